This design comes from an exercise in tuning for small area and few clock cycles on the open sky130 flow, not from production work.
At most, simulation tests tie the RTL to the original design; equivalence was not proved.
The runs stand in the order in which they began. Some may have run side by side, so a run need not build on the results above it, and the first need not be the original design.
The series may have gaps, and a smaller design here may also do less where the tests do not look.
Only the layout flow was run in runs 3, 6, 7 and 12; the RTL was not checked for function there.

**flow/run.sh**
```bash
#!/bin/bash
# synth_recipe.tcl (not shown) runs the flow's synth.tcl, then flattens the netlist and writes it again
# the make line also repeats each setting of config.mk as NAME=value (left out here)
make -C /OpenROAD-flow-scripts/flow DESIGN_CONFIG=/design/flow/config.mk WORK_HOME=/design/flow/orfs CLKGATE_MAP_FILE= SYNTH_SCRIPT=/design/flow/synth_recipe.tcl finish
```
**flow/config.mk**
```make
export PLATFORM = sky130hd
export DESIGN_NAME = ALU
export DESIGN_NICKNAME = ALU
export VERILOG_FILES = /design/flow/design.v
export SDC_FILE = /design/flow/constraint.sdc
export NUM_CORES = 4
export LEC_CHECK = 0
export CAP_MARGIN = 20
export CORE_MARGIN = 2
export CORE_UTILIZATION = 40
export SLEW_MARGIN = 20
```
**flow/constraint.sdc**
```tcl
create_clock -name core_clock -period 10.0 [get_ports {clk}]
set_input_delay 2.0000 -clock core_clock [delete_from_list [all_inputs] [get_ports {clk}]]
set_output_delay 2.0000 -clock core_clock [all_outputs]
set_load 0.01 [all_outputs]
```
**flow/design.v**
```verilog
module ALU(
    clk,
    rst_n,
    valid,
    ready,
    mode,
    in_A,
    in_B,
    out
);
    input         clk, rst_n;
    input         valid;
    input  [1:0]  mode;  
    output        ready;
    input  [31:0] in_A, in_B;
    output [63:0] out;
    parameter IDLE = 3'd0;
    parameter MUL  = 3'd1;
    parameter DIV  = 3'd2;
    parameter AND  = 3'd3;
    parameter AVG  = 3'd4;
    parameter OUT  = 3'd5;
    reg  [ 2:0] state, state_nxt;
    reg  [ 4:0] counter, counter_nxt;
    reg  [64:0] shreg, shreg_nxt;  
    reg  [31:0] alu_in, alu_in_nxt;
    reg  [32:0] alu_out;
    reg         ready_;
    assign ready = ready_;
    assign out = shreg[63:0];
    always @(*) begin
        case(state)
            IDLE: begin
                if (valid) 
                    case (mode)
                        0 : state_nxt = MUL;
                        1 : state_nxt = DIV;
                        2 : state_nxt = AND;
                        3 : state_nxt = AVG;
                    endcase
                else state_nxt = IDLE;
            end
            MUL : state_nxt = (counter != 31) ? MUL : OUT;
            DIV : state_nxt = (counter != 31) ? DIV : OUT;
            AND : state_nxt = OUT;
            AVG : state_nxt = OUT;
            OUT : state_nxt = IDLE;
            default : state_nxt = IDLE;
        endcase
    end
    always @(*) begin
        if ((state == MUL) || (state == DIV)) counter_nxt = counter + 1; 
        else                                  counter_nxt = 0;
    end
    always @(*) begin
        case(state)
            IDLE: begin
                if (valid) alu_in_nxt = in_B;
                else       alu_in_nxt = 0;
            end
            OUT : alu_in_nxt = 0;
            default: alu_in_nxt = alu_in;
        endcase
    end
    always @(*) begin
        case (state)
            MUL : begin
                if (shreg[0]) alu_out = shreg[63:32] + alu_in;
                else          alu_out = shreg[63:32];
            end
            DIV : alu_out = shreg[64:32] - {1'b0, alu_in};
            AND : alu_out = shreg[31:0] & alu_in;
            AVG : alu_out = (shreg[31:0] + alu_in) >> 1;
            default alu_out = 0;
        endcase
    end
    always @(*) begin
        case (state)
            IDLE: begin
                if (valid) begin
                    shreg_nxt = {33'b0, in_A};
                    if (state_nxt == DIV) shreg_nxt = shreg_nxt << 1;                 
                end
                else shreg_nxt = 0;
            end
            MUL : shreg_nxt = {1'b0, alu_out, shreg[31:1]};
            DIV : begin
                if (shreg[64:32] < {1'b0, alu_in}) shreg_nxt = shreg << 1;
                else                      shreg_nxt = {alu_out[31:0], shreg[31:0], 1'b1};
                if (counter == 31) shreg_nxt = {1'b0, shreg_nxt[64:33], shreg_nxt[31:0]};
            end
            AND : shreg_nxt = {32'b0, alu_out};
            AVG : shreg_nxt = {32'b0, alu_out};
            OUT : shreg_nxt = 0;
            default : shreg_nxt = 0;
        endcase
    end
    always @(posedge clk or negedge rst_n) begin
        if (!rst_n) begin
            state   <= IDLE;
            counter <= 0;
            shreg   <= 0;
            alu_in  <= 0;
            ready_  <= 0;
        end
        else begin
            state   <= state_nxt;
            counter <= counter_nxt;
            shreg   <= shreg_nxt;
            alu_in  <= alu_in_nxt;
            ready_  <= (state_nxt == OUT) ? 1 : 0;
        end
    end
endmodule
```
==> flow_summary_export.csv, run 1 <==
group,metric,value,unit
critical_path,worstPathCellList,"clkdlybuf4s50_1 > and2_4 > a21oi_1 > or3_1 > buf_4 > mux2_1 > a222oi_1 > nand2_1",
cts,cts_tree,"built",
critical_path,cp_slowest_stage_delay,0.66,ns
sta,hold_viol_final,0,
routing,drt-initial-drc-count,1371,
cts,clock_path_buffers,2,
job,max-cap-violations,0,
routing,firstDrtPassIters,7,
logic_synthesis,syn_area,0.0129,mm2
cells_and_area,layout-drive-gt1-share,6.19,%
sta,period_minus_slack,4.87,ns
critical_path,cp_slowest_cell,"or3_1",
global_routing,grt_pass1_vias,12300,
sta,fin_skew,0.0183,ns
routing,vias,13000,
logic_synthesis,synthFlopType,"dfrtp_1",
sta,fin_crit_sh,48.7,%
logic_synthesis,ys_warn_count,1,
global_routing,grt_max_degree,55,
cts,clk-insertion-delay-late,0.39,ns
global_routing,grt_antenna_before_repair,0,
cts,cts.sinks,106,
logic_synthesis,ys_types,105,
cts,htree_levels,3,
global_routing,grt_pass1_wl,77000,um
critical_path,worstSetupStartpointType,"primary input",
critical_path,worst_ep_required_time,10.24,ns
critical_path,r2r-start,"shreg[0]$_DFF_PN0_",
logic_synthesis,synth.avg_cell_area,8.01,um2
floorplan,start_util,40.8,%
critical_path,crit_start,"valid",
cts,cts_root_buf,"clkbuf_16",
sta,maxSlewViolCount,0,
routing,vias_per_cell,6.43,
sta,worst_pin_slew,1.09,ns
routing,drc,0,
cts,cts-resized-gates,0,
floorplan,die_w,184,um
logic_synthesis,synth_edf_count,0,
logic_synthesis,synth_top_area_share,20.6,%
floorplan,die_h,184,um
worst_hold_path,min_path_type,"flip-flop to flip-flop",
logic_synthesis,synthArstFlopShare,100,%
floorplan,die_area,0.0337,mm2
logic_synthesis,synth.most_common_cell,"a21oi_1",
routing,drt_wl_total,51500,um
cts,clk_pin_slew,0.08,ns
cells_and_area,fin_nets,1782,
routing,routedWlPerCell,25.5,um
cells_and_area,area_delta_synth_final,9.76,%
logic_synthesis,yosysTopAreaCell,"dfrtp_1",
cts,cts-hold-fix-buffers,0,
critical_path,reg2reg_depth,13,
critical_path,worstPathArrival,5.11,ns
placed_design,gp_congestion,0.969,
logic_synthesis,yosys_register_bits,106,
critical_path,cp_max_fo,54,
sta,rsz0062_at_grt,"no",
logic_synthesis,synthTopCellsByArea,"dfrtp_1 (21%), ha_1 (9.7%), a21oi_1 (5.6%)",
global_routing,grt_usage,30.2,%
critical_path,end_kind,"flip-flop",
outcome,status,"finished clean",
logic_synthesis,netlist_instances,1610,
floorplan,core,0.0316,mm2
worst_hold_path,hold_depth,1,
cells_and_area,antennaDiodeCount,0,
placed_design,place_hpwl,39800,um
sta,setup_violations,0,
floorplan,io_pins,134,
logic_synthesis,yosysSeqAreaShare,20.6,%
sta,setup_tns,0,ns
worst_hold_path,min_from,"counter[0]$_DFF_PN0_",
logic_synthesis,synth_commonest_cells,"a21oi_1 (145), nand2_1 (127), nor2_1 (127)",
sta,max_slew_margin,27.2,%
logic_synthesis,syn_nets,1782,
critical_path,path_class,"primary input to flip-flop",
sta,max_clock_freq,0.205,GHz
cts,cts_made_buffers,9,
global_routing,gr-total-overflow,0,
floorplan,rows,65,
placed_design,port_buffers,133,
routing,drtAntennaViolNets,0,
cts,cts_setup_buffers,0,
==> flip-flops by register name, summed over array words and instances (netlist names) <==
signal   cells
alu_in      32
state        3
shreg       65
ready_       1
counter      5
==> per-layer routing <==
metal  GRT usage, %  share of wire (%)  vias to the layer above
met5              0                  0                        -
li1               -                  -                     5954
met1           39.0                 42                     6337
met2           51.0                 47                      584
met4           12.0                4.4                        0
met3           3.84                6.3                       97
==> path summary, 6_finish.rpt <==
path | slack [ns] | end
setup / recovery | 5.13 | shreg[7]$_DFF_PN0_
hold / removal | 0.47 | counter[0]$_DFF_PN0_
setup reg to reg | 5.40 | shreg[60]$_DFF_PN0_
hold reg to reg | 0.47 | counter[0]$_DFF_PN0_
max in group asynchronous | 7.13 | shreg[4]$_DFF_PN0_
min in group asynchronous | 1.68 | alu_in[29]$_DFFE_PN0P_
==> worst max-delay path, delay by kind of cell <==
family,cells,cell delay (ns)
AO/OA/AOI/OAI,2,0.51
buffers and inverters,2,0.87
multiplexers,1,0.35
AND/OR/NAND/NOR,3,1.35
==> area by class of cell <==
| class | instances | area (um2) |
|---|---|---|
| clock inverters | 7 | 85.1 |
| multi-input cells | 1259 | 8920 |
| well taps | 402 | 503 |
| flip-flops and latches | 106 | 2650 |
| fillers | 3207 | 17500 |
| inverters | 85 | 319 |
| repair buffers | 149 | 1450 |
| clock buffers | 9 | 225 |
==> layout by cell type, fill, tap and decap left out, types with 21 or more instances in the layout <==
master | Yosys | layout
nor3_1 | 32 | 32
a211oi_1 | 23 | 23
clkdlybuf4s50_1 | 0 | 132
inv_1 | 75 | 75
nand3_1 | 30 | 30
mux2i_1 | 37 | 37
nand2_1 | 127 | 127
a21o_1 | 22 | 22
o21ai_0 | 75 | 75
o211ai_1 | 31 | 31
nor2_1 | 127 | 125
a21oi_1 | 145 | 145
o21ai_1 | 21 | 21
dfrtp_1 | 106 | 106
ha_1 | 100 | 100
a22o_1 | 35 | 35
xnor2_1 | 57 | 57
==> cell families (layout without fill, tap and decap cells) <==
family	Yosys count	count (layout)	share of synthesized area [%]
buf+inv	245	250	10.5
simple gates	448	448	16.9
compound gates	583	583	32.5
xor+xnor	67	67	4.61
fa+ha+maj	103	103	10.2
mux	58	58	4.71
flops	106	106	20.6
==> metrics by stage <==
stage,util [%],hold WS (ns),cells,setup slack [ns],area (um2)
3_3_place_gp,43.7,0.447,2001,4.40,13800
5_1_grt,44.7,0.496,2017,4.91,14200
2_1_floorplan,-,0.433,1610,5.91,12900
3_5_place_dp,43.7,0.464,2001,4.36,13800
6_report,44.7,0.468,2017,5.13,14200
4_1_cts,44.7,0.475,2017,4.76,14200
Testbench counts, summed over its fixed seeds: cycles 43,519.
Power of run 1 is not shown: the default activity estimate is doubtful for this run.
==> run 2: changes to the inputs <==
==> flow/design.v (replaced) <==
module ALU(
    clk,
    rst_n,
    valid,
    ready,
    mode,
    in_A,
    in_B,
    out
);
    input         clk, rst_n;
    input         valid;
    input  [1:0]  mode;  
    output        ready;
    input  [31:0] in_A, in_B;
    output [63:0] out;
    parameter K = 4;                 
    localparam NSTEP = 32 / K;
    localparam IDLE  = 3'd0;
    localparam MUL   = 3'd1;
    localparam DSRCH = 3'd2;         
    localparam DSTEP = 3'd3;         
    localparam AVG   = 3'd4;
    reg  [2:0]  state;
    reg  [4:0]  cnt;
    reg         ready_;
    reg  [31:0] X;    
    reg  [31:0] H;    
    reg  [31:0] L;    
    assign ready = ready_;
    assign out   = {H, L};
    wire is_mul = (state == MUL);
    wire is_div = (state == DSRCH) || (state == DSTEP);
    wire [K-1:0] m = is_mul ? L[K-1:0] : {{(K-1){1'b0}}, 1'b1};
    reg  [31+K:0] S;
    integer j;
    always @(*) begin
        S = {{K{1'b0}}, H} + {{K{1'b0}}, (X & {32{m[0]}}) ^ {32{is_div}}} + is_div;
        for (j = 1; j < K; j = j + 1)
            S = S + ({{K{1'b0}}, X & {32{m[j]}}} << j);
    end
    wire c1 = S[32];                                    
    wire c2 = (state == DSRCH) && !X[31] && (cnt != 5'd31) &&
              (H[31:1] >= X[30:0]);                     
    always @(posedge clk) begin
        case (state)
            IDLE: begin
                X <= in_B;
                H <= (mode[0]) ? in_A : 32'd0;
                L <= in_A & ((mode == 2'd0) ? 32'hffffffff : (mode == 2'd2) ? in_B : 32'd0);
            end
            MUL: begin
                H <= S[31+K:K];
                L <= {S[K-1:0], L[31:K]};
            end
            DSRCH, DSTEP: begin
                if (c2) X <= X << 1;
                else begin
                    X <= X >> 1;
                    if (c1) H <= S[31:0];
                    L <= {L[30:0], c1};
                end
            end
            default: begin  
                H <= 32'd0;
                L <= S[32:1];
            end
        endcase
    end
    always @(posedge clk or negedge rst_n) begin
        if (!rst_n) begin
            state  <= IDLE;
            cnt    <= 5'd0;
            ready_ <= 1'b0;
        end else begin
            ready_ <= 1'b0;
            case (state)
                IDLE: begin
                    cnt <= 5'd0;
                    if (valid && !ready_) begin
                        case (mode)
                            2'd0: state <= MUL;
                            2'd1: state <= DSRCH;
                            2'd2: ready_ <= 1'b1;
                            2'd3: state <= AVG;
                        endcase
                    end
                end
                MUL: begin
                    cnt <= cnt + 5'd1;
                    if (cnt == NSTEP - 1) begin
                        state  <= IDLE;
                        ready_ <= 1'b1;
                    end
                end
                DSRCH, DSTEP: begin
                    if (c2) cnt <= cnt + 5'd1;
                    else begin
                        cnt <= cnt - 5'd1;
                        state <= DSTEP;
                        if (cnt == 5'd0) begin
                            state  <= IDLE;
                            ready_ <= 1'b1;
                        end
                    end
                end
                default: begin
                    state  <= IDLE;
                    ready_ <= 1'b1;
                end
            endcase
        end
    end
endmodule
==> run 2 against run 1 <==
Still clean on timing, DRC and antenna. Global-route usage down 3.6 points. Sequential cell count is 1 lower. Wire length shrank 22%. Critical path depth grew 13. First-iteration DRC count down 19%. Sequential share of layout area is 4.1 points higher. Critical path type is now flip-flop to flip-flop. Via count down 20%.
==> flow_summary_export.csv, run 2 <==
group,metric,value,unit
outcome,status,"finished clean",
sta,period_minus_slack,7.54,ns
sta,rsz0062_at_grt,"no",
logic_synthesis,synthFlopType,"edfxtp_1",
floorplan,core,0.0286,mm2
critical_path,path_class,"flip-flop to flip-flop",
global_routing,gr-total-overflow,0,
cts,htree_levels,3,
routing,routedWlPerCell,23.0,um
cts,cts_made_buffers,9,
sta,fin_skew,0.0128,ns
worst_hold_path,min_path_type,"flip-flop to flip-flop",
critical_path,worstPathCellList,"buf_4 > nor2b_4 > nand2_1 > or2_2 > nand2_1 > xnor2_1 > fa_1 > fa_1 > inv_1 > fa_1 > inv_1 > ha_1 > a21oi_2 > o211ai_1 > a31oi_2 > a211oi_4 > o31ai_1 > and3_1 > nor2_1 > a21oi_4 > buf_4",
floorplan,rows,62,
logic_synthesis,yosysSeqAreaShare,26.8,%
sta,max_clock_freq,0.133,GHz
logic_synthesis,ys_types,73,
cells_and_area,fin_nets,1589,
cts,clk-insertion-delay-late,0.37,ns
global_routing,grt_pass1_wl,62100,um
cts,cts.sinks,105,
logic_synthesis,ys_warn_count,1,
routing,vias_per_cell,5.95,
sta,maxSlewViolCount,0,
routing,drt-initial-drc-count,1112,
floorplan,die_area,0.0304,mm2
cells_and_area,layout_commonest_cell,"inv_1",
logic_synthesis,synth_commonest_cells,"inv_1 (166), nand2_1 (105), edfxtp_1 (96)",
floorplan,start_util,40.5,%
routing,drtAntennaViolNets,0,
cells_and_area,fillCellCount,2720,
global_routing,grt_antenna_before_repair,1,
cells_and_area,layout_common_cells,"inv_1 (165), clkdlybuf4s50_1 (133), nand2_1 (104), edfxtp_1 (96), fa_1 (93)",
cts,cts-resized-gates,0,
critical_path,worst_ep_required_time,10.00,ns
sta,hold_viol_final,0,
critical_path,reg2reg_depth,21,
logic_synthesis,syn_area,0.0116,mm2
global_routing,grt_max_degree,60,
floorplan,die_h,174,um
floorplan,die_w,174,um
cells_and_area,antennaDiodeCount,0,
floorplan,io_pins,134,
logic_synthesis,synth.most_common_cell,"inv_1",
worst_hold_path,hold_depth,1,
logic_synthesis,synthArstFlopShare,8.57,%
cts,cts_setup_buffers,0,
critical_path,cp_slowest_stage_delay,0.78,ns
sta,worst_pin_slew,1.21,ns
sta,setup_violations,0,
logic_synthesis,synth_edf_count,96,
logic_synthesis,syn_nets,1500,
cells_and_area,area_delta_synth_final,17.4,%
cts,clock_path_buffers,2,
cells_and_area,layout-drive-gt1-share,4.56,%
logic_synthesis,yosys_register_bits,105,
logic_synthesis,synth.avg_cell_area,9.16,um2
logic_synthesis,synth_top_area_share,24.9,%
critical_path,worstSetupStartpointType,"flip-flop",
logic_synthesis,netlist_instances,1265,
placed_design,place_hpwl,30200,um
cts,cts-hold-fix-buffers,0,
critical_path,cp_slowest_cell,"or2_2",
job,max-cap-violations,0,
logic_synthesis,yosysTopAreaCell,"edfxtp_1",
cts,clk_pin_slew,0.09,ns
placed_design,port_buffers,133,
routing,vias,10400,
sta,fin_crit_sh,75.4,%
routing,drc,0,
placed_design,gp_congestion,0.925,
cts,cts_tree,"built",
global_routing,grt_pass1_vias,10200,
cts,cts_root_buf,"clkbuf_16",
sta,max_slew_margin,18.9,%
critical_path,crit_top_cell,"fa_1",
critical_path,worstPathArrival,7.55,ns
cells_and_area,reg_top3,"H (32), L (32), X (32)",
routing,drt_wl_total,40100,um
global_routing,grt_usage,26.6,%
sta,setup_tns,0,ns
logic_synthesis,synthTopCellsByArea,"edfxtp_1 (25%), fa_1 (16%), ha_1 (7.9%)",
critical_path,cp_max_fo,59,
cells_and_area,ff_latch_area,0.00311,mm2
critical_path,end_kind,"flip-flop",
routing,firstDrtPassIters,6,
cells_and_area,multi_input_area,0.00760,mm2
[run 2: cell types whose count changed after synthesis, moves of 31 or more]
cell,before,now
a21oi_1,145,57
a22o_1,35,1
and2_1,5,66
buf_4,69,0
dfrtp_1,106,9
edfxtp_1,0,96
fa_1,3,93
inv_1,75,166
mux2i_1,37,6
nor2_1,127,72
[run 2: cell type report]
cell class                 instances  share of cell area [%]
timing repair buffer             152                    10.9
inverter                         166                    4.58
clock inverter                     5                   0.331
multi-input combinational        920                    55.8
tap                              384                    3.53
clock buffer                      11                    1.94
sequential                       105                    22.9
[run 2: path summary, 6_finish.rpt]
| check | startpoint | to | slack (ns) |
|---|---|---|---|
| setup / recovery | state[1]$_DFFE_PN0P_ | H[13]$_DFFE_PP_ | 2.46 |
| hold / removal | cnt[0]$_DFFE_PN0N_ | cnt[0]$_DFFE_PN0N_ | 0.56 |
| setup reg to reg | state[1]$_DFFE_PN0P_ | H[13]$_DFFE_PP_ | 2.46 |
| hold reg to reg | cnt[0]$_DFFE_PN0N_ | cnt[0]$_DFFE_PN0N_ | 0.56 |
| max in group asynchronous | rst_n | state[2]$_DFFE_PN0P_ | 7.73 |
| min in group asynchronous | rst_n | ready_$_DFF_PN0_ | 1.93 |
[run 2: logic make-up (layout without fill, tap and decap cells)]
kind of cell,count (synthesis),after routing,share of synthesized area (%)
buffers and inverters,240,334,7.92
xor gates and xnor gates,54,54,4.08
DFF,105,105,26.8
muxes,8,8,0.712
and+or+nand+nor,348,348,14.7
AOI/OAI and AO/OA,344,344,21.9
adders and majority gates,166,166,23.9
[run 2: per-layer routing]
metal / up-vias / GRT usage, % / part of all wire [%]
li1: 4695 / - / -
met3: 75 / 4.33 / 7.9
met2: 470 / 42.3 / 46
met4: 2 / 8.86 / 3.1
met5: - / 0 / 0.032
met1: 5134 / 36.9 / 43
[run 2: critical path, delay by kind of cell, from the launching register on]
| kind | cells | cell delay [ns] |
|---|---|---|
| fa+ha+maj | 4 | 1.96 |
| flops | 1 | 0.37 |
| buf+inv | 4 | 1.14 |
| xor+xnor | 1 | 0.24 |
| simple gates | 6 | 1.92 |
| compound gates | 6 | 1.52 |
[run 2: per-stage QoR]
stage | hold WS [ns] | cell area (um2) | setup WS, ns | util (%) | instances
after floorplan | 0.504 | 11600 | 2.81 | - | 1265
after global placement | 0.532 | 13300 | 2.77 | 46.4 | 1726
after detailed placement | 0.544 | 13300 | 2.65 | 46.4 | 1726
after CTS | 0.563 | 13600 | 2.60 | 47.5 | 1742
after global routing | 0.586 | 13600 | 2.06 | 47.5 | 1743
final | 0.563 | 13600 | 2.46 | 47.5 | 1743
Testbench counts for the RTL of run 2, summed over its fixed seeds: cycles 9,501.
Power of run 2 is left out: the tool's default activity adds up to more than one toggle a clock period on the data nets, which glitch-free logic cannot reach.
==> run 3: changes to the inputs <==
--- a/flow/design.v
+++ b/flow/design.v
@@ -15,6 +15,8 @@
     input  [31:0] in_A, in_B;
     output [63:0] out;
-    parameter K = 4;                 
+    parameter K  = 4;                
+    parameter CW = 4;                
     localparam NSTEP = 32 / K;
+    localparam W = 32 + K;           
     localparam IDLE  = 3'd0;
     localparam MUL   = 3'd1;
@@ -33,14 +35,40 @@
     wire is_div = (state == DSRCH) || (state == DSTEP);
     wire [K-1:0] m = is_mul ? L[K-1:0] : {{(K-1){1'b0}}, 1'b1};
-    reg  [31+K:0] S;
+    reg [W-1:0] cs_s, cs_c, pp;
+    reg [W-1:0] t;
     integer j;
     always @(*) begin
-        S = {{K{1'b0}}, H} + {{K{1'b0}}, (X & {32{m[0]}}) ^ {32{is_div}}} + is_div;
-        for (j = 1; j < K; j = j + 1)
-            S = S + ({{K{1'b0}}, X & {32{m[j]}}} << j);
+        cs_s = {{K{1'b0}}, H};
+        pp   = {{K{1'b0}}, (X & {32{m[0]}}) ^ {32{is_div}}};
+        t    = {{(K-1){1'b0}}, X & {32{m[1]}}, is_div};
+        cs_c = ((cs_s & pp) | (cs_s & t) | (pp & t)) << 1;
+        cs_s = cs_s ^ pp ^ t;
+        for (j = 2; j < K; j = j + 1) begin
+            pp   = {{K{1'b0}}, X & {32{m[j]}}} << j;
+            t    = ((cs_s & cs_c) | (cs_s & pp) | (cs_c & pp)) << 1;
+            cs_s = cs_s ^ cs_c ^ pp;
+            cs_c = t;
+        end
     end
+    reg [W-1:0] G, P;
+    integer i, d;
+    always @(*) begin
+        G = cs_s & cs_c;
+        P = cs_s ^ cs_c;
+        for (d = 1; d < W; d = d * 2)
+            for (i = 2*d-1; i < W; i = i + 2*d) begin
+                G[i] = G[i] | (P[i] & G[i-d]);
+                P[i] = P[i] & P[i-d];
+            end
+        for (d = 64; d >= 1; d = d / 2)
+            for (i = 3*d-1; i < W; i = i + 2*d) begin
+                G[i] = G[i] | (P[i] & G[i-d]);
+                P[i] = P[i] & P[i-d];
+            end
+    end
+    wire [W-1:0] S = cs_s ^ cs_c ^ {G[W-2:0], 1'b0};
     wire c1 = S[32];                                    
     wire c2 = (state == DSRCH) && !X[31] && (cnt != 5'd31) &&
-              (H[31:1] >= X[30:0]);                     
+              (H[31:32-CW] >= X[30:31-CW]);
     always @(posedge clk) begin
         case (state)
@@ -59,6 +87,6 @@
                     X <= X >> 1;
                     if (c1) H <= S[31:0];
-                    L <= {L[30:0], c1};
                 end
+                L <= {L[30:0], c1 & !c2};
             end
             default: begin  
==> flow/flow/run.sh (new file) <==
#!/bin/bash
# Standard layout, with the port buffers made of the smallest buffer cell.
cp standard.sh standard_sh.log
cp config.mk config_mk.log
export BUFFER_PORTS_ARGS="-buffer_cell sky130_fd_sc_hd__buf_1"
bash standard.sh > standard_run.log 2>&1
==> flow/standard.sh (new file) <==
#!/bin/bash
# synth_recipe.tcl (not shown) runs the flow's synth.tcl, then flattens the netlist and writes it again
# the make line also repeats each setting of config.mk as NAME=value (left out here)
make -C /OpenROAD-flow-scripts/flow DESIGN_CONFIG=/design/flow/config.mk WORK_HOME=/design/flow/orfs CLKGATE_MAP_FILE= SYNTH_SCRIPT=/design/flow/synth_recipe.tcl "${@:-finish}"
removed: flow/run.sh
==> run 3 against run 2 <==
Still clean. Die area decreased by 13%. Sequential share of layout area increased by 2.3 points. Area after synthesis decreased by 14%. Via count decreased by 18%. Utilization decreased by 2.2 points. Fmax decreased by 3.8%. Wire length decreased by 19%. Critical path type unchanged. Largest cell class unchanged.
==> flow_summary_export.csv, run 3 <==
group,metric,value,unit
outcome,status,"finished clean",
cts,clk_pin_slew,0.07,ns
sta,rsz0062_at_grt,"no",
logic_synthesis,netlist_instances,1080,
critical_path,cp_slowest_stage_delay,1.10,ns
critical_path,cp_max_fo,90,
global_routing,grt_max_degree,91,
cts,cts_tree,"built",
placed_design,dpl-instance-area,0.0108,mm2
critical_path,r2r-start,"state[2]$_DFFE_PN0P_",
cells_and_area,final_area,0.0111,mm2
placed_design,place_hpwl,23700,um
global_routing,grt_pass1_wl,50300,um
sta,worst_pin_slew,1.08,ns
cts,clk-insertion-delay-late,0.37,ns
sta,hold_viol_final,0,
critical_path,worst_ep_required_time,10.06,ns
sta,fin_skew,0.0155,ns
cells_and_area,antennaDiodeCount,0,
critical_path,crit_start,"state[2]$_DFFE_PN0P_",
floorplan,die_area,0.0263,mm2
critical_path,cp_top_family,"adder cells",
logic_synthesis,yosys_register_bits,105,
sta,setup_tns,0,ns
global_routing,grt_pass1_vias,8548,
routing,firstDrtPassIters,6,
cells_and_area,area_delta_synth_final,10.9,%
global_routing,gr-total-overflow,0,
cells_and_area,reg_top3,"H (32), L (32), X (32)",
sta,setup_violations,0,
critical_path,end_kind,"flip-flop",
logic_synthesis,synth.most_common_cell,"nand2_1",
sta,max_clock_freq,0.127,GHz
cts,clock_path_buffers,2,
cts,htree_levels,3,
logic_synthesis,syn_area,0.0100,mm2
sta,fin_crit_sh,78.4,%
routing,drt_wl_total,32300,um
cts,cts_setup_buffers,0,
routing,drc,0,
critical_path,path_buf_inv,4,
job,max-cap-violations,0,
cells_and_area,layout-drive-gt1-share,3.99,%
routing,drt-initial-drc-count,937,
critical_path,worstPathCellList,"nand2b_1 > or2_1 > buf_4 > nand2_1 > xnor2_1 > fa_1 > fa_1 > inv_1 > fa_1 > ha_1 > a21o_1 > a21o_1 > a21oi_1 > o21ai_1 > a31oi_2 > o211ai_1 > and2_1 > fa_1 > inv_1 > o21ai_4 > buf_4",
floorplan,io_pins,134,
routing,vias,8519,
cts,cts_root_buf,"clkbuf_16",
worst_hold_path,min_from,"cnt[2]$_DFFE_PN0N_",
critical_path,crit_top_cell,"fa_1",
logic_synthesis,synthTopCellsByArea,"fa_1 (22%), edfxtp_1 (19%), nand2_1 (6.4%)",
sta,period_minus_slack,7.84,ns
placed_design,port_buffers,133,
critical_path,worstSetupStartpointType,"flip-flop",
cells_and_area,layout_common_cells,"nand2_1 (172), inv_1 (151), buf_1 (132), fa_1 (109), edfxtp_1 (64)",
worst_hold_path,min_path_type,"flip-flop to flip-flop",
routing,drtAntennaViolNets,0,
floorplan,start_util,40.9,%
cells_and_area,layout_commonest_cell,"nand2_1",
critical_path,worstPathArrival,7.90,ns
cells_and_area,fin_nets,1391,
routing,vias_per_cell,5.68,
cts,cts_made_buffers,9,
floorplan,core,0.0245,mm2
routing,routedWlPerCell,21.5,um
logic_synthesis,synth.avg_cell_area,9.27,um2
sta,max_slew_margin,28.3,%
logic_synthesis,synth_commonest_cells,"nand2_1 (172), inv_1 (151), fa_1 (109)",
logic_synthesis,syn_nets,1299,
logic_synthesis,synth_top_area_share,21.8,%
global_routing,grt_usage,25.1,%
critical_path,cp_slowest_cell,"dfrtp_4",
logic_synthesis,yosysSeqAreaShare,27.8,%
cts,cts.sinks,105,
sta,maxSlewViolCount,0,
floorplan,rows,57,
logic_synthesis,synthArstFlopShare,8.57,%
floorplan,die_w,162,um
logic_synthesis,ys_types,57,
logic_synthesis,synth_edf_count,64,
global_routing,grt_antenna_before_repair,0,
logic_synthesis,yosysTopAreaCell,"fa_1",
cts,cts-resized-gates,0,
placed_design,gp_congestion,0.835,
cts,cts-hold-fix-buffers,0,
logic_synthesis,ys_warn_count,1,
floorplan,die_h,162,um
logic_synthesis,synthFlopType,"edfxtp_1",
critical_path,path_class,"flip-flop to flip-flop",
run 3: path summary, 6_finish.rpt:
kind | end | slack (ns) | cells past startpoint
setup / recovery | H[5]$_DFFE_PP_ | 2.16 | 21
hold reg to reg | cnt[2]$_DFFE_PN0N_ | 0.61 | 1
min in group asynchronous | cnt[4]$_DFFE_PN0N_ | 1.58 | 1
setup reg to reg | H[5]$_DFFE_PP_ | 2.16 | 21
hold / removal | cnt[2]$_DFFE_PN0N_ | 0.61 | 1
max in group asynchronous | state[2]$_DFFE_PN0P_ | 8.02 | 1
run 3: cell type report:
class                           count  area (um2)
Multi-Input combinational cell    756        6430
Fill cell                        2415       13400
Clock inverter                      4        25.0
Timing Repair Buffer              147         606
Inverter                          153         576
Tap cell                          324         405
Clock buffer                       12         268
Sequential cell                   105        2790
run 3: routing by layer:
layer	global-route usage (%)	wire length (um)
met4	7.72	921
met2	39.6	14700
met1	35.2	14100
met3	4.42	2530
met5	0	0
run 3: stage by stage:
stage / hold slack, ns / utilization [%] / std cells / worst slack [ns]
after detailed placement: 0.588 / 44.2 / 1485 / 2.15
after CTS: 0.602 / 45.4 / 1501 / 2.12
after global placement: 0.588 / 44.2 / 1484 / 2.40
final: 0.606 / 45.4 / 1501 / 2.16
after global routing: 0.649 / 45.4 / 1501 / 1.58
after floorplan: 0.530 / - / 1080 / 3.04
run 3: logic make-up (layout without fill, tap and decap cells):
kind of cell | Yosys count | count (layout) | share of synthesized area, %
AO/OA/AOI/OAI | 237 | 237 | 17.3
buffers and inverters | 219 | 316 | 8.52
multiplexers | 1 | 1 | 0.112
adder cells (fa/ha/maj) | 150 | 150 | 26.9
flip-flops | 105 | 105 | 27.8
XOR/XNOR | 48 | 48 | 4.20
AND/OR/NAND/NOR | 320 | 320 | 15.1
run 3: worst reg2reg max path, stage by stage, from the launching register on:
cell and delay (ns):
dfrtp_4 1.10, nand2b_1 0.26, or2_1 0.73, buf_4 0.37, nand2_1 0.10, xnor2_1 0.20
fa_1 0.47, fa_1 0.49, inv_1 0.05, fa_1 0.43, ha_1 0.34, a21o_1 0.18
a21o_1 0.17, a21oi_1 0.15, o21ai_1 0.09, a31oi_2 0.37, o211ai_1 0.19, and2_1 0.19
fa_1 0.55, inv_1 0.10, o21ai_4 0.64, buf_4 0.37
Power of run 3 is left out for the same reason.
==> run 4: changes to the inputs <==
==> flow/design.v (replaced) <==
module ALU(
    clk,
    rst_n,
    valid,
    ready,
    mode,
    in_A,
    in_B,
    out
);
    input         clk, rst_n;
    input         valid;
    input  [1:0]  mode;  
    output        ready;
    input  [31:0] in_A, in_B;
    output [63:0] out;
    parameter K  = 8;                
    parameter CW = 4;                
    localparam NSTEP = 32 / K;
    localparam W = 32 + K;           
    localparam IDLE  = 2'd0;
    localparam MUL   = 2'd1;
    localparam DSRCH = 2'd2;         
    localparam DSTEP = 2'd3;         
    reg  [1:0]  state;
    reg  [4:0]  cnt;
    reg         ready_;
    reg  [31:0] X;
    reg  [31:0] H;
    reg  [31:0] L;
    assign ready = ready_;
    assign out   = {H, L};
    wire idle   = (state == IDLE);
    wire start  = idle && valid && !ready_;
    wire op_mul = idle ? (mode == 2'd0) : (state == MUL);
    wire op_div = idle ? (mode == 2'd1) : state[1];
    wire srch   = idle ? 1'b1 : (state == DSRCH);
    wire [31:0] Xi = idle ? in_B : X;
    wire [31:0] Hi = idle ? (in_A & {32{mode[0]}}) : H;
    wire [31:0] Li = idle ? (in_A & {32{mode == 2'd0}}) : L;
    wire [K-1:0] m = op_mul ? Li[K-1:0] : {{(K-1){1'b0}}, 1'b1};
    reg [W-1:0] cs_s, cs_c, pp;
    reg [W-1:0] t;
    integer j;
    always @(*) begin
        cs_s = {{K{1'b0}}, Hi};
        pp   = {{K{1'b0}}, (Xi & {32{m[0]}}) ^ {32{op_div}}};
        t    = {{(K-1){1'b0}}, Xi & {32{m[1]}}, op_div};
        cs_c = ((cs_s & pp) | (cs_s & t) | (pp & t)) << 1;
        cs_s = cs_s ^ pp ^ t;
        for (j = 2; j < K; j = j + 1) begin
            pp   = {{K{1'b0}}, Xi & {32{m[j]}}} << j;
            t    = ((cs_s & cs_c) | (cs_s & pp) | (cs_c & pp)) << 1;
            cs_s = cs_s ^ cs_c ^ pp;
            cs_c = t;
        end
    end
    reg [W-1:0] G, P;
    integer i, d;
    always @(*) begin
        G = cs_s & cs_c;
        P = cs_s ^ cs_c;
        for (d = 1; d < W; d = d * 2)
            for (i = 2*d-1; i < W; i = i + 2*d) begin
                G[i] = G[i] | (P[i] & G[i-d]);
                P[i] = P[i] & P[i-d];
            end
        for (d = 64; d >= 1; d = d / 2)
            for (i = 3*d-1; i < W; i = i + 2*d) begin
                G[i] = G[i] | (P[i] & G[i-d]);
                P[i] = P[i] & P[i-d];
            end
    end
    wire [W-1:0] S = cs_s ^ cs_c ^ {G[W-2:0], 1'b0};
    wire c1 = S[32];                                    
    wire c2 = srch && !Xi[31] && (cnt != 5'd31) &&
              (Hi[31:32-CW] >= Xi[30:31-CW]);
    always @(posedge clk) begin
        if (op_mul) begin
            X <= Xi;
            H <= S[31+K:K];
            L <= {S[K-1:0], Li[31:K]};
        end else if (op_div) begin
            if (c2) begin
                X <= Xi << 1;
                H <= Hi;
            end else begin
                X <= Xi >> 1;
                H <= c1 ? S[31:0] : Hi;
            end
            L <= {Li[30:0], c1 & !c2};
        end else begin  
            H <= 32'd0;
            L <= mode[0] ? S[32:1] : (in_A & in_B);
        end
    end
    always @(posedge clk or negedge rst_n) begin
        if (!rst_n) begin
            state  <= IDLE;
            cnt    <= 5'd0;
            ready_ <= 1'b0;
        end else begin
            ready_ <= 1'b0;
            case (state)
                IDLE: begin
                    if (start) begin
                        case (mode)
                            2'd0: begin
                                cnt   <= 5'd1;
                                state <= MUL;
                            end
                            2'd1: begin
                                if (c2) begin
                                    cnt   <= 5'd1;
                                    state <= DSRCH;
                                end else
                                    ready_ <= 1'b1;    
                            end
                            default: ready_ <= 1'b1;
                        endcase
                    end
                end
                MUL: begin
                    cnt <= cnt + 5'd1;
                    if (cnt == NSTEP - 1) begin
                        cnt    <= 5'd0;
                        state  <= IDLE;
                        ready_ <= 1'b1;
                    end
                end
                default: begin  
                    if (c2) cnt <= cnt + 5'd1;
                    else begin
                        cnt   <= cnt - 5'd1;
                        state <= DSTEP;
                        if (cnt == 5'd0) begin
                            cnt    <= 5'd0;
                            state  <= IDLE;
                            ready_ <= 1'b1;
                        end
                    end
                end
            endcase
        end
    end
endmodule
==> flow/run.sh (new file) <==
#!/bin/bash
# synth_recipe.tcl (not shown) runs the flow's synth.tcl, then flattens the netlist and writes it again
# the make line also repeats each setting of config.mk as NAME=value (left out here)
make -C /OpenROAD-flow-scripts/flow DESIGN_CONFIG=/design/flow/config.mk WORK_HOME=/design/flow/orfs CLKGATE_MAP_FILE= SYNTH_SCRIPT=/design/flow/synth_recipe.tcl finish
removed: flow/flow/run.sh
removed: flow/standard.sh
==> run 4 against run 3 <==
Still clean. Sequential cell count down 1. Critical path depth up 11. Non-clock buffer count up 121. Global-route usage up 3.1 points. Setup slack worse by 1.7 ns. Final cell count up 47%. Register-to-register slack worse by 0.75 ns. Utilization up 3.7 points. Design area up 51%. Worst hold slack worse by 0.10 ns. Wire length up 54%. Highest routed layer unchanged.
==> flow_summary_export.csv, run 4 <==
group,metric,value,unit
logic_synthesis,syn_area,0.0139,mm2
global_routing,grt_max_degree,77,
critical_path,path_class,"primary input to flip-flop",
floorplan,die_area,0.0361,mm2
sta,setup_violations,0,
routing,wl_met3,3880,um
sta,hold_viol_final,0,
placed_design,place_hpwl,39100,um
sta,fin_crit_sh,95.4,%
critical_path,cp_slowest_cell,"fa_1",
logic_synthesis,synth.most_common_cell,"nand2_1",
critical_path,worst_ep_required_time,10.26,ns
cts,clock_path_buffers,2,
sta,maxSlewViolCount,0,
sta,max_clock_freq,0.105,GHz
logic_synthesis,yosysTopAreaCell,"fa_1",
sta,setup_ws,0.458,ns
cells_and_area,layout-drive-gt1-share,11.4,%
logic_synthesis,ys_warn_count,1,
placed_design,port_buffers,133,
sta,max_slew_margin,39.3,%
logic_synthesis,synthTopCellsByArea,"fa_1 (34%), dfxtp_1 (9.2%), nand2_1 (7.7%)",
floorplan,core,0.0343,mm2
floorplan,die_h,190,um
sta,worst_pin_slew,0.910,ns
routing,vias_per_cell,5.77,
global_routing,grt_usage,28.2,%
cells_and_area,area_delta_synth_final,21.4,%
sta,fin_skew,0.0126,ns
critical_path,worstSetupStartpointType,"primary input",
routing,firstDrtPassIters,6,
critical_path,end_kind,"flip-flop",
logic_synthesis,yosys_register_bits,104,
cts,htree_levels,3,
logic_synthesis,ys_types,62,
worst_hold_path,min_path_type,"flip-flop to flip-flop",
global_routing,grt_pass1_wl,77200,um
cells_and_area,layout_commonest_cell,"nand2_1",
logic_synthesis,yosysSeqAreaShare,17.6,%
cts,clk_pin_slew,0.08,ns
routing,vias,12700,
routing,drc,0,
routing,drt_wl_total,49700,um
floorplan,start_util,40.4,%
global_routing,grt_pass1_vias,13200,
placed_design,placedCellCount,2185,
cells_and_area,ff_latch_area,0.00244,mm2
cells_and_area,antennaDiodeCount,0,
placed_design,gp_congestion,0.924,
cts,cts.sinks,104,
placed_design,pre_cts_ws,-0.218,ns
job,max-cap-violations,0,
critical_path,worstPathArrival,9.80,ns
outcome,status,"finished clean",
cells_and_area,fillCellCount,3294,
critical_path,crit_top_cell,"fa_1",
cells_and_area,multi_input_area,0.0106,mm2
sta,period_minus_slack,9.54,ns
floorplan,io_pins,134,
cts,cts_root_buf,"clkbuf_16",
logic_synthesis,synthArstFlopShare,7.69,%
cells_and_area,reg_top3,"H (32), L (32), X (32)",
sta,hold_slack,0.505,ns
cts,cts_tree,"built",
routing,met2_length,23100,um
floorplan,rows,68,
cts,cts_made_buffers,9,
cells_and_area,fin_nets,2088,
critical_path,cp_max_fo,28,
global_routing,gr-total-overflow,0,
cts,clk-insertion-delay-late,0.38,ns
routing,highest_layer,"met4",
cells_and_area,layout_common_cells,"nand2_1 (285), fa_1 (233), clkdlybuf4s50_1 (131), buf_4 (126), nor2_1 (121)",
sta,rsz0062_at_grt,"no",
sta,setup_tns,0,ns
logic_synthesis,synth_edf_count,32,
routing,routedWlPerCell,22.6,um
logic_synthesis,synth_top_area_share,33.7,%
floorplan,die_w,190,um
logic_synthesis,synth_commonest_cells,"nand2_1 (286), fa_1 (233), nor2_1 (125)",
logic_synthesis,netlist_instances,1566,
logic_synthesis,syn_nets,1912,
cts,cts-hold-fix-buffers,0,
routing,met1_length,20700,um
cells_and_area,layoutNonFillerInstCount,2202,
critical_path,cp_slowest_stage_delay,0.55,ns
logic_synthesis,synthFlopType,"dfxtp_1",
routing,drtAntennaViolNets,0,
routing,drt-initial-drc-count,1143,
global_routing,grt_antenna_before_repair,0,
logic_synthesis,synth.avg_cell_area,8.85,um2
run 4: cell types whose count changed after synthesis, sizes merged, moves of 42 or more:
cell   delta
fa      +124
nand2   +114
nor2     +98
nor3     +52
a21oi    +46
mux2i    +42
run 4: timing repair:
item,4_1_cts,5_1_grt
buffers inserted,0,1
resized for setup,0,10
setup endpoints to repair,0,38
run 4: worst paths after layout:
path,startpoint,to,slack [ns],cells past startpoint
max in group asynchronous,rst_n,state[1]$_DFFE_PN0P_,7.77,1
worst max-delay path,in_A[0],H[0]$_DFF_P_,0.46,32
worst min register to register,L[9]$_DFF_P_,L[10]$_DFF_P_,0.51,2
worst max register to register,state[0]$_DFFE_PN0P_,H[0]$_DFF_P_,1.41,31
min in group asynchronous,rst_n,ready_$_DFF_PN0_,1.92,1
worst min-delay path,L[9]$_DFF_P_,L[10]$_DFF_P_,0.51,2
run 4: final cells by class:
class / count / area share [%]
well taps: 455 / 3.39
multi-input cells: 1242 / 63.2
clock buffers: 9 / 1.34
repair buffers: 268 / 14.5
flip-flops and latches: 104 / 14.5
inverters: 117 / 2.61
clock inverters: 7 / 0.372
run 4: worst max-delay path, delay by kind of cell:
family	cells	cell delay (ns)
adder cells (fa/ha/maj)	9	4.12
buffers and inverters	8	1.56
AND/OR/NAND/NOR	8	0.92
XOR/XNOR	2	0.32
AO/OA/AOI/OAI	5	0.85
run 4: stage by stage:
stage                     utilization (%)  area [um2]
after floorplan                         -       13900
after global placement               48.0       16500
after detailed placement             48.0       16500
after CTS                            48.9       16800
after global routing                 49.0       16800
final                                49.0       16800
run 4: cells by family (layout without fill, tap and decap cells):
family / count (synthesis) / count (layout) / synth area share (%)
AOI/OAI and AO/OA: 298 / 298 / 13.9
xor gates and xnor gates: 48 / 48 / 3.03
adders and majority gates: 277 / 277 / 37.6
buffers and inverters: 220 / 401 / 6.32
DFF: 104 / 104 / 17.6
muxes: 44 / 44 / 3.36
and+or+nand+nor: 575 / 575 / 18.1
run 4: per-layer routing:
| metal | GRT usage, % | vias to the layer above |
|---|---|---|
| li1 | - | 5608 |
| met1 | 37.7 | 6421 |
| met2 | 45.5 | 583 |
| met3 | 4.45 | 100 |
| met4 | 12.0 | 0 |
| met5 | 0 | - |
Testbench counts for the RTL of run 4, summed over its fixed seeds: cycles 5,710.
Power of run 4 is left out for the same reason.
==> run 5: changes to the inputs <==
--- a/flow/design.v
+++ b/flow/design.v
@@ -15,8 +15,8 @@
     input  [31:0] in_A, in_B;
     output [63:0] out;
-    parameter K  = 8;                
-    parameter CW = 4;                
-    localparam NSTEP = 32 / K;
-    localparam W = 32 + K;           
+    localparam K  = 8;               
+    localparam CW = 4;               
+    localparam NSTEP = 4;
+    localparam W = 40;               
     localparam IDLE  = 2'd0;
     localparam MUL   = 2'd1;
@@ -40,25 +40,249 @@
     wire [31:0] Li = idle ? (in_A & {32{mode == 2'd0}}) : L;
     wire [K-1:0] m = op_mul ? Li[K-1:0] : {{(K-1){1'b0}}, 1'b1};
-    reg [W-1:0] cs_s, cs_c, pp;
-    reg [W-1:0] t;
-    integer j;
-    always @(*) begin
-        cs_s = {{K{1'b0}}, Hi};
-        pp   = {{K{1'b0}}, (Xi & {32{m[0]}}) ^ {32{op_div}}};
-        t    = {{(K-1){1'b0}}, Xi & {32{m[1]}}, op_div};
-        cs_c = ((cs_s & pp) | (cs_s & t) | (pp & t)) << 1;
-        cs_s = cs_s ^ pp ^ t;
-        for (j = 2; j < K; j = j + 1) begin
-            pp   = {{K{1'b0}}, Xi & {32{m[j]}}} << j;
-            t    = ((cs_s & cs_c) | (cs_s & pp) | (cs_c & pp)) << 1;
-            cs_s = cs_s ^ cs_c ^ pp;
-            cs_c = t;
-        end
-    end
+    wire [31:0] nHi = ~Hi;
+    wire        ncin = ~op_div;
+    wire [31:0] npp0 = ~((Xi & {32{m[0]}}) ^ {32{op_div}});
+    wire [31:0] npp1 = ~(Xi & {32{m[1]}});
+    wire [31:0] npp2 = ~(Xi & {32{m[2]}});
+    wire [31:0] npp3 = ~(Xi & {32{m[3]}});
+    wire [31:0] npp4 = ~(Xi & {32{m[4]}});
+    wire [31:0] npp5 = ~(Xi & {32{m[5]}});
+    wire [31:0] npp6 = ~(Xi & {32{m[6]}});
+    wire [31:0] npp7 = ~(Xi & {32{m[7]}});
+    wire fs0, fc0, fs1, fc1, fs2, fc2, fs3, fc3, fs4, fc4, fs5, fc5, fs6, fc6, fs7, fc7, fs8, fc8, fs9, fc9, fs10, fc10, fs11, fc11, fs12, fc12, fs13, fc13, fs14, fc14, fs15, fc15, fs16, fc16, fs17, fc17, fs18, fc18, fs19, fc19, fs20, fc20, fs21, fc21, fs22, fc22, fs23, fc23, fs24, fc24, fs25, fc25, fs26, fc26, fs27, fc27, fs28, fc28, fs29, fc29, fs30, fc30, fs31, fc31, fs32, fc32, fs33, fc33, fs34, fc34, fs35, fc35, fs36, fc36, fs37, fc37, fs38, fc38, fs39, fc39, fs40, fc40, fs41, fc41, fs42, fc42, fs43, fc43, fs44, fc44, fs45, fc45, fs46, fc46, fs47, fc47, fs48, fc48, fs49, fc49, fs50, fc50, fs51, fc51, fs52, fc52, fs53, fc53, fs54, fc54, fs55, fc55, fs56, fc56, fs57, fc57, fs58, fc58, fs59, fc59, fs60, fc60, fs61, fc61, fs62, fc62, fs63, fc63, fs64, fc64, fs65, fc65, fs66, fc66, fs67, fc67, fs68, fc68, fs69, fc69, fs70, fc70, fs71, fc71, fs72, fc72, fs73, fc73, fs74, fc74, fs75, fc75, fs76, fc76, fs77, fc77, fs78, fc78, fs79, fc79, fs80, fc80, fs81, fc81, fs82, fc82, fs83, fc83, fs84, fc84, fs85, fc85, fs86, fc86, fs87, fc87, fs88, fc88, fs89, fc89, fs90, fc90, fs91, fc91, fs92, fc92, fs93, fc93, fs94, fc94, fs95, fc95, fs96, fc96, fs97, fc97, fs98, fc98, fs99, fc99, fs100, fc100, fs101, fc101, fs102, fc102, fs103, fc103, fs104, fc104, fs105, fc105, fs106, fc106, fs107, fc107, fs108, fc108, fs109, fc109, fs110, fc110, fs111, fc111, fs112, fc112, fs113, fc113, fs114, fc114, fs115, fc115, fs116, fc116, fs117, fc117, fs118, fc118, fs119, fc119, fs120, fc120, fs121, fc121, fs122, fc122, fs123, fc123, fs124, fc124, fs125, fc125, fs126, fc126, fs127, fc127, fs128, fc128, fs129, fc129, fs130, fc130, fs131, fc131, fs132, fc132, fs133, fc133, fs134, fc134, fs135, fc135, fs136, fc136, fs137, fc137, fs138, fc138, fs139, fc139, fs140, fc140, fs141, fc141, fs142, fc142, fs143, fc143, fs144, fc144, fs145, fc145, fs146, fc146, fs147, fc147, fs148, fc148, fs149, fc149, fs150, fc150, fs151, fc151, fs152, fc152, fs153, fc153, fs154, fc154, fs155, fc155, fs156, fc156, fs157, fc157, fs158, fc158, fs159, fc159, fs160, fc160, fs161, fc161, fs162, fc162, fs163, fc163, fs164, fc164, fs165, fc165, fs166, fc166, fs167, fc167, fs168, fc168, fs169, fc169, fs170, fc170, fs171, fc171, fs172, fc172, fs173, fc173, fs174, fc174, fs175, fc175, fs176, fc176, fs177, fc177, fs178, fc178, fs179, fc179, fs180, fc180, fs181, fc181, fs182, fc182, fs183, fc183, fs184, fc184, fs185, fc185, fs186, fc186, fs187, fc187, fs188, fc188, fs189, fc189, fs190, fc190, fs191, fc191, fs192, fc192, fs193, fc193, fs194, fc194, fs195, fc195, fs196, fc196, fs197, fc197, fs198, fc198, fs199, fc199, fs200, fc200, fs201, fc201, fs202, fc202, fs203, fc203, fs204, fc204, fs205, fc205, fs206, fc206, fs207, fc207, fs208, fc208, fs209, fc209, fs210, fc210;
+    wire hs0, hc0, hs1, hc1, hs2, hc2, hs3, hc3, hs4, hc4, hs5, hc5, hs6, hc6;
+    assign hs0 = ~(nHi[5] ^ npp0[5]);
+    assign hc0 = nHi[5] | npp0[5];
+    ALU_fa u_fa0 (.a(nHi[6]), .b(npp0[6]), .c(npp1[5]), .s(fs0), .co(fc0));
+    assign hs1 = ~(npp2[4] ^ npp3[3]);
+    assign hc1 = npp2[4] | npp3[3];
+    ALU_fa u_fa1 (.a(nHi[7]), .b(npp0[7]), .c(npp1[6]), .s(fs1), .co(fc1));
+    ALU_fa u_fa2 (.a(npp2[5]), .b(npp3[4]), .c(npp4[3]), .s(fs2), .co(fc2));
+    assign hs2 = ~(npp5[2] ^ npp6[1]);
+    assign hc2 = npp5[2] | npp6[1];
+    ALU_fa u_fa3 (.a(nHi[8]), .b(npp0[8]), .c(npp1[7]), .s(fs3), .co(fc3));
+    ALU_fa u_fa4 (.a(npp2[6]), .b(npp3[5]), .c(npp4[4]), .s(fs4), .co(fc4));
+    ALU_fa u_fa5 (.a(npp5[3]), .b(npp6[2]), .c(npp7[1]), .s(fs5), .co(fc5));
+    ALU_fa u_fa6 (.a(nHi[9]), .b(npp0[9]), .c(npp1[8]), .s(fs6), .co(fc6));
+    ALU_fa u_fa7 (.a(npp2[7]), .b(npp3[6]), .c(npp4[5]), .s(fs7), .co(fc7));
+    ALU_fa u_fa8 (.a(npp5[4]), .b(npp6[3]), .c(npp7[2]), .s(fs8), .co(fc8));
+    ALU_fa u_fa9 (.a(nHi[10]), .b(npp0[10]), .c(npp1[9]), .s(fs9), .co(fc9));
+    ALU_fa u_fa10 (.a(npp2[8]), .b(npp3[7]), .c(npp4[6]), .s(fs10), .co(fc10));
+    ALU_fa u_fa11 (.a(npp5[5]), .b(npp6[4]), .c(npp7[3]), .s(fs11), .co(fc11));
+    ALU_fa u_fa12 (.a(nHi[11]), .b(npp0[11]), .c(npp1[10]), .s(fs12), .co(fc12));
+    ALU_fa u_fa13 (.a(npp2[9]), .b(npp3[8]), .c(npp4[7]), .s(fs13), .co(fc13));
+    ALU_fa u_fa14 (.a(npp5[6]), .b(npp6[5]), .c(npp7[4]), .s(fs14), .co(fc14));
+    ALU_fa u_fa15 (.a(nHi[12]), .b(npp0[12]), .c(npp1[11]), .s(fs15), .co(fc15));
+    ALU_fa u_fa16 (.a(npp2[10]), .b(npp3[9]), .c(npp4[8]), .s(fs16), .co(fc16));
+    ALU_fa u_fa17 (.a(npp5[7]), .b(npp6[6]), .c(npp7[5]), .s(fs17), .co(fc17));
+    ALU_fa u_fa18 (.a(nHi[13]), .b(npp0[13]), .c(npp1[12]), .s(fs18), .co(fc18));
+    ALU_fa u_fa19 (.a(npp2[11]), .b(npp3[10]), .c(npp4[9]), .s(fs19), .co(fc19));
+    ALU_fa u_fa20 (.a(npp5[8]), .b(npp6[7]), .c(npp7[6]), .s(fs20), .co(fc20));
+    ALU_fa u_fa21 (.a(nHi[14]), .b(npp0[14]), .c(npp1[13]), .s(fs21), .co(fc21));
+    ALU_fa u_fa22 (.a(npp2[12]), .b(npp3[11]), .c(npp4[10]), .s(fs22), .co(fc22));
+    ALU_fa u_fa23 (.a(npp5[9]), .b(npp6[8]), .c(npp7[7]), .s(fs23), .co(fc23));
+    ALU_fa u_fa24 (.a(nHi[15]), .b(npp0[15]), .c(npp1[14]), .s(fs24), .co(fc24));
+    ALU_fa u_fa25 (.a(npp2[13]), .b(npp3[12]), .c(npp4[11]), .s(fs25), .co(fc25));
+    ALU_fa u_fa26 (.a(npp5[10]), .b(npp6[9]), .c(npp7[8]), .s(fs26), .co(fc26));
+    ALU_fa u_fa27 (.a(nHi[16]), .b(npp0[16]), .c(npp1[15]), .s(fs27), .co(fc27));
+    ALU_fa u_fa28 (.a(npp2[14]), .b(npp3[13]), .c(npp4[12]), .s(fs28), .co(fc28));
+    ALU_fa u_fa29 (.a(npp5[11]), .b(npp6[10]), .c(npp7[9]), .s(fs29), .co(fc29));
+    ALU_fa u_fa30 (.a(nHi[17]), .b(npp0[17]), .c(npp1[16]), .s(fs30), .co(fc30));
+    ALU_fa u_fa31 (.a(npp2[15]), .b(npp3[14]), .c(npp4[13]), .s(fs31), .co(fc31));
+    ALU_fa u_fa32 (.a(npp5[12]), .b(npp6[11]), .c(npp7[10]), .s(fs32), .co(fc32));
+    ALU_fa u_fa33 (.a(nHi[18]), .b(npp0[18]), .c(npp1[17]), .s(fs33), .co(fc33));
+    ALU_fa u_fa34 (.a(npp2[16]), .b(npp3[15]), .c(npp4[14]), .s(fs34), .co(fc34));
+    ALU_fa u_fa35 (.a(npp5[13]), .b(npp6[12]), .c(npp7[11]), .s(fs35), .co(fc35));
+    ALU_fa u_fa36 (.a(nHi[19]), .b(npp0[19]), .c(npp1[18]), .s(fs36), .co(fc36));
+    ALU_fa u_fa37 (.a(npp2[17]), .b(npp3[16]), .c(npp4[15]), .s(fs37), .co(fc37));
+    ALU_fa u_fa38 (.a(npp5[14]), .b(npp6[13]), .c(npp7[12]), .s(fs38), .co(fc38));
+    ALU_fa u_fa39 (.a(nHi[20]), .b(npp0[20]), .c(npp1[19]), .s(fs39), .co(fc39));
+    ALU_fa u_fa40 (.a(npp2[18]), .b(npp3[17]), .c(npp4[16]), .s(fs40), .co(fc40));
+    ALU_fa u_fa41 (.a(npp5[15]), .b(npp6[14]), .c(npp7[13]), .s(fs41), .co(fc41));
+    ALU_fa u_fa42 (.a(nHi[21]), .b(npp0[21]), .c(npp1[20]), .s(fs42), .co(fc42));
+    ALU_fa u_fa43 (.a(npp2[19]), .b(npp3[18]), .c(npp4[17]), .s(fs43), .co(fc43));
+    ALU_fa u_fa44 (.a(npp5[16]), .b(npp6[15]), .c(npp7[14]), .s(fs44), .co(fc44));
+    ALU_fa u_fa45 (.a(nHi[22]), .b(npp0[22]), .c(npp1[21]), .s(fs45), .co(fc45));
+    ALU_fa u_fa46 (.a(npp2[20]), .b(npp3[19]), .c(npp4[18]), .s(fs46), .co(fc46));
+    ALU_fa u_fa47 (.a(npp5[17]), .b(npp6[16]), .c(npp7[15]), .s(fs47), .co(fc47));
+    ALU_fa u_fa48 (.a(nHi[23]), .b(npp0[23]), .c(npp1[22]), .s(fs48), .co(fc48));
+    ALU_fa u_fa49 (.a(npp2[21]), .b(npp3[20]), .c(npp4[19]), .s(fs49), .co(fc49));
+    ALU_fa u_fa50 (.a(npp5[18]), .b(npp6[17]), .c(npp7[16]), .s(fs50), .co(fc50));
+    ALU_fa u_fa51 (.a(nHi[24]), .b(npp0[24]), .c(npp1[23]), .s(fs51), .co(fc51));
+    ALU_fa u_fa52 (.a(npp2[22]), .b(npp3[21]), .c(npp4[20]), .s(fs52), .co(fc52));
+    ALU_fa u_fa53 (.a(npp5[19]), .b(npp6[18]), .c(npp7[17]), .s(fs53), .co(fc53));
+    ALU_fa u_fa54 (.a(nHi[25]), .b(npp0[25]), .c(npp1[24]), .s(fs54), .co(fc54));
+    ALU_fa u_fa55 (.a(npp2[23]), .b(npp3[22]), .c(npp4[21]), .s(fs55), .co(fc55));
+    ALU_fa u_fa56 (.a(npp5[20]), .b(npp6[19]), .c(npp7[18]), .s(fs56), .co(fc56));
+    ALU_fa u_fa57 (.a(nHi[26]), .b(npp0[26]), .c(npp1[25]), .s(fs57), .co(fc57));
+    ALU_fa u_fa58 (.a(npp2[24]), .b(npp3[23]), .c(npp4[22]), .s(fs58), .co(fc58));
+    ALU_fa u_fa59 (.a(npp5[21]), .b(npp6[20]), .c(npp7[19]), .s(fs59), .co(fc59));
+    ALU_fa u_fa60 (.a(nHi[27]), .b(npp0[27]), .c(npp1[26]), .s(fs60), .co(fc60));
+    ALU_fa u_fa61 (.a(npp2[25]), .b(npp3[24]), .c(npp4[23]), .s(fs61), .co(fc61));
+    ALU_fa u_fa62 (.a(npp5[22]), .b(npp6[21]), .c(npp7[20]), .s(fs62), .co(fc62));
+    ALU_fa u_fa63 (.a(nHi[28]), .b(npp0[28]), .c(npp1[27]), .s(fs63), .co(fc63));
+    ALU_fa u_fa64 (.a(npp2[26]), .b(npp3[25]), .c(npp4[24]), .s(fs64), .co(fc64));
+    ALU_fa u_fa65 (.a(npp5[23]), .b(npp6[22]), .c(npp7[21]), .s(fs65), .co(fc65));
+    ALU_fa u_fa66 (.a(nHi[29]), .b(npp0[29]), .c(npp1[28]), .s(fs66), .co(fc66));
+    ALU_fa u_fa67 (.a(npp2[27]), .b(npp3[26]), .c(npp4[25]), .s(fs67), .co(fc67));
+    ALU_fa u_fa68 (.a(npp5[24]), .b(npp6[23]), .c(npp7[22]), .s(fs68), .co(fc68));
+    ALU_fa u_fa69 (.a(nHi[30]), .b(npp0[30]), .c(npp1[29]), .s(fs69), .co(fc69));
+    ALU_fa u_fa70 (.a(npp2[28]), .b(npp3[27]), .c(npp4[26]), .s(fs70), .co(fc70));
+    ALU_fa u_fa71 (.a(npp5[25]), .b(npp6[24]), .c(npp7[23]), .s(fs71), .co(fc71));
+    ALU_fa u_fa72 (.a(nHi[31]), .b(npp0[31]), .c(npp1[30]), .s(fs72), .co(fc72));
+    ALU_fa u_fa73 (.a(npp2[29]), .b(npp3[28]), .c(npp4[27]), .s(fs73), .co(fc73));
+    ALU_fa u_fa74 (.a(npp5[26]), .b(npp6[25]), .c(npp7[24]), .s(fs74), .co(fc74));
+    ALU_fa u_fa75 (.a(npp1[31]), .b(npp2[30]), .c(npp3[29]), .s(fs75), .co(fc75));
+    ALU_fa u_fa76 (.a(npp4[28]), .b(npp5[27]), .c(npp6[26]), .s(fs76), .co(fc76));
+    ALU_fa u_fa77 (.a(npp2[31]), .b(npp3[30]), .c(npp4[29]), .s(fs77), .co(fc77));
+    assign hs3 = ~(nHi[3] ^ npp0[3]);
+    assign hc3 = nHi[3] | npp0[3];
+    ALU_fa u_fa78 (.a(nHi[4]), .b(npp0[4]), .c(npp1[3]), .s(fs78), .co(fc78));
+    assign hs4 = ~(npp2[2] ^ npp3[1]);
+    assign hc4 = npp2[2] | npp3[1];
+    ALU_fa u_fa79 (.a(hs0), .b(npp1[4]), .c(npp2[3]), .s(fs79), .co(fc79));
+    ALU_fa u_fa80 (.a(npp3[2]), .b(npp4[1]), .c(npp5[0]), .s(fs80), .co(fc80));
+    ALU_fa u_fa81 (.a(hc0), .b(fs0), .c(hs1), .s(fs81), .co(fc81));
+    ALU_fa u_fa82 (.a(npp4[2]), .b(npp5[1]), .c(npp6[0]), .s(fs82), .co(fc82));
+    ALU_fa u_fa83 (.a(fc0), .b(hc1), .c(fs1), .s(fs83), .co(fc83));
+    ALU_fa u_fa84 (.a(fs2), .b(hs2), .c(npp7[0]), .s(fs84), .co(fc84));
+    ALU_fa u_fa85 (.a(fc1), .b(fc2), .c(hc2), .s(fs85), .co(fc85));
+    ALU_fa u_fa86 (.a(fs3), .b(fs4), .c(fs5), .s(fs86), .co(fc86));
+    ALU_fa u_fa87 (.a(fc3), .b(fc4), .c(fc5), .s(fs87), .co(fc87));
+    ALU_fa u_fa88 (.a(fs6), .b(fs7), .c(fs8), .s(fs88), .co(fc88));
+    ALU_fa u_fa89 (.a(fc6), .b(fc7), .c(fc8), .s(fs89), .co(fc89));
+    ALU_fa u_fa90 (.a(fs9), .b(fs10), .c(fs11), .s(fs90), .co(fc90));
+    ALU_fa u_fa91 (.a(fc9), .b(fc10), .c(fc11), .s(fs91), .co(fc91));
+    ALU_fa u_fa92 (.a(fs12), .b(fs13), .c(fs14), .s(fs92), .co(fc92));
+    ALU_fa u_fa93 (.a(fc12), .b(fc13), .c(fc14), .s(fs93), .co(fc93));
+    ALU_fa u_fa94 (.a(fs15), .b(fs16), .c(fs17), .s(fs94), .co(fc94));
+    ALU_fa u_fa95 (.a(fc15), .b(fc16), .c(fc17), .s(fs95), .co(fc95));
+    ALU_fa u_fa96 (.a(fs18), .b(fs19), .c(fs20), .s(fs96), .co(fc96));
+    ALU_fa u_fa97 (.a(fc18), .b(fc19), .c(fc20), .s(fs97), .co(fc97));
+    ALU_fa u_fa98 (.a(fs21), .b(fs22), .c(fs23), .s(fs98), .co(fc98));
+    ALU_fa u_fa99 (.a(fc21), .b(fc22), .c(fc23), .s(fs99), .co(fc99));
+    ALU_fa u_fa100 (.a(fs24), .b(fs25), .c(fs26), .s(fs100), .co(fc100));
+    ALU_fa u_fa101 (.a(fc24), .b(fc25), .c(fc26), .s(fs101), .co(fc101));
+    ALU_fa u_fa102 (.a(fs27), .b(fs28), .c(fs29), .s(fs102), .co(fc102));
+    ALU_fa u_fa103 (.a(fc27), .b(fc28), .c(fc29), .s(fs103), .co(fc103));
+    ALU_fa u_fa104 (.a(fs30), .b(fs31), .c(fs32), .s(fs104), .co(fc104));
+    ALU_fa u_fa105 (.a(fc30), .b(fc31), .c(fc32), .s(fs105), .co(fc105));
+    ALU_fa u_fa106 (.a(fs33), .b(fs34), .c(fs35), .s(fs106), .co(fc106));
+    ALU_fa u_fa107 (.a(fc33), .b(fc34), .c(fc35), .s(fs107), .co(fc107));
+    ALU_fa u_fa108 (.a(fs36), .b(fs37), .c(fs38), .s(fs108), .co(fc108));
+    ALU_fa u_fa109 (.a(fc36), .b(fc37), .c(fc38), .s(fs109), .co(fc109));
+    ALU_fa u_fa110 (.a(fs39), .b(fs40), .c(fs41), .s(fs110), .co(fc110));
+    ALU_fa u_fa111 (.a(fc39), .b(fc40), .c(fc41), .s(fs111), .co(fc111));
+    ALU_fa u_fa112 (.a(fs42), .b(fs43), .c(fs44), .s(fs112), .co(fc112));
+    ALU_fa u_fa113 (.a(fc42), .b(fc43), .c(fc44), .s(fs113), .co(fc113));
+    ALU_fa u_fa114 (.a(fs45), .b(fs46), .c(fs47), .s(fs114), .co(fc114));
+    ALU_fa u_fa115 (.a(fc45), .b(fc46), .c(fc47), .s(fs115), .co(fc115));
+    ALU_fa u_fa116 (.a(fs48), .b(fs49), .c(fs50), .s(fs116), .co(fc116));
+    ALU_fa u_fa117 (.a(fc48), .b(fc49), .c(fc50), .s(fs117), .co(fc117));
+    ALU_fa u_fa118 (.a(fs51), .b(fs52), .c(fs53), .s(fs118), .co(fc118));
+    ALU_fa u_fa119 (.a(fc51), .b(fc52), .c(fc53), .s(fs119), .co(fc119));
+    ALU_fa u_fa120 (.a(fs54), .b(fs55), .c(fs56), .s(fs120), .co(fc120));
+    ALU_fa u_fa121 (.a(fc54), .b(fc55), .c(fc56), .s(fs121), .co(fc121));
+    ALU_fa u_fa122 (.a(fs57), .b(fs58), .c(fs59), .s(fs122), .co(fc122));
+    ALU_fa u_fa123 (.a(fc57), .b(fc58), .c(fc59), .s(fs123), .co(fc123));
+    ALU_fa u_fa124 (.a(fs60), .b(fs61), .c(fs62), .s(fs124), .co(fc124));
+    ALU_fa u_fa125 (.a(fc60), .b(fc61), .c(fc62), .s(fs125), .co(fc125));
+    ALU_fa u_fa126 (.a(fs63), .b(fs64), .c(fs65), .s(fs126), .co(fc126));
+    ALU_fa u_fa127 (.a(fc63), .b(fc64), .c(fc65), .s(fs127), .co(fc127));
+    ALU_fa u_fa128 (.a(fs66), .b(fs67), .c(fs68), .s(fs128), .co(fc128));
+    ALU_fa u_fa129 (.a(fc66), .b(fc67), .c(fc68), .s(fs129), .co(fc129));
+    ALU_fa u_fa130 (.a(fs69), .b(fs70), .c(fs71), .s(fs130), .co(fc130));
+    ALU_fa u_fa131 (.a(fc69), .b(fc70), .c(fc71), .s(fs131), .co(fc131));
+    ALU_fa u_fa132 (.a(fs72), .b(fs73), .c(fs74), .s(fs132), .co(fc132));
+    ALU_fa u_fa133 (.a(fc72), .b(fc73), .c(fc74), .s(fs133), .co(fc133));
+    ALU_fa u_fa134 (.a(fs75), .b(fs76), .c(npp7[25]), .s(fs134), .co(fc134));
+    ALU_fa u_fa135 (.a(fc75), .b(fc76), .c(fs77), .s(fs135), .co(fc135));
+    ALU_fa u_fa136 (.a(npp5[28]), .b(npp6[27]), .c(npp7[26]), .s(fs136), .co(fc136));
+    ALU_fa u_fa137 (.a(fc77), .b(npp3[31]), .c(npp4[30]), .s(fs137), .co(fc137));
+    ALU_fa u_fa138 (.a(npp5[29]), .b(npp6[28]), .c(npp7[27]), .s(fs138), .co(fc138));
+    ALU_fa u_fa139 (.a(npp4[31]), .b(npp5[30]), .c(npp6[29]), .s(fs139), .co(fc139));
+    assign hs5 = ~(nHi[2] ^ npp0[2]);
+    assign hc5 = nHi[2] | npp0[2];
+    ALU_fa u_fa140 (.a(hs3), .b(npp1[2]), .c(npp2[1]), .s(fs140), .co(fc140));
+    ALU_fa u_fa141 (.a(hc3), .b(fs78), .c(hs4), .s(fs141), .co(fc141));
+    ALU_fa u_fa142 (.a(fc78), .b(hc4), .c(fs79), .s(fs142), .co(fc142));
+    ALU_fa u_fa143 (.a(fc79), .b(fc80), .c(fs81), .s(fs143), .co(fc143));
+    ALU_fa u_fa144 (.a(fc81), .b(fc82), .c(fs83), .s(fs144), .co(fc144));
+    ALU_fa u_fa145 (.a(fc83), .b(fc84), .c(fs85), .s(fs145), .co(fc145));
+    ALU_fa u_fa146 (.a(fc85), .b(fc86), .c(fs87), .s(fs146), .co(fc146));
+    ALU_fa u_fa147 (.a(fc87), .b(fc88), .c(fs89), .s(fs147), .co(fc147));
+    ALU_fa u_fa148 (.a(fc89), .b(fc90), .c(fs91), .s(fs148), .co(fc148));
+    ALU_fa u_fa149 (.a(fc91), .b(fc92), .c(fs93), .s(fs149), .co(fc149));
+    ALU_fa u_fa150 (.a(fc93), .b(fc94), .c(fs95), .s(fs150), .co(fc150));
+    ALU_fa u_fa151 (.a(fc95), .b(fc96), .c(fs97), .s(fs151), .co(fc151));
+    ALU_fa u_fa152 (.a(fc97), .b(fc98), .c(fs99), .s(fs152), .co(fc152));
+    ALU_fa u_fa153 (.a(fc99), .b(fc100), .c(fs101), .s(fs153), .co(fc153));
+    ALU_fa u_fa154 (.a(fc101), .b(fc102), .c(fs103), .s(fs154), .co(fc154));
+    ALU_fa u_fa155 (.a(fc103), .b(fc104), .c(fs105), .s(fs155), .co(fc155));
+    ALU_fa u_fa156 (.a(fc105), .b(fc106), .c(fs107), .s(fs156), .co(fc156));
+    ALU_fa u_fa157 (.a(fc107), .b(fc108), .c(fs109), .s(fs157), .co(fc157));
+    ALU_fa u_fa158 (.a(fc109), .b(fc110), .c(fs111), .s(fs158), .co(fc158));
+    ALU_fa u_fa159 (.a(fc111), .b(fc112), .c(fs113), .s(fs159), .co(fc159));
+    ALU_fa u_fa160 (.a(fc113), .b(fc114), .c(fs115), .s(fs160), .co(fc160));
+    ALU_fa u_fa161 (.a(fc115), .b(fc116), .c(fs117), .s(fs161), .co(fc161));
+    ALU_fa u_fa162 (.a(fc117), .b(fc118), .c(fs119), .s(fs162), .co(fc162));
+    ALU_fa u_fa163 (.a(fc119), .b(fc120), .c(fs121), .s(fs163), .co(fc163));
+    ALU_fa u_fa164 (.a(fc121), .b(fc122), .c(fs123), .s(fs164), .co(fc164));
+    ALU_fa u_fa165 (.a(fc123), .b(fc124), .c(fs125), .s(fs165), .co(fc165));
+    ALU_fa u_fa166 (.a(fc125), .b(fc126), .c(fs127), .s(fs166), .co(fc166));
+    ALU_fa u_fa167 (.a(fc127), .b(fc128), .c(fs129), .s(fs167), .co(fc167));
+    ALU_fa u_fa168 (.a(fc129), .b(fc130), .c(fs131), .s(fs168), .co(fc168));
+    ALU_fa u_fa169 (.a(fc131), .b(fc132), .c(fs133), .s(fs169), .co(fc169));
+    ALU_fa u_fa170 (.a(fc133), .b(fc134), .c(fs135), .s(fs170), .co(fc170));
+    ALU_fa u_fa171 (.a(fc135), .b(fc136), .c(fs137), .s(fs171), .co(fc171));
+    ALU_fa u_fa172 (.a(fc137), .b(fc138), .c(fs139), .s(fs172), .co(fc172));
+    ALU_fa u_fa173 (.a(fc139), .b(npp5[31]), .c(npp6[30]), .s(fs173), .co(fc173));
+    assign hs6 = ~(nHi[0] ^ npp0[0]);
+    assign hc6 = nHi[0] | npp0[0];
+    ALU_fa u_fa174 (.a(nHi[1]), .b(npp0[1]), .c(npp1[0]), .s(fs174), .co(fc174));
+    ALU_fa u_fa175 (.a(hs5), .b(npp1[1]), .c(npp2[0]), .s(fs175), .co(fc175));
+    ALU_fa u_fa176 (.a(hc5), .b(fs140), .c(npp3[0]), .s(fs176), .co(fc176));
+    ALU_fa u_fa177 (.a(fc140), .b(fs141), .c(npp4[0]), .s(fs177), .co(fc177));
+    ALU_fa u_fa178 (.a(fc141), .b(fs142), .c(fs80), .s(fs178), .co(fc178));
+    ALU_fa u_fa179 (.a(fc142), .b(fs143), .c(fs82), .s(fs179), .co(fc179));
+    ALU_fa u_fa180 (.a(fc143), .b(fs144), .c(fs84), .s(fs180), .co(fc180));
+    ALU_fa u_fa181 (.a(fc144), .b(fs145), .c(fs86), .s(fs181), .co(fc181));
+    ALU_fa u_fa182 (.a(fc145), .b(fs146), .c(fs88), .s(fs182), .co(fc182));
+    ALU_fa u_fa183 (.a(fc146), .b(fs147), .c(fs90), .s(fs183), .co(fc183));
+    ALU_fa u_fa184 (.a(fc147), .b(fs148), .c(fs92), .s(fs184), .co(fc184));
+    ALU_fa u_fa185 (.a(fc148), .b(fs149), .c(fs94), .s(fs185), .co(fc185));
+    ALU_fa u_fa186 (.a(fc149), .b(fs150), .c(fs96), .s(fs186), .co(fc186));
+    ALU_fa u_fa187 (.a(fc150), .b(fs151), .c(fs98), .s(fs187), .co(fc187));
+    ALU_fa u_fa188 (.a(fc151), .b(fs152), .c(fs100), .s(fs188), .co(fc188));
+    ALU_fa u_fa189 (.a(fc152), .b(fs153), .c(fs102), .s(fs189), .co(fc189));
+    ALU_fa u_fa190 (.a(fc153), .b(fs154), .c(fs104), .s(fs190), .co(fc190));
+    ALU_fa u_fa191 (.a(fc154), .b(fs155), .c(fs106), .s(fs191), .co(fc191));
+    ALU_fa u_fa192 (.a(fc155), .b(fs156), .c(fs108), .s(fs192), .co(fc192));
+    ALU_fa u_fa193 (.a(fc156), .b(fs157), .c(fs110), .s(fs193), .co(fc193));
+    ALU_fa u_fa194 (.a(fc157), .b(fs158), .c(fs112), .s(fs194), .co(fc194));
+    ALU_fa u_fa195 (.a(fc158), .b(fs159), .c(fs114), .s(fs195), .co(fc195));
+    ALU_fa u_fa196 (.a(fc159), .b(fs160), .c(fs116), .s(fs196), .co(fc196));
+    ALU_fa u_fa197 (.a(fc160), .b(fs161), .c(fs118), .s(fs197), .co(fc197));
+    ALU_fa u_fa198 (.a(fc161), .b(fs162), .c(fs120), .s(fs198), .co(fc198));
+    ALU_fa u_fa199 (.a(fc162), .b(fs163), .c(fs122), .s(fs199), .co(fc199));
+    ALU_fa u_fa200 (.a(fc163), .b(fs164), .c(fs124), .s(fs200), .co(fc200));
+    ALU_fa u_fa201 (.a(fc164), .b(fs165), .c(fs126), .s(fs201), .co(fc201));
+    ALU_fa u_fa202 (.a(fc165), .b(fs166), .c(fs128), .s(fs202), .co(fc202));
+    ALU_fa u_fa203 (.a(fc166), .b(fs167), .c(fs130), .s(fs203), .co(fc203));
+    ALU_fa u_fa204 (.a(fc167), .b(fs168), .c(fs132), .s(fs204), .co(fc204));
+    ALU_fa u_fa205 (.a(fc168), .b(fs169), .c(fs134), .s(fs205), .co(fc205));
+    ALU_fa u_fa206 (.a(fc169), .b(fs170), .c(fs136), .s(fs206), .co(fc206));
+    ALU_fa u_fa207 (.a(fc170), .b(fs171), .c(fs138), .s(fs207), .co(fc207));
+    ALU_fa u_fa208 (.a(fc171), .b(fs172), .c(npp7[28]), .s(fs208), .co(fc208));
+    ALU_fa u_fa209 (.a(fc172), .b(fs173), .c(npp7[29]), .s(fs209), .co(fc209));
+    ALU_fa u_fa210 (.a(fc173), .b(npp6[31]), .c(npp7[30]), .s(fs210), .co(fc210));
+    wire [W-1:0] na = {1'b1, fc210, fc209, fc208, fc207, fc206, fc205, fc204, fc203, fc202, fc201, fc200, fc199, fc198, fc197, fc196, fc195, fc194, fc193, fc192, fc191, fc190, fc189, fc188, fc187, fc186, fc185, fc184, fc183, fc182, fc181, fc180, fc179, fc178, fc177, fc176, fc175, fc174, hc6, hs6};
+    wire [W-1:0] nb = {1'b1, npp7[31], fs210, fs209, fs208, fs207, fs206, fs205, fs204, fs203, fs202, fs201, fs200, fs199, fs198, fs197, fs196, fs195, fs194, fs193, fs192, fs191, fs190, fs189, fs188, fs187, fs186, fs185, fs184, fs183, fs182, fs181, fs180, fs179, fs178, fs177, fs176, fs175, fs174, ncin};
     reg [W-1:0] G, P;
     integer i, d;
     always @(*) begin
-        G = cs_s & cs_c;
-        P = cs_s ^ cs_c;
+        G = na & nb;
+        P = na ^ nb;
+        G[0] = G[0] | P[0];                              
         for (d = 1; d < W; d = d * 2)
             for (i = 2*d-1; i < W; i = i + 2*d) begin
@@ -72,5 +296,5 @@
             end
     end
-    wire [W-1:0] S = cs_s ^ cs_c ^ {G[W-2:0], 1'b0};
+    wire [W-1:0] S = ~(na ^ nb ^ {G[W-2:0], 1'b1});
     wire c1 = S[32];                                    
     wire c2 = srch && !Xi[31] && (cnt != 5'd31) &&
@@ -145,2 +369,8 @@
     end
 endmodule
+module ALU_fa(a, b, c, s, co);
+    input  a, b, c;
+    output s, co;
+    assign s  = a ^ b ^ c;
+    assign co = (a & b) | (a & c) | (b & c);
+endmodule
==> flow/flow/run.sh (new file) <==
#!/bin/bash
# The standard layout (standard.sh), with one change: the buffers that
# buffer_ports puts on every input and output port are the smallest buffer
# cell instead of the default choice. ORFS's global_place.tcl passes
# BUFFER_PORTS_ARGS to buffer_ports.
set -euo pipefail
export BUFFER_PORTS_ARGS="-buffer_cell sky130_fd_sc_hd__buf_1"
bash standard.sh > standard_run.log 2>&1
==> flow/standard.sh (new file) <==
#!/bin/bash
# synth_recipe.tcl (not shown) runs the flow's synth.tcl, then flattens the netlist and writes it again
# the make line also repeats each setting of config.mk as NAME=value (left out here)
make -C /OpenROAD-flow-scripts/flow DESIGN_CONFIG=/design/flow/config.mk WORK_HOME=/design/flow/orfs CLKGATE_MAP_FILE= SYNTH_SCRIPT=/design/flow/synth_recipe.tcl "${@:-finish}"
--- a/flow/config.mk
+++ b/flow/config.mk
@@ -9,3 +9,6 @@
 export CORE_MARGIN = 2
 export CORE_UTILIZATION = 40
+export CTS_BUF_LIST = sky130_fd_sc_hd__clkbuf_8
 export SLEW_MARGIN = 20
+export SYNTH_HIERARCHICAL = 1
+export SYNTH_MINIMUM_KEEP_SIZE = 0
removed: flow/run.sh
==> run 5 against run 4 <==
Non-clock buffer count fell by 98. Wire length fell by 2.0%. Fmax rose by 7.8%.
==> flow_summary_export.csv, run 5 <==
group,metric,value,unit
worst_hold_path,hold_path_end,"L[6]$_DFF_P_",
global_routing,gr-usage-met3,7.66,%
placed_design,gp_congestion,0.919,
critical_path,reg2reg_to,"H[25]$_DFF_P_",
placed_design,port_buffers,133,
critical_path,worst_ep_required_time,10.31,ns
floorplan,die_h,189,um
global_routing,grt_pass1_vias,12300,
floorplan,die_w,189,um
critical_path,path_buf_inv,3,
worst_hold_path,min_from,"L[5]$_DFF_P_",
critical_path,end_kind,"flip-flop",
global_routing,grt_antenna_before_repair,0,
cts,clk-insertion-delay-late,0.41,ns
logic_synthesis,synth.avg_cell_area,9.01,um2
logic_synthesis,ys_types,55,
floorplan,rows,67,
global_routing,grt_usage,27.7,%
logic_synthesis,yosysTopAreaCell,"fa_1",
floorplan,io_pins,134,
critical_path,reg2reg_depth,22,
outcome,status,"finished clean",
cts,cts-resized-gates,0,
logic_synthesis,netlist_instances,1518,
logic_synthesis,synth_top_area_share,33.8,%
critical_path,cp_max_fo,35,
job,max-cap-violations,0,
placed_design,place_hpwl,38300,um
logic_synthesis,synthArstFlopShare,7.69,%
sta,max_slew_margin,25.3,%
logic_synthesis,syn_nets,1869,
logic_synthesis,synthTopCellsByArea,"fa_1 (34%), nand2_1 (10%), dfxtp_1 (9.4%)",
routing,drtAntennaViolNets,0,
critical_path,worstPathCellList,"buf_1 > nor2_1 > o21ai_4 > buf_4 > nor2_1 > nand2_1 > fa_1 > fa_1 > fa_1 > fa_1 > ha_1 > nand4_1 > nor3_1 > nand4_1 > and3_1 > o21a_1 > o21bai_1 > fa_1 > a21oi_4 > buf_4 > mux2i_1 > a22o_1",
sta,worst_pin_slew,1.12,ns
critical_path,worstSetupStartpointType,"primary input",
floorplan,die_area,0.0357,mm2
logic_synthesis,synth_edf_count,32,
worst_hold_path,min_path_type,"flip-flop to flip-flop",
logic_synthesis,synth.most_common_cell,"nand2_1",
critical_path,cp_top_family,"adder cells",
logic_synthesis,synth_commonest_cells,"nand2_1 (381), fa_1 (231), nor2_1 (108)",
cts,cts.sinks,104,
cells_and_area,antennaDiodeCount,0,
critical_path,rrSetupSlack,1.59,ns
sta,setup_tns,0,ns
cts,clk_pin_slew,0.12,ns
cts,cts_made_buffers,9,
global_routing,met1_usage,37.4,%
global_routing,gr-total-overflow,0,
sta,max_clock_freq,0.113,GHz
cells_and_area,reg_top3,"H (32), L (32), X (32)",
critical_path,cp_slowest_cell,"o21ai_4",
logic_synthesis,yosysSeqAreaShare,17.8,%
critical_path,cp_slowest_stage_delay,0.82,ns
cts,clock_path_buffers,2,
cts,cts_tree,"built",
global_routing,grt_pass1_wl,74700,um
sta,fin_crit_sh,88.6,%
routing,vias_per_cell,5.89,
cells_and_area,fin_nets,1959,
sta,period_minus_slack,8.86,ns
cells_and_area,layout_commonest_cell,"nand2_1",
sta,hold_viol_final,0,
critical_path,path_class,"primary input to flip-flop",
sta,rsz0062_at_grt,"no",
sta,fin_skew,0.0157,ns
critical_path,crit_top_cell,"fa_1",
cts,cts_setup_buffers,0,
cts,cts_root_buf,"clkbuf_8",
logic_synthesis,yosys_register_bits,104,
routing,drt-initial-drc-count,1218,
critical_path,r2r-start,"state[0]$_DFFE_PN0P_",
cts,cts-hold-fix-buffers,0,
global_routing,grt_max_degree,65,
cells_and_area,layout-drive-gt1-share,5.58,%
critical_path,worstPathArrival,9.16,ns
routing,firstDrtPassIters,6,
logic_synthesis,syn_area,0.0137,mm2
logic_synthesis,ys_warn_count,7,
global_routing,top_usage_layer,"met2",
sta,maxSlewViolCount,0,
cts,htree_levels,3,
routing,drc,0,
critical_path,crit_start,"mode[1]",
floorplan,core,0.0336,mm2
logic_synthesis,synthFlopType,"dfxtp_1",
routing,routedWlPerCell,23.6,um
cells_and_area,area_delta_synth_final,9.22,%
routing,vias,12100,
global_routing,use_met2,42.6,%
floorplan,start_util,40.7,%
routing,drt_wl_total,48700,um
cells_and_area,layout_common_cells,"nand2_1 (380), fa_1 (231), buf_1 (132), nor2_1 (106), a21oi_1 (73)",
worst_hold_path,hold_depth,2,
sta,setup_violations,0,
-- run 5: worst max-delay path by stage --
stage	to	slack, ns	cells after the start
finish	H[25]$_DFF_P_	1.14	22
floorplan	H[26]$_DFF_P_	1.89	22
CTS	H[19]$_DFF_P_	1.22	22
detailed placement	H[25]$_DFF_P_	0.79	22
global route	H[17]$_DFF_P_	0.68	22
global placement	H[25]$_DFF_P_	0.92	22
-- run 5: logic make-up (layout without fill, tap and decap cells) --
kind of cell | after synthesis | count (layout) | share of synthesized area [%]
fa+ha+maj | 282 | 282 | 38.5
buf+inv | 156 | 251 | 4.43
flops | 104 | 104 | 17.8
mux | 47 | 47 | 3.52
simple gates | 605 | 605 | 18.5
xor+xnor | 53 | 53 | 3.39
compound gates | 271 | 271 | 13.9
-- run 5: layout make-up --
cell class                      count  area (um2)
Fill cell                        3329       18700
Multi-Input combinational cell   1258       10700
Clock buffer                       10         138
Inverter                           65         244
Sequential cell                   104        2440
Timing Repair Buffer              170         793
Clock inverter                      6        85.1
Tap cell                          448         561
-- run 5: per-stage QoR --
| step | cell area, um2 | hold WS, ns | setup slack [ns] | utilization (%) | cells |
|---|---|---|---|---|---|
| 2_1_floorplan | 13700 | 0.489 | 1.89 | - | 1518 |
| 3_3_place_gp | 14700 | 0.486 | 0.918 | 43.8 | 2045 |
| 3_5_place_dp | 14700 | 0.496 | 0.786 | 43.8 | 2045 |
| 4_1_cts | 14900 | 0.525 | 1.22 | 44.5 | 2061 |
| 5_1_grt | 14900 | 0.561 | 0.678 | 44.5 | 2061 |
| 6_report | 14900 | 0.526 | 1.14 | 44.5 | 2061 |
-- run 5: worst min-delay path, delay by kind of cell (launching register included) --
family           cells  cell delay, ns
flip-flops           1            0.38
AO/OA/AOI/OAI        1            0.06
AND/OR/NAND/NOR      1            0.06
-- run 5: modules after synthesis, one instance, submodules excluded --
module | flip-flops and latches | area (um2) | times used
ALU_fa | 0 | 20.0 | 211
ALU | 104 | 9460 | 1
-- run 5: per-layer routing --
| layer | vias up | routed length [um] |
|---|---|---|
| li1 | 5301 | - |
| met1 | 6052 | 20100 |
| met2 | 691 | 21700 |
| met3 | 98 | 5040 |
| met4 | 0 | 1810 |
| met5 | - | 0 |
Testbench counts for the RTL of run 5, summed over its fixed seeds: cycles 5,710.
Power of run 5 is left out for the same reason.
==> run 6: changes to the inputs <==
--- a/flow/design.v
+++ b/flow/design.v
@@ -19,9 +19,11 @@
     localparam NSTEP = 4;
     localparam W = 40;               
-    localparam IDLE  = 2'd0;
-    localparam MUL   = 2'd1;
-    localparam DSRCH = 2'd2;         
-    localparam DSTEP = 2'd3;         
-    reg  [1:0]  state;
+    localparam IDLE  = 3'd0;
+    localparam MUL   = 3'd1;
+    localparam DSRCH = 3'd2;         
+    localparam DSTEP = 3'd3;         
+    localparam LAND  = 3'd4;         
+    localparam LAVG  = 3'd5;         
+    reg  [2:0]  state;
     reg  [4:0]  cnt;
     reg         ready_;
@@ -29,13 +31,14 @@
     reg  [31:0] H;
     reg  [31:0] L;
+    reg  [31:0] X_nx, H_nx, L_nx;
     assign ready = ready_;
-    assign out   = {H, L};
+    assign out   = {H_nx, L_nx};
     wire idle   = (state == IDLE);
     wire start  = idle && valid && !ready_;
     wire op_mul = idle ? (mode == 2'd0) : (state == MUL);
-    wire op_div = idle ? (mode == 2'd1) : state[1];
-    wire srch   = idle ? 1'b1 : (state == DSRCH);
+    wire op_div = idle ? (mode == 2'd1) : (state == DSRCH) || (state == DSTEP);
+    wire srch   = idle ? (mode == 2'd1) : (state == DSRCH);
     wire [31:0] Xi = idle ? in_B : X;
-    wire [31:0] Hi = idle ? (in_A & {32{mode[0]}}) : H;
+    wire [31:0] Hi = idle ? (in_A & {32{mode != 2'd0}}) : H;
     wire [31:0] Li = idle ? (in_A & {32{mode == 2'd0}}) : L;
     wire [K-1:0] m = op_mul ? Li[K-1:0] : {{(K-1){1'b0}}, 1'b1};
@@ -300,23 +303,30 @@
     wire c2 = srch && !Xi[31] && (cnt != 5'd31) &&
               (Hi[31:32-CW] >= Xi[30:31-CW]);
-    always @(posedge clk) begin
+    wire load = idle && !op_mul && !c2;
+    always @(*) begin
         if (op_mul) begin
-            X <= Xi;
-            H <= S[31+K:K];
-            L <= {S[K-1:0], Li[31:K]};
-        end else if (op_div) begin
-            if (c2) begin
-                X <= Xi << 1;
-                H <= Hi;
+            X_nx = Xi;
+            H_nx = S[31+K:K];
+            L_nx = {S[K-1:0], Li[31:K]};
+        end else if (op_div || idle) begin
+            if (c2 || load) begin
+                X_nx = c2 ? Xi << 1 : Xi;
+                H_nx = Hi;
             end else begin
-                X <= Xi >> 1;
-                H <= c1 ? S[31:0] : Hi;
+                X_nx = Xi >> 1;
+                H_nx = c1 ? S[31:0] : Hi;
             end
-            L <= {Li[30:0], c1 & !c2};
+            L_nx = {Li[30:0], c1 & !c2 & !load};
         end else begin  
-            H <= 32'd0;
-            L <= mode[0] ? S[32:1] : (in_A & in_B);
+            X_nx = Xi;
+            H_nx = 32'd0;
+            L_nx = (state == LAVG) ? S[32:1] : (Hi & Xi);
         end
     end
+    always @(posedge clk) begin
+        X <= X_nx;
+        H <= H_nx;
+        L <= L_nx;
+    end
     always @(posedge clk or negedge rst_n) begin
         if (!rst_n) begin
@@ -331,6 +341,7 @@
                         case (mode)
                             2'd0: begin
-                                cnt   <= 5'd1;
-                                state <= MUL;
+                                cnt    <= 5'd1;
+                                state  <= MUL;
+                                ready_ <= (NSTEP == 2);
                             end
                             2'd1: begin
@@ -338,8 +349,17 @@
                                     cnt   <= 5'd1;
                                     state <= DSRCH;
-                                end else
-                                    ready_ <= 1'b1;    
+                                end else begin
+                                    state  <= DSTEP;
+                                    ready_ <= 1'b1;
+                                end
+                            end
+                            2'd2: begin
+                                state  <= LAND;
+                                ready_ <= 1'b1;
+                            end
+                            2'd3: begin
+                                state  <= LAVG;
+                                ready_ <= 1'b1;
                             end
-                            default: ready_ <= 1'b1;
                         endcase
                     end
@@ -347,22 +367,23 @@
                 MUL: begin
                     cnt <= cnt + 5'd1;
-                    if (cnt == NSTEP - 1) begin
-                        cnt    <= 5'd0;
-                        state  <= IDLE;
-                        ready_ <= 1'b1;
+                    if (cnt == NSTEP - 2) ready_ <= 1'b1;
+                    if (ready_) begin
+                        cnt   <= 5'd0;
+                        state <= IDLE;
                     end
                 end
-                default: begin  
+                DSRCH, DSTEP: begin
                     if (c2) cnt <= cnt + 5'd1;
                     else begin
                         cnt   <= cnt - 5'd1;
                         state <= DSTEP;
+                        if (cnt == 5'd1) ready_ <= 1'b1;
                         if (cnt == 5'd0) begin
-                            cnt    <= 5'd0;
-                            state  <= IDLE;
-                            ready_ <= 1'b1;
+                            cnt   <= 5'd0;
+                            state <= IDLE;
                         end
                     end
                 end
+                default: state <= IDLE;
             endcase
         end
--- a/flow/config.mk
+++ b/flow/config.mk
@@ -9,5 +9,4 @@
 export CORE_MARGIN = 2
 export CORE_UTILIZATION = 40
-export CTS_BUF_LIST = sky130_fd_sc_hd__clkbuf_8
 export SLEW_MARGIN = 20
 export SYNTH_HIERARCHICAL = 1
==> run 6 against run 5 <==
The layout now fails its checks (setup timing). Area after synthesis down 1.4%. Final cell count up 13%. Worst hold slack better by 0.038 ns. Sequential share of layout area down 4.3 points. Non-clock buffer count up 239.
==> flow_summary_export.csv, run 6 <==
group,metric,value,unit
logic_synthesis,syn_area,0.0135,mm2
cts,clock_path_buffers,2,
logic_synthesis,yosysTopAreaCell,"fa_1",
routing,drc,0,
floorplan,die_w,188,um
critical_path,cp_slowest_cell,"fa_1",
job,max-cap-violations,0,
sta,max_slew_margin,20.7,%
floorplan,die_area,0.0352,mm2
worst_hold_path,min_path_type,"flip-flop to flip-flop",
cells_and_area,utilization,53.6,%
logic_synthesis,synthFlopType,"dfxtp_1",
cts,cts_tree,"built",
placed_design,gp_congestion,0.936,
logic_synthesis,yosys_register_bits,105,
critical_path,cp_slowest_stage_delay,0.54,ns
cts,htree_levels,3,
outcome,status,"finished with violations",
critical_path,end_kind,"output pin",
logic_synthesis,synthArstFlopShare,8.57,%
cells_and_area,antennaDiodeCount,0,
cts,cts-hold-fix-buffers,0,
sta,period_minus_slack,10.26,ns
placed_design,place_hpwl,41000,um
routing,routedWlPerCell,22.8,um
logic_synthesis,yosysSeqAreaShare,15.9,%
cts,clk-insertion-delay-late,0.40,ns
placed_design,port_buffers,133,
floorplan,die_h,188,um
logic_synthesis,netlist_instances,1580,
routing,drt-initial-drc-count,1262,
routing,firstDrtPassIters,5,
logic_synthesis,ys_warn_count,7,
logic_synthesis,synth_top_area_share,34.3,%
routing,drt_wl_total,53300,um
critical_path,worstSetupStartpointType,"primary input",
global_routing,grt_max_degree,64,
logic_synthesis,syn_nets,1934,
logic_synthesis,synthTopCellsByArea,"fa_1 (34%), dfxtp_1 (14%), nand2_1 (11%)",
cells_and_area,area_delta_synth_final,32.5,%
floorplan,core,0.0334,mm2
cells_and_area,reg_top3,"H (32), L (32), X (32)",
sta,setup_ws,-0.260,ns
critical_path,path_class,"primary input to output pin",
cells_and_area,layout_common_cells,"nand2_1 (388), buf_4 (234), fa_1 (176), dfxtp_1 (96), nor2_1 (93)",
logic_synthesis,ys_types,56,
routing,vias_per_cell,5.73,
outcome,so_faults,"setup timing",
critical_path,worstPathArrival,8.26,ns
global_routing,grt_pass1_vias,13700,
routing,vias,13400,
sta,max_clock_freq,0.0975,GHz
routing,drtAntennaViolNets,0,
sta,maxSlewViolCount,0,
logic_synthesis,synth.most_common_cell,"nand2_1",
cells_and_area,layout-drive-gt1-share,28.7,%
sta,worst_pin_slew,1.18,ns
critical_path,worst_ep_required_time,8.00,ns
global_routing,grt_usage,30.4,%
cts,cts.sinks,105,
global_routing,gr-total-overflow,0,
cts,cts_made_buffers,9,
cts,clk_pin_slew,0.09,ns
logic_synthesis,synth_commonest_cells,"nand2_1 (407), fa_1 (231), nor2_1 (107)",
cells_and_area,fin_nets,2237,
sta,setup_violations,35,
critical_path,cp_max_fo,6,
cells_and_area,layout_commonest_cell,"nand2_1",
floorplan,start_util,40.4,%
sta,fin_skew,0.0192,ns
sta,fin_crit_sh,103,%
cts,cts_root_buf,"clkbuf_16",
logic_synthesis,synth_edf_count,0,
sta,rsz0062_at_grt,"yes",
global_routing,grt_pass1_wl,80700,um
floorplan,io_pins,134,
floorplan,rows,67,
global_routing,grt_antenna_before_repair,1,
sta,hold_viol_final,0,
logic_synthesis,synth.avg_cell_area,8.54,um2
[run 6: changes by cell type after synthesis, moves of 18 or more]
cell | before | now
o21ai_0 | 24 | 81
dfxtp_1 | 64 | 96
edfxtp_1 | 32 | 0
a22oi_1 | 34 | 64
a21oi_1 | 74 | 103
buf_2 | 11 | 40
nand2_1 | 381 | 407
a211oi_1 | 3 | 28
o221ai_1 | 26 | 1
and3_1 | 28 | 5
a31o_2 | 19 | 1
[run 6: layout make-up]
class / count / area [um2]
multi-input combinational: 1299 / 11500
inverter: 59 / 221
clock inverter: 7 / 72.6
timing repair buffer: 409 / 3100
fill: 3148 / 15500
clock buffer: 9 / 225
tap: 448 / 561
sequential: 105 / 2150
[run 6: cells by family (layout without fill, tap and decap cells)]
logic type | count (synthesis) | in the layout | synth area share [%]
adder cells (fa/ha/maj) | 285 | 285 | 39.3
AO/OA/AOI/OAI | 340 | 343 | 15.8
AND/OR/NAND/NOR | 580 | 580 | 17.2
XOR/XNOR | 50 | 50 | 3.25
buffers and inverters | 179 | 484 | 5.38
multiplexers | 41 | 41 | 3.18
flip-flops | 105 | 105 | 15.9
[run 6: per-layer routing]
| layer | part of all wire, % | global-route usage, % | vias to the layer above |
|---|---|---|---|
| met2 | 46 | 47.3 | 738 |
| met1 | 39 | 39.9 | 6610 |
| met5 | 0.017 | 0 | - |
| met4 | 5.3 | 15.8 | 2 |
| li1 | - | - | 5857 |
| met3 | 9.7 | 6.63 | 167 |
[run 6: worst max-delay path: cells and delay by family]
kind            cells  cell delay [ns]
buf+inv             9             1.21
simple gates        6             1.01
compound gates      8             1.42
fa+ha+maj           6             2.60
[run 6: repair_timing]
item	in CTS	in global routing
pin swaps	44	57
setup buffers	25	12
gates cloned	8	0
hold endpoints to repair	0	0
gates resized for setup	208	151
setup endpoints to repair	47	52
[run 6: path summary, 6_finish.rpt]
check	start	to	slack [ns]	cells after the start
max in group asynchronous	rst_n	state[0]$_DFFE_PN0P_	8.10	1
hold / removal	X[31]$_DFF_P_	X[31]$_DFF_P_	0.56	2
setup reg to reg	state[1]$_DFFE_PN0P_	H[18]$_DFF_P_	2.57	26
hold reg to reg	X[31]$_DFF_P_	X[31]$_DFF_P_	0.56	2
min in group asynchronous	rst_n	state[2]$_DFFE_PN0P_	1.55	1
setup / recovery	mode[0]	out[63]	-0.26	29
[run 6: per-module statistics from Yosys, one instance, submodules excluded]
module | flip-flops and latches | area [um2]
ALU | 105 | 9260
ALU_fa | 0 | 20.0
[run 6: metrics by stage]
step           instance area [um2]  hold WS (ns)  worst slack [ns]  TNS [ns]  instances
3_3_place_gp                 16100         0.538            -0.662    -17.64       2279
5_1_grt                      17900         0.606            -0.467    -14.11       2336
3_5_place_dp                 16100         0.544            -0.751    -20.64       2279
2_1_floorplan                13500         0.506            0.0139         0       1580
4_1_cts                      17400         0.565            -0.247     -5.31       2328
6_report                     17900         0.564            -0.260     -5.44       2336
Power of run 6 is left out for the same reason.
==> run 7: changes to the inputs <==
--- a/flow/design.v
+++ b/flow/design.v
@@ -36,12 +36,13 @@
     wire idle   = (state == IDLE);
     wire start  = idle && valid && !ready_;
-    wire op_mul = idle ? (mode == 2'd0) : (state == MUL);
-    wire op_div = idle ? (mode == 2'd1) : (state == DSRCH) || (state == DSTEP);
+    wire op_mul = idle || (state == MUL);
+    wire op_div = (state == DSRCH) || (state == DSTEP);
     wire srch   = idle ? (mode == 2'd1) : (state == DSRCH);
     wire [31:0] Xi = idle ? in_B : X;
-    wire [31:0] Hi = idle ? (in_A & {32{mode != 2'd0}}) : H;
-    wire [31:0] Li = idle ? (in_A & {32{mode == 2'd0}}) : L;
+    wire [31:0] Hi = idle ? in_A : H;            
+    wire [31:0] Ha = idle ? 32'd0 : H;           
+    wire [31:0] Li = idle ? in_A : L;
     wire [K-1:0] m = op_mul ? Li[K-1:0] : {{(K-1){1'b0}}, 1'b1};
-    wire [31:0] nHi = ~Hi;
+    wire [31:0] nHi = ~Ha;
     wire        ncin = ~op_div;
     wire [31:0] npp0 = ~((Xi & {32{m[0]}}) ^ {32{op_div}});
@@ -303,7 +304,7 @@
     wire c2 = srch && !Xi[31] && (cnt != 5'd31) &&
               (Hi[31:32-CW] >= Xi[30:31-CW]);
-    wire load = idle && !op_mul && !c2;
+    wire load = idle && !c2;
     always @(*) begin
-        if (op_mul) begin
+        if (idle ? (mode == 2'd0) : op_mul) begin
             X_nx = Xi;
             H_nx = S[31+K:K];
@@ -317,5 +318,5 @@
                 H_nx = c1 ? S[31:0] : Hi;
             end
-            L_nx = {Li[30:0], c1 & !c2 & !load};
+            L_nx = {Li[30:0] & {31{!idle}}, c1 & !c2 & !load};
         end else begin  
             X_nx = Xi;
==> run 7 against run 6 <==
First-iteration DRC count is 2.2% higher. Sequential cell count stayed put. Global-route usage is 0.67 points lower. Fmax is 1.3% higher. Synthesized cell count is 3.4% higher. The layout still fails its checks (setup timing). Highest routed layer unchanged. Non-clock buffer count is 150 lower.
==> flow_summary_export.csv, run 7 <==
group,metric,value,unit
outcome,status,"finished with violations",
outcome,so_faults,"setup timing",
sta,fin_crit_sh,101,%
sta,max_slew_margin,40.3,%
cells_and_area,reg_top3,"H (32), L (32), X (32)",
sta,hold_viol_final,0,
worst_hold_path,hold_depth,2,
cts,htree_levels,3,
logic_synthesis,synth.avg_cell_area,8.23,um2
cells_and_area,multi_input_area,0.0111,mm2
routing,drt_wl_total,52100,um
routing,firstDrtPassIters,5,
critical_path,worst-path-stages,26,
critical_path,reg2reg_depth,26,
global_routing,grt_antenna_before_repair,1,
logic_synthesis,ys_types,59,
placed_design,gp_congestion,0.986,
critical_path,path_buf_inv,8,
critical_path,cp_top_family,"adder cells",
floorplan,die_area,0.0351,mm2
critical_path,worstSetupStartpointType,"primary input",
logic_synthesis,yosys_register_bits,105,
sta,worst_pin_slew,0.896,ns
logic_synthesis,synth.most_common_cell,"nand2_1",
cts,cts-hold-fix-buffers,0,
logic_synthesis,synth_commonest_cells,"nand2_1 (474), fa_1 (231), a21oi_1 (112)",
placed_design,port_buffers,133,
floorplan,die_w,187,um
logic_synthesis,yosysTopAreaCell,"fa_1",
cells_and_area,ff_latch_area,0.00215,mm2
floorplan,rows,67,
sta,max_clock_freq,0.0987,GHz
placed_design,placedCellCount,2211,
logic_synthesis,syn_area,0.0134,mm2
cts,clock_path_buffers,2,
cts,clk_pin_slew,0.09,ns
worst_hold_path,min_path_type,"flip-flop to flip-flop",
critical_path,cp_slowest_stage_delay,0.49,ns
logic_synthesis,synth_edf_count,0,
logic_synthesis,synthArstFlopShare,8.57,%
floorplan,core,0.0333,mm2
critical_path,worstPathArrival,8.13,ns
cts,clk-insertion-delay-late,0.39,ns
cells_and_area,layout-drive-gt1-share,15.3,%
logic_synthesis,synthFlopType,"dfxtp_1",
cells_and_area,area_delta_synth_final,20.6,%
critical_path,path_class,"primary input to output pin",
cts,cts_made_buffers,9,
cts,cts_tree,"built",
cells_and_area,fin_nets,2152,
sta,fin_skew,0.0201,ns
routing,vias,13100,
job,max-cap-violations,0,
placed_design,pre_cts_ws,-0.507,ns
logic_synthesis,yosysSeqAreaShare,16.0,%
sta,period_minus_slack,10.13,ns
cts,cts_root_buf,"clkbuf_16",
sta,setup_violations,19,
sta,rsz0062_at_grt,"yes",
floorplan,io_pins,134,
logic_synthesis,syn_nets,1987,
logic_synthesis,netlist_instances,1633,
routing,drt-initial-drc-count,1290,
cts,cts.sinks,105,
critical_path,cp_slowest_cell,"fa_1",
cells_and_area,layoutNonFillerInstCount,2251,
routing,routedWlPerCell,23.1,um
critical_path,cp_max_fo,6,
sta,setup_ws,-0.127,ns
cells_and_area,fillCellCount,3239,
global_routing,grt_pass1_vias,13300,
cells_and_area,layout_common_cells,"nand2_1 (467), fa_1 (201), buf_1 (111), buf_4 (100), dfxtp_1 (96)",
routing,drc,0,
critical_path,worst_ep_required_time,8.00,ns
global_routing,grt_max_degree,73,
routing,drtAntennaViolNets,0,
critical_path,end_kind,"output pin",
logic_synthesis,ys_warn_count,7,
global_routing,gr-total-overflow,0,
global_routing,grt_pass1_wl,79400,um
floorplan,die_h,187,um
placed_design,place_hpwl,39800,um
cells_and_area,layout_commonest_cell,"nand2_1",
critical_path,crit_top_cell,"fa_2",
logic_synthesis,synth_top_area_share,34.4,%
sta,maxSlewViolCount,0,
cells_and_area,antennaDiodeCount,0,
floorplan,start_util,40.4,%
global_routing,grt_usage,29.7,%
routing,vias_per_cell,5.84,
logic_synthesis,synthTopCellsByArea,"fa_1 (34%), dfxtp_1 (14%), nand2_1 (13%)",
-- run 7: routing by layer --
| metal | vias up | track usage (%) | share of wire (%) |
|---|---|---|---|
| met2 | 725 | 47.4 | 46 |
| li1 | 5778 | - | - |
| met5 | - | 0 | 0.033 |
| met3 | 129 | 6.36 | 9.0 |
| met1 | 6505 | 38.8 | 41 |
| met4 | 2 | 13.6 | 4.5 |
-- run 7: logic make-up (layout without fill, tap and decap cells) --
| kind of cell | count (synthesis) | in the layout | share of synthesized area [%] |
|---|---|---|---|
| buffers and inverters | 195 | 364 | 5.45 |
| AND/OR/NAND/NOR | 656 | 657 | 19.7 |
| AO/OA/AOI/OAI | 356 | 356 | 16.9 |
| XOR/XNOR | 24 | 24 | 1.56 |
| adder cells (fa/ha/maj) | 285 | 285 | 39.4 |
| multiplexers | 12 | 12 | 0.940 |
| flip-flops | 105 | 105 | 16.0 |
-- run 7: final timing paths --
check / start / to / slack [ns]
setup / recovery: in_A[0] / out[45] / -0.13
hold / removal: X[31]$_DFF_P_ / L[31]$_DFF_P_ / 0.52
setup reg to reg: state[1]$_DFFE_PN0P_ / H[7]$_DFF_P_ / 2.59
hold reg to reg: X[31]$_DFF_P_ / L[31]$_DFF_P_ / 0.52
max in group asynchronous: rst_n / state[2]$_DFFE_PN0P_ / 8.01
min in group asynchronous: rst_n / ready_$_DFF_PN0_ / 1.58
-- run 7: area by class of cell --
type | count | share of cell area, %
tap | 448 | 3.46
sequential | 105 | 13.3
multi-input combinational | 1334 | 68.5
clock buffer | 13 | 1.61
clock inverter | 3 | 0.178
timing repair buffer | 259 | 10.9
inverter | 89 | 2.06
-- run 7: per-module statistics from Yosys (local to each module, per instance) --
module	cell area, um2	flops+latches	copies in the design	cells inside
ALU	9210	105	1	1422
ALU_fa	20.0	0	211	1
-- run 7: timing repair --
action,4_1_cts,5_1_grt
resized for setup,77,88
cloned,3,0
setup buffers,6,16
pin swaps,41,44
setup endpoints to repair,39,34
-- run 7: stage by stage --
step | hold slack (ns) | instance area [um2] | util, % | TNS, ns
after floorplan | 0.507 | 13400 | - | 0
after global placement | 0.507 | 15100 | 45.3 | -6.32
after detailed placement | 0.502 | 15100 | 45.3 | -12.00
after CTS | 0.522 | 15800 | 47.4 | 0
after global routing | 0.555 | 16200 | 48.7 | -5.71
final | 0.522 | 16200 | 48.7 | -1.08
-- run 7: worst reg2reg max path: cells and delay by family, from the launching register on --
family          cells  cell delay [ns]
compound gates      9             1.63
buf+inv             6             0.93
fa+ha+maj           6             2.70
flops               1             0.58
simple gates        5             1.42
Power of run 7 is left out for the same reason.
==> run 8: changes to the inputs <==
==> flow/design.v: back to that of run 5 <==
==> run 8 against run 7 <==
Now clean on timing, DRC and antenna. Design area fell by 7.1%. Clock skew fell by 0.0063 ns. Worst hold slack got worse by 0.0061 ns. Highest routed layer is now met4. First-iteration DRC count fell by 0.85%. Utilization fell by 3.9 points. Sequential share of layout area rose by 3.0 points. Clock-buffer cell count fell by 1. Critical path depth fell by 4. Synthesized cell count fell by 7.0%. Fmax rose by 13%. Sequential cell count fell by 1.
==> flow_summary_export.csv, run 8 <==
group,metric,value,unit
critical_path,reg2reg_depth,22,
cts,cts_root_buf,"clkbuf_16",
logic_synthesis,syn_area,0.0137,mm2
global_routing,grt_pass1_vias,12300,
logic_synthesis,syn_nets,1869,
logic_synthesis,synthArstFlopShare,7.69,%
cells_and_area,layout_commonest_cell,"nand2_1",
sta,worst_pin_slew,1.13,ns
logic_synthesis,yosysTopAreaCell,"fa_1",
floorplan,die_h,189,um
logic_synthesis,synth_top_area_share,33.8,%
placed_design,place_hpwl,38300,um
sta,hold_slack,0.516,ns
logic_synthesis,ys_types,55,
worst_hold_path,min_from,"L[4]$_DFF_P_",
routing,firstDrtPassIters,5,
cts,cts_tree,"built",
logic_synthesis,synth.most_common_cell,"nand2_1",
cts,clk-insertion-delay-late,0.38,ns
sta,maxSlewViolCount,0,
sta,max_slew_margin,24.6,%
placed_design,port_buffers,133,
critical_path,worstSetupStartpointType,"primary input",
cts,clock_path_buffers,2,
cells_and_area,fin_nets,1959,
global_routing,gr-total-overflow,0,
cells_and_area,layout-drive-gt1-share,5.58,%
sta,setup_tns,0,ns
critical_path,reg2reg_to,"H[19]$_DFF_P_",
cells_and_area,layout_common_cells,"nand2_1 (380), fa_1 (231), buf_1 (132), nor2_1 (106), a21oi_1 (73)",
sta,max_clock_freq,0.112,GHz
logic_synthesis,synth.avg_cell_area,9.01,um2
logic_synthesis,ys_warn_count,7,
worst_hold_path,min_path_type,"flip-flop to flip-flop",
worst_hold_path,hold_depth,2,
placed_design,gp_congestion,0.919,
routing,drc,0,
sta,fin_skew,0.0138,ns
global_routing,grt_pass1_wl,75000,um
cts,cts.sinks,104,
sta,setup_violations,0,
logic_synthesis,synthTopCellsByArea,"fa_1 (34%), nand2_1 (10%), dfxtp_1 (9.4%)",
cts,cts-resized-gates,0,
cells_and_area,reg_top3,"H (32), L (32), X (32)",
cts,htree_levels,3,
critical_path,rrSetupSlack,1.59,ns
global_routing,grt_usage,27.7,%
cells_and_area,area_delta_synth_final,9.96,%
worst_hold_path,hold_path_end,"L[5]$_DFF_P_",
routing,routedWlPerCell,23.6,um
routing,drt_wl_total,48700,um
logic_synthesis,synth_edf_count,32,
floorplan,die_area,0.0357,mm2
critical_path,cp_max_fo,35,
logic_synthesis,synth_commonest_cells,"nand2_1 (381), fa_1 (231), nor2_1 (108)",
routing,vias_per_cell,5.89,
cells_and_area,antennaDiodeCount,0,
global_routing,grt_max_degree,65,
sta,rsz0062_at_grt,"no",
logic_synthesis,yosysSeqAreaShare,17.8,%
cells_and_area,utilization,44.8,%
floorplan,core,0.0336,mm2
critical_path,worst_ep_required_time,10.27,ns
floorplan,io_pins,134,
sta,fin_crit_sh,89.5,%
routing,drt-initial-drc-count,1279,
cts,cts-hold-fix-buffers,0,
cts,cts_setup_buffers,0,
logic_synthesis,netlist_instances,1518,
routing,vias,12100,
critical_path,r2r-start,"state[0]$_DFFE_PN0P_",
global_routing,grt_antenna_before_repair,0,
logic_synthesis,synthFlopType,"dfxtp_1",
floorplan,rows,67,
cts,clk_pin_slew,0.08,ns
sta,period_minus_slack,8.95,ns
floorplan,start_util,40.7,%
floorplan,die_w,189,um
sta,hold_viol_final,0,
cts,cts_made_buffers,9,
job,max-cap-violations,0,
logic_synthesis,yosys_register_bits,104,
critical_path,path_class,"primary input to flip-flop",
routing,drtAntennaViolNets,0,
critical_path,worstPathArrival,9.22,ns
outcome,status,"finished clean",
critical_path,end_kind,"flip-flop",
[run 8: cell types whose count changed in the layout (fill, tap and decap cells not counted), moves of 32 or more]
| cell | before | now |
|---|---|---|
| a22oi_1 | 2 | 34 |
| buf_4 | 100 | 36 |
| dfxtp_1 | 96 | 64 |
| edfxtp_1 | 0 | 32 |
| nand2_1 | 467 | 380 |
| o22ai_1 | 52 | 4 |
[run 8: how the worst max path moves through the flow]
stage | endpoint | cells after the start | startpoint
after floorplan | H[26]$_DFF_P_ | 22 | mode[0]
after global placement | H[25]$_DFF_P_ | 22 | mode[1]
after detailed placement | H[25]$_DFF_P_ | 22 | mode[1]
after CTS | H[19]$_DFF_P_ | 22 | mode[1]
after global routing | H[17]$_DFF_P_ | 22 | mode[1]
final | H[19]$_DFF_P_ | 22 | mode[1]
[run 8: stage by stage]
stage | instance area [um2] | worst slack (ns) | cells
floorplan | 13700 | 1.89 | 1518
global placement | 14700 | 0.918 | 2045
detailed placement | 14700 | 0.786 | 2045
CTS | 15000 | 1.17 | 2061
global route | 15000 | 0.636 | 2061
finish | 15000 | 1.05 | 2061
[run 8: per-layer routing]
layer	GRT usage, %	part of all wire, %
met2	43.0	45
met4	8.71	3.2
met1	38.7	42
met5	0	0
met3	6.17	10
[run 8: worst max-delay path, cell delays in order]
cell	delay, ns
buf_1	0.28
nor2_1	0.14
o21ai_4	0.82
buf_4	0.39
nor2_1	0.19
nand2_1	0.13
fa_1	0.45
fa_1	0.46
fa_1	0.51
fa_1	0.52
ha_1	0.34
nand4_1	0.20
nor3_1	0.30
nand4_1	0.13
and3_1	0.30
o21a_1	0.25
o21bai_1	0.25
fa_1	0.52
a21oi_4	0.35
buf_4	0.31
nor2b_1	0.07
o32ai_1	0.28
[run 8: kinds of logic (layout without fill, tap and decap cells)]
| logic type | after synthesis | in the layout | share of synthesized area (%) |
|---|---|---|---|
| DFF | 104 | 104 | 17.8 |
| buffers and inverters | 156 | 251 | 4.43 |
| and+or+nand+nor | 605 | 605 | 18.5 |
| xor gates and xnor gates | 53 | 53 | 3.39 |
| AOI/OAI and AO/OA | 271 | 271 | 13.9 |
| muxes | 47 | 47 | 3.52 |
| adders and majority gates | 282 | 282 | 38.5 |
[run 8: per-module statistics from Yosys, one instance, submodules excluded]
module | times used | cell area [um2] | flip-flops and latches | cells inside
ALU | 1 | 9460 | 104 | 1307
ALU_fa | 211 | 20.0 | 0 | 1
[run 8: area by class of cell]
| cell class | count | area, um2 |
|---|---|---|
| multi-input combinational | 1258 | 10700 |
| timing repair buffer | 170 | 793 |
| tap | 448 | 561 |
| clock buffer | 12 | 246 |
| clock inverter | 4 | 77.6 |
| sequential | 104 | 2440 |
| fill | 3325 | 18600 |
| inverter | 65 | 244 |
Testbench counts for the RTL of run 8, summed over its fixed seeds: cycles 5,710.
Power of run 8 is left out for the same reason.
==> run 9: changes to the inputs <==
--- a/flow/design.v
+++ b/flow/design.v
@@ -19,9 +19,11 @@
     localparam NSTEP = 4;
     localparam W = 40;               
-    localparam IDLE  = 2'd0;
-    localparam MUL   = 2'd1;
-    localparam DSRCH = 2'd2;         
-    localparam DSTEP = 2'd3;         
-    reg  [1:0]  state;
+    localparam IDLE  = 3'd0;
+    localparam MUL   = 3'd1;
+    localparam DSRCH = 3'd2;         
+    localparam DSTEP = 3'd3;         
+    localparam LAND  = 3'd4;         
+    localparam LAVG  = 3'd5;         
+    reg  [2:0]  state;
     reg  [4:0]  cnt;
     reg         ready_;
@@ -29,25 +31,25 @@
     reg  [31:0] H;
     reg  [31:0] L;
+    reg  [31:0] X_nx, H_nx, L_nx;
     assign ready = ready_;
-    assign out   = {H, L};
+    assign out   = {H_nx, L_nx};
     wire idle   = (state == IDLE);
     wire start  = idle && valid && !ready_;
-    wire op_mul = idle ? (mode == 2'd0) : (state == MUL);
-    wire op_div = idle ? (mode == 2'd1) : state[1];
-    wire srch   = idle ? 1'b1 : (state == DSRCH);
+    wire op_mul = (state == MUL);
+    wire op_div = (state == DSRCH) || (state == DSTEP);
+    wire srch   = idle ? (mode == 2'd1) : (state == DSRCH);
     wire [31:0] Xi = idle ? in_B : X;
-    wire [31:0] Hi = idle ? (in_A & {32{mode[0]}}) : H;
-    wire [31:0] Li = idle ? (in_A & {32{mode == 2'd0}}) : L;
-    wire [K-1:0] m = op_mul ? Li[K-1:0] : {{(K-1){1'b0}}, 1'b1};
-    wire [31:0] nHi = ~Hi;
+    wire [31:0] Hi = idle ? in_A : H;
+    wire [K-1:0] m = op_mul ? L[K-1:0] : {{(K-1){1'b0}}, 1'b1};
+    wire [31:0] nHi = ~H;
     wire        ncin = ~op_div;
-    wire [31:0] npp0 = ~((Xi & {32{m[0]}}) ^ {32{op_div}});
-    wire [31:0] npp1 = ~(Xi & {32{m[1]}});
-    wire [31:0] npp2 = ~(Xi & {32{m[2]}});
-    wire [31:0] npp3 = ~(Xi & {32{m[3]}});
-    wire [31:0] npp4 = ~(Xi & {32{m[4]}});
-    wire [31:0] npp5 = ~(Xi & {32{m[5]}});
-    wire [31:0] npp6 = ~(Xi & {32{m[6]}});
-    wire [31:0] npp7 = ~(Xi & {32{m[7]}});
+    wire [31:0] npp0 = ~((X & {32{m[0]}}) ^ {32{op_div}});
+    wire [31:0] npp1 = ~(X & {32{m[1]}});
+    wire [31:0] npp2 = ~(X & {32{m[2]}});
+    wire [31:0] npp3 = ~(X & {32{m[3]}});
+    wire [31:0] npp4 = ~(X & {32{m[4]}});
+    wire [31:0] npp5 = ~(X & {32{m[5]}});
+    wire [31:0] npp6 = ~(X & {32{m[6]}});
+    wire [31:0] npp7 = ~(X & {32{m[7]}});
     wire fs0, fc0, fs1, fc1, fs2, fc2, fs3, fc3, fs4, fc4, fs5, fc5, fs6, fc6, fs7, fc7, fs8, fc8, fs9, fc9, fs10, fc10, fs11, fc11, fs12, fc12, fs13, fc13, fs14, fc14, fs15, fc15, fs16, fc16, fs17, fc17, fs18, fc18, fs19, fc19, fs20, fc20, fs21, fc21, fs22, fc22, fs23, fc23, fs24, fc24, fs25, fc25, fs26, fc26, fs27, fc27, fs28, fc28, fs29, fc29, fs30, fc30, fs31, fc31, fs32, fc32, fs33, fc33, fs34, fc34, fs35, fc35, fs36, fc36, fs37, fc37, fs38, fc38, fs39, fc39, fs40, fc40, fs41, fc41, fs42, fc42, fs43, fc43, fs44, fc44, fs45, fc45, fs46, fc46, fs47, fc47, fs48, fc48, fs49, fc49, fs50, fc50, fs51, fc51, fs52, fc52, fs53, fc53, fs54, fc54, fs55, fc55, fs56, fc56, fs57, fc57, fs58, fc58, fs59, fc59, fs60, fc60, fs61, fc61, fs62, fc62, fs63, fc63, fs64, fc64, fs65, fc65, fs66, fc66, fs67, fc67, fs68, fc68, fs69, fc69, fs70, fc70, fs71, fc71, fs72, fc72, fs73, fc73, fs74, fc74, fs75, fc75, fs76, fc76, fs77, fc77, fs78, fc78, fs79, fc79, fs80, fc80, fs81, fc81, fs82, fc82, fs83, fc83, fs84, fc84, fs85, fc85, fs86, fc86, fs87, fc87, fs88, fc88, fs89, fc89, fs90, fc90, fs91, fc91, fs92, fc92, fs93, fc93, fs94, fc94, fs95, fc95, fs96, fc96, fs97, fc97, fs98, fc98, fs99, fc99, fs100, fc100, fs101, fc101, fs102, fc102, fs103, fc103, fs104, fc104, fs105, fc105, fs106, fc106, fs107, fc107, fs108, fc108, fs109, fc109, fs110, fc110, fs111, fc111, fs112, fc112, fs113, fc113, fs114, fc114, fs115, fc115, fs116, fc116, fs117, fc117, fs118, fc118, fs119, fc119, fs120, fc120, fs121, fc121, fs122, fc122, fs123, fc123, fs124, fc124, fs125, fc125, fs126, fc126, fs127, fc127, fs128, fc128, fs129, fc129, fs130, fc130, fs131, fc131, fs132, fc132, fs133, fc133, fs134, fc134, fs135, fc135, fs136, fc136, fs137, fc137, fs138, fc138, fs139, fc139, fs140, fc140, fs141, fc141, fs142, fc142, fs143, fc143, fs144, fc144, fs145, fc145, fs146, fc146, fs147, fc147, fs148, fc148, fs149, fc149, fs150, fc150, fs151, fc151, fs152, fc152, fs153, fc153, fs154, fc154, fs155, fc155, fs156, fc156, fs157, fc157, fs158, fc158, fs159, fc159, fs160, fc160, fs161, fc161, fs162, fc162, fs163, fc163, fs164, fc164, fs165, fc165, fs166, fc166, fs167, fc167, fs168, fc168, fs169, fc169, fs170, fc170, fs171, fc171, fs172, fc172, fs173, fc173, fs174, fc174, fs175, fc175, fs176, fc176, fs177, fc177, fs178, fc178, fs179, fc179, fs180, fc180, fs181, fc181, fs182, fc182, fs183, fc183, fs184, fc184, fs185, fc185, fs186, fc186, fs187, fc187, fs188, fc188, fs189, fc189, fs190, fc190, fs191, fc191, fs192, fc192, fs193, fc193, fs194, fc194, fs195, fc195, fs196, fc196, fs197, fc197, fs198, fc198, fs199, fc199, fs200, fc200, fs201, fc201, fs202, fc202, fs203, fc203, fs204, fc204, fs205, fc205, fs206, fc206, fs207, fc207, fs208, fc208, fs209, fc209, fs210, fc210;
     wire hs0, hc0, hs1, hc1, hs2, hc2, hs3, hc3, hs4, hc4, hs5, hc5, hs6, hc6;
@@ -300,23 +302,33 @@
     wire c2 = srch && !Xi[31] && (cnt != 5'd31) &&
               (Hi[31:32-CW] >= Xi[30:31-CW]);
-    always @(posedge clk) begin
-        if (op_mul) begin
-            X <= Xi;
-            H <= S[31+K:K];
-            L <= {S[K-1:0], Li[31:K]};
+    always @(*) begin
+        if (idle) begin
+            X_nx = c2 ? in_B << 1 : in_B;
+            H_nx = in_A & {32{mode != 2'd0}};
+            L_nx = in_A & {32{mode == 2'd0}};
+        end else if (op_mul) begin
+            X_nx = X;
+            H_nx = S[31+K:K];
+            L_nx = {S[K-1:0], L[31:K]};
         end else if (op_div) begin
             if (c2) begin
-                X <= Xi << 1;
-                H <= Hi;
+                X_nx = X << 1;
+                H_nx = H;
             end else begin
-                X <= Xi >> 1;
-                H <= c1 ? S[31:0] : Hi;
+                X_nx = X >> 1;
+                H_nx = c1 ? S[31:0] : H;
             end
-            L <= {Li[30:0], c1 & !c2};
+            L_nx = {L[30:0], c1 & !c2};
         end else begin  
-            H <= 32'd0;
-            L <= mode[0] ? S[32:1] : (in_A & in_B);
+            X_nx = X;
+            H_nx = 32'd0;
+            L_nx = (state == LAVG) ? S[32:1] : (H & X);
         end
     end
+    always @(posedge clk) begin
+        X <= X_nx;
+        H <= H_nx;
+        L <= L_nx;
+    end
     always @(posedge clk or negedge rst_n) begin
         if (!rst_n) begin
@@ -330,16 +342,22 @@
                     if (start) begin
                         case (mode)
-                            2'd0: begin
-                                cnt   <= 5'd1;
-                                state <= MUL;
-                            end
+                            2'd0: state <= MUL;
                             2'd1: begin
                                 if (c2) begin
                                     cnt   <= 5'd1;
                                     state <= DSRCH;
-                                end else
-                                    ready_ <= 1'b1;    
+                                end else begin
+                                    state  <= DSTEP;
+                                    ready_ <= 1'b1;
+                                end
+                            end
+                            2'd2: begin
+                                state  <= LAND;
+                                ready_ <= 1'b1;
+                            end
+                            2'd3: begin
+                                state  <= LAVG;
+                                ready_ <= 1'b1;
                             end
-                            default: ready_ <= 1'b1;
                         endcase
                     end
@@ -347,22 +365,23 @@
                 MUL: begin
                     cnt <= cnt + 5'd1;
-                    if (cnt == NSTEP - 1) begin
-                        cnt    <= 5'd0;
-                        state  <= IDLE;
-                        ready_ <= 1'b1;
+                    if (cnt == NSTEP - 2) ready_ <= 1'b1;
+                    if (ready_) begin
+                        cnt   <= 5'd0;
+                        state <= IDLE;
                     end
                 end
-                default: begin  
+                DSRCH, DSTEP: begin
                     if (c2) cnt <= cnt + 5'd1;
                     else begin
                         cnt   <= cnt - 5'd1;
                         state <= DSTEP;
+                        if (cnt == 5'd1) ready_ <= 1'b1;
                         if (cnt == 5'd0) begin
-                            cnt    <= 5'd0;
-                            state  <= IDLE;
-                            ready_ <= 1'b1;
+                            cnt   <= 5'd0;
+                            state <= IDLE;
                         end
                     end
                 end
+                default: state <= IDLE;
             endcase
         end
==> run 9 against run 8 <==
Setup slack worse by 0.72 ns. Worst hold slack better by 0.055 ns. Utilization is 0.73 points lower. Final cell count is 6.6% lower. Wire length is 3.1% lower. Area after synthesis is 0.40% lower. Critical path depth is 2 lower. Die area is 0.40% lower. Still clean on timing, DRC and antenna.
==> flow_summary_export.csv, run 9 <==
group,metric,value,unit
outcome,status,"finished clean",
routing,routedWlPerCell,24.5,um
logic_synthesis,yosysSeqAreaShare,18.1,%
logic_synthesis,syn_nets,1765,
critical_path,worstPathArrival,7.67,ns
sta,fin_skew,0.0183,ns
critical_path,worstSetupStartpointType,"flip-flop",
critical_path,end_kind,"output pin",
cells_and_area,layout-drive-gt1-share,6.83,%
global_routing,grt_pass1_wl,72100,um
routing,vias_per_cell,5.90,
logic_synthesis,synthArstFlopShare,8.57,%
sta,maxSlewViolCount,0,
placed_design,placedCellCount,1907,
cells_and_area,ff_latch_area,0.00247,mm2
critical_path,crit_top_cell,"fa_1",
floorplan,die_w,189,um
sta,setup_tns,0,ns
global_routing,top_usage_layer,"met2",
logic_synthesis,synth_commonest_cells,"nand2_1 (331), fa_1 (231), clkbuf_1 (98)",
routing,firstDrtPassIters,6,
routing,drtAntennaViolNets,0,
cells_and_area,layoutNonFillerInstCount,1926,
floorplan,rows,67,
floorplan,io_pins,134,
routing,vias,11400,
cells_and_area,area_delta_synth_final,8.34,%
cells_and_area,layout_commonest_cell,"nand2_1",
logic_synthesis,yosys_register_bits,105,
global_routing,grt_max_degree,52,
critical_path,path_buf_inv,3,
sta,setup_violations,0,
logic_synthesis,synth_edf_count,32,
cells_and_area,reg_top3,"H (32), L (32), X (32)",
cts,cts_root_buf,"clkbuf_16",
logic_synthesis,synth_top_area_share,33.9,%
sta,fin_crit_sh,96.7,%
global_routing,use_met2,42.2,%
global_routing,grt_antenna_before_repair,0,
critical_path,cp_slowest_cell,"fa_1",
critical_path,cp_max_fo,19,
floorplan,start_util,40.6,%
cts,htree_levels,3,
global_routing,gr-usage-met3,5.16,%
worst_hold_path,min_path_type,"flip-flop to flip-flop",
global_routing,met1_usage,36.5,%
cells_and_area,fillCellCount,3311,
sta,rsz0062_at_grt,"no",
placed_design,gp_congestion,0.930,
logic_synthesis,netlist_instances,1412,
floorplan,die_area,0.0356,mm2
routing,drt-initial-drc-count,1165,
logic_synthesis,synthTopCellsByArea,"fa_1 (34%), dfxtp_1 (9.4%), nand2_1 (9.1%)",
sta,max_clock_freq,0.103,GHz
global_routing,grt_usage,27.1,%
critical_path,cp_slowest_stage_delay,0.57,ns
logic_synthesis,synth.most_common_cell,"nand2_1",
critical_path,worst_ep_required_time,8.00,ns
sta,hold_viol_final,0,
cts,cts_tree,"built",
logic_synthesis,synth.avg_cell_area,9.65,um2
sta,worst_pin_slew,1.06,ns
logic_synthesis,ys_types,62,
logic_synthesis,yosysTopAreaCell,"fa_1",
cells_and_area,multi_input_area,0.0104,mm2
cells_and_area,fin_nets,1826,
cells_and_area,antennaDiodeCount,0,
cts,cts.sinks,105,
cts,cts_made_buffers,9,
critical_path,path_class,"flip-flop to output pin",
placed_design,port_buffers,133,
global_routing,grt_pass1_vias,11900,
cells_and_area,layout_common_cells,"nand2_1 (330), fa_1 (231), buf_1 (133), inv_1 (77), dfxtp_1 (64)",
cts,clk_pin_slew,0.09,ns
cts,clock_path_buffers,2,
floorplan,core,0.0335,mm2
routing,drt_wl_total,47200,um
sta,period_minus_slack,9.67,ns
floorplan,die_h,189,um
placed_design,place_hpwl,35900,um
job,max-cap-violations,0,
logic_synthesis,synthFlopType,"dfxtp_1",
logic_synthesis,syn_area,0.0136,mm2
cts,clk-insertion-delay-late,0.39,ns
global_routing,gr-total-overflow,0,
routing,drc,0,
sta,max_slew_margin,29.1,%
logic_synthesis,ys_warn_count,7,
critical_path,cp_top_family,"adder cells",
critical_path,worstPathCellList,"nor2b_1 > and3_1 > buf_4 > nand2_1 > fa_1 > fa_1 > fa_1 > fa_1 > ha_1 > and4_1 > and3_1 > a31oi_4 > o31a_1 > o21ai_0 > fa_1 > a21oi_4 > buf_4 > nor2_1 > o31ai_1 > buf_1",
==> run 9: cell type report <==
class                           count  area share, %
Clock buffer                       11           1.58
Timing Repair Buffer              172           5.36
Tap cell                          448           3.80
Sequential cell                   105           16.7
Inverter                           77           1.96
Clock inverter                      5          0.271
Multi-Input combinational cell   1108           70.3
==> run 9: worst register-to-register path, delay by kind of cell, from the launching register on <==
kind | cells | cell delay, ns
adder cells (fa/ha/maj) | 6 | 2.85
AO/OA/AOI/OAI | 5 | 1.72
AND/OR/NAND/NOR | 6 | 1.44
buffers and inverters | 2 | 0.62
flip-flops | 1 | 0.44
==> run 9: Yosys stat by module (local to each module, per instance) <==
module,cells,copies in the design
ALU_fa,1,211
ALU,1201,1
==> run 9: worst paths after layout <==
| kind | endpoint | startpoint | cells past startpoint | slack [ns] |
|---|---|---|---|---|
| worst max-delay path | out[58] | state[0]$_DFFE_PN0P_ | 20 | 0.33 |
| worst min-delay path | ready_$_DFF_PN0_ | cnt[4]$_DFFE_PN0P_ | 1 | 0.57 |
| worst max register to register | H[26]$_DFF_P_ | state[0]$_DFFE_PN0P_ | 19 | 2.78 |
| worst min register to register | ready_$_DFF_PN0_ | cnt[4]$_DFFE_PN0P_ | 1 | 0.57 |
| max in group asynchronous | ready_$_DFF_PN0_ | rst_n | 1 | 8.04 |
| min in group asynchronous | cnt[4]$_DFFE_PN0P_ | rst_n | 1 | 1.58 |
==> run 9: kinds of logic after synthesis <==
kind of cell,synth area share [%]
fa+ha+maj,38.8
buf+inv,6.03
xor+xnor,3.41
flops,18.1
compound gates,12.8
mux,6.82
simple gates,14.0
==> run 9: what timing repair did <==
action | CTS | global route
buffers inserted | 3 | 0
hold buffers | 0 | 0
resized for setup | 0 | 8
endpoints found under the setup margin | 2 | 18
==> run 9: routing by layer <==
metal  up-vias  wire [um]
li1       4874          -
met1      5716      19100
met2       648      21500
met3       121       4310
met4         0       2330
met5         -          0
==> run 9: metrics by stage <==
step	setup slack, ns	hold WS (ns)	area, um2	utilization [%]
final	0.332	0.571	14800	44.0
after global routing	0.00630	0.598	14800	44.0
after CTS	0.251	0.576	14800	44.0
after detailed placement	0.391	0.554	14500	43.1
after global placement	0.523	0.556	14500	43.1
after floorplan	1.52	0.508	13600	-
Testbench counts for the RTL of run 9, summed over its fixed seeds: cycles 5,537.
Power of run 9 is left out for the same reason.
==> run 10: changes to the inputs <==
--- a/flow/config.mk
+++ b/flow/config.mk
@@ -6,8 +6,8 @@
 export NUM_CORES = 4
 export LEC_CHECK = 0
-export CAP_MARGIN = 20
+export CAP_MARGIN = 5
 export CORE_MARGIN = 2
-export CORE_UTILIZATION = 40
-export SLEW_MARGIN = 20
+export CORE_UTILIZATION = 55
+export SLEW_MARGIN = 5
 export SYNTH_HIERARCHICAL = 1
 export SYNTH_MINIMUM_KEEP_SIZE = 0
==> run 10 against run 9 <==
Global-route usage rose by 8.9 points. Clock-buffer cell count fell by 2. Utilization rose by 16 points. Synthesized cell count did not move. Critical path depth rose by 1. First-iteration DRC count rose by 4.4%. Register-to-register slack got worse by 0.09 ns. Final cell count fell by 6.6%. Design area fell by 0.75%.
==> flow_summary_export.csv, run 10 <==
group,metric,value,unit
critical_path,worst_ep_required_time,8.00,ns
cells_and_area,layout_commonest_cell,"nand2_1",
worst_hold_path,hold_depth,1,
sta,fin_skew,0.0175,ns
routing,vias_per_cell,6.32,
critical_path,worstSetupStartpointType,"flip-flop",
logic_synthesis,yosysSeqAreaShare,18.1,%
floorplan,rows,57,
routing,drt-initial-drc-count,1216,
sta,max_clock_freq,0.103,GHz
cells_and_area,fillCellCount,2144,
logic_synthesis,synthArstFlopShare,8.57,%
cts,cts-hold-fix-buffers,0,
floorplan,start_util,56.0,%
outcome,status,"finished clean",
critical_path,cp_max_fo,16,
critical_path,reg2reg_to,"H[6]$_DFF_P_",
sta,setup_violations,0,
logic_synthesis,yosys_register_bits,105,
logic_synthesis,yosysTopAreaCell,"fa_1",
cells_and_area,layout_common_cells,"nand2_1 (330), fa_1 (231), buf_1 (133), inv_1 (76), dfxtp_1 (64)",
sta,fin_crit_sh,97.5,%
cts,clock_path_buffers,2,
logic_synthesis,ys_warn_count,7,
logic_synthesis,synth.most_common_cell,"nand2_1",
global_routing,grt_pass1_wl,70200,um
cells_and_area,fin_nets,1823,
job,max-cap-violations,0,
logic_synthesis,synthFlopType,"dfxtp_1",
global_routing,grt_antenna_before_repair,1,
sta,maxSlewViolCount,0,
floorplan,io_pins,134,
cts,cts_root_buf,"clkbuf_16",
floorplan,core,0.0243,mm2
cts,cts.sinks,105,
cells_and_area,layout-drive-gt1-share,6.78,%
cts,cts_made_buffers,9,
placed_design,gp_congestion,0.935,
critical_path,r2r-start,"state[0]$_DFFE_PN0P_",
logic_synthesis,ys_types,62,
logic_synthesis,synth.avg_cell_area,9.65,um2
placed_design,place_hpwl,34700,um
cells_and_area,multi_input_area,0.0104,mm2
sta,worst_pin_slew,1.07,ns
sta,period_minus_slack,9.75,ns
routing,drtAntennaViolNets,0,
critical_path,path_class,"flip-flop to output pin",
worst_hold_path,min_from,"cnt[4]$_DFFE_PN0P_",
cells_and_area,ff_latch_area,0.00247,mm2
logic_synthesis,synth_top_area_share,33.9,%
sta,setup_tns,0,ns
critical_path,worstPathArrival,7.75,ns
global_routing,grt_pass1_vias,11600,
floorplan,die_area,0.0261,mm2
floorplan,die_w,161,um
cells_and_area,antennaDiodeCount,0,
logic_synthesis,synthTopCellsByArea,"fa_1 (34%), dfxtp_1 (9.4%), nand2_1 (9.1%)",
critical_path,rrSetupSlack,2.69,ns
logic_synthesis,synth_edf_count,32,
global_routing,gr-total-overflow,0,
sta,max_slew_margin,28.8,%
worst_hold_path,min_path_type,"flip-flop to flip-flop",
sta,hold_viol_final,0,
routing,routedWlPerCell,25.4,um
cts,clk-insertion-delay-late,0.38,ns
critical_path,end_kind,"output pin",
cells_and_area,area_delta_synth_final,7.52,%
critical_path,reg2reg_depth,20,
sta,rsz0062_at_grt,"no",
placed_design,port_buffers,133,
logic_synthesis,netlist_instances,1412,
routing,drt_wl_total,45700,um
cells_and_area,reg_top3,"H (32), L (32), X (32)",
logic_synthesis,syn_area,0.0136,mm2
logic_synthesis,synth_commonest_cells,"nand2_1 (331), fa_1 (231), clkbuf_1 (98)",
routing,firstDrtPassIters,6,
cts,htree_levels,3,
logic_synthesis,syn_nets,1765,
routing,drc,0,
cts,cts_tree,"built",
routing,vias,11400,
floorplan,die_h,161,um
cts,clk_pin_slew,0.10,ns
global_routing,grt_usage,36.1,%
worst_hold_path,hold_path_end,"ready_$_DFF_PN0_",
global_routing,grt_max_degree,58,
-- run 10: logic make-up (layout without fill, tap and decap cells) --
family	after synthesis	count (layout)	share of synthesized area (%)
and+or+nand+nor	460	460	14.0
xor gates and xnor gates	53	53	3.41
buffers and inverters	199	262	6.03
AOI/OAI and AO/OA	252	252	12.8
muxes	59	59	6.82
adders and majority gates	284	284	38.8
DFF	105	105	18.1
-- run 10: final cells by class --
type / instances / share of cell area [%]
tap: 324 / 2.77
multi-input combinational: 1108 / 70.8
clock inverter: 7 / 0.606
sequential: 105 / 16.8
inverter: 77 / 2.00
clock buffer: 9 / 1.54
timing repair buffer: 169 / 5.42
-- run 10: layer usage --
layer  GRT usage (%)  wire length, um  share of wire, %
met5               0                0                 0
met4            9.90             1270               2.8
met2            56.8            21400                47
met1            51.4            18800                41
met3            7.04             4240               9.3
-- run 10: critical path, stage by stage, from the launching register on --
cell,delay [ns]
dfrtp_1,0.58
nand2b_1,0.11
or3_1,0.63
buf_4,0.34
nand2_1,0.12
xnor2_1,0.15
fa_1,0.47
fa_1,0.46
fa_1,0.54
fa_1,0.43
ha_1,0.34
and4_1,0.18
a221o_1,0.35
a31oi_4,0.24
o31a_1,0.34
o21ai_0,0.20
fa_1,0.60
a21oi_4,0.32
buf_4,0.28
mux2i_1,0.09
o21ai_0,0.39
buf_1,0.20
-- run 10: worst max path at each step --
| stage | start | endpoint | slack, ns | depth (start not counted) |
|---|---|---|---|---|
| floorplan | state[0]$_DFFE_PN0P_ | out[33] | 1.52 | 22 |
| global placement | state[0]$_DFFE_PN0P_ | out[49] | 0.48 | 20 |
| detailed placement | state[0]$_DFFE_PN0P_ | out[49] | 0.35 | 20 |
| CTS | state[0]$_DFFE_PN0P_ | out[49] | 0.01 | 20 |
| global route | state[0]$_DFFE_PN0P_ | out[51] | 0.02 | 21 |
| finish | state[0]$_DFFE_PN0P_ | out[38] | 0.25 | 21 |
-- run 10: metrics by stage --
step	utilization (%)	hold WS, ns	worst slack [ns]	cell area (um2)	std cells
after floorplan	-	0.508	1.52	13600	1412
after global placement	58.8	0.573	0.476	14300	1780
after detailed placement	58.8	0.570	0.352	14300	1780
after CTS	60.1	0.589	0.0135	14600	1796
after global routing	60.3	0.631	0.0249	14700	1799
final	60.3	0.585	0.255	14700	1799
-- run 10: timing repair --
action,CTS,global route
setup endpoints to repair,7,33
buffers inserted,0,3
gates resized for setup,1,5
-- run 10: modules after synthesis (local to each module, per instance) --
module  cells  times used  cell area, um2  flops+latches
ALU      1201           1            9400            105
ALU_fa      1         211            20.0              0
Power of run 10 is left out for the same reason.
==> run 11: changes to the inputs <==
--- a/flow/design.v
+++ b/flow/design.v
@@ -39,114 +39,113 @@
     wire op_div = (state == DSRCH) || (state == DSTEP);
     wire srch   = idle ? (mode == 2'd1) : (state == DSRCH);
-    wire [31:0] Xi = idle ? in_B : X;
+    wire [31:0] Xi = idle ? in_B : ~X;
     wire [31:0] Hi = idle ? in_A : H;
     wire [K-1:0] m = op_mul ? L[K-1:0] : {{(K-1){1'b0}}, 1'b1};
-    wire [31:0] nHi = ~H;
-    wire        ncin = ~op_div;
-    wire [31:0] npp0 = ~((X & {32{m[0]}}) ^ {32{op_div}});
-    wire [31:0] npp1 = ~(X & {32{m[1]}});
-    wire [31:0] npp2 = ~(X & {32{m[2]}});
-    wire [31:0] npp3 = ~(X & {32{m[3]}});
-    wire [31:0] npp4 = ~(X & {32{m[4]}});
-    wire [31:0] npp5 = ~(X & {32{m[5]}});
-    wire [31:0] npp6 = ~(X & {32{m[6]}});
-    wire [31:0] npp7 = ~(X & {32{m[7]}});
+    wire        cin = op_div;
+    wire [31:0] pp0 = op_div ? X : ~(X | {32{~m[0]}});
+    wire [31:0] pp1 = ~(X | {32{~m[1]}});
+    wire [31:0] pp2 = ~(X | {32{~m[2]}});
+    wire [31:0] pp3 = ~(X | {32{~m[3]}});
+    wire [31:0] pp4 = ~(X | {32{~m[4]}});
+    wire [31:0] pp5 = ~(X | {32{~m[5]}});
+    wire [31:0] pp6 = ~(X | {32{~m[6]}});
+    wire [31:0] pp7 = ~(X | {32{~m[7]}});
     wire fs0, fc0, fs1, fc1, fs2, fc2, fs3, fc3, fs4, fc4, fs5, fc5, fs6, fc6, fs7, fc7, fs8, fc8, fs9, fc9, fs10, fc10, fs11, fc11, fs12, fc12, fs13, fc13, fs14, fc14, fs15, fc15, fs16, fc16, fs17, fc17, fs18, fc18, fs19, fc19, fs20, fc20, fs21, fc21, fs22, fc22, fs23, fc23, fs24, fc24, fs25, fc25, fs26, fc26, fs27, fc27, fs28, fc28, fs29, fc29, fs30, fc30, fs31, fc31, fs32, fc32, fs33, fc33, fs34, fc34, fs35, fc35, fs36, fc36, fs37, fc37, fs38, fc38, fs39, fc39, fs40, fc40, fs41, fc41, fs42, fc42, fs43, fc43, fs44, fc44, fs45, fc45, fs46, fc46, fs47, fc47, fs48, fc48, fs49, fc49, fs50, fc50, fs51, fc51, fs52, fc52, fs53, fc53, fs54, fc54, fs55, fc55, fs56, fc56, fs57, fc57, fs58, fc58, fs59, fc59, fs60, fc60, fs61, fc61, fs62, fc62, fs63, fc63, fs64, fc64, fs65, fc65, fs66, fc66, fs67, fc67, fs68, fc68, fs69, fc69, fs70, fc70, fs71, fc71, fs72, fc72, fs73, fc73, fs74, fc74, fs75, fc75, fs76, fc76, fs77, fc77, fs78, fc78, fs79, fc79, fs80, fc80, fs81, fc81, fs82, fc82, fs83, fc83, fs84, fc84, fs85, fc85, fs86, fc86, fs87, fc87, fs88, fc88, fs89, fc89, fs90, fc90, fs91, fc91, fs92, fc92, fs93, fc93, fs94, fc94, fs95, fc95, fs96, fc96, fs97, fc97, fs98, fc98, fs99, fc99, fs100, fc100, fs101, fc101, fs102, fc102, fs103, fc103, fs104, fc104, fs105, fc105, fs106, fc106, fs107, fc107, fs108, fc108, fs109, fc109, fs110, fc110, fs111, fc111, fs112, fc112, fs113, fc113, fs114, fc114, fs115, fc115, fs116, fc116, fs117, fc117, fs118, fc118, fs119, fc119, fs120, fc120, fs121, fc121, fs122, fc122, fs123, fc123, fs124, fc124, fs125, fc125, fs126, fc126, fs127, fc127, fs128, fc128, fs129, fc129, fs130, fc130, fs131, fc131, fs132, fc132, fs133, fc133, fs134, fc134, fs135, fc135, fs136, fc136, fs137, fc137, fs138, fc138, fs139, fc139, fs140, fc140, fs141, fc141, fs142, fc142, fs143, fc143, fs144, fc144, fs145, fc145, fs146, fc146, fs147, fc147, fs148, fc148, fs149, fc149, fs150, fc150, fs151, fc151, fs152, fc152, fs153, fc153, fs154, fc154, fs155, fc155, fs156, fc156, fs157, fc157, fs158, fc158, fs159, fc159, fs160, fc160, fs161, fc161, fs162, fc162, fs163, fc163, fs164, fc164, fs165, fc165, fs166, fc166, fs167, fc167, fs168, fc168, fs169, fc169, fs170, fc170, fs171, fc171, fs172, fc172, fs173, fc173, fs174, fc174, fs175, fc175, fs176, fc176, fs177, fc177, fs178, fc178, fs179, fc179, fs180, fc180, fs181, fc181, fs182, fc182, fs183, fc183, fs184, fc184, fs185, fc185, fs186, fc186, fs187, fc187, fs188, fc188, fs189, fc189, fs190, fc190, fs191, fc191, fs192, fc192, fs193, fc193, fs194, fc194, fs195, fc195, fs196, fc196, fs197, fc197, fs198, fc198, fs199, fc199, fs200, fc200, fs201, fc201, fs202, fc202, fs203, fc203, fs204, fc204, fs205, fc205, fs206, fc206, fs207, fc207, fs208, fc208, fs209, fc209, fs210, fc210;
     wire hs0, hc0, hs1, hc1, hs2, hc2, hs3, hc3, hs4, hc4, hs5, hc5, hs6, hc6;
-    assign hs0 = ~(nHi[5] ^ npp0[5]);
-    assign hc0 = nHi[5] | npp0[5];
-    ALU_fa u_fa0 (.a(nHi[6]), .b(npp0[6]), .c(npp1[5]), .s(fs0), .co(fc0));
-    assign hs1 = ~(npp2[4] ^ npp3[3]);
-    assign hc1 = npp2[4] | npp3[3];
-    ALU_fa u_fa1 (.a(nHi[7]), .b(npp0[7]), .c(npp1[6]), .s(fs1), .co(fc1));
-    ALU_fa u_fa2 (.a(npp2[5]), .b(npp3[4]), .c(npp4[3]), .s(fs2), .co(fc2));
-    assign hs2 = ~(npp5[2] ^ npp6[1]);
-    assign hc2 = npp5[2] | npp6[1];
-    ALU_fa u_fa3 (.a(nHi[8]), .b(npp0[8]), .c(npp1[7]), .s(fs3), .co(fc3));
-    ALU_fa u_fa4 (.a(npp2[6]), .b(npp3[5]), .c(npp4[4]), .s(fs4), .co(fc4));
-    ALU_fa u_fa5 (.a(npp5[3]), .b(npp6[2]), .c(npp7[1]), .s(fs5), .co(fc5));
-    ALU_fa u_fa6 (.a(nHi[9]), .b(npp0[9]), .c(npp1[8]), .s(fs6), .co(fc6));
-    ALU_fa u_fa7 (.a(npp2[7]), .b(npp3[6]), .c(npp4[5]), .s(fs7), .co(fc7));
-    ALU_fa u_fa8 (.a(npp5[4]), .b(npp6[3]), .c(npp7[2]), .s(fs8), .co(fc8));
-    ALU_fa u_fa9 (.a(nHi[10]), .b(npp0[10]), .c(npp1[9]), .s(fs9), .co(fc9));
-    ALU_fa u_fa10 (.a(npp2[8]), .b(npp3[7]), .c(npp4[6]), .s(fs10), .co(fc10));
-    ALU_fa u_fa11 (.a(npp5[5]), .b(npp6[4]), .c(npp7[3]), .s(fs11), .co(fc11));
-    ALU_fa u_fa12 (.a(nHi[11]), .b(npp0[11]), .c(npp1[10]), .s(fs12), .co(fc12));
-    ALU_fa u_fa13 (.a(npp2[9]), .b(npp3[8]), .c(npp4[7]), .s(fs13), .co(fc13));
-    ALU_fa u_fa14 (.a(npp5[6]), .b(npp6[5]), .c(npp7[4]), .s(fs14), .co(fc14));
-    ALU_fa u_fa15 (.a(nHi[12]), .b(npp0[12]), .c(npp1[11]), .s(fs15), .co(fc15));
-    ALU_fa u_fa16 (.a(npp2[10]), .b(npp3[9]), .c(npp4[8]), .s(fs16), .co(fc16));
-    ALU_fa u_fa17 (.a(npp5[7]), .b(npp6[6]), .c(npp7[5]), .s(fs17), .co(fc17));
-    ALU_fa u_fa18 (.a(nHi[13]), .b(npp0[13]), .c(npp1[12]), .s(fs18), .co(fc18));
-    ALU_fa u_fa19 (.a(npp2[11]), .b(npp3[10]), .c(npp4[9]), .s(fs19), .co(fc19));
-    ALU_fa u_fa20 (.a(npp5[8]), .b(npp6[7]), .c(npp7[6]), .s(fs20), .co(fc20));
-    ALU_fa u_fa21 (.a(nHi[14]), .b(npp0[14]), .c(npp1[13]), .s(fs21), .co(fc21));
-    ALU_fa u_fa22 (.a(npp2[12]), .b(npp3[11]), .c(npp4[10]), .s(fs22), .co(fc22));
-    ALU_fa u_fa23 (.a(npp5[9]), .b(npp6[8]), .c(npp7[7]), .s(fs23), .co(fc23));
-    ALU_fa u_fa24 (.a(nHi[15]), .b(npp0[15]), .c(npp1[14]), .s(fs24), .co(fc24));
-    ALU_fa u_fa25 (.a(npp2[13]), .b(npp3[12]), .c(npp4[11]), .s(fs25), .co(fc25));
-    ALU_fa u_fa26 (.a(npp5[10]), .b(npp6[9]), .c(npp7[8]), .s(fs26), .co(fc26));
-    ALU_fa u_fa27 (.a(nHi[16]), .b(npp0[16]), .c(npp1[15]), .s(fs27), .co(fc27));
-    ALU_fa u_fa28 (.a(npp2[14]), .b(npp3[13]), .c(npp4[12]), .s(fs28), .co(fc28));
-    ALU_fa u_fa29 (.a(npp5[11]), .b(npp6[10]), .c(npp7[9]), .s(fs29), .co(fc29));
-    ALU_fa u_fa30 (.a(nHi[17]), .b(npp0[17]), .c(npp1[16]), .s(fs30), .co(fc30));
-    ALU_fa u_fa31 (.a(npp2[15]), .b(npp3[14]), .c(npp4[13]), .s(fs31), .co(fc31));
-    ALU_fa u_fa32 (.a(npp5[12]), .b(npp6[11]), .c(npp7[10]), .s(fs32), .co(fc32));
-    ALU_fa u_fa33 (.a(nHi[18]), .b(npp0[18]), .c(npp1[17]), .s(fs33), .co(fc33));
-    ALU_fa u_fa34 (.a(npp2[16]), .b(npp3[15]), .c(npp4[14]), .s(fs34), .co(fc34));
-    ALU_fa u_fa35 (.a(npp5[13]), .b(npp6[12]), .c(npp7[11]), .s(fs35), .co(fc35));
-    ALU_fa u_fa36 (.a(nHi[19]), .b(npp0[19]), .c(npp1[18]), .s(fs36), .co(fc36));
-    ALU_fa u_fa37 (.a(npp2[17]), .b(npp3[16]), .c(npp4[15]), .s(fs37), .co(fc37));
-    ALU_fa u_fa38 (.a(npp5[14]), .b(npp6[13]), .c(npp7[12]), .s(fs38), .co(fc38));
-    ALU_fa u_fa39 (.a(nHi[20]), .b(npp0[20]), .c(npp1[19]), .s(fs39), .co(fc39));
-    ALU_fa u_fa40 (.a(npp2[18]), .b(npp3[17]), .c(npp4[16]), .s(fs40), .co(fc40));
-    ALU_fa u_fa41 (.a(npp5[15]), .b(npp6[14]), .c(npp7[13]), .s(fs41), .co(fc41));
-    ALU_fa u_fa42 (.a(nHi[21]), .b(npp0[21]), .c(npp1[20]), .s(fs42), .co(fc42));
-    ALU_fa u_fa43 (.a(npp2[19]), .b(npp3[18]), .c(npp4[17]), .s(fs43), .co(fc43));
-    ALU_fa u_fa44 (.a(npp5[16]), .b(npp6[15]), .c(npp7[14]), .s(fs44), .co(fc44));
-    ALU_fa u_fa45 (.a(nHi[22]), .b(npp0[22]), .c(npp1[21]), .s(fs45), .co(fc45));
-    ALU_fa u_fa46 (.a(npp2[20]), .b(npp3[19]), .c(npp4[18]), .s(fs46), .co(fc46));
-    ALU_fa u_fa47 (.a(npp5[17]), .b(npp6[16]), .c(npp7[15]), .s(fs47), .co(fc47));
-    ALU_fa u_fa48 (.a(nHi[23]), .b(npp0[23]), .c(npp1[22]), .s(fs48), .co(fc48));
-    ALU_fa u_fa49 (.a(npp2[21]), .b(npp3[20]), .c(npp4[19]), .s(fs49), .co(fc49));
-    ALU_fa u_fa50 (.a(npp5[18]), .b(npp6[17]), .c(npp7[16]), .s(fs50), .co(fc50));
-    ALU_fa u_fa51 (.a(nHi[24]), .b(npp0[24]), .c(npp1[23]), .s(fs51), .co(fc51));
-    ALU_fa u_fa52 (.a(npp2[22]), .b(npp3[21]), .c(npp4[20]), .s(fs52), .co(fc52));
-    ALU_fa u_fa53 (.a(npp5[19]), .b(npp6[18]), .c(npp7[17]), .s(fs53), .co(fc53));
-    ALU_fa u_fa54 (.a(nHi[25]), .b(npp0[25]), .c(npp1[24]), .s(fs54), .co(fc54));
-    ALU_fa u_fa55 (.a(npp2[23]), .b(npp3[22]), .c(npp4[21]), .s(fs55), .co(fc55));
-    ALU_fa u_fa56 (.a(npp5[20]), .b(npp6[19]), .c(npp7[18]), .s(fs56), .co(fc56));
-    ALU_fa u_fa57 (.a(nHi[26]), .b(npp0[26]), .c(npp1[25]), .s(fs57), .co(fc57));
-    ALU_fa u_fa58 (.a(npp2[24]), .b(npp3[23]), .c(npp4[22]), .s(fs58), .co(fc58));
-    ALU_fa u_fa59 (.a(npp5[21]), .b(npp6[20]), .c(npp7[19]), .s(fs59), .co(fc59));
-    ALU_fa u_fa60 (.a(nHi[27]), .b(npp0[27]), .c(npp1[26]), .s(fs60), .co(fc60));
-    ALU_fa u_fa61 (.a(npp2[25]), .b(npp3[24]), .c(npp4[23]), .s(fs61), .co(fc61));
-    ALU_fa u_fa62 (.a(npp5[22]), .b(npp6[21]), .c(npp7[20]), .s(fs62), .co(fc62));
-    ALU_fa u_fa63 (.a(nHi[28]), .b(npp0[28]), .c(npp1[27]), .s(fs63), .co(fc63));
-    ALU_fa u_fa64 (.a(npp2[26]), .b(npp3[25]), .c(npp4[24]), .s(fs64), .co(fc64));
-    ALU_fa u_fa65 (.a(npp5[23]), .b(npp6[22]), .c(npp7[21]), .s(fs65), .co(fc65));
-    ALU_fa u_fa66 (.a(nHi[29]), .b(npp0[29]), .c(npp1[28]), .s(fs66), .co(fc66));
-    ALU_fa u_fa67 (.a(npp2[27]), .b(npp3[26]), .c(npp4[25]), .s(fs67), .co(fc67));
-    ALU_fa u_fa68 (.a(npp5[24]), .b(npp6[23]), .c(npp7[22]), .s(fs68), .co(fc68));
-    ALU_fa u_fa69 (.a(nHi[30]), .b(npp0[30]), .c(npp1[29]), .s(fs69), .co(fc69));
-    ALU_fa u_fa70 (.a(npp2[28]), .b(npp3[27]), .c(npp4[26]), .s(fs70), .co(fc70));
-    ALU_fa u_fa71 (.a(npp5[25]), .b(npp6[24]), .c(npp7[23]), .s(fs71), .co(fc71));
-    ALU_fa u_fa72 (.a(nHi[31]), .b(npp0[31]), .c(npp1[30]), .s(fs72), .co(fc72));
-    ALU_fa u_fa73 (.a(npp2[29]), .b(npp3[28]), .c(npp4[27]), .s(fs73), .co(fc73));
-    ALU_fa u_fa74 (.a(npp5[26]), .b(npp6[25]), .c(npp7[24]), .s(fs74), .co(fc74));
-    ALU_fa u_fa75 (.a(npp1[31]), .b(npp2[30]), .c(npp3[29]), .s(fs75), .co(fc75));
-    ALU_fa u_fa76 (.a(npp4[28]), .b(npp5[27]), .c(npp6[26]), .s(fs76), .co(fc76));
-    ALU_fa u_fa77 (.a(npp2[31]), .b(npp3[30]), .c(npp4[29]), .s(fs77), .co(fc77));
-    assign hs3 = ~(nHi[3] ^ npp0[3]);
-    assign hc3 = nHi[3] | npp0[3];
-    ALU_fa u_fa78 (.a(nHi[4]), .b(npp0[4]), .c(npp1[3]), .s(fs78), .co(fc78));
-    assign hs4 = ~(npp2[2] ^ npp3[1]);
-    assign hc4 = npp2[2] | npp3[1];
-    ALU_fa u_fa79 (.a(hs0), .b(npp1[4]), .c(npp2[3]), .s(fs79), .co(fc79));
-    ALU_fa u_fa80 (.a(npp3[2]), .b(npp4[1]), .c(npp5[0]), .s(fs80), .co(fc80));
+    assign hs0 = H[5] ^ pp0[5];
+    assign hc0 = H[5] & pp0[5];
+    ALU_fa u_fa0 (.a(H[6]), .b(pp0[6]), .c(pp1[5]), .s(fs0), .co(fc0));
+    assign hs1 = pp2[4] ^ pp3[3];
+    assign hc1 = pp2[4] & pp3[3];
+    ALU_fa u_fa1 (.a(H[7]), .b(pp0[7]), .c(pp1[6]), .s(fs1), .co(fc1));
+    ALU_fa u_fa2 (.a(pp2[5]), .b(pp3[4]), .c(pp4[3]), .s(fs2), .co(fc2));
+    assign hs2 = pp5[2] ^ pp6[1];
+    assign hc2 = pp5[2] & pp6[1];
+    ALU_fa u_fa3 (.a(H[8]), .b(pp0[8]), .c(pp1[7]), .s(fs3), .co(fc3));
+    ALU_fa u_fa4 (.a(pp2[6]), .b(pp3[5]), .c(pp4[4]), .s(fs4), .co(fc4));
+    ALU_fa u_fa5 (.a(pp5[3]), .b(pp6[2]), .c(pp7[1]), .s(fs5), .co(fc5));
+    ALU_fa u_fa6 (.a(H[9]), .b(pp0[9]), .c(pp1[8]), .s(fs6), .co(fc6));
+    ALU_fa u_fa7 (.a(pp2[7]), .b(pp3[6]), .c(pp4[5]), .s(fs7), .co(fc7));
+    ALU_fa u_fa8 (.a(pp5[4]), .b(pp6[3]), .c(pp7[2]), .s(fs8), .co(fc8));
+    ALU_fa u_fa9 (.a(H[10]), .b(pp0[10]), .c(pp1[9]), .s(fs9), .co(fc9));
+    ALU_fa u_fa10 (.a(pp2[8]), .b(pp3[7]), .c(pp4[6]), .s(fs10), .co(fc10));
+    ALU_fa u_fa11 (.a(pp5[5]), .b(pp6[4]), .c(pp7[3]), .s(fs11), .co(fc11));
+    ALU_fa u_fa12 (.a(H[11]), .b(pp0[11]), .c(pp1[10]), .s(fs12), .co(fc12));
+    ALU_fa u_fa13 (.a(pp2[9]), .b(pp3[8]), .c(pp4[7]), .s(fs13), .co(fc13));
+    ALU_fa u_fa14 (.a(pp5[6]), .b(pp6[5]), .c(pp7[4]), .s(fs14), .co(fc14));
+    ALU_fa u_fa15 (.a(H[12]), .b(pp0[12]), .c(pp1[11]), .s(fs15), .co(fc15));
+    ALU_fa u_fa16 (.a(pp2[10]), .b(pp3[9]), .c(pp4[8]), .s(fs16), .co(fc16));
+    ALU_fa u_fa17 (.a(pp5[7]), .b(pp6[6]), .c(pp7[5]), .s(fs17), .co(fc17));
+    ALU_fa u_fa18 (.a(H[13]), .b(pp0[13]), .c(pp1[12]), .s(fs18), .co(fc18));
+    ALU_fa u_fa19 (.a(pp2[11]), .b(pp3[10]), .c(pp4[9]), .s(fs19), .co(fc19));
+    ALU_fa u_fa20 (.a(pp5[8]), .b(pp6[7]), .c(pp7[6]), .s(fs20), .co(fc20));
+    ALU_fa u_fa21 (.a(H[14]), .b(pp0[14]), .c(pp1[13]), .s(fs21), .co(fc21));
+    ALU_fa u_fa22 (.a(pp2[12]), .b(pp3[11]), .c(pp4[10]), .s(fs22), .co(fc22));
+    ALU_fa u_fa23 (.a(pp5[9]), .b(pp6[8]), .c(pp7[7]), .s(fs23), .co(fc23));
+    ALU_fa u_fa24 (.a(H[15]), .b(pp0[15]), .c(pp1[14]), .s(fs24), .co(fc24));
+    ALU_fa u_fa25 (.a(pp2[13]), .b(pp3[12]), .c(pp4[11]), .s(fs25), .co(fc25));
+    ALU_fa u_fa26 (.a(pp5[10]), .b(pp6[9]), .c(pp7[8]), .s(fs26), .co(fc26));
+    ALU_fa u_fa27 (.a(H[16]), .b(pp0[16]), .c(pp1[15]), .s(fs27), .co(fc27));
+    ALU_fa u_fa28 (.a(pp2[14]), .b(pp3[13]), .c(pp4[12]), .s(fs28), .co(fc28));
+    ALU_fa u_fa29 (.a(pp5[11]), .b(pp6[10]), .c(pp7[9]), .s(fs29), .co(fc29));
+    ALU_fa u_fa30 (.a(H[17]), .b(pp0[17]), .c(pp1[16]), .s(fs30), .co(fc30));
+    ALU_fa u_fa31 (.a(pp2[15]), .b(pp3[14]), .c(pp4[13]), .s(fs31), .co(fc31));
+    ALU_fa u_fa32 (.a(pp5[12]), .b(pp6[11]), .c(pp7[10]), .s(fs32), .co(fc32));
+    ALU_fa u_fa33 (.a(H[18]), .b(pp0[18]), .c(pp1[17]), .s(fs33), .co(fc33));
+    ALU_fa u_fa34 (.a(pp2[16]), .b(pp3[15]), .c(pp4[14]), .s(fs34), .co(fc34));
+    ALU_fa u_fa35 (.a(pp5[13]), .b(pp6[12]), .c(pp7[11]), .s(fs35), .co(fc35));
+    ALU_fa u_fa36 (.a(H[19]), .b(pp0[19]), .c(pp1[18]), .s(fs36), .co(fc36));
+    ALU_fa u_fa37 (.a(pp2[17]), .b(pp3[16]), .c(pp4[15]), .s(fs37), .co(fc37));
+    ALU_fa u_fa38 (.a(pp5[14]), .b(pp6[13]), .c(pp7[12]), .s(fs38), .co(fc38));
+    ALU_fa u_fa39 (.a(H[20]), .b(pp0[20]), .c(pp1[19]), .s(fs39), .co(fc39));
+    ALU_fa u_fa40 (.a(pp2[18]), .b(pp3[17]), .c(pp4[16]), .s(fs40), .co(fc40));
+    ALU_fa u_fa41 (.a(pp5[15]), .b(pp6[14]), .c(pp7[13]), .s(fs41), .co(fc41));
+    ALU_fa u_fa42 (.a(H[21]), .b(pp0[21]), .c(pp1[20]), .s(fs42), .co(fc42));
+    ALU_fa u_fa43 (.a(pp2[19]), .b(pp3[18]), .c(pp4[17]), .s(fs43), .co(fc43));
+    ALU_fa u_fa44 (.a(pp5[16]), .b(pp6[15]), .c(pp7[14]), .s(fs44), .co(fc44));
+    ALU_fa u_fa45 (.a(H[22]), .b(pp0[22]), .c(pp1[21]), .s(fs45), .co(fc45));
+    ALU_fa u_fa46 (.a(pp2[20]), .b(pp3[19]), .c(pp4[18]), .s(fs46), .co(fc46));
+    ALU_fa u_fa47 (.a(pp5[17]), .b(pp6[16]), .c(pp7[15]), .s(fs47), .co(fc47));
+    ALU_fa u_fa48 (.a(H[23]), .b(pp0[23]), .c(pp1[22]), .s(fs48), .co(fc48));
+    ALU_fa u_fa49 (.a(pp2[21]), .b(pp3[20]), .c(pp4[19]), .s(fs49), .co(fc49));
+    ALU_fa u_fa50 (.a(pp5[18]), .b(pp6[17]), .c(pp7[16]), .s(fs50), .co(fc50));
+    ALU_fa u_fa51 (.a(H[24]), .b(pp0[24]), .c(pp1[23]), .s(fs51), .co(fc51));
+    ALU_fa u_fa52 (.a(pp2[22]), .b(pp3[21]), .c(pp4[20]), .s(fs52), .co(fc52));
+    ALU_fa u_fa53 (.a(pp5[19]), .b(pp6[18]), .c(pp7[17]), .s(fs53), .co(fc53));
+    ALU_fa u_fa54 (.a(H[25]), .b(pp0[25]), .c(pp1[24]), .s(fs54), .co(fc54));
+    ALU_fa u_fa55 (.a(pp2[23]), .b(pp3[22]), .c(pp4[21]), .s(fs55), .co(fc55));
+    ALU_fa u_fa56 (.a(pp5[20]), .b(pp6[19]), .c(pp7[18]), .s(fs56), .co(fc56));
+    ALU_fa u_fa57 (.a(H[26]), .b(pp0[26]), .c(pp1[25]), .s(fs57), .co(fc57));
+    ALU_fa u_fa58 (.a(pp2[24]), .b(pp3[23]), .c(pp4[22]), .s(fs58), .co(fc58));
+    ALU_fa u_fa59 (.a(pp5[21]), .b(pp6[20]), .c(pp7[19]), .s(fs59), .co(fc59));
+    ALU_fa u_fa60 (.a(H[27]), .b(pp0[27]), .c(pp1[26]), .s(fs60), .co(fc60));
+    ALU_fa u_fa61 (.a(pp2[25]), .b(pp3[24]), .c(pp4[23]), .s(fs61), .co(fc61));
+    ALU_fa u_fa62 (.a(pp5[22]), .b(pp6[21]), .c(pp7[20]), .s(fs62), .co(fc62));
+    ALU_fa u_fa63 (.a(H[28]), .b(pp0[28]), .c(pp1[27]), .s(fs63), .co(fc63));
+    ALU_fa u_fa64 (.a(pp2[26]), .b(pp3[25]), .c(pp4[24]), .s(fs64), .co(fc64));
+    ALU_fa u_fa65 (.a(pp5[23]), .b(pp6[22]), .c(pp7[21]), .s(fs65), .co(fc65));
+    ALU_fa u_fa66 (.a(H[29]), .b(pp0[29]), .c(pp1[28]), .s(fs66), .co(fc66));
+    ALU_fa u_fa67 (.a(pp2[27]), .b(pp3[26]), .c(pp4[25]), .s(fs67), .co(fc67));
+    ALU_fa u_fa68 (.a(pp5[24]), .b(pp6[23]), .c(pp7[22]), .s(fs68), .co(fc68));
+    ALU_fa u_fa69 (.a(H[30]), .b(pp0[30]), .c(pp1[29]), .s(fs69), .co(fc69));
+    ALU_fa u_fa70 (.a(pp2[28]), .b(pp3[27]), .c(pp4[26]), .s(fs70), .co(fc70));
+    ALU_fa u_fa71 (.a(pp5[25]), .b(pp6[24]), .c(pp7[23]), .s(fs71), .co(fc71));
+    ALU_fa u_fa72 (.a(H[31]), .b(pp0[31]), .c(pp1[30]), .s(fs72), .co(fc72));
+    ALU_fa u_fa73 (.a(pp2[29]), .b(pp3[28]), .c(pp4[27]), .s(fs73), .co(fc73));
+    ALU_fa u_fa74 (.a(pp5[26]), .b(pp6[25]), .c(pp7[24]), .s(fs74), .co(fc74));
+    ALU_fa u_fa75 (.a(pp1[31]), .b(pp2[30]), .c(pp3[29]), .s(fs75), .co(fc75));
+    ALU_fa u_fa76 (.a(pp4[28]), .b(pp5[27]), .c(pp6[26]), .s(fs76), .co(fc76));
+    ALU_fa u_fa77 (.a(pp2[31]), .b(pp3[30]), .c(pp4[29]), .s(fs77), .co(fc77));
+    assign hs3 = H[3] ^ pp0[3];
+    assign hc3 = H[3] & pp0[3];
+    ALU_fa u_fa78 (.a(H[4]), .b(pp0[4]), .c(pp1[3]), .s(fs78), .co(fc78));
+    assign hs4 = pp2[2] ^ pp3[1];
+    assign hc4 = pp2[2] & pp3[1];
+    ALU_fa u_fa79 (.a(hs0), .b(pp1[4]), .c(pp2[3]), .s(fs79), .co(fc79));
+    ALU_fa u_fa80 (.a(pp3[2]), .b(pp4[1]), .c(pp5[0]), .s(fs80), .co(fc80));
     ALU_fa u_fa81 (.a(hc0), .b(fs0), .c(hs1), .s(fs81), .co(fc81));
-    ALU_fa u_fa82 (.a(npp4[2]), .b(npp5[1]), .c(npp6[0]), .s(fs82), .co(fc82));
+    ALU_fa u_fa82 (.a(pp4[2]), .b(pp5[1]), .c(pp6[0]), .s(fs82), .co(fc82));
     ALU_fa u_fa83 (.a(fc0), .b(hc1), .c(fs1), .s(fs83), .co(fc83));
-    ALU_fa u_fa84 (.a(fs2), .b(hs2), .c(npp7[0]), .s(fs84), .co(fc84));
+    ALU_fa u_fa84 (.a(fs2), .b(hs2), .c(pp7[0]), .s(fs84), .co(fc84));
     ALU_fa u_fa85 (.a(fc1), .b(fc2), .c(hc2), .s(fs85), .co(fc85));
     ALU_fa u_fa86 (.a(fs3), .b(fs4), .c(fs5), .s(fs86), .co(fc86));
@@ -198,13 +197,13 @@
     ALU_fa u_fa132 (.a(fs72), .b(fs73), .c(fs74), .s(fs132), .co(fc132));
     ALU_fa u_fa133 (.a(fc72), .b(fc73), .c(fc74), .s(fs133), .co(fc133));
-    ALU_fa u_fa134 (.a(fs75), .b(fs76), .c(npp7[25]), .s(fs134), .co(fc134));
+    ALU_fa u_fa134 (.a(fs75), .b(fs76), .c(pp7[25]), .s(fs134), .co(fc134));
     ALU_fa u_fa135 (.a(fc75), .b(fc76), .c(fs77), .s(fs135), .co(fc135));
-    ALU_fa u_fa136 (.a(npp5[28]), .b(npp6[27]), .c(npp7[26]), .s(fs136), .co(fc136));
-    ALU_fa u_fa137 (.a(fc77), .b(npp3[31]), .c(npp4[30]), .s(fs137), .co(fc137));
-    ALU_fa u_fa138 (.a(npp5[29]), .b(npp6[28]), .c(npp7[27]), .s(fs138), .co(fc138));
-    ALU_fa u_fa139 (.a(npp4[31]), .b(npp5[30]), .c(npp6[29]), .s(fs139), .co(fc139));
-    assign hs5 = ~(nHi[2] ^ npp0[2]);
-    assign hc5 = nHi[2] | npp0[2];
-    ALU_fa u_fa140 (.a(hs3), .b(npp1[2]), .c(npp2[1]), .s(fs140), .co(fc140));
+    ALU_fa u_fa136 (.a(pp5[28]), .b(pp6[27]), .c(pp7[26]), .s(fs136), .co(fc136));
+    ALU_fa u_fa137 (.a(fc77), .b(pp3[31]), .c(pp4[30]), .s(fs137), .co(fc137));
+    ALU_fa u_fa138 (.a(pp5[29]), .b(pp6[28]), .c(pp7[27]), .s(fs138), .co(fc138));
+    ALU_fa u_fa139 (.a(pp4[31]), .b(pp5[30]), .c(pp6[29]), .s(fs139), .co(fc139));
+    assign hs5 = H[2] ^ pp0[2];
+    assign hc5 = H[2] & pp0[2];
+    ALU_fa u_fa140 (.a(hs3), .b(pp1[2]), .c(pp2[1]), .s(fs140), .co(fc140));
     ALU_fa u_fa141 (.a(hc3), .b(fs78), .c(hs4), .s(fs141), .co(fc141));
     ALU_fa u_fa142 (.a(fc78), .b(hc4), .c(fs79), .s(fs142), .co(fc142));
@@ -239,11 +238,11 @@
     ALU_fa u_fa171 (.a(fc135), .b(fc136), .c(fs137), .s(fs171), .co(fc171));
     ALU_fa u_fa172 (.a(fc137), .b(fc138), .c(fs139), .s(fs172), .co(fc172));
-    ALU_fa u_fa173 (.a(fc139), .b(npp5[31]), .c(npp6[30]), .s(fs173), .co(fc173));
-    assign hs6 = ~(nHi[0] ^ npp0[0]);
-    assign hc6 = nHi[0] | npp0[0];
-    ALU_fa u_fa174 (.a(nHi[1]), .b(npp0[1]), .c(npp1[0]), .s(fs174), .co(fc174));
-    ALU_fa u_fa175 (.a(hs5), .b(npp1[1]), .c(npp2[0]), .s(fs175), .co(fc175));
-    ALU_fa u_fa176 (.a(hc5), .b(fs140), .c(npp3[0]), .s(fs176), .co(fc176));
-    ALU_fa u_fa177 (.a(fc140), .b(fs141), .c(npp4[0]), .s(fs177), .co(fc177));
+    ALU_fa u_fa173 (.a(fc139), .b(pp5[31]), .c(pp6[30]), .s(fs173), .co(fc173));
+    assign hs6 = H[0] ^ pp0[0];
+    assign hc6 = H[0] & pp0[0];
+    ALU_fa u_fa174 (.a(H[1]), .b(pp0[1]), .c(pp1[0]), .s(fs174), .co(fc174));
+    ALU_fa u_fa175 (.a(hs5), .b(pp1[1]), .c(pp2[0]), .s(fs175), .co(fc175));
+    ALU_fa u_fa176 (.a(hc5), .b(fs140), .c(pp3[0]), .s(fs176), .co(fc176));
+    ALU_fa u_fa177 (.a(fc140), .b(fs141), .c(pp4[0]), .s(fs177), .co(fc177));
     ALU_fa u_fa178 (.a(fc141), .b(fs142), .c(fs80), .s(fs178), .co(fc178));
     ALU_fa u_fa179 (.a(fc142), .b(fs143), .c(fs82), .s(fs179), .co(fc179));
@@ -276,15 +275,14 @@
     ALU_fa u_fa206 (.a(fc169), .b(fs170), .c(fs136), .s(fs206), .co(fc206));
     ALU_fa u_fa207 (.a(fc170), .b(fs171), .c(fs138), .s(fs207), .co(fc207));
-    ALU_fa u_fa208 (.a(fc171), .b(fs172), .c(npp7[28]), .s(fs208), .co(fc208));
-    ALU_fa u_fa209 (.a(fc172), .b(fs173), .c(npp7[29]), .s(fs209), .co(fc209));
-    ALU_fa u_fa210 (.a(fc173), .b(npp6[31]), .c(npp7[30]), .s(fs210), .co(fc210));
-    wire [W-1:0] na = {1'b1, fc210, fc209, fc208, fc207, fc206, fc205, fc204, fc203, fc202, fc201, fc200, fc199, fc198, fc197, fc196, fc195, fc194, fc193, fc192, fc191, fc190, fc189, fc188, fc187, fc186, fc185, fc184, fc183, fc182, fc181, fc180, fc179, fc178, fc177, fc176, fc175, fc174, hc6, hs6};
-    wire [W-1:0] nb = {1'b1, npp7[31], fs210, fs209, fs208, fs207, fs206, fs205, fs204, fs203, fs202, fs201, fs200, fs199, fs198, fs197, fs196, fs195, fs194, fs193, fs192, fs191, fs190, fs189, fs188, fs187, fs186, fs185, fs184, fs183, fs182, fs181, fs180, fs179, fs178, fs177, fs176, fs175, fs174, ncin};
+    ALU_fa u_fa208 (.a(fc171), .b(fs172), .c(pp7[28]), .s(fs208), .co(fc208));
+    ALU_fa u_fa209 (.a(fc172), .b(fs173), .c(pp7[29]), .s(fs209), .co(fc209));
+    ALU_fa u_fa210 (.a(fc173), .b(pp6[31]), .c(pp7[30]), .s(fs210), .co(fc210));
+    wire [W-1:0] ra = {1'b0, fc210, fc209, fc208, fc207, fc206, fc205, fc204, fc203, fc202, fc201, fc200, fc199, fc198, fc197, fc196, fc195, fc194, fc193, fc192, fc191, fc190, fc189, fc188, fc187, fc186, fc185, fc184, fc183, fc182, fc181, fc180, fc179, fc178, fc177, fc176, fc175, fc174, hc6, hs6};
+    wire [W-1:0] rb = {1'b0, pp7[31], fs210, fs209, fs208, fs207, fs206, fs205, fs204, fs203, fs202, fs201, fs200, fs199, fs198, fs197, fs196, fs195, fs194, fs193, fs192, fs191, fs190, fs189, fs188, fs187, fs186, fs185, fs184, fs183, fs182, fs181, fs180, fs179, fs178, fs177, fs176, fs175, fs174, cin};
     reg [W-1:0] G, P;
     integer i, d;
     always @(*) begin
-        G = na & nb;
-        P = na ^ nb;
-        G[0] = G[0] | P[0];                              
+        G = ra & rb;
+        P = ra ^ rb;
         for (d = 1; d < W; d = d * 2)
             for (i = 2*d-1; i < W; i = i + 2*d) begin
@@ -298,5 +296,13 @@
             end
     end
-    wire [W-1:0] S = ~(na ^ nb ^ {G[W-2:0], 1'b1});
+    wire [W-1:0] P0 = ra ^ rb;
+    wire [W-1:0] S;
+    assign S[0] = P0[0];
+    genvar gs;
+    generate
+        for (gs = 1; gs < W; gs = gs + 1) begin: sx
+            ALU_xor2 u_x (.a(P0[gs]), .b(G[gs-1]), .y(S[gs]));
+        end
+    endgenerate
     wire c1 = S[32];                                    
     wire c2 = srch && !Xi[31] && (cnt != 5'd31) &&
@@ -304,5 +310,5 @@
     always @(*) begin
         if (idle) begin
-            X_nx = c2 ? in_B << 1 : in_B;
+            X_nx = c2 ? ~(in_B << 1) : ~in_B;
             H_nx = in_A & {32{mode != 2'd0}};
             L_nx = in_A & {32{mode == 2'd0}};
@@ -313,8 +319,8 @@
         end else if (op_div) begin
             if (c2) begin
-                X_nx = X << 1;
+                X_nx = {X[30:0], 1'b1};      
                 H_nx = H;
             end else begin
-                X_nx = X >> 1;
+                X_nx = {1'b1, X[31:1]};      
                 H_nx = c1 ? S[31:0] : H;
             end
@@ -323,5 +329,5 @@
             X_nx = X;
             H_nx = 32'd0;
-            L_nx = (state == LAVG) ? S[32:1] : (H & X);
+            L_nx = (state == LAVG) ? S[32:1] : (H & ~X);
         end
     end
@@ -394,2 +400,7 @@
     assign co = (a & b) | (a & c) | (b & c);
 endmodule
+module ALU_xor2(a, b, y);
+    input  a, b;
+    output y;
+    assign y = a ^ b;
+endmodule
--- a/flow/config.mk
+++ b/flow/config.mk
@@ -6,8 +6,8 @@
 export NUM_CORES = 4
 export LEC_CHECK = 0
-export CAP_MARGIN = 5
+export CAP_MARGIN = 20
 export CORE_MARGIN = 2
-export CORE_UTILIZATION = 55
-export SLEW_MARGIN = 5
+export CORE_UTILIZATION = 40
+export SLEW_MARGIN = 20
 export SYNTH_HIERARCHICAL = 1
 export SYNTH_MINIMUM_KEEP_SIZE = 0
==> run 11 against run 10 <==
Register-to-register slack better by 0.19 ns. Worst hold slack worse by 0.020 ns. Global-route usage fell by 9.0 points. Design area shrank 1.4%. Via count increased by 4.0%. Fmax is 2.2% higher. Highest routed layer unchanged.
==> flow_summary_export.csv, run 11 <==
group,metric,value,unit
logic_synthesis,synthSimpleGateAreaFrac,15.6,%
sta,hold_viol_final,0,
cts,cts_setup_buffers,0,
cells_and_area,layout_commonest_cell,"nor2_1",
critical_path,worstPathCellList,"nor2b_2 > nor2b_1 > nand2_1 > buf_4 > nor2_1 > fa_1 > fa_1 > fa_1 > fa_1 > ha_1 > a21o_1 > a21o_1 > a21oi_1 > o21ai_0 > a21oi_1 > inv_1 > xor2_1 > nand2_2 > buf_12 > mux2i_1 > a21oi_1 > a21o_1 > buf_1",
global_routing,grt_pass1_vias,12000,
critical_path,worstSetupStartpointType,"flip-flop",
logic_synthesis,synth_xor_area_share,2.64,%
cts,htree_levels,3,
logic_synthesis,ys_types,53,
floorplan,start_util,40.7,%
placed_design,port_buffers,133,
critical_path,rrSetupSlack,2.88,ns
placed_design,gp_congestion,0.966,
sta,maxSlewViolCount,0,
sta,max_slew_margin,28.8,%
sta,fin_skew,0.0138,ns
cells_and_area,layout_common_cells,"nor2_1 (248), fa_1 (211), nand2_1 (179), a21oi_1 (158), buf_1 (133)",
critical_path,path_class,"flip-flop to output pin",
sta,worst_pin_slew,1.07,ns
logic_synthesis,syn_area,0.0133,mm2
job,max-cap-violations,0,
cells_and_area,fin_nets,1883,
logic_synthesis,synth_top_family_by_area,"adder cells",
critical_path,cp_top_family,"adder cells",
routing,drtAntennaViolNets,0,
critical_path,cp_slowest_stage_delay,0.62,ns
logic_synthesis,ys_warn_count,7,
placed_design,place_hpwl,33700,um
logic_synthesis,synthTopCellsByArea,"fa_1 (32%), dfxtp_1 (9.6%), edfxtp_1 (7.2%)",
logic_synthesis,netlist_instances,1500,
sta,fin_crit_sh,95.4,%
routing,vias,11800,
sta,setup_violations,0,
critical_path,end_kind,"output pin",
logic_synthesis,yosysTopAreaCell,"fa_1",
cells_and_area,layout-drive-gt1-share,3.99,%
critical_path,cp_slowest_cell,"nand2_1",
logic_synthesis,synth_commonest_cells,"nor2_1 (251), fa_1 (211), nand2_1 (180)",
routing,firstDrtPassIters,6,
logic_synthesis,synth_edf_count,32,
cts,clk-insertion-delay-late,0.38,ns
cts,cts_root_buf,"clkbuf_16",
cts,cts_tree,"built",
global_routing,gr-total-overflow,0,
logic_synthesis,yosysSeqAreaShare,18.6,%
sta,max_clock_freq,0.105,GHz
logic_synthesis,synthFlopType,"dfxtp_1",
critical_path,cp_max_fo,18,
cts,cts-resized-gates,0,
logic_synthesis,muxShareOfSynthArea,2.41,%
critical_path,worst_ep_required_time,8.00,ns
floorplan,die_area,0.0347,mm2
routing,vias_per_cell,5.93,
floorplan,die_w,186,um
logic_synthesis,yosys_register_bits,105,
global_routing,grt_usage,27.0,%
logic_synthesis,synth_top_area_share,31.8,%
cts,clk_pin_slew,0.08,ns
sta,setup_tns,0,ns
logic_synthesis,synthArstFlopShare,8.57,%
worst_hold_path,min_path_type,"flip-flop to flip-flop",
routing,routedWlPerCell,22.9,um
logic_synthesis,synth.avg_cell_area,8.86,um2
logic_synthesis,synth_compound_area_share,19.8,%
logic_synthesis,synthAdderAreaFrac,37.1,%
routing,drc,0,
routing,drt_wl_total,45700,um
logic_synthesis,syn_nets,1836,
cts,clock_path_buffers,2,
cells_and_area,reg_top3,"H (32), L (32), X (32)",
cells_and_area,area_delta_synth_final,8.78,%
critical_path,worstPathArrival,7.54,ns
critical_path,crit_top_cell,"fa_1",
cells_and_area,antennaDiodeCount,0,
floorplan,io_pins,134,
sta,rsz0062_at_grt,"no",
global_routing,grt_antenna_before_repair,0,
routing,drt-initial-drc-count,1145,
global_routing,grt_pass1_wl,70200,um
floorplan,core,0.0326,mm2
cts,cts-hold-fix-buffers,0,
floorplan,rows,66,
critical_path,path_buf_inv,4,
cts,cts_made_buffers,9,
global_routing,grt_max_degree,103,
sta,period_minus_slack,9.54,ns
cts,cts.sinks,105,
outcome,status,"finished clean",
logic_synthesis,synth.most_common_cell,"nor2_1",
cells_and_area,fillCellCount,3190,
floorplan,die_h,186,um
[run 11: area by class of cell]
cell class / instances / area, um2 / share of cell area, %
multi-input combinational: 1259 / 10300 / 71.6
clock inverter: 5 / 35.0 / 0.242
tap: 442 / 553 / 3.83
inverter: 11 / 41.3 / 0.286
clock buffer: 11 / 253 / 1.75
sequential: 105 / 2470 / 17.1
timing repair buffer: 161 / 747 / 5.17
[run 11: per-layer routing]
layer | up-vias | track usage (%) | share of wire [%] | wire, um
met5 | - | 0 | 0 | 0
met4 | 0 | 8.63 | 2.8 | 1260
met3 | 86 | 6.80 | 9.5 | 4340
met2 | 597 | 42.8 | 46 | 20900
met1 | 5911 | 36.5 | 42 | 19200
li1 | 5226 | - | - | -
[run 11: worst paths after layout]
| path | from | end | depth (start not counted) |
|---|---|---|---|
| worst min register to register | cnt[4]$_DFFE_PN0P_ | ready_$_DFF_PN0_ | 1 |
| max in group asynchronous | rst_n | state[1]$_DFFE_PN0P_ | 1 |
| worst min-delay path | cnt[4]$_DFFE_PN0P_ | ready_$_DFF_PN0_ | 1 |
| worst max-delay path | state[1]$_DFFE_PN0P_ | out[45] | 23 |
| worst max register to register | state[1]$_DFFE_PN0P_ | H[12]$_DFF_P_ | 22 |
| min in group asynchronous | rst_n | cnt[4]$_DFFE_PN0P_ | 1 |
[run 11: cell families after synthesis]
family / Yosys count
and+or+nand+nor: 498
AOI/OAI and AO/OA: 421
adders and majority gates: 267
buffers and inverters: 136
DFF: 105
xor gates and xnor gates: 40
muxes: 32
other: 1
[run 11: per-module statistics from Yosys (local to each module, per instance)]
module	flops+latches	cell area (um2)	copies in the design
ALU	105	8720	1
ALU_fa	0	20.0	211
ALU_xor2	0	8.76	39
[run 11: worst reg2reg max path, stage by stage, from the launching register on]
cell and delay, ns:
dfrtp_4 0.49, nor2b_2 0.13, nor2b_1 0.27, nand2_1 0.62, buf_4 0.46, nor2_1 0.15, fa_1 0.45, fa_1 0.40
fa_1 0.54, fa_1 0.43, ha_1 0.36, a21o_1 0.20, a21o_1 0.16, a21oi_1 0.30, o21ai_0 0.14, a21oi_1 0.19
inv_1 0.10, xor2_1 0.36, nand2_2 0.42, buf_12 0.32, mux2i_1 0.19, a21oi_1 0.12, a21o_1 0.23
[run 11: stage by stage]
stage                     std cells  area (um2)  util [%]  setup WS (ns)  hold slack [ns]
after detailed placement       1978       14200      43.4          0.980            0.548
after global placement         1978       14200      43.4           1.09            0.544
after global routing           1994       14400      44.3         0.0963            0.590
final                          1994       14400      44.3          0.463            0.565
after CTS                      1994       14400      44.3          0.555            0.562
after floorplan                1500       13300         -           2.23            0.513
Testbench counts for the RTL of run 11, summed over its fixed seeds: cycles 5,537.
Power of run 11 is left out for the same reason.
==> run 12: changes to the inputs <==
--- a/flow/design.v
+++ b/flow/design.v
@@ -36,100 +36,102 @@
     wire idle   = (state == IDLE);
     wire start  = idle && valid && !ready_;
-    wire op_mul = (state == MUL);
+    wire op_mul = idle || (state == MUL);
     wire op_div = (state == DSRCH) || (state == DSTEP);
     wire srch   = idle ? (mode == 2'd1) : (state == DSRCH);
-    wire [31:0] Xi = idle ? in_B : ~X;
+    wire [31:0] Xi = idle ? in_B : ~X;           
     wire [31:0] Hi = idle ? in_A : H;
-    wire [K-1:0] m = op_mul ? L[K-1:0] : {{(K-1){1'b0}}, 1'b1};
+    wire [31:0] Li = idle ? in_A : L;
+    wire [31:0] Ha = H & {32{!idle}};            
+    wire [K-1:0] m = op_mul ? Li[K-1:0] : {{(K-1){1'b0}}, 1'b1};
     wire        cin = op_div;
-    wire [31:0] pp0 = op_div ? X : ~(X | {32{~m[0]}});
-    wire [31:0] pp1 = ~(X | {32{~m[1]}});
-    wire [31:0] pp2 = ~(X | {32{~m[2]}});
-    wire [31:0] pp3 = ~(X | {32{~m[3]}});
-    wire [31:0] pp4 = ~(X | {32{~m[4]}});
-    wire [31:0] pp5 = ~(X | {32{~m[5]}});
-    wire [31:0] pp6 = ~(X | {32{~m[6]}});
-    wire [31:0] pp7 = ~(X | {32{~m[7]}});
+    wire [31:0] pp0 = op_div ? X : (Xi & {32{m[0]}});
+    wire [31:0] pp1 = Xi & {32{m[1]}};
+    wire [31:0] pp2 = Xi & {32{m[2]}};
+    wire [31:0] pp3 = Xi & {32{m[3]}};
+    wire [31:0] pp4 = Xi & {32{m[4]}};
+    wire [31:0] pp5 = Xi & {32{m[5]}};
+    wire [31:0] pp6 = Xi & {32{m[6]}};
+    wire [31:0] pp7 = Xi & {32{m[7]}};
     wire fs0, fc0, fs1, fc1, fs2, fc2, fs3, fc3, fs4, fc4, fs5, fc5, fs6, fc6, fs7, fc7, fs8, fc8, fs9, fc9, fs10, fc10, fs11, fc11, fs12, fc12, fs13, fc13, fs14, fc14, fs15, fc15, fs16, fc16, fs17, fc17, fs18, fc18, fs19, fc19, fs20, fc20, fs21, fc21, fs22, fc22, fs23, fc23, fs24, fc24, fs25, fc25, fs26, fc26, fs27, fc27, fs28, fc28, fs29, fc29, fs30, fc30, fs31, fc31, fs32, fc32, fs33, fc33, fs34, fc34, fs35, fc35, fs36, fc36, fs37, fc37, fs38, fc38, fs39, fc39, fs40, fc40, fs41, fc41, fs42, fc42, fs43, fc43, fs44, fc44, fs45, fc45, fs46, fc46, fs47, fc47, fs48, fc48, fs49, fc49, fs50, fc50, fs51, fc51, fs52, fc52, fs53, fc53, fs54, fc54, fs55, fc55, fs56, fc56, fs57, fc57, fs58, fc58, fs59, fc59, fs60, fc60, fs61, fc61, fs62, fc62, fs63, fc63, fs64, fc64, fs65, fc65, fs66, fc66, fs67, fc67, fs68, fc68, fs69, fc69, fs70, fc70, fs71, fc71, fs72, fc72, fs73, fc73, fs74, fc74, fs75, fc75, fs76, fc76, fs77, fc77, fs78, fc78, fs79, fc79, fs80, fc80, fs81, fc81, fs82, fc82, fs83, fc83, fs84, fc84, fs85, fc85, fs86, fc86, fs87, fc87, fs88, fc88, fs89, fc89, fs90, fc90, fs91, fc91, fs92, fc92, fs93, fc93, fs94, fc94, fs95, fc95, fs96, fc96, fs97, fc97, fs98, fc98, fs99, fc99, fs100, fc100, fs101, fc101, fs102, fc102, fs103, fc103, fs104, fc104, fs105, fc105, fs106, fc106, fs107, fc107, fs108, fc108, fs109, fc109, fs110, fc110, fs111, fc111, fs112, fc112, fs113, fc113, fs114, fc114, fs115, fc115, fs116, fc116, fs117, fc117, fs118, fc118, fs119, fc119, fs120, fc120, fs121, fc121, fs122, fc122, fs123, fc123, fs124, fc124, fs125, fc125, fs126, fc126, fs127, fc127, fs128, fc128, fs129, fc129, fs130, fc130, fs131, fc131, fs132, fc132, fs133, fc133, fs134, fc134, fs135, fc135, fs136, fc136, fs137, fc137, fs138, fc138, fs139, fc139, fs140, fc140, fs141, fc141, fs142, fc142, fs143, fc143, fs144, fc144, fs145, fc145, fs146, fc146, fs147, fc147, fs148, fc148, fs149, fc149, fs150, fc150, fs151, fc151, fs152, fc152, fs153, fc153, fs154, fc154, fs155, fc155, fs156, fc156, fs157, fc157, fs158, fc158, fs159, fc159, fs160, fc160, fs161, fc161, fs162, fc162, fs163, fc163, fs164, fc164, fs165, fc165, fs166, fc166, fs167, fc167, fs168, fc168, fs169, fc169, fs170, fc170, fs171, fc171, fs172, fc172, fs173, fc173, fs174, fc174, fs175, fc175, fs176, fc176, fs177, fc177, fs178, fc178, fs179, fc179, fs180, fc180, fs181, fc181, fs182, fc182, fs183, fc183, fs184, fc184, fs185, fc185, fs186, fc186, fs187, fc187, fs188, fc188, fs189, fc189, fs190, fc190, fs191, fc191, fs192, fc192, fs193, fc193, fs194, fc194, fs195, fc195, fs196, fc196, fs197, fc197, fs198, fc198, fs199, fc199, fs200, fc200, fs201, fc201, fs202, fc202, fs203, fc203, fs204, fc204, fs205, fc205, fs206, fc206, fs207, fc207, fs208, fc208, fs209, fc209, fs210, fc210;
     wire hs0, hc0, hs1, hc1, hs2, hc2, hs3, hc3, hs4, hc4, hs5, hc5, hs6, hc6;
-    assign hs0 = H[5] ^ pp0[5];
-    assign hc0 = H[5] & pp0[5];
-    ALU_fa u_fa0 (.a(H[6]), .b(pp0[6]), .c(pp1[5]), .s(fs0), .co(fc0));
+    assign hs0 = Ha[5] ^ pp0[5];
+    assign hc0 = Ha[5] & pp0[5];
+    ALU_fa u_fa0 (.a(Ha[6]), .b(pp0[6]), .c(pp1[5]), .s(fs0), .co(fc0));
     assign hs1 = pp2[4] ^ pp3[3];
     assign hc1 = pp2[4] & pp3[3];
-    ALU_fa u_fa1 (.a(H[7]), .b(pp0[7]), .c(pp1[6]), .s(fs1), .co(fc1));
+    ALU_fa u_fa1 (.a(Ha[7]), .b(pp0[7]), .c(pp1[6]), .s(fs1), .co(fc1));
     ALU_fa u_fa2 (.a(pp2[5]), .b(pp3[4]), .c(pp4[3]), .s(fs2), .co(fc2));
     assign hs2 = pp5[2] ^ pp6[1];
     assign hc2 = pp5[2] & pp6[1];
-    ALU_fa u_fa3 (.a(H[8]), .b(pp0[8]), .c(pp1[7]), .s(fs3), .co(fc3));
+    ALU_fa u_fa3 (.a(Ha[8]), .b(pp0[8]), .c(pp1[7]), .s(fs3), .co(fc3));
     ALU_fa u_fa4 (.a(pp2[6]), .b(pp3[5]), .c(pp4[4]), .s(fs4), .co(fc4));
     ALU_fa u_fa5 (.a(pp5[3]), .b(pp6[2]), .c(pp7[1]), .s(fs5), .co(fc5));
-    ALU_fa u_fa6 (.a(H[9]), .b(pp0[9]), .c(pp1[8]), .s(fs6), .co(fc6));
+    ALU_fa u_fa6 (.a(Ha[9]), .b(pp0[9]), .c(pp1[8]), .s(fs6), .co(fc6));
     ALU_fa u_fa7 (.a(pp2[7]), .b(pp3[6]), .c(pp4[5]), .s(fs7), .co(fc7));
     ALU_fa u_fa8 (.a(pp5[4]), .b(pp6[3]), .c(pp7[2]), .s(fs8), .co(fc8));
-    ALU_fa u_fa9 (.a(H[10]), .b(pp0[10]), .c(pp1[9]), .s(fs9), .co(fc9));
+    ALU_fa u_fa9 (.a(Ha[10]), .b(pp0[10]), .c(pp1[9]), .s(fs9), .co(fc9));
     ALU_fa u_fa10 (.a(pp2[8]), .b(pp3[7]), .c(pp4[6]), .s(fs10), .co(fc10));
     ALU_fa u_fa11 (.a(pp5[5]), .b(pp6[4]), .c(pp7[3]), .s(fs11), .co(fc11));
-    ALU_fa u_fa12 (.a(H[11]), .b(pp0[11]), .c(pp1[10]), .s(fs12), .co(fc12));
+    ALU_fa u_fa12 (.a(Ha[11]), .b(pp0[11]), .c(pp1[10]), .s(fs12), .co(fc12));
     ALU_fa u_fa13 (.a(pp2[9]), .b(pp3[8]), .c(pp4[7]), .s(fs13), .co(fc13));
     ALU_fa u_fa14 (.a(pp5[6]), .b(pp6[5]), .c(pp7[4]), .s(fs14), .co(fc14));
-    ALU_fa u_fa15 (.a(H[12]), .b(pp0[12]), .c(pp1[11]), .s(fs15), .co(fc15));
+    ALU_fa u_fa15 (.a(Ha[12]), .b(pp0[12]), .c(pp1[11]), .s(fs15), .co(fc15));
     ALU_fa u_fa16 (.a(pp2[10]), .b(pp3[9]), .c(pp4[8]), .s(fs16), .co(fc16));
     ALU_fa u_fa17 (.a(pp5[7]), .b(pp6[6]), .c(pp7[5]), .s(fs17), .co(fc17));
-    ALU_fa u_fa18 (.a(H[13]), .b(pp0[13]), .c(pp1[12]), .s(fs18), .co(fc18));
+    ALU_fa u_fa18 (.a(Ha[13]), .b(pp0[13]), .c(pp1[12]), .s(fs18), .co(fc18));
     ALU_fa u_fa19 (.a(pp2[11]), .b(pp3[10]), .c(pp4[9]), .s(fs19), .co(fc19));
     ALU_fa u_fa20 (.a(pp5[8]), .b(pp6[7]), .c(pp7[6]), .s(fs20), .co(fc20));
-    ALU_fa u_fa21 (.a(H[14]), .b(pp0[14]), .c(pp1[13]), .s(fs21), .co(fc21));
+    ALU_fa u_fa21 (.a(Ha[14]), .b(pp0[14]), .c(pp1[13]), .s(fs21), .co(fc21));
     ALU_fa u_fa22 (.a(pp2[12]), .b(pp3[11]), .c(pp4[10]), .s(fs22), .co(fc22));
     ALU_fa u_fa23 (.a(pp5[9]), .b(pp6[8]), .c(pp7[7]), .s(fs23), .co(fc23));
-    ALU_fa u_fa24 (.a(H[15]), .b(pp0[15]), .c(pp1[14]), .s(fs24), .co(fc24));
+    ALU_fa u_fa24 (.a(Ha[15]), .b(pp0[15]), .c(pp1[14]), .s(fs24), .co(fc24));
     ALU_fa u_fa25 (.a(pp2[13]), .b(pp3[12]), .c(pp4[11]), .s(fs25), .co(fc25));
     ALU_fa u_fa26 (.a(pp5[10]), .b(pp6[9]), .c(pp7[8]), .s(fs26), .co(fc26));
-    ALU_fa u_fa27 (.a(H[16]), .b(pp0[16]), .c(pp1[15]), .s(fs27), .co(fc27));
+    ALU_fa u_fa27 (.a(Ha[16]), .b(pp0[16]), .c(pp1[15]), .s(fs27), .co(fc27));
     ALU_fa u_fa28 (.a(pp2[14]), .b(pp3[13]), .c(pp4[12]), .s(fs28), .co(fc28));
     ALU_fa u_fa29 (.a(pp5[11]), .b(pp6[10]), .c(pp7[9]), .s(fs29), .co(fc29));
-    ALU_fa u_fa30 (.a(H[17]), .b(pp0[17]), .c(pp1[16]), .s(fs30), .co(fc30));
+    ALU_fa u_fa30 (.a(Ha[17]), .b(pp0[17]), .c(pp1[16]), .s(fs30), .co(fc30));
     ALU_fa u_fa31 (.a(pp2[15]), .b(pp3[14]), .c(pp4[13]), .s(fs31), .co(fc31));
     ALU_fa u_fa32 (.a(pp5[12]), .b(pp6[11]), .c(pp7[10]), .s(fs32), .co(fc32));
-    ALU_fa u_fa33 (.a(H[18]), .b(pp0[18]), .c(pp1[17]), .s(fs33), .co(fc33));
+    ALU_fa u_fa33 (.a(Ha[18]), .b(pp0[18]), .c(pp1[17]), .s(fs33), .co(fc33));
     ALU_fa u_fa34 (.a(pp2[16]), .b(pp3[15]), .c(pp4[14]), .s(fs34), .co(fc34));
     ALU_fa u_fa35 (.a(pp5[13]), .b(pp6[12]), .c(pp7[11]), .s(fs35), .co(fc35));
-    ALU_fa u_fa36 (.a(H[19]), .b(pp0[19]), .c(pp1[18]), .s(fs36), .co(fc36));
+    ALU_fa u_fa36 (.a(Ha[19]), .b(pp0[19]), .c(pp1[18]), .s(fs36), .co(fc36));
     ALU_fa u_fa37 (.a(pp2[17]), .b(pp3[16]), .c(pp4[15]), .s(fs37), .co(fc37));
     ALU_fa u_fa38 (.a(pp5[14]), .b(pp6[13]), .c(pp7[12]), .s(fs38), .co(fc38));
-    ALU_fa u_fa39 (.a(H[20]), .b(pp0[20]), .c(pp1[19]), .s(fs39), .co(fc39));
+    ALU_fa u_fa39 (.a(Ha[20]), .b(pp0[20]), .c(pp1[19]), .s(fs39), .co(fc39));
     ALU_fa u_fa40 (.a(pp2[18]), .b(pp3[17]), .c(pp4[16]), .s(fs40), .co(fc40));
     ALU_fa u_fa41 (.a(pp5[15]), .b(pp6[14]), .c(pp7[13]), .s(fs41), .co(fc41));
-    ALU_fa u_fa42 (.a(H[21]), .b(pp0[21]), .c(pp1[20]), .s(fs42), .co(fc42));
+    ALU_fa u_fa42 (.a(Ha[21]), .b(pp0[21]), .c(pp1[20]), .s(fs42), .co(fc42));
     ALU_fa u_fa43 (.a(pp2[19]), .b(pp3[18]), .c(pp4[17]), .s(fs43), .co(fc43));
     ALU_fa u_fa44 (.a(pp5[16]), .b(pp6[15]), .c(pp7[14]), .s(fs44), .co(fc44));
-    ALU_fa u_fa45 (.a(H[22]), .b(pp0[22]), .c(pp1[21]), .s(fs45), .co(fc45));
+    ALU_fa u_fa45 (.a(Ha[22]), .b(pp0[22]), .c(pp1[21]), .s(fs45), .co(fc45));
     ALU_fa u_fa46 (.a(pp2[20]), .b(pp3[19]), .c(pp4[18]), .s(fs46), .co(fc46));
     ALU_fa u_fa47 (.a(pp5[17]), .b(pp6[16]), .c(pp7[15]), .s(fs47), .co(fc47));
-    ALU_fa u_fa48 (.a(H[23]), .b(pp0[23]), .c(pp1[22]), .s(fs48), .co(fc48));
+    ALU_fa u_fa48 (.a(Ha[23]), .b(pp0[23]), .c(pp1[22]), .s(fs48), .co(fc48));
     ALU_fa u_fa49 (.a(pp2[21]), .b(pp3[20]), .c(pp4[19]), .s(fs49), .co(fc49));
     ALU_fa u_fa50 (.a(pp5[18]), .b(pp6[17]), .c(pp7[16]), .s(fs50), .co(fc50));
-    ALU_fa u_fa51 (.a(H[24]), .b(pp0[24]), .c(pp1[23]), .s(fs51), .co(fc51));
+    ALU_fa u_fa51 (.a(Ha[24]), .b(pp0[24]), .c(pp1[23]), .s(fs51), .co(fc51));
     ALU_fa u_fa52 (.a(pp2[22]), .b(pp3[21]), .c(pp4[20]), .s(fs52), .co(fc52));
     ALU_fa u_fa53 (.a(pp5[19]), .b(pp6[18]), .c(pp7[17]), .s(fs53), .co(fc53));
-    ALU_fa u_fa54 (.a(H[25]), .b(pp0[25]), .c(pp1[24]), .s(fs54), .co(fc54));
+    ALU_fa u_fa54 (.a(Ha[25]), .b(pp0[25]), .c(pp1[24]), .s(fs54), .co(fc54));
     ALU_fa u_fa55 (.a(pp2[23]), .b(pp3[22]), .c(pp4[21]), .s(fs55), .co(fc55));
     ALU_fa u_fa56 (.a(pp5[20]), .b(pp6[19]), .c(pp7[18]), .s(fs56), .co(fc56));
-    ALU_fa u_fa57 (.a(H[26]), .b(pp0[26]), .c(pp1[25]), .s(fs57), .co(fc57));
+    ALU_fa u_fa57 (.a(Ha[26]), .b(pp0[26]), .c(pp1[25]), .s(fs57), .co(fc57));
     ALU_fa u_fa58 (.a(pp2[24]), .b(pp3[23]), .c(pp4[22]), .s(fs58), .co(fc58));
     ALU_fa u_fa59 (.a(pp5[21]), .b(pp6[20]), .c(pp7[19]), .s(fs59), .co(fc59));
-    ALU_fa u_fa60 (.a(H[27]), .b(pp0[27]), .c(pp1[26]), .s(fs60), .co(fc60));
+    ALU_fa u_fa60 (.a(Ha[27]), .b(pp0[27]), .c(pp1[26]), .s(fs60), .co(fc60));
     ALU_fa u_fa61 (.a(pp2[25]), .b(pp3[24]), .c(pp4[23]), .s(fs61), .co(fc61));
     ALU_fa u_fa62 (.a(pp5[22]), .b(pp6[21]), .c(pp7[20]), .s(fs62), .co(fc62));
-    ALU_fa u_fa63 (.a(H[28]), .b(pp0[28]), .c(pp1[27]), .s(fs63), .co(fc63));
+    ALU_fa u_fa63 (.a(Ha[28]), .b(pp0[28]), .c(pp1[27]), .s(fs63), .co(fc63));
     ALU_fa u_fa64 (.a(pp2[26]), .b(pp3[25]), .c(pp4[24]), .s(fs64), .co(fc64));
     ALU_fa u_fa65 (.a(pp5[23]), .b(pp6[22]), .c(pp7[21]), .s(fs65), .co(fc65));
-    ALU_fa u_fa66 (.a(H[29]), .b(pp0[29]), .c(pp1[28]), .s(fs66), .co(fc66));
+    ALU_fa u_fa66 (.a(Ha[29]), .b(pp0[29]), .c(pp1[28]), .s(fs66), .co(fc66));
     ALU_fa u_fa67 (.a(pp2[27]), .b(pp3[26]), .c(pp4[25]), .s(fs67), .co(fc67));
     ALU_fa u_fa68 (.a(pp5[24]), .b(pp6[23]), .c(pp7[22]), .s(fs68), .co(fc68));
-    ALU_fa u_fa69 (.a(H[30]), .b(pp0[30]), .c(pp1[29]), .s(fs69), .co(fc69));
+    ALU_fa u_fa69 (.a(Ha[30]), .b(pp0[30]), .c(pp1[29]), .s(fs69), .co(fc69));
     ALU_fa u_fa70 (.a(pp2[28]), .b(pp3[27]), .c(pp4[26]), .s(fs70), .co(fc70));
     ALU_fa u_fa71 (.a(pp5[25]), .b(pp6[24]), .c(pp7[23]), .s(fs71), .co(fc71));
-    ALU_fa u_fa72 (.a(H[31]), .b(pp0[31]), .c(pp1[30]), .s(fs72), .co(fc72));
+    ALU_fa u_fa72 (.a(Ha[31]), .b(pp0[31]), .c(pp1[30]), .s(fs72), .co(fc72));
     ALU_fa u_fa73 (.a(pp2[29]), .b(pp3[28]), .c(pp4[27]), .s(fs73), .co(fc73));
     ALU_fa u_fa74 (.a(pp5[26]), .b(pp6[25]), .c(pp7[24]), .s(fs74), .co(fc74));
@@ -137,7 +139,7 @@
     ALU_fa u_fa76 (.a(pp4[28]), .b(pp5[27]), .c(pp6[26]), .s(fs76), .co(fc76));
     ALU_fa u_fa77 (.a(pp2[31]), .b(pp3[30]), .c(pp4[29]), .s(fs77), .co(fc77));
-    assign hs3 = H[3] ^ pp0[3];
-    assign hc3 = H[3] & pp0[3];
-    ALU_fa u_fa78 (.a(H[4]), .b(pp0[4]), .c(pp1[3]), .s(fs78), .co(fc78));
+    assign hs3 = Ha[3] ^ pp0[3];
+    assign hc3 = Ha[3] & pp0[3];
+    ALU_fa u_fa78 (.a(Ha[4]), .b(pp0[4]), .c(pp1[3]), .s(fs78), .co(fc78));
     assign hs4 = pp2[2] ^ pp3[1];
     assign hc4 = pp2[2] & pp3[1];
@@ -203,6 +205,6 @@
     ALU_fa u_fa138 (.a(pp5[29]), .b(pp6[28]), .c(pp7[27]), .s(fs138), .co(fc138));
     ALU_fa u_fa139 (.a(pp4[31]), .b(pp5[30]), .c(pp6[29]), .s(fs139), .co(fc139));
-    assign hs5 = H[2] ^ pp0[2];
-    assign hc5 = H[2] & pp0[2];
+    assign hs5 = Ha[2] ^ pp0[2];
+    assign hc5 = Ha[2] & pp0[2];
     ALU_fa u_fa140 (.a(hs3), .b(pp1[2]), .c(pp2[1]), .s(fs140), .co(fc140));
     ALU_fa u_fa141 (.a(hc3), .b(fs78), .c(hs4), .s(fs141), .co(fc141));
@@ -239,7 +241,7 @@
     ALU_fa u_fa172 (.a(fc137), .b(fc138), .c(fs139), .s(fs172), .co(fc172));
     ALU_fa u_fa173 (.a(fc139), .b(pp5[31]), .c(pp6[30]), .s(fs173), .co(fc173));
-    assign hs6 = H[0] ^ pp0[0];
-    assign hc6 = H[0] & pp0[0];
-    ALU_fa u_fa174 (.a(H[1]), .b(pp0[1]), .c(pp1[0]), .s(fs174), .co(fc174));
+    assign hs6 = Ha[0] ^ pp0[0];
+    assign hc6 = Ha[0] & pp0[0];
+    ALU_fa u_fa174 (.a(Ha[1]), .b(pp0[1]), .c(pp1[0]), .s(fs174), .co(fc174));
     ALU_fa u_fa175 (.a(hs5), .b(pp1[1]), .c(pp2[0]), .s(fs175), .co(fc175));
     ALU_fa u_fa176 (.a(hc5), .b(fs140), .c(pp3[0]), .s(fs176), .co(fc176));
@@ -305,5 +307,6 @@
         end
     endgenerate
-    wire c1 = S[32];                                    
+    wire c1;
+    ALU_ge u_ge (.h(H), .xn(X), .ge(c1));
     wire c2 = srch && !Xi[31] && (cnt != 5'd31) &&
               (Hi[31:32-CW] >= Xi[30:31-CW]);
@@ -311,6 +314,6 @@
         if (idle) begin
             X_nx = c2 ? ~(in_B << 1) : ~in_B;
-            H_nx = in_A & {32{mode != 2'd0}};
-            L_nx = in_A & {32{mode == 2'd0}};
+            H_nx = (mode == 2'd0) ? S[31+K:K] : in_A;
+            L_nx = (mode == 2'd0) ? {S[K-1:0], in_A[31:K]} : 32'd0;
         end else if (op_mul) begin
             X_nx = X;
@@ -348,5 +351,9 @@
                     if (start) begin
                         case (mode)
-                            2'd0: state <= MUL;
+                            2'd0: begin
+                                cnt    <= 5'd1;
+                                state  <= MUL;
+                                ready_ <= (NSTEP == 2);
+                            end
                             2'd1: begin
                                 if (c2) begin
@@ -400,4 +407,24 @@
     assign co = (a & b) | (a & c) | (b & c);
 endmodule
+module ALU_ge(h, xn, ge);
+    input  [31:0] h, xn;
+    output        ge;
+    wire [31:0] g = h & xn;
+    wire [31:0] t = h | xn;
+    wire [8:0]  c;
+    assign c[0] = 1'b1;
+    genvar k;
+    generate
+        for (k = 0; k < 8; k = k + 1) begin: grp
+            wire [3:0] gg = g[4*k+3:4*k];
+            wire [3:0] tt = t[4*k+3:4*k];
+            wire G = gg[3] | (tt[3] & gg[2]) | (tt[3] & tt[2] & gg[1]) |
+                     (tt[3] & tt[2] & tt[1] & gg[0]);
+            wire T = &tt;
+            assign c[k+1] = G | (T & c[k]);
+        end
+    endgenerate
+    assign ge = c[8];
+endmodule
 module ALU_xor2(a, b, y);
     input  a, b;
==> run 12 against run 11 <==
Clock-buffer cell count decreased by 1. Worst hold slack improved by 0.028 ns. Highest routed layer unchanged. Synthesized cell count increased by 9.3%. Critical path depth unchanged.
==> flow_summary_export.csv, run 12 <==
group,metric,value,unit
outcome,status,"finished clean",
critical_path,path_class,"primary input to output pin",
critical_path,cp_max_fo,32,
floorplan,die_area,0.0377,mm2
critical_path,rrSetupSlack,3.15,ns
logic_synthesis,netlist_instances,1639,
logic_synthesis,yosys_register_bits,105,
routing,met1_length,22600,um
routing,vias_per_cell,6.00,
critical_path,cp_slowest_stage_delay,0.55,ns
global_routing,grt_pass1_vias,13900,
placed_design,placedCellCount,2243,
cells_and_area,layout-drive-gt1-share,12.8,%
cts,clk-insertion-delay-late,0.39,ns
floorplan,rows,69,
placed_design,dpl-instance-area,0.0161,mm2
routing,vias,13600,
cells_and_area,fin_nets,2130,
routing,drt-initial-drc-count,1249,
global_routing,grt_pass1_wl,84400,um
job,max-cap-violations,0,
critical_path,cp_slowest_cell,"fa_1",
routing,highest_layer,"met4",
critical_path,end_kind,"output pin",
global_routing,grt_usage,29.4,%
floorplan,core,0.0356,mm2
cells_and_area,area_delta_synth_final,14.1,%
critical_path,worstSetupStartpointType,"primary input",
cts,cts_setup_buffers,0,
logic_synthesis,syn_nets,1975,
logic_synthesis,synthTopCellsByArea,"fa_1 (29%), dfxtp_1 (8.9%), nor2_1 (7.3%)",
routing,met2_length,24900,um
logic_synthesis,synth_top_area_share,29.2,%
logic_synthesis,yosysSeqAreaShare,17.0,%
global_routing,grt_antenna_before_repair,2,
sta,setup_violations,0,
logic_synthesis,synth_compound_area_share,16.3,%
critical_path,worstPathArrival,7.75,ns
routing,drc,0,
critical_path,crit_top_cell,"fa_1",
worst_hold_path,hold_depth,1,
logic_synthesis,synth_commonest_cells,"nor2_1 (283), fa_1 (211), nand2_1 (165)",
routing,wl_met3,4940,um
routing,drtAntennaViolNets,0,
worst_hold_path,hold_path_end,"cnt[4]$_DFFE_PN0P_",
logic_synthesis,synth_edf_count,32,
routing,routedWlPerCell,24.2,um
logic_synthesis,synth_top_family_by_area,"adder cells",
global_routing,grt_max_degree,64,
floorplan,die_h,194,um
cts,clk_pin_slew,0.08,ns
cts,htree_levels,3,
worst_hold_path,min_from,"cnt[4]$_DFFE_PN0P_",
cts,cts_tree,"built",
critical_path,reg2reg_depth,23,
critical_path,cp_top_family,"adder cells",
cells_and_area,final_area,0.0165,mm2
logic_synthesis,ys_types,70,
cells_and_area,layoutNonFillerInstCount,2261,
floorplan,die_w,194,um
cts,clock_path_buffers,2,
sta,maxSlewViolCount,0,
sta,worst_pin_slew,0.805,ns
logic_synthesis,synth.most_common_cell,"nor2_1",
sta,fin_crit_sh,97.5,%
logic_synthesis,syn_area,0.0145,mm2
cts,cts.sinks,105,
sta,max_slew_margin,46.4,%
cells_and_area,layout_commonest_cell,"nor2_1",
floorplan,io_pins,134,
floorplan,start_util,40.7,%
logic_synthesis,synthFlopType,"dfxtp_1",
critical_path,r2r-start,"state[1]$_DFFE_PN0P_",
critical_path,worstPathCellList,"buf_1 > mux2_2 > nand2_1 > buf_12 > nor2_1 > fa_1 > fa_1 > fa_1 > fa_1 > ha_1 > a21oi_1 > o21ai_1 > a22oi_1 > a31oi_2 > or2_4 > a221o_1 > a21o_1 > xor2_2 > mux2_2 > nor2_1 > a211oi_1 > buf_4 > buf_1",
sta,period_minus_slack,9.75,ns
cts,cts_made_buffers,9,
logic_synthesis,synthArstFlopShare,8.57,%
routing,drt_wl_total,54700,um
global_routing,gr-total-overflow,0,
logic_synthesis,synth.avg_cell_area,8.83,um2
logic_synthesis,synthAdderAreaFrac,34.4,%
logic_synthesis,ys_warn_count,7,
cells_and_area,layout_common_cells,"nor2_1 (279), fa_1 (211), nand2_1 (162), buf_1 (133), buf_4 (103)",
routing,firstDrtPassIters,6,
placed_design,port_buffers,133,
cells_and_area,reg_top3,"H (32), L (32), X (32)",
logic_synthesis,muxShareOfSynthArea,7.14,%
sta,fin_skew,0.0151,ns
worst_hold_path,min_path_type,"flip-flop to flip-flop",
critical_path,path_buf_inv,4,
critical_path,reg2reg_to,"H[29]$_DFF_P_",
sta,rsz0062_at_grt,"yes",
sta,max_clock_freq,0.103,GHz
placed_design,place_hpwl,42300,um
critical_path,worst_ep_required_time,8.00,ns
logic_synthesis,synth_xor_area_share,2.42,%
placed_design,gp_congestion,0.938,
logic_synthesis,synthSimpleGateAreaFrac,19.5,%
sta,hold_viol_final,0,
cts,cts_root_buf,"clkbuf_16",
logic_synthesis,yosysTopAreaCell,"fa_1",
[run 12: cell count changes after synthesis, sizes merged, moves of 34 or more]
cell | previous run | this run
a21o | 94 | 40
a21oi | 158 | 69
and2 | 1 | 35
mux2 | 0 | 79
nand3 | 4 | 48
o21ai | 78 | 135
[run 12: worst max-delay path by stage]
| stage | start | to | slack (ns) | cells after the start |
|---|---|---|---|---|
| 2_1_floorplan | in_A[2] | out[54] | 0.73 | 21 |
| 3_3_place_gp | in_A[0] | out[54] | 0.1 | 25 |
| 3_5_place_dp | in_A[0] | out[54] | -0.07 | 25 |
| 4_1_cts | in_A[0] | out[61] | 0.07 | 26 |
| 5_1_grt | in_A[0] | out[61] | -0.04 | 26 |
| 6_report | in_A[3] | out[57] | 0.25 | 23 |
[run 12: area by class of cell]
| class | count | area [um2] |
|---|---|---|
| Antenna cell | 1 | 2.50 |
| Inverter | 15 | 56.3 |
| Clock inverter | 6 | 43.8 |
| Tap cell | 461 | 577 |
| Fill cell | 3503 | 19000 |
| Sequential cell | 105 | 2470 |
| Clock buffer | 10 | 229 |
| Timing Repair Buffer | 246 | 1480 |
| Multi-Input combinational cell | 1417 | 11700 |
[run 12: logic make-up after synthesis]
kind of cell               Yosys count
and+or+nand+nor                    634
adders and majority gates          272
other                                1
AOI/OAI and AO/OA                  377
buffers and inverters              117
muxes                               93
xor gates and xnor gates            40
DFF                                105
[run 12: stage by stage]
stage	util (%)	hold slack [ns]	TNS, ns	worst slack [ns]
floorplan	-	0.524	0	0.729
global placement	45.4	0.568	0	0.0965
detailed placement	45.4	0.568	-0.110	-0.0715
CTS	46.2	0.587	0	0.0655
global route	46.4	0.642	-0.147	-0.0422
finish	46.4	0.593	0	0.254
[run 12: layer usage]
| metal | GRT usage, % | up-vias |
|---|---|---|
| li1 | - | 5999 |
| met1 | 39.9 | 6758 |
| met2 | 46.2 | 686 |
| met3 | 5.10 | 125 |
| met4 | 12.6 | 0 |
| met5 | 0 | - |
[run 12: per-module statistics from Yosys (local to each module, per instance)]
module    area (um2)  times used  flip-flops and latches  cells inside
ALU             9360           1                     105          1292
ALU_fa          20.0         211                       0             1
ALU_ge           551           1                       0            97
ALU_xor2        8.76          39                       0             1
[run 12: worst reg2reg max path, cell delays in order (launching register included)]
cell	delay [ns]
dfrtp_2	0.50
or3_4	0.60
buf_4	0.34
o21ai_1	0.44
nor2_1	0.13
fa_1	0.50
fa_1	0.40
fa_1	0.55
fa_1	0.45
ha_1	0.33
a21oi_1	0.14
o21ai_1	0.10
a22oi_1	0.28
a31oi_2	0.21
or2_4	0.33
a21oi_2	0.14
inv_1	0.09
a21o_1	0.19
xor2_1	0.15
buf_4	0.15
mux2_1	0.28
a22oi_1	0.17
a31oi_1	0.07
buf_4	0.20
[run 12: repair_timing]
action	4_1_cts	5_1_grt
gates resized for setup	3	22
pin swaps	0	2
hold buffers	0	0
setup endpoints to repair	3	26
gates cloned	0	1
Power of run 12 is left out for the same reason.
==> run 13: changes to the inputs <==
==> flow/design.v: back to that of run 11 <==
--- a/flow/config.mk
+++ b/flow/config.mk
@@ -9,4 +9,5 @@
 export CORE_MARGIN = 2
 export CORE_UTILIZATION = 40
+export GPL_TIMING_DRIVEN = 0
 export SLEW_MARGIN = 20
 export SYNTH_HIERARCHICAL = 1
==> run 13 against run 12 <==
Synthesized cell count down 8.5%. Register-to-register slack worse by 0.35 ns. Sequential cell count unchanged. Non-clock buffer count up 13. Die area down 8.1%. Design area down 11%. Clock-buffer cell count unchanged. Critical endpoint is now out[33].
==> flow_summary_export.csv, run 13 <==
group,metric,value,unit
sta,worst_pin_slew,0.938,ns
logic_synthesis,synth.avg_cell_area,8.86,um2
sta,rsz0062_at_grt,"no",
cts,cts_tree,"built",
floorplan,rows,66,
routing,wl_met3,4770,um
cells_and_area,utilization,45.1,%
critical_path,path_class,"flip-flop to output pin",
floorplan,die_h,186,um
cells_and_area,layout-drive-gt1-share,3.09,%
critical_path,cp_top_family,"adder cells",
global_routing,grt_pass1_wl,74700,um
logic_synthesis,ys_warn_count,7,
placed_design,place_hpwl,40200,um
critical_path,worstSetupStartpointType,"flip-flop",
routing,vias,12300,
global_routing,grt_pass1_vias,12300,
logic_synthesis,syn_nets,1836,
critical_path,cp_slowest_cell,"clkbuf_1",
routing,routedWlPerCell,23.9,um
routing,met2_length,23000,um
cells_and_area,reg_top3,"H (32), L (32), X (32)",
worst_hold_path,min_path_type,"flip-flop to flip-flop",
cts,clk_pin_slew,0.09,ns
cts,cts-hold-fix-buffers,0,
global_routing,grt_usage,29.3,%
sta,max_slew_margin,37.5,%
logic_synthesis,synthArstFlopShare,8.57,%
floorplan,io_pins,134,
logic_synthesis,synthTopCellsByArea,"fa_1 (32%), dfxtp_1 (9.6%), edfxtp_1 (7.2%)",
sta,fin_skew,0.0210,ns
cells_and_area,layout_common_cells,"nor2_1 (250), fa_1 (211), nand2_1 (172), a21oi_1 (158), buf_1 (139)",
logic_synthesis,synth_commonest_cells,"nor2_1 (251), fa_1 (211), nand2_1 (180)",
cells_and_area,ff_latch_area,0.00247,mm2
outcome,status,"finished clean",
placed_design,pre_cts_ws,0.166,ns
sta,period_minus_slack,9.61,ns
placed_design,port_buffers,133,
cts,cts.sinks,105,
placed_design,dpl-instance-area,0.0144,mm2
routing,highest_layer,"met4",
cells_and_area,antennaDiodeCount,0,
cts,clock_path_buffers,2,
cts,cts_root_buf,"clkbuf_16",
logic_synthesis,synthFlopType,"dfxtp_1",
sta,fin_crit_sh,96.1,%
sta,max_clock_freq,0.104,GHz
cells_and_area,fin_nets,1981,
cts,htree_levels,3,
logic_synthesis,synth_edf_count,32,
critical_path,worstPathCellList,"nor2b_1 > clkbuf_1 > nor2b_1 > clkbuf_2 > nand2_2 > clkbuf_1 > nor2_1 > fa_1 > fa_1 > fa_1 > fa_1 > ha_1 > nand4_1 > or3_1 > nor3b_1 > a21oi_1 > inv_1 > xor2_2 > nand2_2 > buf_2 > mux2i_1 > a21oi_1 > a21o_1 > buf_1",
routing,firstDrtPassIters,5,
logic_synthesis,syn_area,0.0133,mm2
cells_and_area,layout_commonest_cell,"nor2_1",
critical_path,crit_top_cell,"fa_1",
logic_synthesis,synth.most_common_cell,"nor2_1",
routing,drt-initial-drc-count,1254,
placed_design,placedCellCount,2076,
logic_synthesis,netlist_instances,1500,
global_routing,gr-total-overflow,0,
routing,vias_per_cell,5.90,
placed_design,gp_congestion,0.980,
cells_and_area,fillCellCount,3271,
cells_and_area,area_delta_synth_final,10.9,%
critical_path,crit_start,"state[0]$_DFFE_PN0P_",
critical_path,worstPathArrival,7.61,ns
critical_path,worst_ep_required_time,8.00,ns
critical_path,cp_slowest_stage_delay,0.59,ns
floorplan,start_util,40.7,%
cells_and_area,final_area,0.0147,mm2
worst_hold_path,min_from,"cnt[3]$_DFFE_PN0P_",
sta,setup_violations,0,
floorplan,die_w,186,um
logic_synthesis,ys_types,53,
cts,cts_made_buffers,9,
sta,setup_ws,0.394,ns
critical_path,end_kind,"output pin",
job,max-cap-violations,0,
logic_synthesis,synth_top_area_share,31.8,%
routing,drt_wl_total,50100,um
logic_synthesis,yosys_register_bits,105,
floorplan,die_area,0.0347,mm2
logic_synthesis,yosysSeqAreaShare,18.6,%
cts,clk-insertion-delay-late,0.38,ns
critical_path,cp_max_fo,10,
global_routing,grt_antenna_before_repair,0,
routing,drc,0,
routing,drtAntennaViolNets,0,
routing,met1_length,20300,um
sta,maxSlewViolCount,0,
sta,hold_viol_final,0,
cells_and_area,layoutNonFillerInstCount,2092,
logic_synthesis,yosysTopAreaCell,"fa_1",
critical_path,r2r-start,"state[0]$_DFFE_PN0P_",
critical_path,path_buf_inv,6,
global_routing,grt_max_degree,21,
cells_and_area,multi_input_area,0.0104,mm2
floorplan,core,0.0326,mm2
## run 13: stage by stage
step                hold WS [ns]  setup TNS (ns)
detailed placement         0.564               0
global placement           0.571           -4.46
CTS                        0.575               0
finish                     0.582               0
global route               0.616               0
floorplan                  0.513               0
## run 13: Yosys stat by module, one instance, submodules excluded
module,flip-flops and latches,times used,cells
ALU,105,1,1250
ALU_xor2,0,39,1
ALU_fa,0,211,1
## run 13: worst paths after layout
kind,to,slack (ns),cells past startpoint
setup / recovery,out[33],0.39,24
hold / removal,cnt[3]$_DFFE_PN0P_,0.58,1
max in group asynchronous,cnt[1]$_DFFE_PN0P_,8.08,1
hold reg to reg,cnt[3]$_DFFE_PN0P_,0.58,1
setup reg to reg,H[13]$_DFF_P_,2.80,23
min in group asynchronous,ready_$_DFF_PN0_,1.57,1
## run 13: layout make-up
class                           count  share of cell area, %
Timing Repair Buffer              134                   3.58
Multi-Input combinational cell   1259                   70.3
Clock buffer                       10                   1.55
Clock inverter                      6                  0.408
Sequential cell                   105                   16.8
Tap cell                          442                   3.76
Buffer                            125                   3.32
Inverter                           11                  0.306
## run 13: timing repair
item                                    CTS  global route
endpoints found under the setup margin   30            34
gates resized for setup                  10            23
buffers inserted                          0             0
cloned                                    0             0
## run 13: metal layers
layer	global-route usage [%]	vias to the layer above
met4	11.8	0
met3	5.65	94
met5	0	-
li1	-	5434
met2	46.9	664
met1	39.1	6147
## run 13: worst reg2reg max path: cells and delay by family (launching register included)
| family | cells | cell delay (ns) |
|---|---|---|
| fa+ha+maj | 5 | 2.29 |
| simple gates | 8 | 1.88 |
| buf+inv | 5 | 1.46 |
| compound gates | 3 | 0.46 |
| flops | 1 | 0.42 |
| xor+xnor | 1 | 0.33 |
| mux | 1 | 0.22 |
## run 13: kinds of logic (layout without fill, tap and decap cells)
kind of cell / count (synthesis) / in the layout / share of synthesized area, %
adder cells (fa/ha/maj): 267 / 267 / 37.1
multiplexers: 32 / 32 / 2.41
AND/OR/NAND/NOR: 498 / 498 / 15.6
AO/OA/AOI/OAI: 421 / 421 / 19.8
other: 1 / 1 / 0.0282
buffers and inverters: 136 / 286 / 3.88
XOR/XNOR: 40 / 40 / 2.64
flip-flops: 105 / 105 / 18.6
Testbench counts for the RTL of run 13, summed over its fixed seeds: cycles 5,537.
Power of run 13 is left out for the same reason.
==> run 14: changes to the inputs <==
--- a/flow/design.v
+++ b/flow/design.v
@@ -23,6 +23,5 @@
     localparam DSRCH = 3'd2;         
     localparam DSTEP = 3'd3;         
-    localparam LAND  = 3'd4;         
-    localparam LAVG  = 3'd5;         
+    localparam LAA   = 3'd4;         
     reg  [2:0]  state;
     reg  [4:0]  cnt;
@@ -310,6 +309,6 @@
     always @(*) begin
         if (idle) begin
-            X_nx = c2 ? ~(in_B << 1) : ~in_B;
-            H_nx = in_A & {32{mode != 2'd0}};
+            X_nx = c2 ? ~(in_B << 1) : ~((mode == 2'd2) ? (in_A & in_B) : in_B);
+            H_nx = (mode == 2'd0) ? 32'd0 : (mode == 2'd2) ? (in_A & in_B) : in_A;
             L_nx = in_A & {32{mode == 2'd0}};
         end else if (op_mul) begin
@@ -329,5 +328,5 @@
             X_nx = X;
             H_nx = 32'd0;
-            L_nx = (state == LAVG) ? S[32:1] : (H & ~X);
+            L_nx = S[32:1];
         end
     end
@@ -358,10 +357,6 @@
                                 end
                             end
-                            2'd2: begin
-                                state  <= LAND;
-                                ready_ <= 1'b1;
-                            end
-                            2'd3: begin
-                                state  <= LAVG;
+                            default: begin   
+                                state  <= LAA;
                                 ready_ <= 1'b1;
                             end
--- a/flow/config.mk
+++ b/flow/config.mk
@@ -9,5 +9,4 @@
 export CORE_MARGIN = 2
 export CORE_UTILIZATION = 40
-export GPL_TIMING_DRIVEN = 0
 export SLEW_MARGIN = 20
 export SYNTH_HIERARCHICAL = 1
==> run 14 against run 13 <==
Still clean on timing, DRC and antenna. Setup slack improved by 0.097 ns. Clock-buffer cell count did not move. Critical path depth fell by 2. First-iteration DRC count fell by 4.1%. Global-route usage fell by 1.6 points. Fmax rose by 1.0%. Critical path type unchanged. Largest cell class unchanged.
==> flow_summary_export.csv, run 14 <==
group,metric,value,unit
routing,routedWlPerCell,24.1,um
floorplan,die_w,185,um
cells_and_area,layoutNonFillerInstCount,1905,
cells_and_area,layout-drive-gt1-share,4.10,%
cells_and_area,multi_input_area,0.0101,mm2
floorplan,core,0.0324,mm2
cts,cts_made_buffers,9,
sta,worst_pin_slew,1.08,ns
critical_path,path_buf_inv,3,
critical_path,crit_start,"state[2]$_DFFE_PN0P_",
critical_path,cp_slowest_cell,"dfrtp_2",
cts,htree_levels,3,
sta,setup_violations,0,
cells_and_area,reg_top3,"H (32), L (32), X (32)",
critical_path,r2r-start,"state[2]$_DFFE_PN0P_",
logic_synthesis,synth_commonest_cells,"nor2_1 (276), fa_1 (211), nand2_1 (129)",
placed_design,gp_congestion,0.932,
critical_path,crit_top_cell,"fa_1",
job,max-cap-violations,0,
logic_synthesis,yosysSeqAreaShare,18.9,%
placed_design,place_hpwl,34600,um
sta,rsz0062_at_grt,"no",
global_routing,grt_antenna_before_repair,0,
critical_path,worst_ep_required_time,8.00,ns
routing,vias_per_cell,6.01,
cts,cts_tree,"built",
routing,vias,11500,
global_routing,grt_max_degree,73,
logic_synthesis,ys_warn_count,7,
routing,drc,0,
logic_synthesis,yosysTopAreaCell,"fa_1",
routing,drt-initial-drc-count,1202,
worst_hold_path,min_from,"cnt[4]$_DFFE_PN0P_",
sta,max_clock_freq,0.105,GHz
logic_synthesis,synth_edf_count,32,
global_routing,gr-total-overflow,0,
sta,max_slew_margin,27.9,%
critical_path,worstPathArrival,7.51,ns
sta,fin_crit_sh,95.1,%
cts,cts.sinks,105,
sta,hold_viol_final,0,
global_routing,grt_pass1_vias,11600,
cts,clk-insertion-delay-late,0.38,ns
routing,drtAntennaViolNets,0,
placed_design,port_buffers,133,
logic_synthesis,netlist_instances,1409,
worst_hold_path,min_path_type,"flip-flop to flip-flop",
floorplan,io_pins,134,
cells_and_area,fin_nets,1793,
critical_path,end_kind,"output pin",
critical_path,worstSetupStartpointType,"flip-flop",
placed_design,dpl-instance-area,0.0139,mm2
sta,setup_tns,0,ns
cts,cts_root_buf,"clkbuf_16",
routing,drt_wl_total,45900,um
cells_and_area,fillCellCount,3252,
sta,fin_skew,0.0203,ns
sta,maxSlewViolCount,0,
critical_path,worstPathCellList,"nand2b_4 > clkinv_1 > buf_4 > nand2_1 > o21ai_0 > fa_1 > fa_1 > fa_1 > fa_1 > ha_1 > a21oi_1 > o21ai_0 > a22oi_1 > nand4b_1 > a21o_1 > a41oi_1 > a21oi_1 > a21o_1 > xor2_1 > mux2i_1 > o221ai_1 > buf_1",
placed_design,placedCellCount,1889,
cts,clk_pin_slew,0.08,ns
logic_synthesis,synth_top_area_share,32.3,%
cells_and_area,layout_commonest_cell,"nor2_1",
floorplan,start_util,40.4,%
floorplan,rows,66,
outcome,status,"finished clean",
critical_path,cp_slowest_stage_delay,0.78,ns
sta,period_minus_slack,9.51,ns
critical_path,cp_top_family,"adder cells",
cells_and_area,antennaDiodeCount,0,
cells_and_area,area_delta_synth_final,8.24,%
cells_and_area,final_area,0.0142,mm2
critical_path,cp_max_fo,34,
logic_synthesis,synthTopCellsByArea,"fa_1 (32%), dfxtp_1 (9.8%), nor2_1 (7.9%)",
logic_synthesis,yosys_register_bits,105,
logic_synthesis,synthFlopType,"dfxtp_1",
logic_synthesis,syn_area,0.0131,mm2
global_routing,grt_pass1_wl,70100,um
routing,firstDrtPassIters,5,
logic_synthesis,syn_nets,1744,
cts,cts-hold-fix-buffers,0,
floorplan,die_h,185,um
logic_synthesis,synth.most_common_cell,"nor2_1",
critical_path,path_class,"flip-flop to output pin",
logic_synthesis,synth.avg_cell_area,9.29,um2
cells_and_area,layout_common_cells,"nor2_1 (276), fa_1 (211), buf_1 (133), nand2_1 (126), o21ai_0 (100)",
floorplan,die_area,0.0342,mm2
cts,cts_setup_buffers,0,
cts,clock_path_buffers,2,
cells_and_area,ff_latch_area,0.00247,mm2
global_routing,grt_usage,27.7,%
logic_synthesis,ys_types,60,
logic_synthesis,synthArstFlopShare,8.57,%
-- run 14: cell count changes after synthesis, moves of 25 or more --
cell      previous run  this run
nand2_1            180       129
nor2_1             251       276
a21o_1              94        29
mux2i_1             32        59
o211ai_1             3        32
o21ai_1              1        35
a221oi_1            31         1
a21oi_1            158        21
nor3b_1             32         1
a22oi_1              2        33
a221o_1              1        32
o221ai_1             1        31
a31oi_1             30         4
-- run 14: path summary, 6_finish.rpt --
path,slack (ns),cells after the start,endpoint
max,0.49,22,out[55]
min,0.56,1,ready_$_DFF_PN0_
max reg2reg,2.95,21,H[27]$_DFF_P_
min reg2reg,0.56,1,ready_$_DFF_PN0_
max in group asynchronous,8.01,1,state[2]$_DFFE_PN0P_
min in group asynchronous,1.59,1,ready_$_DFF_PN0_
-- run 14: kinds of logic (layout without fill, tap and decap cells) --
kind of cell | after synthesis | count (layout) | synth area share, %
muxes | 59 | 59 | 4.51
and+or+nand+nor | 463 | 463 | 14.4
adders and majority gates | 266 | 266 | 37.5
AOI/OAI and AO/OA | 347 | 347 | 18.1
xor gates and xnor gates | 39 | 39 | 2.61
buffers and inverters | 129 | 183 | 4.00
DFF | 105 | 105 | 18.9
other | 1 | 1 | 0.0287
-- run 14: timing repair --
action,4_1_cts,5_1_grt
gates resized for setup,0,3
endpoints found under the setup margin,0,21
endpoints found under the hold margin,0,0
-- run 14: modules after synthesis, one instance, submodules excluded --
module | cells inside | copies in the design | area, um2
ALU | 1159 | 1 | 8520
ALU_fa | 1 | 211 | 20.0
ALU_xor2 | 1 | 39 | 8.76
-- run 14: metal layers --
layer  vias to the layer above  routed length (um)  global-route usage, %
met5                         -                   0                      0
met2                       673               20500                   42.1
li1                       4995                   -                      -
met1                      5677               18700                   37.5
met3                       108                4580                   6.25
met4                         0                2160                   12.8
-- run 14: area by class of cell --
cell class	instances	share of cell area (%)
multi-input combinational	1175	71.6
sequential	105	17.4
timing repair buffer	158	4.94
tap	442	3.90
clock buffer	10	1.62
clock inverter	6	0.292
inverter	9	0.239
-- run 14: stage by stage --
stage,worst slack [ns],util [%],hold WS [ns]
global route,0.00774,43.8,0.589
CTS,0.257,43.7,0.555
floorplan,2.09,-,0.480
finish,0.492,43.8,0.560
detailed placement,0.698,42.9,0.536
global placement,0.758,42.9,0.550
Testbench counts for the RTL of run 14, summed over its fixed seeds: cycles 5,537.
Power of run 14 is left out for the same reason.
==> run 15: changes to the inputs <==
--- a/flow/config.mk
+++ b/flow/config.mk
@@ -9,4 +9,5 @@
 export CORE_MARGIN = 2
 export CORE_UTILIZATION = 40
+export CTS_CLUSTER_SIZE = 30
 export SLEW_MARGIN = 20
 export SYNTH_HIERARCHICAL = 1
==> run 15 against run 14 <==
Still clean. Non-clock buffer count stayed put. Final cell count stayed put. Clock skew stayed put. Synthesized cell count stayed put. Worst hold slack stayed put. Area after synthesis stayed put. Wire length stayed put. Largest cell class unchanged. Highest routed layer unchanged.
==> flow_summary_export.csv, run 15 <==
group,metric,value,unit
critical_path,end_kind,"output pin",
routing,firstDrtPassIters,5,
outcome,status,"finished clean",
critical_path,reg2reg_to,"H[27]$_DFF_P_",
routing,vias,11500,
cts,clock_path_buffers,2,
logic_synthesis,netlist_instances,1409,
critical_path,crit_start,"state[2]$_DFFE_PN0P_",
sta,worst_pin_slew,1.08,ns
critical_path,path_class,"flip-flop to output pin",
sta,setup_ws,0.492,ns
logic_synthesis,syn_nets,1744,
logic_synthesis,synth.most_common_cell,"nor2_1",
cts,cts.sinks,105,
sta,hold_viol_final,0,
logic_synthesis,yosysSeqAreaShare,18.9,%
cells_and_area,fillCellCount,3252,
routing,drtAntennaViolNets,0,
sta,setup_violations,0,
worst_hold_path,min_path_type,"flip-flop to flip-flop",
global_routing,grt_antenna_before_repair,0,
global_routing,use_met2,42.1,%
cells_and_area,layout-drive-gt1-share,4.10,%
sta,fin_skew,0.0203,ns
sta,max_clock_freq,0.105,GHz
logic_synthesis,synthFlopType,"dfxtp_1",
global_routing,grt_pass1_vias,11600,
global_routing,met1_usage,37.5,%
global_routing,grt_pass1_wl,70100,um
cts,cts_setup_buffers,0,
cts,cts_made_buffers,9,
global_routing,top_usage_layer,"met2",
cts,clk-insertion-delay-late,0.38,ns
logic_synthesis,synth_top_area_share,32.3,%
cts,clk_pin_slew,0.08,ns
global_routing,gr-usage-met3,6.25,%
sta,setup_tns,0,ns
critical_path,worst_ep_required_time,8.00,ns
floorplan,rows,66,
critical_path,reg2reg_depth,21,
job,max-cap-violations,0,
routing,drt-initial-drc-count,1202,
sta,maxSlewViolCount,0,
sta,hold_slack,0.560,ns
cells_and_area,layout_common_cells,"nor2_1 (276), fa_1 (211), buf_1 (133), nand2_1 (126), o21ai_0 (100)",
cts,cts_root_buf,"clkbuf_16",
placed_design,pre_cts_ws,0.698,ns
floorplan,die_h,185,um
critical_path,cp_max_fo,34,
critical_path,worstSetupStartpointType,"flip-flop",
critical_path,r2r-start,"state[2]$_DFFE_PN0P_",
cells_and_area,reg_top3,"H (32), L (32), X (32)",
logic_synthesis,ys_types,60,
routing,routedWlPerCell,24.1,um
logic_synthesis,synthArstFlopShare,8.57,%
logic_synthesis,yosys_register_bits,105,
logic_synthesis,synth.avg_cell_area,9.29,um2
floorplan,core,0.0324,mm2
placed_design,port_buffers,133,
logic_synthesis,yosysTopAreaCell,"fa_1",
logic_synthesis,synth_edf_count,32,
floorplan,die_area,0.0342,mm2
sta,rsz0062_at_grt,"no",
cells_and_area,layout_commonest_cell,"nor2_1",
floorplan,start_util,40.4,%
sta,period_minus_slack,9.51,ns
critical_path,rrSetupSlack,2.95,ns
global_routing,grt_usage,27.7,%
sta,fin_crit_sh,95.1,%
cells_and_area,area_delta_synth_final,8.24,%
logic_synthesis,synth_commonest_cells,"nor2_1 (276), fa_1 (211), nand2_1 (129)",
placed_design,place_hpwl,34600,um
logic_synthesis,syn_area,0.0131,mm2
floorplan,die_w,185,um
critical_path,worstPathArrival,7.51,ns
cts,htree_levels,3,
sta,max_slew_margin,27.9,%
routing,drc,0,
logic_synthesis,synthTopCellsByArea,"fa_1 (32%), dfxtp_1 (9.8%), nor2_1 (7.9%)",
global_routing,grt_max_degree,73,
placed_design,gp_congestion,0.932,
cells_and_area,antennaDiodeCount,0,
routing,drt_wl_total,45900,um
cts,cts_tree,"built",
floorplan,io_pins,134,
cells_and_area,fin_nets,1793,
critical_path,critical_path.endpoint,"out[55]",
routing,vias_per_cell,6.01,
logic_synthesis,ys_warn_count,7,
global_routing,gr-total-overflow,0,
run 15: worst max-delay path, stage by stage (launching register included):
cell and delay, ns:
dfrtp_2 0.78, nand2b_4 0.51, clkinv_1 0.15, buf_4 0.25, nand2_1 0.09, o21ai_0 0.16
fa_1 0.61, fa_1 0.44, fa_1 0.53, fa_1 0.44, ha_1 0.34, a21oi_1 0.15
o21ai_0 0.18, a22oi_1 0.24, nand4b_1 0.22, a21o_1 0.27, a41oi_1 0.26, a21oi_1 0.13
a21o_1 0.20, xor2_1 0.50, mux2i_1 0.16, o221ai_1 0.33, buf_1 0.21
run 15: logic make-up (layout without fill, tap and decap cells):
| kind of cell | after synthesis | after routing | share of synthesized area (%) |
|---|---|---|---|
| mux | 59 | 59 | 4.51 |
| simple gates | 463 | 463 | 14.4 |
| buf+inv | 129 | 183 | 4.00 |
| other cells | 1 | 1 | 0.0287 |
| compound gates | 347 | 347 | 18.1 |
| flops | 105 | 105 | 18.9 |
| fa+ha+maj | 266 | 266 | 37.5 |
| xor+xnor | 39 | 39 | 2.61 |
run 15: routing by layer:
layer,up-vias,routed length (um)
li1,4995,-
met1,5677,18700
met2,673,20500
met3,108,4580
met4,0,2160
met5,-,0
run 15: worst min path at each step:
stage,start,cells after the start,endpoint
6_report,cnt[4]$_DFFE_PN0P_,1,ready_$_DFF_PN0_
3_5_place_dp,cnt[4]$_DFFE_PN0P_,1,ready_$_DFF_PN0_
4_1_cts,cnt[4]$_DFFE_PN0P_,1,ready_$_DFF_PN0_
2_1_floorplan,cnt[4]$_DFFE_PN0P_,1,ready_$_DFF_PN0_
3_3_place_gp,cnt[4]$_DFFE_PN0P_,1,ready_$_DFF_PN0_
5_1_grt,cnt[4]$_DFFE_PN0P_,1,ready_$_DFF_PN0_
run 15: per-stage QoR:
stage	cell area (um2)	utilization, %	cells
detailed placement	13900	42.9	1889
finish	14200	43.8	1905
floorplan	13100	-	1409
CTS	14200	43.7	1905
global placement	13900	42.9	1889
global route	14200	43.8	1905
run 15: cell type report:
cell class                      instances  area, um2  share of cell area [%]
Clock buffer                           10        229                    1.62
Clock inverter                          6       41.3                   0.292
Inverter                                9       33.8                   0.239
Multi-Input combinational cell       1175      10100                    71.6
Sequential cell                       105       2470                    17.4
Tap cell                              442        553                    3.90
Timing Repair Buffer                  158        699                    4.94
run 15: what timing repair did:
action	in CTS	in global routing
gates resized for setup	0	3
hold buffers	0	0
setup endpoints to repair	0	21
run 15: modules after synthesis (local to each module, per instance):
module	flops+latches	cells
ALU	105	1159
ALU_fa	0	1
ALU_xor2	0	1
Power of run 15 is left out for the same reason.
==> run 16: changes to the inputs <==
--- a/flow/config.mk
+++ b/flow/config.mk
@@ -9,4 +9,5 @@
 export CORE_MARGIN = 2
 export CORE_UTILIZATION = 40
+export CTS_CLUSTER_DIAMETER = 150
 export CTS_CLUSTER_SIZE = 30
 export SLEW_MARGIN = 20
==> run 16 against run 15 <==
Sequential share of layout area unchanged. Highest routed layer unchanged. Worst hold slack unchanged. Setup slack unchanged. Synthesized cell count unchanged. Design area unchanged. Via count unchanged. Fmax unchanged. Die area unchanged. Clock-buffer cell count unchanged. Global-route usage unchanged. Non-clock buffer count unchanged. Register-to-register slack about the same.
==> flow_summary_export.csv, run 16 <==
group,metric,value,unit
logic_synthesis,synth_commonest_cells,"nor2_1 (276), fa_1 (211), nand2_1 (129)",
sta,max_clock_freq,0.105,GHz
cts,cts_made_buffers,9,
cts,cts_root_buf,"clkbuf_16",
routing,highest_layer,"met4",
placed_design,place_hpwl,34600,um
cells_and_area,multi_input_area,0.0101,mm2
cells_and_area,fin_nets,1793,
critical_path,worstPathCellList,"nand2b_4 > clkinv_1 > buf_4 > nand2_1 > o21ai_0 > fa_1 > fa_1 > fa_1 > fa_1 > ha_1 > a21oi_1 > o21ai_0 > a22oi_1 > nand4b_1 > a21o_1 > a41oi_1 > a21oi_1 > a21o_1 > xor2_1 > mux2i_1 > o221ai_1 > buf_1",
routing,drt-initial-drc-count,1202,
logic_synthesis,synthTopCellsByArea,"fa_1 (32%), dfxtp_1 (9.8%), nor2_1 (7.9%)",
floorplan,start_util,40.4,%
sta,period_minus_slack,9.51,ns
cells_and_area,layout_commonest_cell,"nor2_1",
critical_path,end_kind,"output pin",
sta,fin_skew,0.0203,ns
cts,cts_tree,"built",
sta,setup_violations,0,
logic_synthesis,synth.most_common_cell,"nor2_1",
placed_design,gp_congestion,0.932,
logic_synthesis,synthArstFlopShare,8.57,%
critical_path,r2r-start,"state[2]$_DFFE_PN0P_",
critical_path,cp_max_fo,34,
cells_and_area,antennaDiodeCount,0,
placed_design,port_buffers,133,
routing,wl_met3,4580,um
critical_path,path_class,"flip-flop to output pin",
critical_path,worstPathArrival,7.51,ns
logic_synthesis,syn_area,0.0131,mm2
logic_synthesis,synth_xor_area_share,2.61,%
floorplan,rows,66,
logic_synthesis,synth_top_area_share,32.3,%
sta,fin_crit_sh,95.1,%
logic_synthesis,yosysSeqAreaShare,18.9,%
cells_and_area,layout_common_cells,"nor2_1 (276), fa_1 (211), buf_1 (133), nand2_1 (126), o21ai_0 (100)",
global_routing,grt_max_degree,73,
critical_path,cp_slowest_cell,"dfrtp_2",
global_routing,grt_pass1_vias,11600,
critical_path,critical_path.endpoint,"out[55]",
logic_synthesis,synth_edf_count,32,
cells_and_area,fillCellCount,3252,
cells_and_area,area_delta_synth_final,8.24,%
global_routing,gr-total-overflow,0,
worst_hold_path,min_path_type,"flip-flop to flip-flop",
sta,max_slew_margin,27.9,%
sta,rsz0062_at_grt,"no",
floorplan,die_area,0.0342,mm2
logic_synthesis,synthAdderAreaFrac,37.5,%
cts,htree_levels,3,
floorplan,die_w,185,um
critical_path,reg2reg_depth,21,
outcome,status,"finished clean",
cells_and_area,layout-drive-gt1-share,4.10,%
logic_synthesis,synth_top_family_by_area,"adder cells",
cells_and_area,reg_top3,"H (32), L (32), X (32)",
logic_synthesis,ys_types,60,
job,max-cap-violations,0,
floorplan,core,0.0324,mm2
cells_and_area,ff_latch_area,0.00247,mm2
logic_synthesis,yosysTopAreaCell,"fa_1",
sta,hold_viol_final,0,
sta,maxSlewViolCount,0,
routing,met2_length,20500,um
global_routing,grt_usage,27.7,%
floorplan,die_h,185,um
logic_synthesis,synth.avg_cell_area,9.29,um2
routing,vias,11500,
routing,drtAntennaViolNets,0,
logic_synthesis,syn_nets,1744,
logic_synthesis,ys_warn_count,7,
routing,met1_length,18700,um
logic_synthesis,synthSimpleGateAreaFrac,14.4,%
critical_path,reg2reg_to,"H[27]$_DFF_P_",
sta,setup_ws,0.492,ns
critical_path,crit_top_cell,"fa_1",
cts,clock_path_buffers,2,
logic_synthesis,synthFlopType,"dfxtp_1",
sta,setup_tns,0,ns
logic_synthesis,synth_compound_area_share,18.1,%
floorplan,io_pins,134,
logic_synthesis,netlist_instances,1409,
routing,drc,0,
cts,cts_setup_buffers,0,
critical_path,worst_ep_required_time,8.00,ns
critical_path,rrSetupSlack,2.95,ns
global_routing,grt_pass1_wl,70100,um
logic_synthesis,muxShareOfSynthArea,4.51,%
global_routing,grt_antenna_before_repair,0,
cts,cts.sinks,105,
routing,routedWlPerCell,24.1,um
cts,clk-insertion-delay-late,0.38,ns
placed_design,pre_cts_ws,0.698,ns
cts,clk_pin_slew,0.08,ns
routing,drt_wl_total,45900,um
logic_synthesis,yosys_register_bits,105,
critical_path,cp_slowest_stage_delay,0.78,ns
sta,worst_pin_slew,1.08,ns
critical_path,worstSetupStartpointType,"flip-flop",
critical_path,crit_start,"state[2]$_DFFE_PN0P_",
routing,vias_per_cell,6.01,
routing,firstDrtPassIters,5,
run 16: layout make-up:
type / count / area share [%]
Clock buffer: 10 / 1.62
Clock inverter: 6 / 0.292
Timing Repair Buffer: 158 / 4.94
Sequential cell: 105 / 17.4
Inverter: 9 / 0.239
Multi-Input combinational cell: 1175 / 71.6
Tap cell: 442 / 3.90
run 16: critical path, delay by kind of cell, from the launching register on:
family	cells	cell delay [ns]
AO/OA/AOI/OAI	9	1.92
XOR/XNOR	1	0.50
adder cells (fa/ha/maj)	5	2.36
buffers and inverters	3	0.61
flip-flops	1	0.78
multiplexers	1	0.16
AND/OR/NAND/NOR	3	0.82
run 16: timing repair:
action	in CTS	in global routing
resized for setup	0	3
setup endpoints to repair	0	21
hold buffers	0	0
run 16: cell families after synthesis:
family,count (synthesis)
buffers and inverters,129
AO/OA/AOI/OAI,347
AND/OR/NAND/NOR,463
other,1
multiplexers,59
adder cells (fa/ha/maj),266
flip-flops,105
XOR/XNOR,39
run 16: routing by layer:
| layer | track usage (%) | vias to the layer above |
|---|---|---|
| li1 | - | 4995 |
| met3 | 6.25 | 108 |
| met2 | 42.1 | 673 |
| met5 | 0 | - |
| met1 | 37.5 | 5677 |
| met4 | 12.8 | 0 |
run 16: modules after synthesis (local to each module, per instance):
module | times used | area [um2] | flip-flops and latches
ALU | 1 | 8520 | 105
ALU_fa | 211 | 20.0 | 0
ALU_xor2 | 39 | 8.76 | 0
run 16: through the flow:
step | instances | hold slack (ns) | utilization [%] | cell area [um2]
after detailed placement | 1889 | 0.536 | 42.9 | 13900
after global placement | 1889 | 0.550 | 42.9 | 13900
after global routing | 1905 | 0.589 | 43.8 | 14200
final | 1905 | 0.560 | 43.8 | 14200
after floorplan | 1409 | 0.480 | - | 13100
after CTS | 1905 | 0.555 | 43.7 | 14200
run 16: worst min path at each step:
stage / startpoint / to / slack, ns / depth (start not counted)
2_1_floorplan: cnt[4]$_DFFE_PN0P_ / ready_$_DFF_PN0_ / 0.48 / 1
3_3_place_gp: cnt[4]$_DFFE_PN0P_ / ready_$_DFF_PN0_ / 0.55 / 1
3_5_place_dp: cnt[4]$_DFFE_PN0P_ / ready_$_DFF_PN0_ / 0.54 / 1
4_1_cts: cnt[4]$_DFFE_PN0P_ / ready_$_DFF_PN0_ / 0.55 / 1
5_1_grt: cnt[4]$_DFFE_PN0P_ / ready_$_DFF_PN0_ / 0.59 / 1
6_report: cnt[4]$_DFFE_PN0P_ / ready_$_DFF_PN0_ / 0.56 / 1
Power of run 16 is left out for the same reason.
==> run 17: changes to the inputs <==
--- a/flow/config.mk
+++ b/flow/config.mk
@@ -9,6 +9,5 @@
 export CORE_MARGIN = 2
 export CORE_UTILIZATION = 40
-export CTS_CLUSTER_DIAMETER = 150
-export CTS_CLUSTER_SIZE = 30
+export CTS_BUF_LIST = sky130_fd_sc_hd__clkbuf_8 sky130_fd_sc_hd__clkbuf_16
 export SLEW_MARGIN = 20
 export SYNTH_HIERARCHICAL = 1
==> run 17 against run 16 <==
Still clean. Critical path depth stayed put. Setup slack improved by 0.0021 ns. Non-clock buffer count stayed put. Utilization is the same. Worst hold slack better by 0.00078 ns. Design area is the same. Clock skew is essentially flat. Die area unchanged. Sequential cell count unchanged. Clock-buffer cell count is 1 lower. Area after synthesis did not move. Critical path type unchanged.
==> flow_summary_export.csv, run 17 <==
group,metric,value,unit
outcome,status,"finished clean",
cts,cts.sinks,105,
global_routing,grt_pass1_wl,70100,um
logic_synthesis,synthTopCellsByArea,"fa_1 (32%), dfxtp_1 (9.8%), nor2_1 (7.9%)",
critical_path,rrSetupSlack,2.94,ns
placed_design,dpl-instance-area,0.0139,mm2
sta,setup_tns,0,ns
sta,fin_crit_sh,95.1,%
logic_synthesis,ys_warn_count,7,
logic_synthesis,synth.avg_cell_area,9.29,um2
critical_path,reg2reg_to,"H[27]$_DFF_P_",
critical_path,worst_ep_required_time,8.00,ns
critical_path,end_kind,"output pin",
logic_synthesis,syn_area,0.0131,mm2
sta,period_minus_slack,9.51,ns
sta,hold_viol_final,0,
cts,clk-insertion-delay-late,0.38,ns
worst_hold_path,hold_depth,1,
global_routing,gr-total-overflow,0,
worst_hold_path,min_path_type,"flip-flop to flip-flop",
critical_path,path_class,"flip-flop to output pin",
logic_synthesis,synth_edf_count,32,
critical_path,worstPathArrival,7.51,ns
cts,cts-hold-fix-buffers,0,
routing,firstDrtPassIters,8,
cts,cts_tree,"built",
logic_synthesis,yosysSeqAreaShare,18.9,%
logic_synthesis,yosys_register_bits,105,
sta,maxSlewViolCount,0,
logic_synthesis,synthArstFlopShare,8.57,%
routing,drc,0,
cts,clk_pin_slew,0.08,ns
critical_path,r2r-start,"state[2]$_DFFE_PN0P_",
job,max-cap-violations,0,
cts,clock_path_buffers,2,
routing,vias_per_cell,6.04,
critical_path,reg2reg_depth,21,
cells_and_area,final_area,0.0142,mm2
cells_and_area,layout_commonest_cell,"nor2_1",
cts,cts-resized-gates,0,
routing,vias,11500,
sta,max_slew_margin,27.1,%
routing,drt_wl_total,45900,um
floorplan,die_w,185,um
routing,drt-initial-drc-count,1194,
cts,cts_root_buf,"clkbuf_16",
logic_synthesis,synth.most_common_cell,"nor2_1",
sta,max_clock_freq,0.105,GHz
logic_synthesis,synth_commonest_cells,"nor2_1 (276), fa_1 (211), nand2_1 (129)",
global_routing,grt_pass1_vias,11600,
worst_hold_path,min_from,"cnt[4]$_DFFE_PN0P_",
cts,htree_levels,3,
floorplan,start_util,40.4,%
global_routing,grt_max_degree,73,
cts,cts_setup_buffers,0,
sta,worst_pin_slew,1.09,ns
sta,rsz0062_at_grt,"no",
logic_synthesis,synthFlopType,"dfxtp_1",
routing,drtAntennaViolNets,0,
cells_and_area,layout-drive-gt1-share,4.10,%
floorplan,rows,66,
logic_synthesis,yosysTopAreaCell,"fa_1",
cells_and_area,fin_nets,1793,
critical_path,cp_max_fo,34,
placed_design,place_hpwl,34600,um
critical_path,worstSetupStartpointType,"flip-flop",
placed_design,port_buffers,133,
floorplan,io_pins,134,
cells_and_area,antennaDiodeCount,0,
cts,cts_made_buffers,9,
cells_and_area,area_delta_synth_final,8.24,%
sta,setup_violations,0,
floorplan,core,0.0324,mm2
sta,fin_skew,0.0200,ns
floorplan,die_h,185,um
worst_hold_path,hold_path_end,"ready_$_DFF_PN0_",
cells_and_area,reg_top3,"H (32), L (32), X (32)",
logic_synthesis,synth_top_area_share,32.3,%
routing,routedWlPerCell,24.1,um
placed_design,gp_congestion,0.932,
logic_synthesis,netlist_instances,1409,
floorplan,die_area,0.0342,mm2
logic_synthesis,ys_types,60,
logic_synthesis,syn_nets,1744,
global_routing,grt_usage,27.7,%
global_routing,grt_antenna_before_repair,0,
cells_and_area,layout_common_cells,"nor2_1 (276), fa_1 (211), buf_1 (133), nand2_1 (126), o21ai_0 (100)",
run 17: critical path, cell delays in order, from the launching register on:
cell and delay, ns:
dfrtp_2 0.78, nand2b_4 0.51, clkinv_1 0.15, buf_4 0.25
nand2_1 0.09, o21ai_0 0.16, fa_1 0.61, fa_1 0.44
fa_1 0.53, fa_1 0.44, ha_1 0.34, a21oi_1 0.15
o21ai_0 0.18, a22oi_1 0.24, nand3_1 0.20, a211o_1 0.35
a21o_1 0.21, a21o_1 0.20, a21o_1 0.18, xor2_1 0.46
mux2i_1 0.15, o221ai_1 0.34, buf_1 0.19
run 17: how the worst max path moves through the flow:
stage | endpoint | from | depth (start not counted) | slack [ns]
floorplan | out[59] | state[2]$_DFFE_PN0P_ | 23 | 2.09
global placement | out[59] | state[2]$_DFFE_PN0P_ | 22 | 0.76
detailed placement | out[59] | state[2]$_DFFE_PN0P_ | 21 | 0.70
CTS | out[59] | state[2]$_DFFE_PN0P_ | 22 | 0.26
global route | out[55] | state[0]$_DFFE_PN0P_ | 22 | 0.008
finish | out[59] | state[2]$_DFFE_PN0P_ | 22 | 0.49
run 17: Yosys stat by module, one instance, submodules excluded:
module,cells,flops+latches
ALU,1159,105
ALU_fa,1,0
ALU_xor2,1,0
run 17: routing by layer:
layer  vias to the layer above  share of wire [%]  routed length [um]  track usage, %
met5                         -                  0                   0               0
met3                       113                 10                4580            6.25
met4                         0                4.8                2220            12.8
met1                      5695                 41               18700            37.5
met2                       697                 44               20400            42.1
li1                       4993                  -                   -               -
run 17: stage by stage:
step	worst slack, ns	util [%]	hold WS (ns)	cells
floorplan	2.09	-	0.480	1409
global placement	0.758	42.9	0.550	1889
detailed placement	0.698	42.9	0.536	1889
CTS	0.257	43.7	0.555	1905
global route	0.00774	43.8	0.589	1905
finish	0.494	43.8	0.561	1905
run 17: final cells by class:
type                            count  area (um2)
Tap cell                          442         553
Inverter                            9        33.8
Multi-Input combinational cell   1175       10100
Fill cell                        3252       18200
Clock inverter                      7        45.0
Sequential cell                   105        2470
Timing Repair Buffer              158         699
Clock buffer                        9         225
run 17: logic make-up (layout without fill, tap and decap cells):
family | count (synthesis) | after routing | share of synthesized area, %
AOI/OAI and AO/OA | 347 | 347 | 18.1
xor gates and xnor gates | 39 | 39 | 2.61
adders and majority gates | 266 | 266 | 37.5
buffers and inverters | 129 | 183 | 4.00
DFF | 105 | 105 | 18.9
muxes | 59 | 59 | 4.51
other | 1 | 1 | 0.0287
and+or+nand+nor | 463 | 463 | 14.4
Power of run 17 is left out for the same reason.

[what the ideal ports hide]
How much do the figures lean on ideal ports? The routed layouts below were timed once more, with nothing changed but the port constraints.
Step 1, drivers: a clkbuf_16 drives clk and a buf_2 each remaining input, both assumed.
Step 2 also shifts input and output timing later by t, the mid clock arrival at the registers, as if the neighbouring blocks saw the same clock.
Three values: no drivers, after step 1, after step 2; two values: the first two.
| run | t, ns | setup slack, ns | clock arrival spread, ns | cell pins on the clock port's net |
|---|---|---|---|---|
| run 1 | 0.428 | 5.127 / 5.155 / 4.727 | 0.018 / 0.018 | 1 |
| run 2 | 0.413 | 2.455 / 2.455 / 2.455 | 0.013 / 0.012 | 1 |
| run 3 | 0.409 | 2.156 / 2.156 / 2.156 | 0.016 / 0.015 | 1 |
| run 4 | 0.423 | 0.458 / 0.485 / 0.062 | 0.013 / 0.013 | 1 |
| run 5 | 0.447 | 1.144 / 1.166 / 0.720 | 0.016 / 0.015 | 1 |
| run 6 | 0.433 | -0.260 / -0.300 / -0.300 | 0.019 / 0.019 | 1 |
| run 7 | 0.423 | -0.127 / -0.167 / -0.167 | 0.020 / 0.021 | 1 |
| run 8 | 0.412 | 1.053 / 1.073 / 0.661 | 0.015 / 0.015 | 1 |
| run 9 | 0.432 | 0.332 / 0.284 / 0.716 | 0.018 / 0.018 | 1 |
| run 10 | 0.419 | 0.255 / 0.203 / 0.622 | 0.018 / 0.018 | 1 |
| run 11 | 0.422 | 0.463 / 0.418 / 0.840 | 0.013 / 0.014 | 1 |
| run 12 | 0.435 | 0.254 / 0.224 / 0.224 | 0.015 / 0.015 | 1 |
| run 13 | 0.413 | 0.394 / 0.349 / 0.762 | 0.021 / 0.021 | 1 |
| run 14 | 0.417 | 0.492 / 0.444 / 0.862 | 0.021 / 0.021 | 1 |
| run 15 | 0.417 | 0.492 / 0.444 / 0.862 | 0.021 / 0.021 | 1 |
| run 16 | 0.417 | 0.492 / 0.444 / 0.862 | 0.021 / 0.021 | 1 |
| run 17 | 0.419 | 0.494 / 0.446 / 0.866 | 0.021 / 0.021 | 1 |
The setup slack of run 5, which loses most, moves by +0.022 ns with the drivers and by -0.424 ns with both steps.
